Context: an optimization exercise on an open-source flow, tuned for small area. The choices shown serve that exercise and are no tape-out recipe. RTL that was checked went through simulation tests only; none was proved equivalent to the original. Runs are listed by start time; runs that overlapped did not see each other's results, and the first one shown may already differ from the original design. The series may have gaps, and a smaller design here may also do less where the tests do not look. For runs 9 to 17, 24 to 26 and 33, only the layout was checked, not whether the RTL still works. No driver is modelled on the clock port, so clocking that relies on it looks cheaper here than on a real chip.

**flow/run.sh**
```bash
#!/bin/bash
# synth_recipe.tcl (not shown) runs the flow's synth.tcl, then flattens the netlist and writes it again
# the make line also repeats each setting of config.mk as NAME=value (left out here)
make -C /OpenROAD-flow-scripts/flow DESIGN_CONFIG=/design/flow/config.mk WORK_HOME=/design/flow/orfs CLKGATE_MAP_FILE= SYNTH_SCRIPT=/design/flow/synth_recipe.tcl finish
```
**flow/config.mk**
```make
export PLATFORM = sky130hd
export DESIGN_NAME = uart_caesar_decoder
export DESIGN_NICKNAME = uart_caesar_decoder
export VERILOG_FILES = /design/flow/design.v
export SDC_FILE = /design/flow/constraint.sdc
export NUM_CORES = 8
export LEC_CHECK = 0
export CAP_MARGIN = 30
export CORE_MARGIN = 2
export CORE_UTILIZATION = 30
export SLEW_MARGIN = 20
```
**flow/constraint.sdc**
```tcl
create_clock -name core_clock -period 20.0 [get_ports {clk}]
set_input_delay 4.0000 -clock core_clock [delete_from_list [all_inputs] [get_ports {clk}]]
set_output_delay 4.0000 -clock core_clock [all_outputs]
set_load 0.01 [all_outputs]
```
**flow/design.v**
```verilog
module uart_rx #(parameter CLK_FREQ = 50000000, parameter BAUD_RATE = 9600)(
    input wire clk, rst_n, rx,
    output reg [7:0] rx_data,
    output reg rx_ready,
    input wire rx_ack
);
    localparam integer CLKS_PER_BIT = CLK_FREQ / BAUD_RATE;
    localparam integer HALF_BIT = CLKS_PER_BIT / 2;
    reg [15:0] clk_count;
    reg [3:0] bit_index;
    reg [7:0] data_buffer;
    reg rx_reg, rx_sync;
    reg [1:0] state;
    localparam IDLE=0, START=1, DATA=2, STOP=3;
    always @(posedge clk or negedge rst_n) begin
        if (!rst_n) begin
            rx_ready <= 0;
            state <= IDLE;
            clk_count <= 0;
            bit_index <= 0;
        end else begin
            rx_sync <= rx;
            rx_reg <= rx_sync;
            if (rx_ack) rx_ready <= 0;
            case(state)
                IDLE: begin
                    if (!rx_reg) begin
                        state <= START;
                        clk_count <= 0;
                    end
                end
                START: begin
                    if (clk_count == HALF_BIT) begin
                        if (!rx_reg) begin
                            state <= DATA;
                            clk_count <= 0;
                            bit_index <= 0;
                        end else state <= IDLE;
                    end else clk_count <= clk_count + 1;
                end
                DATA: begin
                    if (clk_count == CLKS_PER_BIT-1) begin
                        clk_count <= 0;
                        data_buffer[bit_index] <= rx_reg;
                        if (bit_index == 7) state <= STOP;
                        bit_index <= bit_index + 1;
                    end else clk_count <= clk_count + 1;
                end
                STOP: begin
                    if (clk_count == CLKS_PER_BIT-1) begin
                        rx_data <= data_buffer;
                        rx_ready <= 1;
                        state <= IDLE;
                    end else clk_count <= clk_count + 1;
                end
            endcase
        end
    end
endmodule
module uart_tx #(parameter CLK_FREQ = 50000000, parameter BAUD_RATE = 9600)(
    input wire clk, rst_n,
    output reg tx,
    input wire [7:0] tx_data,
    input wire tx_start,
    output reg tx_busy
);
    localparam integer CLKS_PER_BIT = CLK_FREQ / BAUD_RATE;
    reg [15:0] clk_count;
    reg [3:0] bit_index;
    reg [9:0] tx_shift;
    always @(posedge clk or negedge rst_n) begin
        if (!rst_n) begin
            tx <= 1;
            tx_busy <= 0;
        end else begin
            if (tx_start && !tx_busy) begin
                tx_shift <= {1'b1, tx_data, 1'b0};
                tx_busy <= 1;
                bit_index <= 0;
                clk_count <= 0;
            end else if (tx_busy) begin
                if (clk_count == CLKS_PER_BIT-1) begin
                    clk_count <= 0;
                    tx <= tx_shift[bit_index];
                    bit_index <= bit_index + 1;
                    if (bit_index == 9) tx_busy <= 0;
                end else clk_count <= clk_count + 1;
            end
        end
    end
endmodule
module uart_caesar_decoder (
    input  wire       clk,         
    input  wire       rst_n,       
    input  wire       uart_rx,     
    output wire       uart_tx,     
    output reg [3:0]  leds         
);
    parameter CLK_FREQ  = 50000000;  
    parameter BAUD_RATE = 1000000;
    wire        rx_ready;
    wire [7:0]  rx_data;
    reg         rx_ack;
    reg         tx_start;
    reg  [7:0]  tx_data;
    wire        tx_busy;
    uart_rx #(
        .CLK_FREQ(CLK_FREQ),
        .BAUD_RATE(BAUD_RATE)
    ) uart_receiver (
        .clk(clk),
        .rst_n(rst_n),
        .rx(uart_rx),
        .rx_data(rx_data),
        .rx_ready(rx_ready),
        .rx_ack(rx_ack)
    );
    uart_tx #(
        .CLK_FREQ(CLK_FREQ),
        .BAUD_RATE(BAUD_RATE)
    ) uart_transmitter (
        .clk(clk),
        .rst_n(rst_n),
        .tx(uart_tx),
        .tx_data(tx_data),
        .tx_start(tx_start),
        .tx_busy(tx_busy)
    );
    localparam S_WAIT_SHIFT = 0;
    localparam S_WAIT_MSG   = 1;
    localparam S_DECODE     = 2;
    localparam S_SEND       = 3;
    reg [1:0] state;
    reg [7:0] shift;
    reg [7:0] message[0:63];  
    reg [6:0] msg_index;
    reg       overflow_flag;
    reg [6:0] decode_index;   
    reg [6:0] send_index;     
    reg signed [8:0] tmp;     
    reg [25:0] blink_counter;
    always @(posedge clk or negedge rst_n) begin
        if (!rst_n) begin
            state <= S_WAIT_SHIFT;
            shift <= 0;
            msg_index <= 0;
            rx_ack <= 0;
            tx_start <= 0;
            overflow_flag <= 0;
            decode_index <= 0;
            send_index <= 0;
            leds <= 4'b0000;
            blink_counter <= 0;
        end else begin
            rx_ack   <= 0;
            tx_start <= 0;
            blink_counter <= blink_counter + 1;
            case (state)
                S_WAIT_SHIFT: begin
                    leds <= 4'b0000;  
                    if (rx_ready && !rx_ack) begin
                        if (rx_data >= "0" && rx_data <= "9")
                            shift <= rx_data - "0";
                        else
                            shift <= rx_data;
                        rx_ack <= 1;
                        msg_index <= 0;
                        overflow_flag <= 0;
                        state <= S_WAIT_MSG;
                    end
                end
                S_WAIT_MSG: begin
                    leds <= (4'b0001 << blink_counter[21:20]);
                    if (rx_ready && !rx_ack) begin
                        rx_ack <= 1;
                        if (rx_data == 8'h0A) begin  
                            decode_index <= 0;
                            state <= S_DECODE;
                        end else begin
                            if (msg_index < 64) begin
                                message[msg_index] <= rx_data;
                                msg_index <= msg_index + 1;
                            end else begin
                                overflow_flag <= 1;  
                            end
                        end
                    end
                end
                S_DECODE: begin
                    leds <= (4'b0001 << blink_counter[21:20]);
                    if (!overflow_flag && decode_index < msg_index && decode_index < 64) begin
                        if (message[decode_index] >= "A" && message[decode_index] <= "Z") begin
                            tmp = message[decode_index] - "A" - shift;
                            if (tmp < 0)
                                tmp = tmp + 26;
                            message[decode_index] <= tmp + "A";
                        end else if (message[decode_index] >= "a" && message[decode_index] <= "z") begin
                            tmp = message[decode_index] - "a" - shift;
                            if (tmp < 0)
                                tmp = tmp + 26;
                            message[decode_index] <= tmp + "a";
                        end
                        decode_index <= decode_index + 1;
                    end else begin
                        send_index <= 0;
                        state <= S_SEND;
                    end
                end
                S_SEND: begin
                    leds <= (4'b0001 << blink_counter[21:20]);
                    if (!tx_busy && !tx_start) begin
                        if (overflow_flag) begin
                            if (send_index == 0) begin
                                tx_data <= "!";
                                tx_start <= 1;
                                send_index <= 1;
                            end else begin
                                tx_data <= 8'h0A;  
                                tx_start <= 1;
                                state <= S_WAIT_SHIFT;
                            end
                        end else begin
                            if (send_index < msg_index) begin
                                tx_data <= message[send_index];
                                tx_start <= 1;
                                send_index <= send_index + 1;
                            end else begin
                                tx_data <= 8'h0A;  
                                tx_start <= 1;
                                state <= S_WAIT_SHIFT;
                            end
                        end
                    end
                end
            endcase
        end
    end
endmodule
```
==> out/results.ini, run 1 <==
[outcome]
run_status = complete, no violations

[final_layout]
top_register = message
final_cells = 4582
syn_to_final_growth_pct = 17.67
drive_gt1_frac = 0.1607
layout.core_utilization = 0.3571
largest_register_ffs = 512
layout.nets = 3087
reg_top3 = message x512, blink_counter x22
fillers = 10870

[setup_path]
cp-endpoint = message[36][4]
r2r_start = decode_index[3]
r2r_setup_slack_ns = 11.57
crit_type = reg2reg
critPathArrivalTime_ns = 8.78
startpoint_type = register
crit_path_max_fanout = 64
crit_start = decode_index[3]
r2r-end = message[36][4]
cp-end-kind = register
crit_required_ns = 20.36
reg2regPathDepth = 23

[clocking]
htreeDepth = 3
clockBufferDepth = 3
clk_latency_ns = 0.69
cts_sinks = 651
cts_buffers = 74
cts_resized = 0
cts_tree = done
root_buffer = clkbuf_16
post_cts_buffers = 0
ctsHoldBuffers = 0
clk_pin_slew_ns = 0.06

[synthesis]
syn-cell-area_sq_mm = 0.03368
syn_avg_cell_area_sq_um = 11.46
synth-async-reset-ratio = 0.1306
yosysSeqAreaShare = 0.5679
synth_ff_type = edfxtp_1
ys_warn_count = 4
synth_cell_types = 83
synth_mux_area_frac = 0.01739
synth_edf_count = 566
synth-compound-area-share = 0.1649
yosysTopAreaCellShare = 0.5047
synth_cells = 2940
ys_ff_latch = 651
synthSimpleGateAreaFrac = 0.1725
ys_top_cells_by_area = edfxtp_1 (50%), dfrtp_1 (6.2%), nand3_1 (5.4%)
synthXorXnorAreaFrac = 0.01965
syn_nets = 3010
synthAdderAreaFrac = 0.02511
synth_top_family_by_area = simple AND/OR/NAND/NOR gates
yosysTopAreaCell = edfxtp_1

[placed_design]
gp_congestion = 1.109
dpl_worst_slack_ns = 11.86
placedCellCount = 4417
io_buffers = 7
dp_hpwl_um = 123200

[timing]
timing.fmax_mhz = 118.6
setup_slack_ns = 11.57
rsz0062_at_grt = false
hold_viol = 0
slew_headroom = 0.1702
finalMaxSlewViolations = 0
period_share = 0.4214
tns_ns = 0
worst_pin_slew_ns = 1.235
setup_viol = 0
period_minus_slack_ns = 8.429
fin_worst_skew_ns = 0.04782

[floorplan]
die_w_um = 339.1
die-area_sq_mm = 0.1150
die_y_um = 339.1
core_sq_mm = 0.1110
rows = 122
initial_utilization = 0.3035
io_pins = 8

[drt]
vias = 31030
vias_per_cell = 6.773
routed_wl_um = 182900
ant_nets = 0
initialDrtViolationCount = 6481
first_pass_iters = 10
wire_per_inst_um = 39.91
drc = 0

[run]
cap_violations = 0

[global_route]
grt_pass1_wl_um = 244900
grt_max_degree = 70
grt_pass1_vias = 28500
antenna_found_initial = 13
track_usage = 0.3099
grt_overflow = 0

[min_path]
min_path_type = reg2reg

metal layers:
| metal | track usage | vias to the layer above | wire length [um] |
|---|---|---|---|
| met1 | 0.3717 | 15300 | 63780 |
| met3 | 0.1578 | 933 | 29460 |
| met5 | 0.01000 | - | 344 |
| met2 | 0.4256 | 3026 | 72450 |
| met4 | 0.2168 | 13 | 16820 |
| li1 | - | 11760 | - |
layout by cell type (no fill, tap or decap), types with 18 or more instances in the layout:
cell type / instances
edfxtp_1: 566
nand3_1: 362
nand2_1: 190
buf_4: 151
a22oi_1: 133
nand4_1: 126
nor2_1: 109
a21oi_1: 108
a22o_1: 88
o21ai_0: 84
dfrtp_1: 80
clkbuf_16: 75
inv_1: 67
a221oi_1: 66
ha_1: 64
xnor2_1: 50
nor2_2: 50
a211oi_4: 50
and3_1: 48
nor3_1: 38
nor4_1: 31
mux2i_1: 27
mux2_2: 24
xor2_1: 23
a31oi_1: 22
and2_1: 21
diode_2: 19
nor2b_1: 19
a21o_1: 19
buf_8: 18
worst min-delay path by stage:
| stage | startpoint | to | depth (start not counted) |
|---|---|---|---|
| after detailed placement | tx_data[2] | uart_transmitter.tx_shift[3] | 0 |
| after CTS | tx_data[2] | uart_transmitter.tx_shift[3] | 0 |
| final | tx_data[2] | uart_transmitter.tx_shift[3] | 0 |
| after floorplan | uart_receiver.rx_sync | uart_receiver.rx_reg | 0 |
| after global routing | tx_data[2] | uart_transmitter.tx_shift[3] | 0 |
| after global placement | tx_data[5] | uart_transmitter.tx_shift[6] | 0 |
layout make-up:
class,instances,area [sq um],area share
Tap cell,1488,1862,0.04698
Antenna cell,19,47.55,0.001200
Inverter,71,266.5,0.006725
Clock buffer,85,1914,0.04831
Timing Repair Buffer,192,1668,0.04209
Sequential cell,651,19130,0.4827
Clock inverter,49,471.7,0.01190
Multi-Input combinational cell,2027,14270,0.3601
synthesized netlist by cell type, types with 38 or more instances:
master    instances
nand3_1         363
and3_1           49
nand4_1         126
o21ai_0          84
clkbuf_1        119
ha_1             66
a22oi_1         133
inv_1            67
nor2_1          162
buf_2            38
a22o_1           90
a221oi_1         69
edfxtp_1        566
nor3_1           44
xnor2_1          50
dfrtp_1          84
a21oi_1         113
a211oi_2         54
nand2_1         190
through the flow:
stage	hold slack, ns	cell area (sq um)
2_1_floorplan	0.4003	33680
3_3_place_gp	0.4037	36660
3_5_place_dp	0.4054	37020
4_1_cts	0.4153	39410
5_1_grt	0.4186	39580
6_report	0.4155	39630
cell families (layout without fill, tap and decap cells):
| group | count (synthesis) | after routing |
|---|---|---|
| adder cells (fa/ha/maj) | 67 | 67 |
| XOR/XNOR | 74 | 74 |
| other | 0 | 19 |
| multiplexers | 53 | 53 |
| flip-flops | 651 | 651 |
| buffers and inverters | 262 | 397 |
| AND/OR/NAND/NOR | 1120 | 1120 |
| AO/OA/AOI/OAI | 713 | 713 |
worst max-delay path: stages (launching register included):
cell	delay, ns
dfrtp_2	0.87
buf_4	0.59
and2_2	0.43
buf_4	0.70
a21oi_1	0.08
o2111ai_1	0.42
or3_1	0.54
mux2i_1	0.55
inv_1	0.14
ha_1	0.32
ha_1	0.20
or3_1	0.39
a2111o_1	0.31
nand3_1	0.13
and2_1	0.37
xnor2_1	0.17
ha_1	0.25
and2_1	0.18
nor3_1	0.06
a41oi_1	0.22
xnor2_1	0.14
mux2i_1	0.13
a21oi_4	0.17
buf_4	0.53
Power of run 1 is not shown: the default activity estimate is doubtful for this run.
==> run 2, diff against run 1 <==
==> flow/design.v (replaced) <==
module uart_rx #(parameter CLK_FREQ = 50000000, parameter BAUD_RATE = 9600)(
    input  wire       clk, rst_n, rx,
    output reg  [7:0] data,
    output wire       done
);
    localparam integer CLKS_PER_BIT = CLK_FREQ / BAUD_RATE;
    localparam integer HALF_BIT = CLKS_PER_BIT / 2;
    localparam IDLE=0, START=1, DATA=2, STOP=3;
    reg       rx_sync, rx_reg;
    reg [1:0] state;
    reg [5:0] cnt;
    reg [2:0] bit_index;
    wire last = (cnt == CLKS_PER_BIT-1);
    assign done = (state == STOP) && last;
    always @(posedge clk) begin
        rx_sync <= rx;
        rx_reg  <= rx_sync;
    end
    always @(posedge clk) begin
        if (state == DATA && last) data <= {rx_reg, data[7:1]};
    end
    always @(posedge clk or negedge rst_n) begin
        if (!rst_n) begin
            state <= IDLE;
            bit_index <= 0;
        end else begin
            case (state)
                IDLE:  if (!rx_reg) state <= START;
                START: if (cnt == HALF_BIT) state <= rx_reg ? IDLE : DATA;
                DATA:  if (last) begin
                           bit_index <= bit_index + 1;
                           if (bit_index == 7) state <= STOP;
                       end
                STOP:  if (last) state <= IDLE;
            endcase
        end
    end
    always @(posedge clk) begin
        if (state == IDLE || (state == START && cnt == HALF_BIT) || last) cnt <= 0;
        else cnt <= cnt + 1;
    end
endmodule
module uart_tx #(parameter CLK_FREQ = 50000000, parameter BAUD_RATE = 9600)(
    input  wire       clk, rst_n,
    output wire       tx,
    input  wire [7:0] data,
    input  wire       start,
    output wire       idle
);
    localparam integer CLKS_PER_BIT = CLK_FREQ / BAUD_RATE;
    reg [5:0] cnt;
    reg [3:0] bit_index;    
    wire last = (cnt == CLKS_PER_BIT-1);
    assign idle = (bit_index == 10);
    assign tx = !(bit_index == 1 || (bit_index >= 2 && bit_index <= 9 && !data[bit_index-2]));
    always @(posedge clk or negedge rst_n) begin
        if (!rst_n) bit_index <= 10;
        else if (start) bit_index <= 15;
        else if (bit_index == 15) bit_index <= 0;
        else if (bit_index != 10 && last) bit_index <= bit_index + 1;
    end
    always @(posedge clk) begin
        if (bit_index == 15 || last) cnt <= 0;
        else cnt <= cnt + 1;
    end
endmodule
module uart_caesar_decoder (
    input  wire       clk,         
    input  wire       rst_n,       
    input  wire       uart_rx,     
    output wire       uart_tx,     
    output wire [3:0] leds         
);
    parameter CLK_FREQ  = 50000000;  
    parameter BAUD_RATE = 1000000;
    wire [7:0] rx_data;
    wire       rx_done;
    wire       tx_idle;
    reg  [7:0] tx_data;
    wire       issue;
    uart_rx #(.CLK_FREQ(CLK_FREQ), .BAUD_RATE(BAUD_RATE)) uart_receiver (
        .clk(clk), .rst_n(rst_n), .rx(uart_rx), .data(rx_data), .done(rx_done));
    uart_tx #(.CLK_FREQ(CLK_FREQ), .BAUD_RATE(BAUD_RATE)) uart_transmitter (
        .clk(clk), .rst_n(rst_n), .tx(uart_tx), .data(tx_data), .start(issue), .idle(tx_idle));
    localparam S_WAIT_SHIFT = 0;
    localparam S_WAIT_MSG   = 1;
    localparam S_DECODE     = 2;
    localparam S_SEND       = 3;
    reg  [1:0] state;
    reg        avail;         
    reg  [7:0] shift;
    reg  [6:0] msg_len;
    reg  [6:0] index;
    reg        overflow_flag;
    reg        active;        
    reg [21:0] blink;
    always @(posedge clk or negedge rst_n)
        if (!rst_n) blink <= 22'h3fffff;
        else        blink <= blink + 1;
    assign leds = active ? (4'b0001 << blink[21:20]) : 4'b0000;
    reg  [511:0] ring;
    wire         slot = (blink[5:0] == index[5:0]);
    wire [4:0] low   = rx_data[4:0];
    wire       alpha = (rx_data[7:6] == 2'b01) && (low != 0) && (low <= 26);
    wire [7:0] dec   = alpha ? (rx_data - shift + ((low <= shift) ? 8'd26 : 8'd0)) : rx_data;
    wire is_digit = (rx_data >= "0" && rx_data <= "9");
    wire newline  = (rx_data == 8'h0A);
    wire write = (state == S_WAIT_MSG) && avail && !newline && !msg_len[6] && slot;
    wire take  = ((state == S_WAIT_SHIFT) && avail) ||
                 ((state == S_WAIT_MSG) && avail && (newline || msg_len[6] || slot));
    assign issue = (state == S_SEND) && tx_idle;
    always @(posedge clk)
        ring <= {ring[503:0], write ? dec : ring[511:504]};
    always @(posedge clk or negedge rst_n) begin
        if (!rst_n) begin
            state  <= S_WAIT_SHIFT;
            avail  <= 0;
            active <= 0;
        end else begin
            active <= (state != S_WAIT_SHIFT);
            if (take) avail <= 0;
            else if (rx_done) avail <= 1;
            case (state)
                S_WAIT_SHIFT: if (avail) state <= S_WAIT_MSG;
                S_WAIT_MSG:   if (avail && newline) state <= S_DECODE;
                S_DECODE:     if (overflow_flag || index == msg_len) state <= S_SEND;
                S_SEND:       if (tx_idle && (overflow_flag ? index != 0 : index == msg_len))
                                  state <= S_WAIT_SHIFT;
            endcase
        end
    end
    always @(posedge clk) begin
        if (rx_done && (state == S_DECODE || state == S_SEND || (state == S_WAIT_SHIFT && !avail)))
            shift <= is_digit ? {4'd0, rx_data[3:0]} : rx_data;
        case (state)
            S_WAIT_SHIFT: begin
                msg_len <= 0;
                index <= 0;
                overflow_flag <= 0;
            end
            S_WAIT_MSG: begin
                if (avail) begin
                    if (newline) index <= 0;
                    else if (msg_len[6]) overflow_flag <= 1;
                    else if (slot) begin
                        msg_len <= msg_len + 1;
                        index <= index + 1;
                    end
                end
            end
            S_DECODE: begin
                if (overflow_flag || index == msg_len) index <= 0;
                else index <= index + 1;
            end
            S_SEND: begin
                if (tx_idle) begin
                    if (overflow_flag) index <= 1;
                    else if (index != msg_len) index <= index + 1;
                end
            end
        endcase
        if (issue) begin
            if (overflow_flag) tx_data <= (index == 0) ? "!" : 8'h0A;
            else if (index == msg_len) tx_data <= 8'h0A;
        end else if (state == S_SEND && !overflow_flag && index != 0 && slot)
            tx_data <= ring[7:0];
    end
endmodule
==> out/results.ini, run 2 <==
[final_layout]
layout.core_utilization = 0.3585
fin_area_sq_mm = 0.01795
drive_gt1_frac = 0.1193
final_cell_mix = dfxtp_1 (526), clkbuf_16 (55), nor2_1 (53)
reg_top3 = ring x512, blink x22
layout.nets = 1075
diodes = 0
syn_to_final_growth_pct = 18.37
final_common_cell = dfxtp_1
largest_register_ffs = 512
top_register = ring
fillers = 4780

[setup_path]
critPathArrivalTime_ns = 2.88
crit_required_ns = 16.00
startpoint_type = register
crit_buf_inv = 2
crit_top_cell = o21ai_0
crit_path_max_fanout = 7
cp-end-kind = primary output
slowest_stage = dfstp_2
cp_top_family = buffers and inverters
cpPeakStageDelay_ns = 0.59
path_cells = inv_1 -> ha_1 -> mux4_2 -> o21ai_0 -> o21ai_0 -> a21oi_1 -> a31oi_1 -> clkdlybuf4s50_1
crit_type = reg2out

[clocking]
ctsHoldBuffers = 0
cts_resized = 0
clk_latency_ns = 0.57
cts_buffers = 53
post_cts_buffers = 0
htreeDepth = 2
root_buffer = clkbuf_16
cts_sinks = 600
cts_tree = done
clockBufferDepth = 3
clk_pin_slew_ns = 0.06

[drt]
vias = 6501
first_pass_iters = 4
vias_per_cell = 3.726
drc = 0
routed_wl_um = 18520
initialDrtViolationCount = 330
wire_per_inst_um = 10.61
ant_nets = 0

[synthesis]
yosysTopAreaCellShare = 0.6944
synth_cell_types = 54
yosysSeqAreaShare = 0.8314
syn_nets = 1021
synth_ff_type = dfxtp_1
yosysTopAreaCell = dfxtp_1
syn-cell-area_sq_mm = 0.01516
synth_most_common_cell = dfxtp_1
synth-async-reset-ratio = 0.05833
synth_cells = 980
syn_avg_cell_area_sq_um = 15.47
ys_top_cells_by_area = dfxtp_1 (69%), edfxtp_1 (7.7%), dfstp_2 (4.2%)
ys_warn_count = 3
synth_commonest_cells = dfxtp_1 (526), nor2_1 (53), edfxtp_1 (39), xnor2_1 (38), nand2_1 (36)
synth_edf_count = 39
ys_ff_latch = 600

[timing]
slew_headroom = 0.4020
rsz0062_at_grt = false
period_minus_slack_ns = 6.882
hold_viol = 0
tns_ns = 0
fin_worst_skew_ns = 0.01620
worst_pin_slew_ns = 0.8937
timing.fmax_mhz = 145.3
finalMaxSlewViolations = 0
setup_viol = 0
period_share = 0.3441

[min_path]
min_path_type = reg2reg

[placed_design]
placed_area_sq_mm = 0.01603
gp_congestion = 0.7922
dp_hpwl_um = 10270
io_buffers = 7

[run]
cap_violations = 0

[floorplan]
core_sq_mm = 0.05007
rows = 82
die-area_sq_mm = 0.05236
initial_utilization = 0.3029
die_w_um = 228.8
die_y_um = 228.8
io_pins = 8

[global_route]
grt_pass1_wl_um = 32230
grt_pass1_vias = 6576
antenna_found_initial = 0
track_usage = 0.07395
grt_max_degree = 36
grt_overflow = 0

[outcome]
run_status = complete, no violations

## run 2: final timing paths
path,start,end,slack (ns),cells past startpoint
worst max-delay path,uart_transmitter.bit_index[1],uart_tx,13.12,8
worst min-delay path,ring[167],ring[175],0.32,0
worst max register to register,uart_receiver.data[2],ring[7],15.89,13
worst min register to register,ring[167],ring[175],0.32,0
max in group asynchronous,rst_n,uart_transmitter.bit_index[3],15.80,2
min in group asynchronous,rst_n,uart_receiver.bit_index[1],3.85,2
## run 2: area by class of cell
class | count | area, sq um | area share
inverters | 33 | 123.9 | 0.006901
clock buffers | 71 | 1546 | 0.08616
well taps | 672 | 840.8 | 0.04684
repair buffers | 9 | 85.08 | 0.004740
flip-flops and latches | 600 | 12610 | 0.7024
multi-input cells | 337 | 2379 | 0.1325
clock inverters | 23 | 367.9 | 0.02049
## run 2: per-layer routing
layer	track usage	vias to the layer above	wire (um)
li1	-	3315	-
met1	0.1034	3056	9727
met2	0.1056	84	7390
met3	0.02146	46	861
met4	0.03287	0	540
met5	0	-	0
## run 2: logic make-up after synthesis
kind of cell	synth area share
xor gates and xnor gates	0.03465
adders and majority gates	0.03333
DFF	0.8314
muxes	0.008828
AOI/OAI and AO/OA	0.02648
buffers and inverters	0.01180
and+or+nand+nor	0.05355
## run 2: stage by stage
stage                     setup WS (ns)  cells  hold slack (ns)
after floorplan                   14.36    980           0.3096
after global placement            13.75   1650           0.3119
after detailed placement          13.73   1650           0.3121
after CTS                         13.11   1744           0.3180
after global routing              12.95   1745           0.3169
final                             13.12   1745           0.3179
Power of run 2 is not shown: the default activity estimate is doubtful for this run.
==> run 3, diff against run 2 <==
--- a/flow/config.mk
+++ b/flow/config.mk
@@ -8,4 +8,6 @@
 export CAP_MARGIN = 30
 export CORE_MARGIN = 2
 export CORE_UTILIZATION = 30
+export CTS_CLUSTER_DIAMETER = 100
+export CTS_CLUSTER_SIZE = 30
 export SLEW_MARGIN = 20
==> out/results.ini, run 3 <==
[clocking]
cts_tree = done
post_cts_buffers = 0
clockBufferDepth = 3
ctsHoldBuffers = 0
cts_sinks = 600
cts_resized = 0
cts_buffers = 23
root_buffer = clkbuf_16
htreeDepth = 1
clk_pin_slew_ns = 0.11
clk_latency_ns = 0.55

[drt]
vias = 6238
ant_nets = 0
drc = 0
routed_wl_um = 17770
wire_per_inst_um = 10.58
first_pass_iters = 6
vias_per_cell = 3.713
initialDrtViolationCount = 435

[global_route]
met3_usage = 0.01659
grt_pass1_wl_um = 30890
track_usage = 0.07002
antenna_found_initial = 0
met2_usage = 0.1014
grt_pass1_vias = 6190
grt_max_degree = 36
grt_overflow = 0
grt_busiest_layer = met1
met1_usage = 0.1032

[final_layout]
reg_top3 = ring x512, blink x22
drive_gt1_frac = 0.06250
diodes = 0
final_cell_mix = dfxtp_1 (526), nor2_1 (53), edfxtp_1 (39)
final_common_cell = dfxtp_1
syn_to_final_growth_pct = 9.720
fillers = 4893
largest_register_ffs = 512
top_register = ring
layout.nets = 1045
final_cells = 1680

[setup_path]
cp-end-kind = primary output
crit_type = reg2out
crit_required_ns = 16.00
critPathArrivalTime_ns = 2.90
crit_path_max_fanout = 7
reg2regPathDepth = 13
startpoint_type = register

[synthesis]
syn-cell-area_sq_mm = 0.01516
yosysSeqAreaShare = 0.8314
synth-async-reset-ratio = 0.05833
syn_avg_cell_area_sq_um = 15.47
synth_commonest_cells = dfxtp_1 (526), nor2_1 (53), edfxtp_1 (39), xnor2_1 (38), nand2_1 (36)
synth_cells = 980
synth_cell_types = 54
synth_most_common_cell = dfxtp_1
synth_edf_count = 39
synth_ff_type = dfxtp_1
ys_warn_count = 3
yosysTopAreaCell = dfxtp_1
syn_nets = 1021
ys_top_cells_by_area = dfxtp_1 (69%), edfxtp_1 (7.7%), dfstp_2 (4.2%)
ys_ff_latch = 600
yosysTopAreaCellShare = 0.6944

[timing]
timing.fmax_mhz = 145.0
fin_worst_skew_ns = 0.01282
setup_viol = 0
period_minus_slack_ns = 6.896
finalMaxSlewViolations = 0
period_share = 0.3448
slew_headroom = 0.4033
tns_ns = 0
rsz0062_at_grt = false
hold_viol = 0
worst_pin_slew_ns = 0.8918

[floorplan]
initial_utilization = 0.3029
die_w_um = 228.8
die-area_sq_mm = 0.05236
die_y_um = 228.8
io_pins = 8
core_sq_mm = 0.05007
rows = 82

[outcome]
run_status = complete, no violations

[min_path]
whs_path_depth = 0
min_path_type = reg2reg

[placed_design]
dp_hpwl_um = 10270
gp_congestion = 0.7922
io_buffers = 7
placedCellCount = 1650

[run]
cap_violations = 0

## run 3: final cells by class
| cell class | instances | area [sq um] | area share |
|---|---|---|---|
| Timing Repair Buffer | 9 | 85.08 | 0.005114 |
| Tap cell | 672 | 840.8 | 0.05053 |
| Sequential cell | 600 | 12610 | 0.7577 |
| Inverter | 33 | 123.9 | 0.007445 |
| Clock inverter | 1 | 8.758 | 0.0005264 |
| Multi-Input combinational cell | 337 | 2379 | 0.1430 |
| Clock buffer | 28 | 594.3 | 0.03572 |
## run 3: cell families after synthesis
kind of cell / synth area share
buf+inv: 0.01180
mux: 0.008828
fa+ha+maj: 0.03333
flops: 0.8314
compound gates: 0.02648
xor+xnor: 0.03465
simple gates: 0.05355
## run 3: critical path, stage by stage (launching register included)
cell and delay (ns):
dfstp_2 0.61, inv_1 0.09, ha_1 0.33, mux4_2 0.21
o21ai_0 0.07, o21ai_0 0.19, a21oi_1 0.11, a31oi_1 0.17
clkdlybuf4s50_1 0.56
## run 3: metal layers
| metal | wire length (um) | vias up |
|---|---|---|
| met2 | 7082 | 44 |
| met1 | 9711 | 2961 |
| li1 | - | 3207 |
| met5 | 0 | - |
| met3 | 580 | 26 |
| met4 | 396 | 0 |
## run 3: final timing paths
| kind | end | slack (ns) | startpoint |
|---|---|---|---|
| min | ring[511] | 0.32 | ring[503] |
| max | uart_tx | 13.10 | uart_transmitter.bit_index[1] |
| max reg2reg | ring[7] | 15.86 | uart_receiver.data[2] |
| min in group asynchronous | uart_receiver.bit_index[1] | 3.85 | rst_n |
| min reg2reg | ring[511] | 0.32 | ring[503] |
| max in group asynchronous | blink[0] | 15.81 | rst_n |
## run 3: per-stage QoR
step	area, sq um	util	setup slack [ns]	hold WS [ns]
after floorplan	15160	-	14.36	0.3096
after global placement	16030	0.3201	13.75	0.3119
after detailed placement	16030	0.3201	13.73	0.3121
after CTS	16630	0.3322	13.09	0.3255
after global routing	16640	0.3323	12.92	0.3314
final	16640	0.3323	13.10	0.3224
Power of run 3 is not shown: the default activity estimate is doubtful for this run.
==> run 4, diff against run 3 <==
--- a/flow/config.mk
+++ b/flow/config.mk
@@ -8,6 +8,5 @@
 export CAP_MARGIN = 30
 export CORE_MARGIN = 2
 export CORE_UTILIZATION = 30
-export CTS_CLUSTER_DIAMETER = 100
-export CTS_CLUSTER_SIZE = 30
+export CTS_BUF_LIST = sky130_fd_sc_hd__clkbuf_8
 export SLEW_MARGIN = 20
==> out/results.ini, run 4 <==
[clocking]
cts_resized = 0
clockBufferDepth = 3
clk_pin_slew_ns = 0.06
cts_buffers = 85
post_cts_buffers = 0
htreeDepth = 3
ctsHoldBuffers = 0
cts_sinks = 600
cts_tree = done
clk_latency_ns = 0.61
root_buffer = clkbuf_8

[global_route]
track_usage = 0.07654
grt_overflow = 0
grt_pass1_vias = 6877
antenna_found_initial = 0
grt_max_degree = 36
grt_pass1_wl_um = 32950

[drt]
initialDrtViolationCount = 333
ant_nets = 0
vias = 6682
routed_wl_um = 18990
wire_per_inst_um = 10.54
vias_per_cell = 3.710
drc = 0
first_pass_iters = 4

[setup_path]
critPathArrivalTime_ns = 2.92
crit_path_max_fanout = 7
reg2regPathDepth = 13
r2r_start = uart_receiver.data[2]
cp-end-kind = primary output
r2r-end = ring[7]
crit_type = reg2out
startpoint_type = register
crit_required_ns = 16.00
r2r_setup_slack_ns = 15.82

[floorplan]
rows = 82
initial_utilization = 0.3029
io_pins = 8
die_w_um = 228.8
die_y_um = 228.8
core_sq_mm = 0.05007
die-area_sq_mm = 0.05236

[final_layout]
fillers = 4828
reg_top3 = ring x512, blink x22
final_cells = 1801
drive_gt1_frac = 0.1453
diodes = 0
largest_register_ffs = 512
final_common_cell = dfxtp_1
final_cell_mix = dfxtp_1 (526), clkbuf_8 (106), inv_1 (58)
syn_to_final_growth_pct = 17.18
layout.nets = 1107
top_register = ring

[timing]
fin_worst_skew_ns = 0.01713
finalMaxSlewViolations = 0
worst_pin_slew_ns = 0.9053
slew_headroom = 0.3942
period_minus_slack_ns = 6.925
timing.fmax_mhz = 144.4
tns_ns = 0
rsz0062_at_grt = false
period_share = 0.3462
setup_viol = 0
hold_viol = 0

[synthesis]
synth-compound-area-share = 0.02649
ys_ff_latch = 600
synthXorXnorAreaFrac = 0.03465
synth_commonest_cells = dfxtp_1 (526), nor2_1 (53), edfxtp_1 (39), xnor2_1 (38), nand2_1 (36)
synth_cell_types = 54
syn-cell-area_sq_mm = 0.01516
synth_edf_count = 39
synth_ff_type = dfxtp_1
yosysSeqAreaShare = 0.8314
ys_warn_count = 3
synthAdderAreaFrac = 0.03333
synth_top_family_by_area = simple AND/OR/NAND/NOR gates
synth_most_common_cell = dfxtp_1
syn_avg_cell_area_sq_um = 15.47
synthSimpleGateAreaFrac = 0.05355
syn_nets = 1021
yosysTopAreaCell = dfxtp_1
yosysTopAreaCellShare = 0.6944
ys_top_cells_by_area = dfxtp_1 (69%), edfxtp_1 (7.7%), dfstp_2 (4.2%)
synth-async-reset-ratio = 0.05833
synth_mux_area_frac = 0.008828
synth_cells = 980

[min_path]
min_from = ring[88]
whs_endpoint = ring[96]
whs_path_depth = 0
min_path_type = reg2reg

[placed_design]
dp_hpwl_um = 10270
io_buffers = 7
placedCellCount = 1650
gp_congestion = 0.7922

[outcome]
run_status = complete, no violations

[run]
cap_violations = 0

run 4: how the worst max path moves through the flow:
stage	startpoint	end	slack (ns)	cells after the start
after global placement	uart_transmitter.bit_index[1]	uart_tx	13.75	8
final	uart_transmitter.bit_index[1]	uart_tx	13.08	8
after detailed placement	uart_transmitter.bit_index[1]	uart_tx	13.73	8
after floorplan	uart_transmitter.bit_index[1]	uart_tx	14.36	7
after CTS	uart_transmitter.bit_index[1]	uart_tx	13.04	8
after global routing	uart_transmitter.bit_index[1]	uart_tx	12.88	8
run 4: area by class of cell:
| type | count | area, sq um | share of cell area |
|---|---|---|---|
| Multi-Input combinational cell | 337 | 2379 | 0.1339 |
| Clock buffer | 106 | 1459 | 0.08210 |
| Tap cell | 672 | 840.8 | 0.04732 |
| Inverter | 33 | 123.9 | 0.006971 |
| Clock inverter | 44 | 275.3 | 0.01549 |
| Sequential cell | 600 | 12610 | 0.7095 |
| Timing Repair Buffer | 9 | 85.08 | 0.004788 |
run 4: through the flow:
| step | util | hold slack, ns | instance area, sq um | setup WS [ns] |
|---|---|---|---|---|
| 6_report | 0.3549 | 0.3134 | 17770 | 13.08 |
| 5_1_grt | 0.3549 | 0.3114 | 17770 | 12.88 |
| 4_1_cts | 0.3548 | 0.2927 | 17760 | 13.04 |
| 3_5_place_dp | 0.3201 | 0.3121 | 16030 | 13.73 |
| 3_3_place_gp | 0.3201 | 0.3119 | 16030 | 13.75 |
| 2_1_floorplan | - | 0.3096 | 15160 | 14.36 |
run 4: kinds of logic after synthesis:
family,Yosys count
flops,600
buf+inv,43
mux,10
xor+xnor,60
simple gates,161
fa+ha+maj,38
compound gates,68
run 4: worst max-delay path, stage by stage, from the launching register on:
cell             delay [ns]
dfstp_2                0.59
inv_1                  0.09
ha_1                   0.33
mux4_2                 0.21
o21ai_0                0.07
o21ai_0                0.19
a21oi_1                0.11
a31oi_1                0.17
clkdlybuf4s50_1        0.56
run 4: routing by layer:
metal	up-vias	wire length, um	GRT usage
met5	-	0	0
met2	87	7640	0.1049
li1	3386	-	-
met4	0	470	0.04241
met3	40	768	0.02695
met1	3169	10110	0.1045
Power of run 4 is not shown: the default activity estimate is doubtful for this run.
==> run 5, diff against run 4 <==
--- a/flow/config.mk
+++ b/flow/config.mk
@@ -8,5 +8,5 @@
 export CAP_MARGIN = 30
 export CORE_MARGIN = 2
 export CORE_UTILIZATION = 30
-export CTS_BUF_LIST = sky130_fd_sc_hd__clkbuf_8
+export CTS_BUF_LIST = sky130_fd_sc_hd__clkbuf_4
 export SLEW_MARGIN = 20
==> out/results.ini, run 5 <==
[setup_path]
cpPeakStageDelay_ns = 0.59
crit_top_cell = o21ai_0
r2r_start = uart_receiver.data[2]
r2r_setup_slack_ns = 15.88
crit_path_max_fanout = 7
crit_required_ns = 16.00
slowest_stage = dfstp_2
cp-end-kind = primary output
startpoint_type = register
r2r-end = ring[7]
reg2regPathDepth = 13
crit_type = reg2out
path_cells = inv_1 -> ha_1 -> mux4_2 -> o21ai_0 -> o21ai_0 -> a21oi_1 -> a31oi_1 -> clkdlybuf4s50_1
critPathArrivalTime_ns = 3.10

[placed_design]
dp_hpwl_um = 10270
io_buffers = 7
gp_congestion = 0.7922

[min_path]
min_path_type = reg2reg
min_from = ring[38]
whs_path_depth = 0
whs_endpoint = ring[46]

[synthesis]
synth_edf_count = 39
yosysSeqAreaShare = 0.8314
ys_warn_count = 3
synth_cells = 980
syn_avg_cell_area_sq_um = 15.47
synth-async-reset-ratio = 0.05833
synth_cell_types = 54
syn-cell-area_sq_mm = 0.01516
synth_most_common_cell = dfxtp_1
synth_ff_type = dfxtp_1
ys_ff_latch = 600
yosysTopAreaCellShare = 0.6944
ys_top_cells_by_area = dfxtp_1 (69%), edfxtp_1 (7.7%), dfstp_2 (4.2%)
syn_nets = 1021
synth_commonest_cells = dfxtp_1 (526), nor2_1 (53), edfxtp_1 (39), xnor2_1 (38), nand2_1 (36)
yosysTopAreaCell = dfxtp_1

[clocking]
ctsHoldBuffers = 0
clk_latency_ns = 0.80
htreeDepth = 4
root_buffer = clkbuf_4
post_cts_buffers = 0
cts_sinks = 600
clockBufferDepth = 3
clk_pin_slew_ns = 0.06
cts_resized = 0
cts_tree = done
cts_buffers = 140

[timing]
fin_worst_skew_ns = 0.04678
worst_pin_slew_ns = 0.8880
period_share = 0.3552
setup_viol = 0
tns_ns = 0
slew_headroom = 0.4058
timing.fmax_mhz = 140.8
finalMaxSlewViolations = 0
hold_viol = 0
rsz0062_at_grt = false
period_minus_slack_ns = 7.103

[global_route]
track_usage = 0.08061
antenna_found_initial = 1
grt_max_degree = 36
grt_pass1_wl_um = 34570
grt_overflow = 0
grt_pass1_vias = 7417

[floorplan]
initial_utilization = 0.3029
io_pins = 8
die_y_um = 228.8
rows = 82
die-area_sq_mm = 0.05236
core_sq_mm = 0.05007
die_w_um = 228.8

[final_layout]
reg_top3 = ring x512, blink x22
drive_gt1_frac = 0.2228
layout.nets = 1162
final_cell_mix = dfxtp_1 (526), clkbuf_4 (217), nor2_1 (53)
top_register = ring
final_common_cell = dfxtp_1
layout.core_utilization = 0.3575
largest_register_ffs = 512
syn_to_final_growth_pct = 18.04

[drt]
first_pass_iters = 4
ant_nets = 0
vias = 7032
vias_per_cell = 3.695
drc = 0
initialDrtViolationCount = 331
wire_per_inst_um = 10.28
routed_wl_um = 19570

[run]
cap_violations = 0

[outcome]
run_status = complete, no violations

-- run 5: critical path, delay by kind of cell, from the launching register on --
kind                     cells  cell delay, ns
adder cells (fa/ha/maj)      1            0.32
flip-flops                   1            0.59
multiplexers                 1            0.21
buffers and inverters        2            0.65
AO/OA/AOI/OAI                4            0.54
-- run 5: cells by family (layout without fill, tap and decap cells) --
family / after synthesis / count (layout) / synth area share
other cells: 0 / 1 / 0
xor+xnor: 60 / 60 / 0.03465
fa+ha+maj: 38 / 38 / 0.03333
flops: 600 / 600 / 0.8314
simple gates: 161 / 161 / 0.05355
mux: 10 / 10 / 0.008828
compound gates: 68 / 68 / 0.02648
buf+inv: 43 / 293 / 0.01180
-- run 5: per-stage QoR --
stage / cell area [sq um] / setup WS [ns] / hold WS (ns) / std cells
2_1_floorplan: 15160 / 14.36 / 0.3096 / 980
3_3_place_gp: 16030 / 13.75 / 0.3119 / 1650
3_5_place_dp: 16030 / 13.73 / 0.3121 / 1650
4_1_cts: 17890 / 12.83 / 0.2892 / 1901
5_1_grt: 17900 / 12.66 / 0.3000 / 1903
6_report: 17900 / 12.90 / 0.2962 / 1903
-- run 5: worst max path at each step --
stage | slack, ns | cells after the start | start | end
global route | 12.66 | 8 | uart_transmitter.bit_index[1] | uart_tx
CTS | 12.83 | 8 | uart_transmitter.bit_index[1] | uart_tx
detailed placement | 13.73 | 8 | uart_transmitter.bit_index[1] | uart_tx
finish | 12.90 | 8 | uart_transmitter.bit_index[1] | uart_tx
floorplan | 14.36 | 7 | uart_transmitter.bit_index[1] | uart_tx
global placement | 13.75 | 8 | uart_transmitter.bit_index[1] | uart_tx
-- run 5: layout make-up --
class,instances,area [sq um]
fill,4912,32170
sequential,600,12610
multi-input combinational,337,2379
clock buffer,217,1629
tap,672,840.8
clock inverter,34,232.7
inverter,33,123.9
timing repair buffer,9,85.08
antenna,1,2.502
-- run 5: layer usage --
layer	wire [um]	track usage
met1	10090	0.1039
met2	7865	0.1080
met3	1028	0.03767
met4	587	0.05032
met5	0	0
Power of run 5 is not shown: the default activity estimate is doubtful for this run.
==> run 6, diff against run 5 <==
--- a/flow/config.mk
+++ b/flow/config.mk
@@ -7,6 +7,6 @@
 export LEC_CHECK = 0
 export CAP_MARGIN = 30
 export CORE_MARGIN = 2
-export CORE_UTILIZATION = 30
-export CTS_BUF_LIST = sky130_fd_sc_hd__clkbuf_4
+export CORE_UTILIZATION = 60
+export PLACE_DENSITY = 0.8
 export SLEW_MARGIN = 20
==> out/results.ini, run 6 <==
[clocking]
cts_tree = done
root_buffer = clkbuf_16
ctsHoldBuffers = 0
post_cts_buffers = 0
cts_buffers = 52
cts_sinks = 600
cts_resized = 0
clk_pin_slew_ns = 0.07
clk_latency_ns = 0.56
htreeDepth = 2
clockBufferDepth = 3

[global_route]
antenna_found_initial = 0
grt_overflow = 0
grt_pass1_wl_um = 35620
grt_pass1_vias = 6975
track_usage = 0.1698
grt_max_degree = 36

[setup_path]
crit_required_ns = 16.00
critPathArrivalTime_ns = 2.84
slowest_stage = dfstp_2
path_cells = inv_1 -> ha_1 -> mux4_2 -> o21ai_0 -> o21ai_0 -> a21oi_1 -> a31oi_1 -> clkdlybuf4s50_1
reg2regPathDepth = 15
r2r_start = uart_receiver.data[1]
cp-end-kind = primary output
crit_top_cell = o21ai_0
crit_type = reg2out
cpPeakStageDelay_ns = 0.59
crit_path_max_fanout = 7
r2r-end = ring[7]
startpoint_type = register
r2r_setup_slack_ns = 15.42

[final_layout]
diodes = 0
top_register = ring
reg_top3 = ring x512, blink x22
final_common_cell = dfxtp_1
layout.nets = 1076
drive_gt1_frac = 0.1197
largest_register_ffs = 512
syn_to_final_growth_pct = 14.98
final_cell_mix = dfxtp_1 (526), nor2_1 (53), clkbuf_16 (53)

[min_path]
min_from = ring[480]
whs_path_depth = 0
whs_endpoint = ring[488]
min_path_type = reg2reg

[synthesis]
synth_most_common_cell = dfxtp_1
syn_nets = 1021
ys_ff_latch = 600
syn_avg_cell_area_sq_um = 15.47
ys_top_cells_by_area = dfxtp_1 (69%), edfxtp_1 (7.7%), dfstp_2 (4.2%)
synth_edf_count = 39
yosysTopAreaCell = dfxtp_1
yosysTopAreaCellShare = 0.6944
yosysSeqAreaShare = 0.8314
synth_ff_type = dfxtp_1
synth-async-reset-ratio = 0.05833
synth_cells = 980
synth_cell_types = 54
syn-cell-area_sq_mm = 0.01516
ys_warn_count = 3
synth_commonest_cells = dfxtp_1 (526), nor2_1 (53), edfxtp_1 (39), xnor2_1 (38), nand2_1 (36)

[drt]
initialDrtViolationCount = 323
routed_wl_um = 21510
vias_per_cell = 4.772
vias = 6719
wire_per_inst_um = 15.28
ant_nets = 0
drc = 0
first_pass_iters = 5

[outcome]
run_status = complete, no violations

[floorplan]
core_sq_mm = 0.02496
die_w_um = 163.0
io_pins = 8
die-area_sq_mm = 0.02656
rows = 58
initial_utilization = 0.6075
die_y_um = 163.0

[timing]
setup_viol = 0
hold_viol = 0
fin_worst_skew_ns = 0.01526
finalMaxSlewViolations = 0
tns_ns = 0
slew_headroom = 0.4095
timing.fmax_mhz = 146.1
worst_pin_slew_ns = 0.8858
period_minus_slack_ns = 6.845
rsz0062_at_grt = false
period_share = 0.3422

[placed_design]
dp_hpwl_um = 10640
gp_congestion = 0.8119
io_buffers = 7

[run]
cap_violations = 0

## run 6: cell type report
class | count | area [sq um]
sequential | 600 | 12610
fill | 1601 | 7528
multi-input combinational | 337 | 2379
clock buffer | 71 | 1484
tap | 330 | 412.9
clock inverter | 26 | 331.6
inverter | 33 | 123.9
timing repair buffer | 11 | 97.59
## run 6: per-layer routing
metal  share of wire  vias to the layer above  routed length (um)  GRT usage
li1                -                     3304                   -          -
met1            0.47                     3204               10160     0.2318
met2            0.46                      156                9832     0.2706
met3           0.044                       55                 952    0.03667
met4           0.026                        0                 567    0.06195
met5               0                        -                   0          0
## run 6: how the worst max path moves through the flow
stage,start,end
final,uart_transmitter.bit_index[1],uart_tx
after CTS,uart_transmitter.bit_index[1],uart_tx
after floorplan,uart_transmitter.bit_index[1],uart_tx
after detailed placement,uart_transmitter.bit_index[1],uart_tx
after global placement,uart_transmitter.bit_index[1],uart_tx
after global routing,uart_transmitter.bit_index[1],uart_tx
## run 6: metrics by stage
stage | setup WS [ns] | hold slack, ns | instances | cell area, sq um | util
2_1_floorplan | 14.36 | 0.3096 | 980 | 15160 | -
3_3_place_gp | 13.77 | 0.3103 | 1308 | 15600 | 0.6249
3_5_place_dp | 13.77 | 0.3121 | 1310 | 15610 | 0.6254
4_1_cts | 13.16 | 0.3203 | 1407 | 17430 | 0.6981
5_1_grt | 13.06 | 0.3193 | 1408 | 17440 | 0.6984
6_report | 13.16 | 0.3163 | 1408 | 17440 | 0.6984
## run 6: cells by family after synthesis
logic type               synth area share
flip-flops                         0.8314
AO/OA/AOI/OAI                     0.02648
multiplexers                     0.008828
XOR/XNOR                          0.03465
buffers and inverters             0.01180
adder cells (fa/ha/maj)           0.03333
AND/OR/NAND/NOR                   0.05355
## run 6: worst max-delay path: cells and delay by family, from the launching register on
family	cells	cell delay [ns]
buffers and inverters	2	0.65
flip-flops	1	0.59
AO/OA/AOI/OAI	4	0.47
adder cells (fa/ha/maj)	1	0.34
multiplexers	1	0.24
Power of run 6 is not shown: the default activity estimate is doubtful for this run.
==> run 7, diff against run 6 <==
--- a/flow/config.mk
+++ b/flow/config.mk
@@ -8,5 +8,7 @@
 export CAP_MARGIN = 30
 export CORE_MARGIN = 2
 export CORE_UTILIZATION = 60
+export CTS_CLUSTER_DIAMETER = 100
+export CTS_CLUSTER_SIZE = 30
 export PLACE_DENSITY = 0.8
 export SLEW_MARGIN = 20
==> out/results.ini, run 7 <==
[global_route]
grt_pass1_wl_um = 30660
track_usage = 0.1430
grt_pass1_vias = 6269
grt_max_degree = 36
antenna_found_initial = 0
grt_overflow = 0

[drt]
wire_per_inst_um = 13.60
ant_nets = 0
vias_per_cell = 4.701
first_pass_iters = 5
initialDrtViolationCount = 297
routed_wl_um = 18260
drc = 0
vias = 6314

[timing]
rsz0062_at_grt = false
timing.fmax_mhz = 146.2
hold_ws_ns = 0.3271
hold_viol = 0
setup_slack_ns = 13.16
slew_headroom = 0.4220
tns_ns = 0
worst_pin_slew_ns = 0.8670
finalMaxSlewViolations = 0
setup_viol = 0
period_share = 0.3421
period_minus_slack_ns = 6.841
fin_worst_skew_ns = 0.01156

[setup_path]
cp-end-kind = primary output
cpPeakStageDelay_ns = 0.61
crit_required_ns = 16.00
crit_top_cell = o21ai_0
startpoint_type = register
crit_path_max_fanout = 7
path_cells = inv_1 -> ha_1 -> mux4_2 -> o21ai_0 -> o21ai_0 -> a21oi_1 -> a31oi_1 -> clkdlybuf4s50_1
slowest_stage = dfstp_2
crit_type = reg2out
reg2regPathDepth = 15
critPathArrivalTime_ns = 2.84

[final_layout]
fillers = 1731
syn_to_final_growth_pct = 7.054
fin_area_sq_mm = 0.01623
top_register = ring
drive_gt1_frac = 0.06417
reg_top3 = ring x512, blink x22
largest_register_ffs = 512
layout.nets = 1047
final_cell_mix = dfxtp_1 (526), nor2_1 (53), edfxtp_1 (39)
diodes = 0
final_common_cell = dfxtp_1

[synthesis]
synth_cell_types = 54
synth_most_common_cell = dfxtp_1
ys_top_cells_by_area = dfxtp_1 (69%), edfxtp_1 (7.7%), dfstp_2 (4.2%)
syn-cell-area_sq_mm = 0.01516
synth_ff_type = dfxtp_1
syn_nets = 1021
yosysTopAreaCellShare = 0.6944
synth_commonest_cells = dfxtp_1 (526), nor2_1 (53), edfxtp_1 (39), xnor2_1 (38), nand2_1 (36)
yosysSeqAreaShare = 0.8314
synth_edf_count = 39
synth_cells = 980
synth-async-reset-ratio = 0.05833
ys_ff_latch = 600
syn_avg_cell_area_sq_um = 15.47
yosysTopAreaCell = dfxtp_1
ys_warn_count = 3

[placed_design]
placed_area_sq_mm = 0.01561
gp_congestion = 0.8119
io_buffers = 7
dp_hpwl_um = 10640
dpl_worst_slack_ns = 13.77

[clocking]
root_buffer = clkbuf_16
htreeDepth = 1
clk_pin_slew_ns = 0.11
clk_latency_ns = 0.55
cts_resized = 0
cts_sinks = 600
clockBufferDepth = 3
cts_tree = done
post_cts_buffers = 0
cts_buffers = 23
ctsHoldBuffers = 0

[floorplan]
core_sq_mm = 0.02496
die_w_um = 163.0
rows = 58
initial_utilization = 0.6075
io_pins = 8
die_y_um = 163.0
die-area_sq_mm = 0.02656

[run]
cap_violations = 0

[outcome]
run_status = complete, no violations

[min_path]
whs_path_depth = 0
min_path_type = reg2reg

==> run 7: cell counts after synthesis <==
No cell type changed its count.
==> run 7: worst paths after layout <==
check / slack (ns) / to / from
min: 0.33 / ring[90] / ring[82]
max reg2reg: 15.80 / ring[7] / uart_receiver.data[1]
min reg2reg: 0.33 / ring[90] / ring[82]
max: 13.16 / uart_tx / uart_transmitter.bit_index[1]
min in group asynchronous: 3.84 / state[0] / rst_n
max in group asynchronous: 15.80 / blink[6] / rst_n
==> run 7: cell type report <==
class / instances / area [sq um] / share of cell area
clock buffer: 31 / 605.6 / 0.03730
clock inverter: 1 / 8.758 / 0.0005395
inverter: 33 / 123.9 / 0.007630
multi-input combinational: 337 / 2379 / 0.1465
sequential: 600 / 12610 / 0.7766
tap: 330 / 412.9 / 0.02543
timing repair buffer: 11 / 97.59 / 0.006012
==> run 7: kinds of logic (layout without fill, tap and decap cells) <==
group / count (synthesis) / in the layout / share of synthesized area
adders and majority gates: 38 / 38 / 0.03333
buffers and inverters: 43 / 76 / 0.01180
and+or+nand+nor: 161 / 161 / 0.05355
DFF: 600 / 600 / 0.8314
xor gates and xnor gates: 60 / 60 / 0.03465
muxes: 10 / 10 / 0.008828
AOI/OAI and AO/OA: 68 / 68 / 0.02648
==> run 7: through the flow <==
step / utilization / std cells
finish: 0.6503 / 1343
global route: 0.6503 / 1343
CTS: 0.6500 / 1342
detailed placement: 0.6254 / 1310
global placement: 0.6249 / 1308
floorplan: - / 980
==> run 7: critical path: cells and delay by family (launching register included) <==
kind	cells	cell delay [ns]
mux	1	0.24
fa+ha+maj	1	0.34
buf+inv	2	0.65
flops	1	0.61
compound gates	4	0.45
==> run 7: metal layers <==
metal  part of all wire  routed length, um  vias up  global-route usage
li1                   -                  -     3202                   -
met1               0.52               9508     2997              0.2158
met2               0.42               7754       88              0.2173
met3              0.036                656       27             0.02266
met4              0.019                340        0             0.03942
met5                  0                  0        -                   0
Power of run 7 is not shown: the default activity estimate is doubtful for this run.
==> run 8, diff against run 7 <==
==> flow/flow/run.sh (new file) <==
#!/bin/bash
# Own layout flow: the standard synthesis, then the combinational logic is
# re-mapped with a stronger ABC script (every register instance is kept as
# it is), then the standard layout with custom clock-tree options.
set -euo pipefail
W=$(pwd)
F=$W/flow
R=$W/orfs/results/$FLOW_PLATFORM/uart_caesar_decoder/base
PLAT=$FLOW_HOME/platforms/$FLOW_PLATFORM
LIB=$PLAT/lib/sky130_fd_sc_hd__tt_025C_1v80.lib

# 1. standard synthesis
bash standard.sh synth > $W/log_1_synth.log 2>&1

# 2. re-map the combinational logic; flip-flops stay as they are
cp $R/1_2_yosys.v $W/std_1_2_yosys.v
DU=$(sed -n '/DONT_USE_CELLS/,/^$/p' $PLAT/config.mk | grep -o 'sky130_fd_sc_hd__[a-z0-9_]*' | sed 's/^/-dont_use /' | tr '\n' ' ')
yosys -l $W/log_2_resyn.log -p "
read_liberty -ignore_miss_func $LIB
blackbox sky130_fd_sc_hd__df* sky130_fd_sc_hd__edf* sky130_fd_sc_hd__sdf* sky130_fd_sc_hd__dl*
read_verilog $W/std_1_2_yosys.v
hierarchy -top $FLOW_TOP
flatten
opt -purge
abc -liberty $LIB $DU -script $F/resyn.abc
opt_clean -purge
hilomap -singleton -hicell sky130_fd_sc_hd__conb_1 HI -locell sky130_fd_sc_hd__conb_1 LO
opt_clean -purge
tee -o $W/resyn_stat.txt stat -liberty $LIB
write_verilog -noattr -nohex -nodec $W/resyn_1_2_yosys.v
" > /dev/null
cp $W/resyn_1_2_yosys.v $R/1_2_yosys.v
rm -f $R/1_synth.odb $R/1_synth.sdc

# 3. layout
export CTS_ARGS="${CTS_ARGS_OVERRIDE:--sink_clustering_enable -repair_clock_nets -sink_clustering_size 30 -sink_clustering_max_diameter 100 -dont_use_dummy_load}"
bash standard.sh finish > $W/log_3_layout.log 2>&1
==> flow/flow/resyn.abc (new file) <==
strash
dc2
dch -f
amap -m
topo
==> flow/standard.sh (new file) <==
#!/bin/bash
# synth_recipe.tcl (not shown) runs the flow's synth.tcl, then flattens the netlist and writes it again
# the make line also repeats each setting of config.mk as NAME=value (left out here)
make -C /OpenROAD-flow-scripts/flow DESIGN_CONFIG=/design/flow/config.mk WORK_HOME=/design/flow/orfs CLKGATE_MAP_FILE= SYNTH_SCRIPT=/design/flow/synth_recipe.tcl "${@:-finish}"
--- a/flow/config.mk
+++ b/flow/config.mk
@@ -7,8 +7,5 @@
 export LEC_CHECK = 0
 export CAP_MARGIN = 30
 export CORE_MARGIN = 2
-export CORE_UTILIZATION = 60
-export CTS_CLUSTER_DIAMETER = 100
-export CTS_CLUSTER_SIZE = 30
-export PLACE_DENSITY = 0.8
+export CORE_UTILIZATION = 30
 export SLEW_MARGIN = 20
removed: flow/run.sh
==> out/results.ini, run 8 <==
[floorplan]
io_pins = 8
initial_utilization = 0.3040
rows = 80
core_sq_mm = 0.04785
die-area_sq_mm = 0.05027
die_y_um = 224.2
die_w_um = 224.2

[drt]
wire_per_inst_um = 10.79
initialDrtViolationCount = 369
routed_wl_um = 17670
first_pass_iters = 4
drc = 0
vias_per_cell = 3.966
vias = 6496
ant_nets = 0

[final_layout]
layout.nets = 1028
layout.core_utilization = 0.3343
final_cell_mix = dfxtp_1 (526), nor2_1 (119), clkinv_1 (62)
largest_register_ffs = 512
final_common_cell = dfxtp_1
reg_top3 = ring x512, blink x22
diodes = 0
top_register = ring
syn_to_final_growth_pct = 9.960
drive_gt1_frac = 0.05083

[clocking]
post_cts_buffers = 0
cts_tree = done
clk_pin_slew_ns = 0.10
ctsHoldBuffers = 0
cts_sinks = 600
htreeDepth = 1
cts_resized = 0
cts_buffers = 23
root_buffer = clkbuf_16
clockBufferDepth = 3
clk_latency_ns = 0.55

[synthesis]
syn_avg_cell_area_sq_um = 14.72
syn-cell-area_sq_mm = 0.01455
ys_warn_count = 3
synth_cells = 988
syn_nets = 991

[timing]
worst_pin_slew_ns = 0.8908
rsz0062_at_grt = false
hold_viol = 0
setup_viol = 0
tns_ns = 0
hold_ws_ns = 0.3116
setup_slack_ns = 13.00
period_share = 0.3501
slew_headroom = 0.3999
timing.fmax_mhz = 142.8
finalMaxSlewViolations = 0
fin_worst_skew_ns = 0.03268
period_minus_slack_ns = 7.002

[setup_path]
r2r-end = blink[21]
r2r_start = blink[0]
critPathArrivalTime_ns = 3.00
crit_start = uart_transmitter.bit_index[1]
reg2regPathDepth = 19
crit_required_ns = 16.00
r2r_setup_slack_ns = 16.45
cp.depth = 6
slowest_stage = dfstp_2
cp-end-kind = primary output
crit_top_cell = clkinv_1
path_cells = clkinv_1 -> o21ai_0 -> clkinv_1 -> a222oi_1 -> o311ai_0 -> clkdlybuf4s50_1
startpoint_type = register
cpPeakStageDelay_ns = 0.60
cp-endpoint = uart_tx
crit_path_max_fanout = 6
crit_type = reg2out
cp_top_family = compound AO/OA/AOI/OAI gates
crit_buf_inv = 3

[outcome]
run_status = complete, no violations

[global_route]
grt_max_degree = 36
grt_overflow = 0
antenna_found_initial = 0
track_usage = 0.07339
grt_pass1_vias = 6388
grt_pass1_wl_um = 30900

[placed_design]
dp_hpwl_um = 10720
dpl_worst_slack_ns = 13.55
gp_congestion = 0.7635
io_buffers = 7

[run]
cap_violations = 0

[min_path]
min_path_type = reg2reg

run 8: per-stage QoR:
step	cell area, sq um	cells
detailed placement	15410	1614
CTS	15990	1637
global placement	15410	1613
global route	16000	1638
finish	16000	1638
floorplan	14550	988
run 8: worst register-to-register path, stage by stage (launching register included):
cell and delay, ns:
dfstp_2 0.56, clkinv_1 0.09, nor2_1 0.15, clkinv_1 0.10, nor2_1 0.15, clkinv_1 0.10
nor2_1 0.15, clkinv_1 0.10, nor2_1 0.17, and3_1 0.22, and3_1 0.20, and3_1 0.20
and3_1 0.20, and3_1 0.21, and3_1 0.22, and3_1 0.21, nand2_1 0.10, nor2_1 0.16
nor2_1 0.06, a21oi_1 0.12
run 8: cell type report:
cell class | count | area [sq um]
multi-input cells | 326 | 1708
fillers | 4615 | 31850
well taps | 615 | 769.5
repair buffers | 12 | 102.6
clock buffers | 23 | 575.6
inverters | 62 | 232.7
flip-flops and latches | 600 | 12610
run 8: per-layer routing:
metal,global-route usage,routed length (um),up-vias
met2,0.1085,7059,95
met3,0.01692,719,26
li1,-,-,3314
met5,0,0,-
met4,0.02008,368,0
met1,0.1074,9525,3061
run 8: worst min-delay path by stage:
stage	from	endpoint	slack, ns	cells past startpoint
final	ring[484]	ring[492]	0.31	0
after global placement	ring[411]	ring[419]	0.31	0
after detailed placement	ring[95]	ring[103]	0.31	0
after floorplan	ring[92]	ring[100]	0.31	0
after CTS	ring[484]	ring[492]	0.32	0
after global routing	ring[484]	ring[492]	0.33	0
Power of run 8 is not shown: the default activity estimate is doubtful for this run.
==> run 9, diff against run 8 <==
--- a/flow/design.v
+++ b/flow/design.v
@@ -105,9 +105,9 @@
     wire [7:0] dec   = alpha ? (rx_data - shift + ((low <= shift) ? 8'd26 : 8'd0)) : rx_data;
     wire is_digit = (rx_data >= "0" && rx_data <= "9");
     wire newline  = (rx_data == 8'h0A);
-    wire write = (state == S_WAIT_MSG) && avail && !newline && !msg_len[6] && slot;
+    wire write = (state == S_WAIT_MSG) && avail && !newline && !index[6] && slot;
     wire take  = ((state == S_WAIT_SHIFT) && avail) ||
-                 ((state == S_WAIT_MSG) && avail && (newline || msg_len[6] || slot));
+                 ((state == S_WAIT_MSG) && avail && (newline || index[6] || slot));
     assign issue = (state == S_SEND) && tx_idle;
     always @(posedge clk)
         ring <= {ring[503:0], write ? dec : ring[511:504]};
@@ -134,18 +134,17 @@
             shift <= is_digit ? {4'd0, rx_data[3:0]} : rx_data;
         case (state)
             S_WAIT_SHIFT: begin
-                msg_len <= 0;
                 index <= 0;
                 overflow_flag <= 0;
             end
             S_WAIT_MSG: begin
                 if (avail) begin
-                    if (newline) index <= 0;
-                    else if (msg_len[6]) overflow_flag <= 1;
-                    else if (slot) begin
-                        msg_len <= msg_len + 1;
-                        index <= index + 1;
+                    if (newline) begin
+                        msg_len <= index;
+                        index <= 0;
                     end
+                    else if (index[6]) overflow_flag <= 1;
+                    else if (slot) index <= index + 1;
                 end
             end
             S_DECODE: begin
--- a/flow/flow/run.sh
+++ b/flow/flow/run.sh
@@ -33,5 +33,7 @@
 rm -f $R/1_synth.odb $R/1_synth.sdc
 
 # 3. layout
-export CTS_ARGS="${CTS_ARGS_OVERRIDE:--sink_clustering_enable -repair_clock_nets -sink_clustering_size 30 -sink_clustering_max_diameter 100 -dont_use_dummy_load}"
+export CTS_ARGS="-sink_clustering_enable -repair_clock_nets -sink_clustering_size 30 -sink_clustering_max_diameter 100 -dont_use_dummy_load"
+if [[ -f $F/cts_args ]]; then export CTS_ARGS="$(cat $F/cts_args)"; fi
+if [[ -f $F/extra_env ]]; then set -a; source $F/extra_env; set +a; fi
 bash standard.sh finish > $W/log_3_layout.log 2>&1
==> flow/flow/cts_args (new file) <==
-sink_clustering_enable -repair_clock_nets -sink_clustering_size 35 -sink_clustering_max_diameter 80 -dont_use_dummy_load
==> out/results.ini, run 9 <==
[drt]
vias = 6342
drc = 0
routed_wl_um = 17230
ant_nets = 0
wire_per_inst_um = 10.56
first_pass_iters = 4
initialDrtViolationCount = 382
vias_per_cell = 3.888

[synthesis]
syn_nets = 986
synth_cells = 983
syn_avg_cell_area_sq_um = 14.73
ys_warn_count = 3
syn-cell-area_sq_mm = 0.01448

[timing]
timing.fmax_mhz = 157.4
rsz0062_at_grt = false
period_minus_slack_ns = 6.354
worst_pin_slew_ns = 0.8087
finalMaxSlewViolations = 0
hold_viol = 0
period_share = 0.3177
slew_headroom = 0.4589
tns_ns = 0
setup_viol = 0
fin_worst_skew_ns = 0.04260

[floorplan]
rows = 80
die_y_um = 223.7
io_pins = 8
die_w_um = 223.7
initial_utilization = 0.3040
die-area_sq_mm = 0.05005
core_sq_mm = 0.04765

[clocking]
clk_pin_slew_ns = 0.12
cts_resized = 0
clk_latency_ns = 0.56
clockBufferDepth = 3
post_cts_buffers = 0
ctsHoldBuffers = 0
cts_sinks = 600
htreeDepth = 1
cts_buffers = 21
root_buffer = clkbuf_16
cts_tree = done

[placed_design]
gp_congestion = 0.8033
io_buffers = 7
dp_hpwl_um = 10680

[final_layout]
drive_gt1_frac = 0.04828
final_common_cell = dfxtp_1
reg_top3 = ring x512, blink x22
layout.nets = 1020
final_cell_mix = dfxtp_1 (526), nor2_1 (125), clkinv_1 (56)
fillers = 4623
top_register = ring
largest_register_ffs = 512
syn_to_final_growth_pct = 9.633

[global_route]
track_usage = 0.06934
antenna_found_initial = 1
grt_overflow = 0
grt_pass1_vias = 6017
grt_pass1_wl_um = 28850
grt_max_degree = 36

[outcome]
run_status = complete, no violations

[setup_path]
critPathArrivalTime_ns = 2.35
cp-end-kind = primary output
slowest_stage = dfstp_2
cpPeakStageDelay_ns = 0.61
path_cells = clkinv_1 -> nor2_1 -> o21ai_0 -> o221ai_1 -> o2111ai_1 -> clkdlybuf4s50_1
crit_required_ns = 16.00
crit_type = reg2out
startpoint_type = register
crit_path_max_fanout = 7

[min_path]
min_path_type = reg2reg

[run]
cap_violations = 0

==> run 9: final timing paths <==
| kind | startpoint | to | slack [ns] | cells after the start |
|---|---|---|---|---|
| setup / recovery | uart_transmitter.bit_index[1] | uart_tx | 13.65 | 6 |
| hold / removal | ring[283] | ring[291] | 0.29 | 0 |
| setup reg to reg | uart_receiver.data[1] | ring[6] | 16.15 | 19 |
| hold reg to reg | ring[283] | ring[291] | 0.29 | 0 |
| max in group asynchronous | rst_n | uart_transmitter.bit_index[3] | 15.77 | 2 |
| min in group asynchronous | rst_n | avail | 3.86 | 2 |
==> run 9: area by class of cell <==
class	instances	area, sq um	share of cell area
clock buffers	21	525.5	0.03310
multi-input cells	327	1665	0.1049
well taps	615	769.5	0.04846
repair buffers	11	97.59	0.006147
flip-flops and latches	600	12610	0.7940
diodes	1	2.502	0.0001576
inverters	56	210.2	0.01324
==> run 9: worst max-delay path, delay by kind of cell, from the launching register on <==
kind,cells,cell delay [ns]
AOI/OAI and AO/OA,3,0.44
buffers and inverters,2,0.64
DFF,1,0.61
and+or+nand+nor,1,0.11
==> run 9: through the flow <==
| step | cells | util | area, sq um | setup WS (ns) | hold slack, ns |
|---|---|---|---|---|---|
| 3_3_place_gp | 1608 | 0.3221 | 15340 | 14.27 | 0.3100 |
| 2_1_floorplan | 983 | - | 14480 | 14.86 | 0.3096 |
| 5_1_grt | 1630 | 0.3332 | 15880 | 13.44 | 0.3030 |
| 3_5_place_dp | 1609 | 0.3222 | 15350 | 14.24 | 0.3121 |
| 4_1_cts | 1630 | 0.3332 | 15880 | 13.61 | 0.2950 |
| 6_report | 1631 | 0.3332 | 15880 | 13.65 | 0.2922 |
==> run 9: routing by layer <==
layer  GRT usage  up-vias  part of all wire
met2      0.1015       82              0.40
li1            -     3275                 -
met3     0.01692       28             0.041
met1      0.1017     2957              0.54
met4     0.01914        0             0.018
met5           0        -                 0
Power of run 9 is not shown: the default activity estimate is doubtful for this run.
==> run 10, diff against run 9 <==
==> flow/flow/cts_args (replaced) <==
-sink_clustering_enable -repair_clock_nets -dont_use_dummy_load
==> out/results.ini, run 10 <==
[timing]
finalMaxSlewViolations = 0
worst_pin_slew_ns = 0.8098
period_minus_slack_ns = 6.348
setup_viol = 0
slew_headroom = 0.4581
tns_ns = 0
period_share = 0.3174
timing.fmax_mhz = 157.5
setup_slack_ns = 13.65
hold_ws_ns = 0.2680
hold_viol = 0
fin_worst_skew_ns = 0.06964
rsz0062_at_grt = false

[synthesis]
syn_nets = 986
syn_avg_cell_area_sq_um = 14.73
syn-cell-area_sq_mm = 0.01448
ys_warn_count = 3
synth_cells = 983

[global_route]
grt_pass1_vias = 6430
grt_max_degree = 36
grt_overflow = 0
grt_pass1_wl_um = 30590
antenna_found_initial = 1
track_usage = 0.07464

[drt]
first_pass_iters = 4
routed_wl_um = 17890
ant_nets = 0
drc = 0
initialDrtViolationCount = 335
vias = 6539
vias_per_cell = 3.939
wire_per_inst_um = 10.78

[run]
cap_violations = 0

[setup_path]
crit_path_max_fanout = 7
crit_start = uart_transmitter.bit_index[1]
crit_required_ns = 16.00
r2r_start = uart_receiver.data[1]
critPathArrivalTime_ns = 2.35
startpoint_type = register
crit_type = reg2out
cp-end-kind = primary output

[floorplan]
die-area_sq_mm = 0.05005
initial_utilization = 0.3040
rows = 80
die_w_um = 223.7
core_sq_mm = 0.04765
die_y_um = 223.7
io_pins = 8

[clocking]
cts_tree = done
ctsHoldBuffers = 0
cts_sinks = 600
clk_pin_slew_ns = 0.06
cts_resized = 0
clk_latency_ns = 0.58
cts_buffers = 50
clockBufferDepth = 3
post_cts_buffers = 0
htreeDepth = 2
root_buffer = clkbuf_16

[final_layout]
syn_to_final_growth_pct = 14.64
final_cell_mix = dfxtp_1 (526), nor2_1 (125), clkinv_1 (56)
largest_register_ffs = 512
reg_top3 = ring x512, blink x22
layout.nets = 1049
top_register = ring
final_cells = 1660
drive_gt1_frac = 0.07471
final_common_cell = dfxtp_1

[placed_design]
dp_hpwl_um = 10680
io_buffers = 7
dpl_worst_slack_ns = 14.24
gp_congestion = 0.8033
placedCellCount = 1609

[min_path]
min_path_type = reg2reg
min_from = ring[230]

[outcome]
run_status = complete, no violations

-- run 10: cell types whose count changed in the layout (fill, tap and decap cells not counted) --
cell / before / now
clkbuf_16: 21 / 50
-- run 10: layer usage --
metal  up-vias  GRT usage  wire length, um
met5         -          0                0
met4         0    0.03462              549
met3        51    0.02269             1032
met2       121     0.1057             7091
met1      3026     0.1041             9222
li1       3341          -                -
-- run 10: critical path, cell delays in order (launching register included) --
cell	delay [ns]
dfstp_2	0.58
clkinv_1	0.11
nor2_1	0.11
o21ai_0	0.08
o221ai_1	0.20
o2111ai_1	0.17
clkdlybuf4s50_1	0.53
-- run 10: worst paths after layout --
kind                            cells after the start  slack [ns]                          to
worst max-delay path                                6       13.65                     uart_tx
worst min-delay path                                0        0.27                   ring[238]
worst max register to register                     19       16.13                     ring[6]
worst min register to register                      0        0.27                   ring[238]
max in group asynchronous                           2       15.75  uart_receiver.bit_index[0]
min in group asynchronous                           2        3.86                      active
-- run 10: final cells by class --
cell class | instances | area, sq um
fill | 4548 | 31040
sequential | 600 | 12610
multi-input combinational | 327 | 1665
clock buffer | 50 | 1251
tap | 615 | 769.5
inverter | 56 | 210.2
timing repair buffer | 11 | 97.59
antenna | 1 | 2.502
-- run 10: metrics by stage --
stage / instance area [sq um] / utilization
after floorplan: 14480 / -
after global placement: 15340 / 0.3221
after detailed placement: 15350 / 0.3222
after CTS: 16600 / 0.3484
after global routing: 16600 / 0.3484
final: 16600 / 0.3485
Power of run 10 is not shown: the default activity estimate is doubtful for this run.
==> run 11, diff against run 10 <==
==> flow/flow/extra_env (new file) <==
BUFFER_PORTS_ARGS="-buffer_cell sky130_fd_sc_hd__buf_1"
removed: flow/flow/cts_args
==> out/results.ini, run 11 <==
[outcome]
run_status = complete, no violations

[setup_path]
cp_top_family = flip-flops
critPathArrivalTime_ns = 1.98
cpPeakStageDelay_ns = 0.60
slowest_stage = dfstp_2
r2r_setup_slack_ns = 16.40
cp-end-kind = primary output
cp-endpoint = uart_tx
crit_type = reg2out
path_cells = clkinv_1 -> nor2_1 -> o21ai_0 -> o221ai_1 -> o2111ai_1 -> buf_1
crit_start = uart_transmitter.bit_index[1]
r2r-end = ring[6]
crit_required_ns = 16.00
crit_buf_inv = 2
r2r_start = uart_receiver.data[1]
startpoint_type = register
reg2regPathDepth = 18
cp.depth = 6
crit_path_max_fanout = 7

[clocking]
cts_sinks = 600
cts_resized = 0
root_buffer = clkbuf_16
htreeDepth = 1
cts_buffers = 23
post_cts_buffers = 0
clk_latency_ns = 0.59
clockBufferDepth = 3
ctsHoldBuffers = 0
clk_pin_slew_ns = 0.11
cts_tree = done

[run]
cap_violations = 0

[final_layout]
layout.nets = 1022
final_common_cell = dfxtp_1
layout.core_utilization = 0.3338
syn_to_final_growth_pct = 9.806
multiInputGateArea_sq_mm = 0.001665
final_cell_mix = dfxtp_1 (526), nor2_1 (125), clkinv_1 (56)
regArea_sq_mm = 0.01261
top_register = ring
reg_top3 = ring x512, blink x22
largest_register_ffs = 512
fillers = 4648
drive_gt1_frac = 0.05113
diodes = 0

[floorplan]
die_w_um = 223.7
initial_utilization = 0.3040
core_sq_mm = 0.04765
die_y_um = 223.7
rows = 80
io_pins = 8
die-area_sq_mm = 0.05005

[placed_design]
gp_congestion = 0.7805
io_buffers = 7
dp_hpwl_um = 10550
dpl_worst_slack_ns = 14.64

[timing]
period_share = 0.2992
setup_viol = 0
timing.fmax_mhz = 167.1
setup_slack_ns = 14.02
period_minus_slack_ns = 5.984
rsz0062_at_grt = false
hold_viol = 0
slew_headroom = 0.4384
finalMaxSlewViolations = 0
worst_pin_slew_ns = 0.8393
tns_ns = 0
fin_worst_skew_ns = 0.07955

[min_path]
min_path_type = reg2reg
whs_path_depth = 0

[global_route]
grt_pass1_vias = 6033
grt_max_degree = 36
antenna_found_initial = 0
track_usage = 0.07074
grt_pass1_wl_um = 29450
grt_overflow = 0

[drt]
wire_per_inst_um = 10.64
initialDrtViolationCount = 430
vias_per_cell = 3.914
routed_wl_um = 17360
first_pass_iters = 4
vias = 6387
drc = 0
ant_nets = 0

[synthesis]
synth_cells = 983
syn_nets = 986
syn-cell-area_sq_mm = 0.01448
ys_warn_count = 3
syn_avg_cell_area_sq_um = 14.73

==> run 11: worst min-delay path by stage <==
stage / from / end / slack (ns)
after floorplan: ring[92] / ring[100] / 0.31
after global placement: ring[263] / ring[271] / 0.31
after detailed placement: ring[124] / ring[132] / 0.31
after CTS: ring[216] / ring[224] / 0.27
after global routing: ring[216] / ring[224] / 0.28
final: ring[216] / ring[224] / 0.28
==> run 11: layer usage <==
metal  track usage  vias to the layer above  part of all wire
met5             0                        -                 0
met1        0.1055                     3024              0.54
met4       0.02194                        0             0.024
met2        0.1010                       62              0.39
li1              -                     3268                 -
met3       0.01653                       33             0.041
==> run 11: cell type report <==
cell class / count / area share
tap: 615 / 0.04839
sequential: 600 / 0.7928
clock buffer: 23 / 0.03619
multi-input combinational: 327 / 0.1047
inverter: 56 / 0.01322
timing repair buffer: 11 / 0.004721
==> run 11: metrics by stage <==
step	cell area, sq um	hold WS (ns)	cells
2_1_floorplan	14480	0.3096	983
3_3_place_gp	15290	0.3102	1607
3_5_place_dp	15300	0.3121	1608
6_report	15900	0.2752	1632
5_1_grt	15900	0.2767	1632
4_1_cts	15880	0.2730	1631
Power of run 11 is not shown: the default activity estimate is doubtful for this run.
==> run 12, diff against run 11 <==
==> flow/flow/cts_args (new file) <==
-sink_clustering_enable -repair_clock_nets -sink_clustering_size 20 -sink_clustering_max_diameter 50 -dont_use_dummy_load -buf_list sky130_fd_sc_hd__clkbuf_8
removed: flow/flow/extra_env
==> out/results.ini, run 12 <==
[timing]
rsz0062_at_grt = false
finalMaxSlewViolations = 0
period_minus_slack_ns = 6.371
worst_pin_slew_ns = 0.7967
timing.fmax_mhz = 157.0
tns_ns = 0
period_share = 0.3185
setup_viol = 0
fin_worst_skew_ns = 0.08713
hold_viol = 0
slew_headroom = 0.4669

[drt]
ant_nets = 0
first_pass_iters = 4
vias_per_cell = 3.877
vias = 6390
routed_wl_um = 17510
initialDrtViolationCount = 364
drc = 0
wire_per_inst_um = 10.63

[floorplan]
die_w_um = 223.7
die-area_sq_mm = 0.05005
io_pins = 8
initial_utilization = 0.3040
rows = 80
core_sq_mm = 0.04765
die_y_um = 223.7

[placed_design]
dp_hpwl_um = 10680
gp_congestion = 0.8033
io_buffers = 7

[final_layout]
drive_gt1_frac = 0.06395
final_common_cell = dfxtp_1
layout.nets = 1037
final_cell_mix = dfxtp_1 (526), nor2_1 (125), clkinv_1 (56)
reg_top3 = ring x512, blink x22
largest_register_ffs = 512
top_register = ring
fillers = 4652
syn_to_final_growth_pct = 9.615

[setup_path]
cp-end-kind = primary output
startpoint_type = register
r2r_start = uart_receiver.data[1]
critPathArrivalTime_ns = 2.37
crit_start = uart_transmitter.bit_index[1]
crit_required_ns = 16.00
r2r_setup_slack_ns = 16.13
cp-endpoint = uart_tx
crit_type = reg2out
r2r-end = ring[6]
reg2regPathDepth = 19
crit_path_max_fanout = 7

[clocking]
htreeDepth = 2
cts_resized = 0
clk_latency_ns = 0.58
clockBufferDepth = 3
cts_buffers = 38
post_cts_buffers = 0
cts_tree = done
ctsHoldBuffers = 0
root_buffer = clkbuf_8
cts_sinks = 600
clk_pin_slew_ns = 0.11

[synthesis]
ys_warn_count = 3
syn_avg_cell_area_sq_um = 14.73
syn-cell-area_sq_mm = 0.01448
syn_nets = 986
synth_cells = 983

[min_path]
min_path_type = reg2reg
min_from = ring[234]

[run]
cap_violations = 0

[global_route]
track_usage = 0.07179
grt_overflow = 0
antenna_found_initial = 1
grt_max_degree = 36
grt_pass1_vias = 6217
grt_pass1_wl_um = 29440

[outcome]
run_status = complete, no violations

## run 12: metal layers
layer | wire (um) | GRT usage | vias up
met5 | 0 | 0 | -
met4 | 405 | 0.03075 | 0
met1 | 9314 | 0.1023 | 2943
met3 | 954 | 0.02059 | 32
met2 | 6837 | 0.1012 | 109
li1 | - | - | 3306
## run 12: worst min path at each step
stage	to	cells past startpoint
2_1_floorplan	ring[100]	0
3_3_place_gp	ring[67]	0
3_5_place_dp	ring[164]	0
4_1_cts	ring[242]	0
5_1_grt	ring[178]	0
6_report	ring[242]	0
## run 12: worst max-delay path, cell delays in order (launching register included)
cell and delay [ns]:
dfstp_2 0.60, clkinv_1 0.11, nor2_1 0.11, o21ai_0 0.08
o221ai_1 0.20, o2111ai_1 0.18, clkdlybuf4s50_1 0.53
## run 12: layout make-up
class	count	area [sq um]	area share
flip-flops and latches	600	12610	0.7941
multi-input cells	327	1665	0.1049
well taps	615	769.5	0.04847
clock buffers	38	523.0	0.03294
inverters	56	210.2	0.01324
repair buffers	11	97.59	0.006148
diodes	1	2.502	0.0001576
## run 12: per-stage QoR
| stage | utilization | instances | area (sq um) | hold slack (ns) | setup slack [ns] |
|---|---|---|---|---|---|
| final | 0.3332 | 1648 | 15880 | 0.2615 | 13.63 |
| after global routing | 0.3331 | 1647 | 15870 | 0.2544 | 13.41 |
| after CTS | 0.3331 | 1647 | 15870 | 0.2675 | 13.57 |
| after detailed placement | 0.3222 | 1609 | 15350 | 0.3121 | 14.24 |
| after global placement | 0.3221 | 1608 | 15340 | 0.3100 | 14.27 |
| after floorplan | - | 983 | 14480 | 0.3096 | 14.86 |
Power of run 12 is not shown: the default activity estimate is doubtful for this run.
==> run 13, diff against run 12 <==
==> flow/flow/cts_args (replaced) <==
-sink_clustering_enable -repair_clock_nets -sink_clustering_size 18 -sink_clustering_max_diameter 60 -dont_use_dummy_load -buf_list sky130_fd_sc_hd__clkbuf_8
==> out/results.ini, run 13 <==
[outcome]
run_status = complete, no violations

[drt]
first_pass_iters = 4
ant_nets = 0
vias_per_cell = 3.885
routed_wl_um = 17550
drc = 0
vias = 6407
wire_per_inst_um = 10.64
initialDrtViolationCount = 323

[clocking]
cts_resized = 0
cts_sinks = 600
cts_tree = done
htreeDepth = 2
root_buffer = clkbuf_8
clk_pin_slew_ns = 0.10
cts_buffers = 39
clk_latency_ns = 0.59
clockBufferDepth = 3
post_cts_buffers = 0
ctsHoldBuffers = 0

[floorplan]
rows = 80
core_sq_mm = 0.04765
io_pins = 8
die-area_sq_mm = 0.05005
die_y_um = 223.7
die_w_um = 223.7
initial_utilization = 0.3040

[run]
cap_violations = 0

[timing]
finalMaxSlewViolations = 0
period_minus_slack_ns = 6.372
tns_ns = 0
setup_viol = 0
timing.fmax_mhz = 156.9
worst_pin_slew_ns = 0.7945
fin_worst_skew_ns = 0.06213
hold_viol = 0
slew_headroom = 0.4684
period_share = 0.3186
rsz0062_at_grt = false

[final_layout]
top_register = ring
largest_register_ffs = 512
drive_gt1_frac = 0.06486
multiInputGateArea_sq_mm = 0.001665
fillers = 4612
final_common_cell = dfxtp_1
layout.core_utilization = 0.3335
reg_top3 = ring x512, blink x22
fin_area_sq_mm = 0.01589
layout.nets = 1038
syn_to_final_growth_pct = 9.711
regArea_sq_mm = 0.01261
final_cell_mix = dfxtp_1 (526), nor2_1 (125), clkinv_1 (56)

[global_route]
antenna_found_initial = 1
grt_overflow = 0
grt_max_degree = 36
grt_pass1_wl_um = 29470
grt_pass1_vias = 6221
track_usage = 0.07190

[synthesis]
synth_cells = 983
syn_nets = 986
ys_warn_count = 3
syn-cell-area_sq_mm = 0.01448
syn_avg_cell_area_sq_um = 14.73

[placed_design]
gp_congestion = 0.8033
io_buffers = 7
placed_area_sq_mm = 0.01535
dp_hpwl_um = 10680

[setup_path]
crit_required_ns = 16.00
crit_path_max_fanout = 7
cp-end-kind = primary output
crit_type = reg2out
startpoint_type = register
critPathArrivalTime_ns = 2.37

[min_path]
min_path_type = reg2reg

## run 13: path summary, 6_finish.rpt
kind,from,end,slack [ns],cells after the start
worst min register to register,ring[271],ring[279],0.30,0
worst max-delay path,uart_transmitter.bit_index[1],uart_tx,13.63,6
worst min-delay path,ring[271],ring[279],0.30,0
min in group asynchronous,rst_n,active,3.83,2
max in group asynchronous,rst_n,state[1],15.78,2
worst max register to register,uart_receiver.data[1],ring[6],16.11,19
## run 13: layer usage
metal / global-route usage / routed length, um
met1: 0.1017 / 9299
met2: 0.1020 / 6828
met5: 0 / 0
met4: 0.03290 / 473
met3: 0.01981 / 947
## run 13: area by class of cell
| cell class | count | area share |
|---|---|---|
| flip-flops and latches | 600 | 0.7934 |
| well taps | 615 | 0.04843 |
| repair buffers | 11 | 0.006142 |
| inverters | 56 | 0.01323 |
| multi-input cells | 327 | 0.1048 |
| clock buffers | 39 | 0.03378 |
| diodes | 1 | 0.0001575 |
## run 13: worst max-delay path, stage by stage (launching register included)
cell and delay, ns:
dfstp_2 0.60, clkinv_1 0.11, nor2_1 0.11, o21ai_0 0.08, o221ai_1 0.20, o2111ai_1 0.18
clkdlybuf4s50_1 0.53
## run 13: per-stage QoR
stage | hold slack (ns) | cells | setup slack, ns
final | 0.2990 | 1649 | 13.63
after global routing | 0.2959 | 1648 | 13.41
after CTS | 0.3062 | 1648 | 13.56
after detailed placement | 0.3121 | 1609 | 14.24
after global placement | 0.3100 | 1608 | 14.27
after floorplan | 0.3096 | 983 | 14.86
Power of run 13 is not shown: the default activity estimate is doubtful for this run.
==> run 14, diff against run 13 <==
==> flow/flow/cts_args (replaced) <==
-sink_clustering_enable -repair_clock_nets -sink_clustering_size 22 -sink_clustering_max_diameter 60 -dont_use_dummy_load -buf_list sky130_fd_sc_hd__clkbuf_8
==> out/results.ini, run 14 <==
[outcome]
run_status = complete, no violations

[setup_path]
cpPeakStageDelay_ns = 0.60
crit_required_ns = 16.00
reg2regPathDepth = 19
cp.depth = 6
slowest_stage = dfstp_2
r2r_setup_slack_ns = 16.16
crit_path_max_fanout = 7
crit_type = reg2out
cp_top_family = buffers and inverters
r2r_start = uart_receiver.data[1]
crit_buf_inv = 2
critPathArrivalTime_ns = 2.36
path_cells = clkinv_1 -> nor2_1 -> o21ai_0 -> o221ai_1 -> o2111ai_1 -> clkdlybuf4s50_1
r2r-end = ring[6]
cp-end-kind = primary output
startpoint_type = register

[clocking]
post_cts_buffers = 0
cts_tree = done
ctsHoldBuffers = 0
clockBufferDepth = 3
htreeDepth = 2
cts_buffers = 34
root_buffer = clkbuf_8
clk_latency_ns = 0.59
cts_sinks = 600
clk_pin_slew_ns = 0.11
cts_resized = 0

[final_layout]
largest_register_ffs = 512
final_cell_mix = dfxtp_1 (526), nor2_1 (125), clkinv_1 (56)
top_register = ring
layout.nets = 1033
drive_gt1_frac = 0.06031
layout.core_utilization = 0.3320
syn_to_final_growth_pct = 9.236
reg_top3 = ring x512, blink x22
final_cells = 1644
final_common_cell = dfxtp_1

[synthesis]
ys_warn_count = 3
syn_avg_cell_area_sq_um = 14.73
synth_cells = 983
syn_nets = 986
syn-cell-area_sq_mm = 0.01448

[min_path]
whs_path_depth = 0
min_from = ring[502]
min_path_type = reg2reg
whs_endpoint = ring[510]

[global_route]
grt_overflow = 0
grt_pass1_vias = 6191
track_usage = 0.07139
grt_max_degree = 36
grt_pass1_wl_um = 29280
antenna_found_initial = 1

[drt]
vias_per_cell = 3.894
drc = 0
ant_nets = 0
initialDrtViolationCount = 379
wire_per_inst_um = 10.58
vias = 6402
routed_wl_um = 17400
first_pass_iters = 6

[timing]
slew_headroom = 0.4579
fin_worst_skew_ns = 0.09751
period_minus_slack_ns = 6.363
setup_slack_ns = 13.64
worst_pin_slew_ns = 0.8101
finalMaxSlewViolations = 0
setup_viol = 0
hold_viol = 0
timing.fmax_mhz = 157.2
rsz0062_at_grt = false
period_share = 0.3181
tns_ns = 0

[placed_design]
dpl_worst_slack_ns = 14.24
dp_hpwl_um = 10680
io_buffers = 7
gp_congestion = 0.8033
placedCellCount = 1609

[floorplan]
die_w_um = 223.7
core_sq_mm = 0.04765
die_y_um = 223.7
rows = 80
io_pins = 8
initial_utilization = 0.3040
die-area_sq_mm = 0.05005

[run]
cap_violations = 0

run 14: cell type report:
class / instances / area, sq um
Clock buffer: 34 / 467.9
Timing Repair Buffer: 11 / 97.59
Sequential cell: 600 / 12610
Fill cell: 4645 / 31830
Tap cell: 615 / 769.5
Inverter: 56 / 210.2
Multi-Input combinational cell: 327 / 1665
Antenna cell: 1 / 2.502
run 14: how the worst max path moves through the flow:
stage | from | to | slack (ns)
finish | uart_transmitter.bit_index[1] | uart_tx | 13.64
global route | uart_transmitter.bit_index[1] | uart_tx | 13.42
CTS | uart_transmitter.bit_index[1] | uart_tx | 13.58
detailed placement | uart_transmitter.bit_index[1] | uart_tx | 14.24
global placement | uart_transmitter.bit_index[1] | uart_tx | 14.27
floorplan | uart_transmitter.bit_index[1] | uart_tx | 14.86
run 14: worst register-to-register path, stage by stage, from the launching register on:
cell	delay, ns
edfxtp_1	0.52
nor2b_1	0.23
nor3_1	0.07
o311ai_0	0.43
nand3_1	0.12
nand2_1	0.10
a21oi_1	0.10
nor2_1	0.13
a21oi_1	0.06
nor2_1	0.23
nor2_1	0.08
nor2_1	0.16
nor2_1	0.07
nor2_1	0.18
o22ai_1	0.16
nor2_1	0.14
nor2_1	0.09
nor2_1	0.09
a211oi_1	0.06
o32ai_1	0.64
run 14: layer usage:
metal | track usage | routed length [um]
met1 | 0.1007 | 9306
met2 | 0.1025 | 6838
met3 | 0.01967 | 791
met4 | 0.03054 | 464
met5 | 0 | 0
run 14: through the flow:
| stage | area (sq um) | hold WS, ns |
|---|---|---|
| after floorplan | 14480 | 0.3096 |
| after global placement | 15340 | 0.3100 |
| after detailed placement | 15350 | 0.3121 |
| after CTS | 15820 | 0.2895 |
| after global routing | 15820 | 0.2942 |
| final | 15820 | 0.2848 |
Power of run 14 is not shown: the default activity estimate is doubtful for this run.
==> run 15, diff against run 14 <==
--- a/flow/config.mk
+++ b/flow/config.mk
@@ -7,5 +7,6 @@
 export LEC_CHECK = 0
 export CAP_MARGIN = 30
 export CORE_MARGIN = 2
-export CORE_UTILIZATION = 30
+export CORE_UTILIZATION = 50
+export PLACE_DENSITY = 0.75
 export SLEW_MARGIN = 20
==> out/results.ini, run 15 <==
[setup_path]
cp-end-kind = primary output
crit_required_ns = 16.00
crit_type = reg2out
crit_path_max_fanout = 7
critPathArrivalTime_ns = 2.31
startpoint_type = register

[timing]
worst_pin_slew_ns = 0.8021
fin_worst_skew_ns = 0.05229
tns_ns = 0
hold_viol = 0
setup_viol = 0
finalMaxSlewViolations = 0
rsz0062_at_grt = false
period_share = 0.3156
timing.fmax_mhz = 158.4
slew_headroom = 0.4616
period_minus_slack_ns = 6.312

[clocking]
cts_sinks = 600
clk_pin_slew_ns = 0.12
cts_resized = 0
clk_latency_ns = 0.55
clockBufferDepth = 3
cts_buffers = 34
ctsHoldBuffers = 0
root_buffer = clkbuf_8
cts_tree = done
post_cts_buffers = 0
htreeDepth = 2

[global_route]
grt_pass1_vias = 6202
grt_pass1_wl_um = 29260
antenna_found_initial = 1
track_usage = 0.1180
grt_max_degree = 36
grt_overflow = 0

[synthesis]
syn_nets = 986
syn_avg_cell_area_sq_um = 14.73
synth_cells = 983
ys_warn_count = 3
syn-cell-area_sq_mm = 0.01448

[floorplan]
die_y_um = 174.2
die-area_sq_mm = 0.03034
die_w_um = 174.2
io_pins = 8
rows = 62
initial_utilization = 0.5059
core_sq_mm = 0.02863

[drt]
routed_wl_um = 17500
vias_per_cell = 4.565
wire_per_inst_um = 12.40
vias = 6441
initialDrtViolationCount = 551
ant_nets = 0
drc = 0
first_pass_iters = 5

[final_layout]
syn_to_final_growth_pct = 7.170
fillers = 2249
fin_area_sq_mm = 0.01552
layout.nets = 1032
reg_top3 = ring x512, blink x22
regArea_sq_mm = 0.01261
final_cells = 1411
diodes = 0
final_cell_mix = dfxtp_1 (526), nor2_1 (125), clkinv_1 (56)
final_common_cell = dfxtp_1
largest_register_ffs = 512
multiInputGateArea_sq_mm = 0.001665
drive_gt1_frac = 0.05940
top_register = ring

[placed_design]
io_buffers = 7
gp_congestion = 0.8498
placedCellCount = 1377
dp_hpwl_um = 10640
placed_area_sq_mm = 0.01505

[run]
cap_violations = 0

[min_path]
min_path_type = reg2reg

[outcome]
run_status = complete, no violations

[run 15: cell types whose count changed in the layout (fill, tap and decap cells not counted), sizes merged]
cell	before	now
diode	1	0
buf	4	3
[run 15: area by class of cell]
cell class                 instances  share of cell area
inverter                          56             0.01354
timing repair buffer              10            0.005804
sequential                       600              0.8123
tap                              384             0.03096
multi-input combinational        327              0.1073
clock buffer                      34             0.03015
[run 15: layer usage]
metal	vias to the layer above	track usage	routed length [um]
met3	46	0.02450	831
met2	111	0.1682	7048
met1	2997	0.1770	9123
met4	0	0.04622	499
li1	3287	-	-
met5	-	0	0
[run 15: final timing paths]
check,start,to,slack [ns],cells after the start
setup reg to reg,uart_receiver.data[2],ring[6],16.26,18
max in group asynchronous,rst_n,uart_transmitter.bit_index[3],15.72,2
hold / removal,ring[467],ring[475],0.30,0
setup / recovery,uart_transmitter.bit_index[1],uart_tx,13.69,6
min in group asynchronous,rst_n,active,3.87,2
hold reg to reg,ring[467],ring[475],0.30,0
[run 15: critical path, stage by stage, from the launching register on]
cell and delay [ns]:
dfstp_2 0.60, clkinv_1 0.12, nor2_1 0.11, o21ai_0 0.11, o221ai_1 0.20, o2111ai_1 0.14, clkdlybuf4s50_1 0.51
[run 15: through the flow]
stage | hold WS [ns] | utilization | setup WS (ns)
2_1_floorplan | 0.3096 | - | 14.86
3_3_place_gp | 0.3097 | 0.5257 | 14.29
3_5_place_dp | 0.3121 | 0.5259 | 14.28
4_1_cts | 0.2982 | 0.5422 | 13.68
5_1_grt | 0.3026 | 0.5422 | 13.50
6_report | 0.3043 | 0.5422 | 13.69
Power of run 15 is not shown: the default activity estimate is doubtful for this run.
==> run 16, diff against run 15 <==
--- a/flow/design.v
+++ b/flow/design.v
@@ -5,38 +5,30 @@
 );
     localparam integer CLKS_PER_BIT = CLK_FREQ / BAUD_RATE;
     localparam integer HALF_BIT = CLKS_PER_BIT / 2;
-    localparam IDLE=0, START=1, DATA=2, STOP=3;
     reg       rx_sync, rx_reg;
-    reg [1:0] state;
+    reg [3:0] state;
     reg [5:0] cnt;
-    reg [2:0] bit_index;
     wire last = (cnt == CLKS_PER_BIT-1);
-    assign done = (state == STOP) && last;
+    assign done = (state == 15) && last;
     always @(posedge clk) begin
         rx_sync <= rx;
         rx_reg  <= rx_sync;
     end
     always @(posedge clk) begin
-        if (state == DATA && last) data <= {rx_reg, data[7:1]};
+        if (state >= 7 && state <= 14 && last) data <= {rx_reg, data[7:1]};
     end
     always @(posedge clk or negedge rst_n) begin
-        if (!rst_n) begin
-            state <= IDLE;
-            bit_index <= 0;
-        end else begin
-            case (state)
-                IDLE:  if (!rx_reg) state <= START;
-                START: if (cnt == HALF_BIT) state <= rx_reg ? IDLE : DATA;
-                DATA:  if (last) begin
-                           bit_index <= bit_index + 1;
-                           if (bit_index == 7) state <= STOP;
-                       end
-                STOP:  if (last) state <= IDLE;
-            endcase
+        if (!rst_n) state <= 0;
+        else if (state == 0) begin
+            if (!rx_reg) state <= 6;
+        end else if (last) begin
+            if (state == 6 && rx_reg) state <= 0;
+            else state <= state + 1;
         end
     end
     always @(posedge clk) begin
-        if (state == IDLE || (state == START && cnt == HALF_BIT) || last) cnt <= 0;
+        if (state == 0) cnt <= CLKS_PER_BIT-1 - HALF_BIT;
+        else if (last) cnt <= 0;
         else cnt <= cnt + 1;
     end
 endmodule
@@ -48,19 +40,19 @@
     output wire       idle
 );
     localparam integer CLKS_PER_BIT = CLK_FREQ / BAUD_RATE;
+    reg [3:0] state;
     reg [5:0] cnt;
-    reg [3:0] bit_index;    
     wire last = (cnt == CLKS_PER_BIT-1);
-    assign idle = (bit_index == 10);
-    assign tx = !(bit_index == 1 || (bit_index >= 2 && bit_index <= 9 && !data[bit_index-2]));
+    assign idle = (state == 0);
+    assign tx = state[3] ? data[state[2:0]] : (state != 7);
     always @(posedge clk or negedge rst_n) begin
-        if (!rst_n) bit_index <= 10;
-        else if (start) bit_index <= 15;
-        else if (bit_index == 15) bit_index <= 0;
-        else if (bit_index != 10 && last) bit_index <= bit_index + 1;
+        if (!rst_n) state <= 0;
+        else if (start) state <= 6;
+        else if (state != 0 && last) state <= state + 1;
     end
     always @(posedge clk) begin
-        if (bit_index == 15 || last) cnt <= 0;
+        if (start) cnt <= 6'h3f;
+        else if (last) cnt <= 0;
         else cnt <= cnt + 1;
     end
 endmodule
--- a/flow/config.mk
+++ b/flow/config.mk
@@ -7,6 +7,5 @@
 export LEC_CHECK = 0
 export CAP_MARGIN = 30
 export CORE_MARGIN = 2
-export CORE_UTILIZATION = 50
-export PLACE_DENSITY = 0.75
+export CORE_UTILIZATION = 30
 export SLEW_MARGIN = 20
==> out/results.ini, run 16 <==
[final_layout]
final_cell_mix = dfxtp_1 (526), nor2_1 (115), clkinv_1 (69)
reg_top3 = ring x512, blink x22
diodes = 0
layout.nets = 1054
top_register = ring
drive_gt1_frac = 0.06101
largest_register_ffs = 512
final_common_cell = dfxtp_1
syn_to_final_growth_pct = 9.467

[synthesis]
syn-cell-area_sq_mm = 0.01454
synth_cells = 1001
syn_nets = 1004
syn_avg_cell_area_sq_um = 14.52
ys_warn_count = 3

[floorplan]
io_pins = 8
initial_utilization = 0.3045
core_sq_mm = 0.04775
die_y_um = 224.1
rows = 80
die-area_sq_mm = 0.05024
die_w_um = 224.1

[drt]
routed_wl_um = 17320
ant_nets = 0
vias = 6562
wire_per_inst_um = 10.41
initialDrtViolationCount = 347
vias_per_cell = 3.944
drc = 0
first_pass_iters = 5

[global_route]
track_usage = 0.07141
grt_pass1_wl_um = 29950
grt_overflow = 0
grt_pass1_vias = 6231
antenna_found_initial = 0
grt_max_degree = 35

[outcome]
run_status = complete, no violations

[placed_design]
gp_congestion = 0.7742
io_buffers = 7
dp_hpwl_um = 10360

[clocking]
cts_sinks = 599
cts_resized = 0
htreeDepth = 2
root_buffer = clkbuf_8
clk_latency_ns = 0.55
clockBufferDepth = 3
cts_buffers = 36
cts_tree = done
ctsHoldBuffers = 0
clk_pin_slew_ns = 0.11
post_cts_buffers = 0

[setup_path]
startpoint_type = register
cp-end-kind = primary output
crit_required_ns = 16.00
r2r-end = ring[7]
critPathArrivalTime_ns = 2.62
crit_type = reg2out
crit_path_max_fanout = 6
r2r_setup_slack_ns = 15.80
r2r_start = uart_receiver.data[1]
reg2regPathDepth = 22

[timing]
period_minus_slack_ns = 6.625
worst_pin_slew_ns = 0.8273
hold_viol = 0
period_share = 0.3312
timing.fmax_mhz = 150.9
rsz0062_at_grt = false
tns_ns = 0
finalMaxSlewViolations = 0
setup_viol = 0
slew_headroom = 0.4439
fin_worst_skew_ns = 0.05868

[min_path]
min_path_type = reg2reg
min_from = ring[447]
whs_path_depth = 0
whs_endpoint = ring[455]

[run]
cap_violations = 0

-- run 16: layer usage --
metal / wire length, um / track usage / share of wire / vias to the layer above
li1: - / - / - / 3344
met1: 9265 / 0.1045 / 0.53 / 3096
met4: 465 / 0.02817 / 0.027 / 0
met5: 0 / 0 / 0 / -
met2: 6774 / 0.09888 / 0.39 / 88
met3: 813 / 0.01967 / 0.047 / 34
-- run 16: worst max-delay path by stage --
stage / cells after the start / slack, ns / end / from
after floorplan: 7 / 14.75 / uart_tx / uart_transmitter.state[1]
after global placement: 8 / 13.98 / uart_tx / uart_transmitter.state[1]
after detailed placement: 8 / 14.02 / uart_tx / uart_transmitter.state[1]
after CTS: 8 / 13.36 / uart_tx / uart_transmitter.state[1]
after global routing: 8 / 13.27 / uart_tx / uart_transmitter.state[1]
final: 8 / 13.38 / uart_tx / uart_transmitter.state[1]
-- run 16: cell type report --
| class | count | area, sq um |
|---|---|---|
| well taps | 615 | 769.5 |
| inverters | 69 | 259.0 |
| repair buffers | 12 | 105.1 |
| fillers | 4585 | 31830 |
| multi-input cells | 333 | 1707 |
| flip-flops and latches | 599 | 12580 |
| clock buffers | 36 | 495.5 |
-- run 16: stage by stage --
stage	hold slack [ns]	util	std cells	setup slack, ns	cell area, sq um
after floorplan	0.3096	-	1001	14.75	14540
after global placement	0.3104	0.3229	1627	13.98	15410
after detailed placement	0.3121	0.3230	1628	14.02	15420
after CTS	0.2706	0.3333	1664	13.36	15920
after global routing	0.2679	0.3333	1664	13.27	15920
final	0.2768	0.3333	1664	13.38	15920
-- run 16: critical path, cell delays in order (launching register included) --
cell,delay (ns)
dfrtp_1,0.47
clkinv_1,0.14
nor2_1,0.15
a22o_1,0.15
a221oi_1,0.04
a22oi_1,0.19
nor2_1,0.06
a31oi_1,0.26
clkdlybuf4s50_1,0.60
Power of run 16 is not shown: the default activity estimate is doubtful for this run.
==> run 17, diff against run 16 <==
==> flow/flow/extra_env (new file) <==
BUFFER_PORTS_ARGS="-buffer_cell sky130_fd_sc_hd__buf_1"
==> out/results.ini, run 17 <==
[outcome]
run_status = complete, no violations

[floorplan]
io_pins = 8
core_sq_mm = 0.04775
rows = 80
die_w_um = 224.1
die_y_um = 224.1
die-area_sq_mm = 0.05024
initial_utilization = 0.3045

[drt]
wire_per_inst_um = 10.61
first_pass_iters = 4
drc = 0
ant_nets = 0
routed_wl_um = 17640
initialDrtViolationCount = 357
vias = 6553
vias_per_cell = 3.940

[placed_design]
dp_hpwl_um = 10560
placed_area_sq_mm = 0.01537
dpl_worst_slack_ns = 14.48
io_buffers = 7
gp_congestion = 0.7976

[timing]
fin_worst_skew_ns = 0.08764
setup_viol = 0
setup_slack_ns = 13.88
worst_pin_slew_ns = 0.9223
slew_headroom = 0.3800
period_share = 0.3061
hold_viol = 0
rsz0062_at_grt = false
timing.fmax_mhz = 163.4
finalMaxSlewViolations = 0
period_minus_slack_ns = 6.121
tns_ns = 0

[clocking]
cts_resized = 0
htreeDepth = 2
ctsHoldBuffers = 0
cts_buffers = 35
post_cts_buffers = 0
cts_tree = done
cts_sinks = 599
clockBufferDepth = 3
clk_pin_slew_ns = 0.12
root_buffer = clkbuf_8
clk_latency_ns = 0.56

[final_layout]
reg_top3 = ring x512, blink x22
drive_gt1_frac = 0.06107
layout.nets = 1053
diodes = 0
fillers = 4554
final_common_cell = dfxtp_1
syn_to_final_growth_pct = 9.217
multiInputGateArea_sq_mm = 0.001707
largest_register_ffs = 512
regArea_sq_mm = 0.01258
final_cell_mix = dfxtp_1 (526), nor2_1 (115), clkinv_1 (69)
top_register = ring
fin_area_sq_mm = 0.01588

[global_route]
antenna_found_initial = 0
grt_pass1_vias = 6259
grt_max_degree = 35
grt_pass1_wl_um = 29880
track_usage = 0.07178
grt_overflow = 0

[setup_path]
cpPeakStageDelay_ns = 0.45
path_cells = clkinv_1 -> nor2_1 -> a22o_1 -> a221oi_1 -> a22oi_1 -> nor2_1 -> a31oi_1 -> buf_1
r2r_setup_slack_ns = 15.98
cp-end-kind = primary output
startpoint_type = register
crit_top_cell = nor2_1
slowest_stage = dfrtp_1
critPathArrivalTime_ns = 2.12
crit_buf_inv = 2
crit_required_ns = 16.00
cp_top_family = compound AO/OA/AOI/OAI gates
crit_type = reg2out
crit_path_max_fanout = 6

[synthesis]
syn-cell-area_sq_mm = 0.01454
syn_nets = 1004
synth_cells = 1001
syn_avg_cell_area_sq_um = 14.52
ys_warn_count = 3

[run]
cap_violations = 0

[min_path]
min_path_type = reg2reg

==> run 17: per-stage QoR <==
stage	hold WS (ns)	instances	util
final	0.2487	1663	0.3326
after global routing	0.2373	1663	0.3326
after CTS	0.2426	1662	0.3320
after detailed placement	0.3121	1627	0.3219
after global placement	0.3100	1626	0.3218
after floorplan	0.3096	1001	-
==> run 17: layer usage <==
metal  part of all wire  track usage
met4              0.024      0.02796
met3              0.048      0.01771
met5                  0            0
met2               0.40       0.1018
met1               0.52       0.1045
==> run 17: final cells by class <==
type / instances / share of cell area
clock buffers: 35 / 0.03034
inverters: 69 / 0.01631
multi-input cells: 333 / 0.1075
flip-flops and latches: 599 / 0.7922
well taps: 615 / 0.04846
repair buffers: 12 / 0.005201
==> run 17: path summary, 6_finish.rpt <==
kind,cells after the start,end,start
min reg2reg,0,ring[399],ring[391]
max reg2reg,22,ring[7],uart_receiver.data[1]
max,8,uart_tx,uart_transmitter.state[1]
min,0,ring[399],ring[391]
max in group asynchronous,2,blink[12],rst_n
min in group asynchronous,1,uart_transmitter.state[3],rst_n
Power of run 17 is not shown: the default activity estimate is doubtful for this run.
==> run 18, diff against run 17 <==
--- a/flow/design.v
+++ b/flow/design.v
@@ -8,7 +8,16 @@
     reg       rx_sync, rx_reg;
     reg [3:0] state;
     reg [5:0] cnt;
-    wire last = (cnt == CLKS_PER_BIT-1);
+    function [5:0] lfsr_at(input integer k);
+        integer i;
+        begin
+            lfsr_at = 6'd1;
+            for (i = 0; i < k; i = i + 1) lfsr_at = {lfsr_at[4:0], lfsr_at[5] ^ lfsr_at[4]};
+        end
+    endfunction
+    localparam [5:0] LAST  = lfsr_at(CLKS_PER_BIT-1);
+    localparam [5:0] START = lfsr_at(CLKS_PER_BIT-1 - HALF_BIT);
+    wire last = (cnt == LAST);
     assign done = (state == 15) && last;
     always @(posedge clk) begin
         rx_sync <= rx;
@@ -27,9 +36,9 @@
         end
     end
     always @(posedge clk) begin
-        if (state == 0) cnt <= CLKS_PER_BIT-1 - HALF_BIT;
-        else if (last) cnt <= 0;
-        else cnt <= cnt + 1;
+        if (state == 0) cnt <= START;
+        else if (last) cnt <= 6'd1;
+        else cnt <= {cnt[4:0], cnt[5] ^ cnt[4]};
     end
 endmodule
 module uart_tx #(parameter CLK_FREQ = 50000000, parameter BAUD_RATE = 9600)(
@@ -42,7 +51,16 @@
     localparam integer CLKS_PER_BIT = CLK_FREQ / BAUD_RATE;
     reg [3:0] state;
     reg [5:0] cnt;
-    wire last = (cnt == CLKS_PER_BIT-1);
+    function [5:0] lfsr_at(input integer k);
+        integer i;
+        begin
+            lfsr_at = 6'd1;
+            for (i = 0; i < k; i = i + 1) lfsr_at = {lfsr_at[4:0], lfsr_at[5] ^ lfsr_at[4]};
+        end
+    endfunction
+    localparam [5:0] LAST = lfsr_at(CLKS_PER_BIT-1);
+    localparam [5:0] WAIT = lfsr_at(62);    
+    wire last = (cnt == LAST);
     assign idle = (state == 0);
     assign tx = state[3] ? data[state[2:0]] : (state != 7);
     always @(posedge clk or negedge rst_n) begin
@@ -51,9 +69,9 @@
         else if (state != 0 && last) state <= state + 1;
     end
     always @(posedge clk) begin
-        if (start) cnt <= 6'h3f;
-        else if (last) cnt <= 0;
-        else cnt <= cnt + 1;
+        if (start) cnt <= WAIT;
+        else if (last) cnt <= 6'd1;
+        else cnt <= {cnt[4:0], cnt[5] ^ cnt[4]};
     end
 endmodule
 module uart_caesar_decoder (
removed: flow/flow/extra_env
==> out/results.ini, run 18 <==
[clocking]
ctsHoldBuffers = 0
cts_resized = 0
clk_latency_ns = 0.57
clk_pin_slew_ns = 0.11
post_cts_buffers = 0
cts_sinks = 599
cts_buffers = 35
root_buffer = clkbuf_8
htreeDepth = 2
cts_tree = done
clockBufferDepth = 3

[placed_design]
io_buffers = 7
dp_hpwl_um = 10290
gp_congestion = 0.7869

[drt]
vias_per_cell = 3.892
initialDrtViolationCount = 348
routed_wl_um = 17380
vias = 6324
ant_nets = 0
drc = 0
wire_per_inst_um = 10.70
first_pass_iters = 5

[setup_path]
cpPeakStageDelay_ns = 0.62
startpoint_type = register
r2r_setup_slack_ns = 16.53
crit_path_max_fanout = 9
cp-end-kind = primary output
crit_start = uart_transmitter.state[0]
reg2regPathDepth = 11
path_cells = clkinv_1 -> nor2_1 -> a32o_1 -> a2111oi_0 -> o31ai_1 -> clkdlybuf4s50_1
critPathArrivalTime_ns = 2.60
slowest_stage = clkdlybuf4s50_1
r2r_start = index[0]
r2r-end = ring[1]
crit_required_ns = 16.00
crit_type = reg2out

[timing]
fin_worst_skew_ns = 0.05797
worst_pin_slew_ns = 0.8460
hold_viol = 0
period_minus_slack_ns = 6.601
period_share = 0.3301
tns_ns = 0
setup_viol = 0
slew_headroom = 0.4360
rsz0062_at_grt = false
finalMaxSlewViolations = 0
timing.fmax_mhz = 151.5

[synthesis]
syn_avg_cell_area_sq_um = 14.89
syn_nets = 967
synth_cells = 964
ys_warn_count = 3
syn-cell-area_sq_mm = 0.01436

[min_path]
min_path_type = reg2reg
whs_endpoint = ring[302]
whs_path_depth = 0
min_from = ring[294]

[final_layout]
regArea_sq_mm = 0.01258
final_common_cell = dfxtp_1
drive_gt1_frac = 0.06040
largest_register_ffs = 512
layout.nets = 1015
multiInputGateArea_sq_mm = 0.001593
fillers = 4640
syn_to_final_growth_pct = 9.352
reg_top3 = ring x512, blink x22
top_register = ring
final_cell_mix = dfxtp_1 (526), nor2_1 (114), clkinv_1 (49)
diodes = 0

[floorplan]
die-area_sq_mm = 0.04962
core_sq_mm = 0.04745
die_y_um = 222.8
die_w_um = 222.8
io_pins = 8
initial_utilization = 0.3026
rows = 80

[global_route]
grt_pass1_vias = 6165
track_usage = 0.07131
grt_overflow = 0
antenna_found_initial = 0
grt_pass1_wl_um = 29380
grt_max_degree = 35

[outcome]
run_status = complete, no violations

[run]
cap_violations = 0

-- run 18: cell types whose count changed in the layout (fill, tap and decap cells not counted), moves of 3 or more --
cell             change
clkdlybuf4s50_1      +6
buf_1                -5
or3_1                -5
a21oi_1              +8
nand3_1              +3
clkinv_1            -20
o21ai_0              -6
nand2_1              -5
and2_0               +6
o22ai_1              -3
o21a_1               -6
nor3_1               -4
-- run 18: layout make-up --
type                    instances  share of cell area
inverters                      49             0.01172
well taps                     615             0.04902
flip-flops and latches        599              0.8013
clock buffers                  35             0.03068
multi-input cells             316              0.1015
repair buffers                 11            0.005818
-- run 18: worst max path at each step --
stage / end / slack [ns]
floorplan: uart_tx / 14.75
global placement: uart_tx / 13.91
detailed placement: uart_tx / 13.89
CTS: uart_tx / 13.26
global route: uart_tx / 13.10
finish: uart_tx / 13.40
-- run 18: critical path, delay by kind of cell (launching register included) --
| family | cells | cell delay [ns] |
|---|---|---|
| compound gates | 3 | 0.63 |
| flops | 1 | 0.52 |
| simple gates | 1 | 0.14 |
| buf+inv | 2 | 0.77 |
-- run 18: metal layers --
metal  GRT usage  part of all wire  up-vias
met4     0.03161             0.033        0
met3     0.01746             0.040       46
met2      0.1012              0.40       72
met5           0                 0        -
met1      0.1025              0.53     2992
li1            -                 -     3214
-- run 18: stage by stage --
step / hold slack (ns) / area [sq um] / utilization / cells / setup WS [ns]
after floorplan: 0.3096 / 14360 / - / 964 / 14.75
after global placement: 0.3098 / 15210 / 0.3206 / 1589 / 13.91
after detailed placement: 0.3121 / 15220 / 0.3207 / 1590 / 13.89
after CTS: 0.2619 / 15700 / 0.3309 / 1625 / 13.26
after global routing: 0.2521 / 15700 / 0.3309 / 1625 / 13.10
final: 0.2594 / 15700 / 0.3309 / 1625 / 13.40
Power of run 18 is not shown: the default activity estimate is doubtful for this run.
==> run 19, diff against run 18 <==
==> flow/flow/extra_env (new file) <==
BUFFER_PORTS_ARGS="-buffer_cell sky130_fd_sc_hd__buf_1"
==> out/results.ini, run 19 <==
[drt]
drc = 0
first_pass_iters = 5
ant_nets = 0
routed_wl_um = 17240
vias_per_cell = 3.915
wire_per_inst_um = 10.62
initialDrtViolationCount = 388
vias = 6358

[floorplan]
die_w_um = 222.8
initial_utilization = 0.3026
io_pins = 8
rows = 80
die-area_sq_mm = 0.04962
die_y_um = 222.8
core_sq_mm = 0.04745

[clocking]
cts_tree = done
cts_resized = 0
clk_latency_ns = 0.57
htreeDepth = 2
clk_pin_slew_ns = 0.11
cts_buffers = 35
clockBufferDepth = 3
post_cts_buffers = 0
ctsHoldBuffers = 0
cts_sinks = 599
root_buffer = clkbuf_8

[final_layout]
drive_gt1_frac = 0.06145
fin_area_sq_mm = 0.01567
syn_to_final_growth_pct = 9.168
fillers = 4635
largest_register_ffs = 512
layout.nets = 1014
final_common_cell = dfxtp_1
diodes = 0
final_cell_mix = dfxtp_1 (526), nor2_1 (114), clkinv_1 (49)
layout.core_utilization = 0.3303
reg_top3 = ring x512, blink x22
top_register = ring
final_cells = 1624

[setup_path]
cp_top_family = compound AO/OA/AOI/OAI gates
path_cells = clkinv_1 -> and3_1 -> a2111oi_0 -> o31ai_1 -> buf_1
cpPeakStageDelay_ns = 0.50
cp-end-kind = primary output
crit_start = uart_transmitter.state[0]
crit_path_max_fanout = 9
r2r-end = ring[1]
crit_type = reg2out
slowest_stage = dfrtp_1
startpoint_type = register
r2r_start = blink[0]
critPathArrivalTime_ns = 2.23
r2r_setup_slack_ns = 16.63
crit_buf_inv = 2
crit_required_ns = 16.00
reg2regPathDepth = 11

[timing]
rsz0062_at_grt = false
period_minus_slack_ns = 6.231
finalMaxSlewViolations = 0
period_share = 0.3115
timing.fmax_mhz = 160.5
slew_headroom = 0.4122
tns_ns = 0
setup_viol = 0
worst_pin_slew_ns = 0.8749
hold_viol = 0
fin_worst_skew_ns = 0.05313

[global_route]
grt_pass1_wl_um = 28860
grt_pass1_vias = 6078
track_usage = 0.06987
antenna_found_initial = 0
grt_overflow = 0
grt_max_degree = 35

[synthesis]
syn_avg_cell_area_sq_um = 14.89
synth_cells = 964
syn-cell-area_sq_mm = 0.01436
ys_warn_count = 3
syn_nets = 967

[min_path]
min_path_type = reg2reg
whs_path_depth = 0
min_from = ring[260]
whs_endpoint = ring[268]

[placed_design]
placed_area_sq_mm = 0.01517
dp_hpwl_um = 10200
io_buffers = 7
gp_congestion = 0.7572
placedCellCount = 1588

[outcome]
run_status = complete, no violations

[run]
cap_violations = 0

run 19: cell count changes in the layout (fill, tap and decap cells not counted), sizes merged:
cell,before,now
clkdlybuf4s50,6,0
buf,5,9
clkbuf,35,36
run 19: metrics by stage:
| stage | hold slack [ns] | worst slack [ns] |
|---|---|---|
| final | 0.3009 | 13.77 |
| after CTS | 0.2851 | 13.73 |
| after global placement | 0.3099 | 14.34 |
| after global routing | 0.2948 | 13.51 |
| after floorplan | 0.3096 | 14.75 |
| after detailed placement | 0.3121 | 14.33 |
run 19: cell type report:
| cell class | instances | area, sq um | share of cell area |
|---|---|---|---|
| Multi-Input combinational cell | 316 | 1598 | 0.1019 |
| Tap cell | 615 | 769.5 | 0.04910 |
| Timing Repair Buffer | 10 | 60.06 | 0.003832 |
| Sequential cell | 599 | 12580 | 0.8027 |
| Clock buffer | 35 | 481.7 | 0.03074 |
| Inverter | 49 | 183.9 | 0.01174 |
run 19: how the worst max path moves through the flow:
stage / endpoint / depth (start not counted)
6_report: uart_tx / 5
5_1_grt: uart_tx / 5
4_1_cts: uart_tx / 6
3_5_place_dp: uart_tx / 6
3_3_place_gp: uart_tx / 6
2_1_floorplan: uart_tx / 5
run 19: layer usage:
metal,wire length (um),track usage
met3,925,0.01970
met4,525,0.03226
met2,6946,0.09950
met1,8843,0.09795
met5,0,0
Power of run 19 is not shown: the default activity estimate is doubtful for this run.
==> run 20, diff against run 19 <==
--- a/flow/config.mk
+++ b/flow/config.mk
@@ -5,7 +5,7 @@
 export SDC_FILE = /design/flow/constraint.sdc
 export NUM_CORES = 8
 export LEC_CHECK = 0
-export CAP_MARGIN = 30
+export CAP_MARGIN = 0
 export CORE_MARGIN = 2
 export CORE_UTILIZATION = 30
-export SLEW_MARGIN = 20
+export SLEW_MARGIN = 0
==> out/results.ini, run 20 <==
[outcome]
run_status = complete, no violations

[global_route]
antenna_found_initial = 1
track_usage = 0.07010
grt_pass1_vias = 6087
grt_overflow = 0
grt_pass1_wl_um = 29000
grt_max_degree = 35

[floorplan]
rows = 80
io_pins = 8
initial_utilization = 0.3026
die_y_um = 222.8
die_w_um = 222.8
core_sq_mm = 0.04745
die-area_sq_mm = 0.04962

[synthesis]
syn_nets = 967
syn_avg_cell_area_sq_um = 14.89
syn-cell-area_sq_mm = 0.01436
synth_cells = 964
ys_warn_count = 3

[final_layout]
final_cell_mix = dfxtp_1 (526), nor2_1 (114), clkinv_1 (49)
fin_area_sq_mm = 0.01565
top_register = ring
diodes = 0
reg_top3 = ring x512, blink x22
drive_gt1_frac = 0.05952
fillers = 4608
regArea_sq_mm = 0.01258
syn_to_final_growth_pct = 8.994
multiInputGateArea_sq_mm = 0.001593
largest_register_ffs = 512
final_common_cell = dfxtp_1
layout.nets = 1013

[drt]
drc = 0
first_pass_iters = 5
ant_nets = 0
vias = 6385
wire_per_inst_um = 10.50
vias_per_cell = 3.934
initialDrtViolationCount = 369
routed_wl_um = 17040

[setup_path]
critPathArrivalTime_ns = 2.24
cp-end-kind = primary output
crit_required_ns = 16.00
startpoint_type = register
crit_path_max_fanout = 9
crit_type = reg2out

[timing]
finalMaxSlewViolations = 0
tns_ns = 0
worst_pin_slew_ns = 1.059
slew_headroom = 0.2867
period_share = 0.3119
period_minus_slack_ns = 6.238
hold_viol = 0
rsz0062_at_grt = false
timing.fmax_mhz = 160.3
setup_viol = 0
fin_worst_skew_ns = 0.05359

[clocking]
post_cts_buffers = 0
cts_buffers = 35
clk_latency_ns = 0.57
clk_pin_slew_ns = 0.11
clockBufferDepth = 3
root_buffer = clkbuf_8
cts_sinks = 599
cts_resized = 0
cts_tree = done
htreeDepth = 2
ctsHoldBuffers = 0

[placed_design]
gp_congestion = 0.7572
placed_area_sq_mm = 0.01516
io_buffers = 7
dp_hpwl_um = 10130

[run]
cap_violations = 0

[min_path]
min_path_type = reg2reg

-- run 20: path summary, 6_finish.rpt --
check                                           from                endpoint  slack [ns]  cells past startpoint
max in group asynchronous                      rst_n                   avail       15.84                      1
hold / removal                              ring[37]                ring[45]        0.27                      0
setup / recovery           uart_transmitter.state[0]                 uart_tx       13.76                      6
hold reg to reg                             ring[37]                ring[45]        0.27                      0
setup reg to reg                            index[0]                 ring[1]       16.58                     11
min in group asynchronous                      rst_n  uart_receiver.state[2]        3.56                      1
-- run 20: layout make-up --
cell class	count	area share
repair buffers	9	0.002559
flip-flops and latches	599	0.8039
clock buffers	35	0.03079
well taps	615	0.04918
multi-input cells	316	0.1018
inverters	49	0.01175
-- run 20: through the flow --
step	util	instances	setup slack, ns	hold slack [ns]
2_1_floorplan	-	964	14.75	0.3096
3_3_place_gp	0.3195	1587	14.34	0.3099
3_5_place_dp	0.3195	1587	14.32	0.3121
4_1_cts	0.3297	1622	13.72	0.2794
5_1_grt	0.3298	1623	13.52	0.2882
6_report	0.3298	1623	13.76	0.2746
-- run 20: worst max-delay path: stages, from the launching register on --
cell	delay [ns]
dfrtp_1	0.47
clkinv_1	0.11
nor2_1	0.06
a32o_1	0.22
a2111oi_0	0.47
o31ai_1	0.23
buf_1	0.17
-- run 20: layer usage --
metal,share of wire,track usage
met1,0.51,0.09804
met2,0.40,0.09940
met3,0.050,0.01970
met4,0.035,0.03399
met5,0.00076,0
Power of run 20 is not shown: the default activity estimate is doubtful for this run.
==> run 21, diff against run 20 <==
--- a/flow/config.mk
+++ b/flow/config.mk
@@ -5,7 +5,8 @@
 export SDC_FILE = /design/flow/constraint.sdc
 export NUM_CORES = 8
 export LEC_CHECK = 0
-export CAP_MARGIN = 0
+export CAP_MARGIN = 30
 export CORE_MARGIN = 2
-export CORE_UTILIZATION = 30
-export SLEW_MARGIN = 0
+export CORE_UTILIZATION = 50
+export PLACE_DENSITY = 0.75
+export SLEW_MARGIN = 20
==> out/results.ini, run 21 <==
[floorplan]
core_sq_mm = 0.02847
die_w_um = 173.4
io_pins = 8
die-area_sq_mm = 0.03008
die_y_um = 173.4
rows = 62
initial_utilization = 0.5043

[synthesis]
syn-cell-area_sq_mm = 0.01436
ys_warn_count = 3
syn_nets = 967
syn_avg_cell_area_sq_um = 14.89
synth_cells = 964

[final_layout]
reg_top3 = ring x512, blink x22
top_register = ring
drive_gt1_frac = 0.05952
layout.nets = 1013
syn_to_final_growth_pct = 6.911
diodes = 0
final_cell_mix = dfxtp_1 (526), nor2_1 (114), clkinv_1 (49)
largest_register_ffs = 512
final_common_cell = dfxtp_1

[placed_design]
dp_hpwl_um = 10120
io_buffers = 7
gp_congestion = 0.8164

[clocking]
cts_sinks = 599
cts_tree = done
htreeDepth = 2
clk_latency_ns = 0.56
ctsHoldBuffers = 0
clk_pin_slew_ns = 0.11
root_buffer = clkbuf_8
clockBufferDepth = 3
post_cts_buffers = 0
cts_resized = 0
cts_buffers = 34

[timing]
slew_headroom = 0.3930
hold_viol = 0
period_share = 0.3077
fin_worst_skew_ns = 0.05203
finalMaxSlewViolations = 0
setup_viol = 0
timing.fmax_mhz = 162.5
tns_ns = 0
rsz0062_at_grt = false
period_minus_slack_ns = 6.155
worst_pin_slew_ns = 0.9072

[setup_path]
cp_top_family = compound AO/OA/AOI/OAI gates
slowest_stage = dfrtp_1
critPathArrivalTime_ns = 2.15
path_cells = clkinv_1 -> nor2_1 -> a32o_1 -> a2111oi_0 -> o31ai_1 -> buf_1
cp-end-kind = primary output
crit_required_ns = 16.00
crit_buf_inv = 2
startpoint_type = register
cpPeakStageDelay_ns = 0.49
crit_type = reg2out
crit_path_max_fanout = 9

[global_route]
grt_max_degree = 35
grt_overflow = 0
grt_pass1_wl_um = 28710
track_usage = 0.1162
grt_pass1_vias = 6073
antenna_found_initial = 0

[run]
cap_violations = 0

[drt]
wire_per_inst_um = 12.19
first_pass_iters = 5
initialDrtViolationCount = 384
routed_wl_um = 16970
drc = 0
vias = 6256
vias_per_cell = 4.494
ant_nets = 0

[min_path]
min_path_type = reg2reg

[outcome]
run_status = complete, no violations

-- run 21: path summary, 6_finish.rpt --
kind	depth (start not counted)	slack [ns]	to	startpoint
worst max-delay path	6	13.85	uart_tx	uart_transmitter.state[0]
worst min-delay path	0	0.29	ring[460]	ring[452]
worst max register to register	10	16.23	ring[1]	index[0]
worst min register to register	0	0.29	ring[460]	ring[452]
max in group asynchronous	1	15.94	avail	rst_n
min in group asynchronous	1	3.53	uart_receiver.state[0]	rst_n
-- run 21: cell type report --
| cell class | instances | area (sq um) |
|---|---|---|
| Tap cell | 384 | 480.5 |
| Multi-Input combinational cell | 316 | 1594 |
| Fill cell | 2331 | 13120 |
| Inverter | 49 | 183.9 |
| Clock buffer | 34 | 467.9 |
| Timing Repair Buffer | 10 | 42.54 |
| Sequential cell | 599 | 12580 |
-- run 21: worst register-to-register path: stages, from the launching register on --
cell,delay [ns]
edfxtp_1,0.48
clkinv_1,0.16
a222oi_1,0.34
o221ai_1,0.17
a2111oi_1,0.78
clkinv_1,0.24
nor2_1,0.17
nand2_1,0.11
nor2_1,0.45
clkinv_1,0.37
o32a_1,0.42
-- run 21: per-stage QoR --
step	hold WS [ns]	utilization	area [sq um]	setup slack, ns	std cells
floorplan	0.3096	-	14360	14.75	964
global placement	0.3095	0.5221	14860	14.53	1355
detailed placement	0.3121	0.5226	14880	14.47	1358
CTS	0.2868	0.5391	15350	13.81	1392
finish	0.2865	0.5391	15350	13.85	1392
global route	0.2824	0.5391	15350	13.66	1392
-- run 21: metal layers --
metal  track usage  wire [um]  part of all wire
met1        0.1751       9131              0.54
met5             0          0                 0
met2        0.1610       6529              0.38
met4       0.04979        464             0.027
met3       0.02654        840             0.050
Power of run 21 is not shown: the default activity estimate is doubtful for this run.
==> run 22, diff against run 21 <==
==> flow/config.mk (replaced) <==
export PLATFORM = sky130hd
export DESIGN_NAME = uart_caesar_decoder
export DESIGN_NICKNAME = uart_caesar_decoder
export VERILOG_FILES = /design/flow/design.v
export SDC_FILE = /design/flow/constraint.sdc
export NUM_CORES = 8
export LEC_CHECK = 0
export CAP_MARGIN = 0
export CORE_MARGIN = 2
export CORE_UTILIZATION = 70
export PLACE_DENSITY = 0.85
export SLEW_MARGIN = 0
==> out/results.ini, run 22 <==
[outcome]
run_status = complete, no violations

[synthesis]
ys_warn_count = 3
syn_nets = 967
syn-cell-area_sq_mm = 0.01436
syn_avg_cell_area_sq_um = 14.89
synth_cells = 964

[global_route]
track_usage = 0.1765
antenna_found_initial = 0
grt_pass1_wl_um = 30520
grt_max_degree = 35
grt_overflow = 0
grt_pass1_vias = 6328

[setup_path]
slowest_stage = dfrtp_1
crit_type = reg2out
crit_path_max_fanout = 9
path_cells = clkinv_1 -> and3_1 -> a2111oi_0 -> o31ai_1 -> buf_1
reg2regPathDepth = 10
r2r-end = ring[1]
startpoint_type = register
cpPeakStageDelay_ns = 0.51
r2r_start = index[0]
critPathArrivalTime_ns = 2.29
crit_required_ns = 16.00
r2r_setup_slack_ns = 16.10
cp-end-kind = primary output

[clocking]
cts_resized = 0
ctsHoldBuffers = 0
cts_buffers = 34
clk_latency_ns = 0.55
cts_sinks = 599
clockBufferDepth = 3
cts_tree = done
htreeDepth = 2
post_cts_buffers = 0
clk_pin_slew_ns = 0.12
root_buffer = clkbuf_8

[timing]
finalMaxSlewViolations = 0
hold_viol = 0
period_share = 0.3147
tns_ns = 0
fin_worst_skew_ns = 0.07699
period_minus_slack_ns = 6.295
timing.fmax_mhz = 158.9
worst_pin_slew_ns = 1.108
setup_viol = 0
rsz0062_at_grt = false
slew_headroom = 0.2571

[drt]
drc = 0
routed_wl_um = 18570
wire_per_inst_um = 14.55
vias = 6366
first_pass_iters = 7
ant_nets = 0
vias_per_cell = 4.989
initialDrtViolationCount = 411

[run]
cap_violations = 0

[final_layout]
final_common_cell = dfxtp_1
syn_to_final_growth_pct = 5.857
layout.nets = 1011
final_cell_mix = dfxtp_1 (526), nor2_1 (114), clkinv_1 (49)
reg_top3 = ring x512, blink x22
diodes = 0
largest_register_ffs = 512
drive_gt1_frac = 0.05765
final_cells = 1276
top_register = ring

[placed_design]
placedCellCount = 1242
io_buffers = 7
gp_congestion = 0.9002
dp_hpwl_um = 11710

[floorplan]
die_w_um = 147.2
die_y_um = 147.2
io_pins = 8
initial_utilization = 0.7118
core_sq_mm = 0.02017
rows = 52
die-area_sq_mm = 0.02167

[min_path]
min_path_type = reg2reg
whs_endpoint = ring[190]
whs_path_depth = 0
min_from = ring[182]

## run 22: critical path: cells and delay by family (launching register included)
family,cells,cell delay [ns]
AND/OR/NAND/NOR,1,0.19
flip-flops,1,0.51
AO/OA/AOI/OAI,2,0.72
buffers and inverters,2,0.33
## run 22: layout make-up
cell class              instances  area (sq um)
flip-flops and latches        599         12580
fillers                      1196          4972
multi-input cells             316          1593
clock buffers                  34         467.9
well taps                     270         337.8
inverters                      49         183.9
repair buffers                  8         35.03
## run 22: worst max-delay path by stage
stage / startpoint / endpoint / slack, ns / depth (start not counted)
2_1_floorplan: uart_transmitter.state[0] / uart_tx / 14.75 / 5
3_3_place_gp: uart_transmitter.state[0] / uart_tx / 14.54 / 6
3_5_place_dp: uart_transmitter.state[0] / uart_tx / 14.30 / 5
4_1_cts: uart_transmitter.state[0] / uart_tx / 13.69 / 5
5_1_grt: uart_transmitter.state[0] / uart_tx / 13.58 / 5
6_report: uart_transmitter.state[0] / uart_tx / 13.71 / 5
## run 22: per-layer routing
layer  GRT usage  vias to the layer above  routed length [um]
met4     0.06010                        0                 486
met2      0.2741                      134                8303
met3     0.03416                       42                 991
li1            -                     3209                   -
met5           0                        -                   0
met1      0.2545                     2981                8785
## run 22: per-stage QoR
step / setup slack [ns] / utilization / hold WS [ns] / instance area, sq um
after floorplan: 14.75 / - / 0.3096 / 14360
after global placement: 14.54 / 0.7303 / 0.3098 / 14730
after detailed placement: 14.30 / 0.7303 / 0.3121 / 14730
after CTS: 13.69 / 0.7535 / 0.2546 / 15200
after global routing: 13.58 / 0.7535 / 0.2585 / 15200
final: 13.71 / 0.7535 / 0.2532 / 15200
Power of run 22 is not shown: the default activity estimate is doubtful for this run.
==> run 23, diff against run 22 <==
--- a/flow/config.mk
+++ b/flow/config.mk
@@ -7,6 +7,6 @@
 export LEC_CHECK = 0
 export CAP_MARGIN = 0
 export CORE_MARGIN = 2
-export CORE_UTILIZATION = 70
-export PLACE_DENSITY = 0.85
+export CORE_UTILIZATION = 50
+export PLACE_DENSITY = 0.75
 export SLEW_MARGIN = 0
==> out/results.ini, run 23 <==
[clocking]
cts_resized = 0
ctsHoldBuffers = 0
post_cts_buffers = 0
root_buffer = clkbuf_8
htreeDepth = 2
clk_latency_ns = 0.57
cts_sinks = 599
clk_pin_slew_ns = 0.11
cts_buffers = 34
cts_tree = done
clockBufferDepth = 3

[global_route]
grt_pass1_vias = 5962
grt_max_degree = 35
grt_pass1_wl_um = 28560
grt_overflow = 0
antenna_found_initial = 1
track_usage = 0.1155

[timing]
setup_slack_ns = 13.90
hold_viol = 0
worst_pin_slew_ns = 1.163
fin_worst_skew_ns = 0.08213
slew_headroom = 0.2049
rsz0062_at_grt = false
period_minus_slack_ns = 6.103
finalMaxSlewViolations = 0
period_share = 0.3052
setup_viol = 0
timing.fmax_mhz = 163.9
tns_ns = 0
hold_ws_ns = 0.2934

[final_layout]
syn_to_final_growth_pct = 6.798
layout.core_utilization = 0.5385
diodes = 0
regArea_sq_mm = 0.01258
fillers = 2293
final_cell_mix = dfxtp_1 (526), nor2_1 (114), clkinv_1 (49)
multiInputGateArea_sq_mm = 0.001593
top_register = ring
drive_gt1_frac = 0.05672
layout.nets = 1010
final_common_cell = dfxtp_1
largest_register_ffs = 512
reg_top3 = ring x512, blink x22

[setup_path]
startpoint_type = register
cp-end-kind = primary output
crit_path_max_fanout = 9
critPathArrivalTime_ns = 2.10
crit_type = reg2out
crit_required_ns = 16.00

[floorplan]
initial_utilization = 0.5043
die-area_sq_mm = 0.03008
die_y_um = 173.4
core_sq_mm = 0.02847
die_w_um = 173.4
rows = 62
io_pins = 8

[drt]
drc = 0
first_pass_iters = 6
ant_nets = 0
wire_per_inst_um = 12.15
vias_per_cell = 4.498
initialDrtViolationCount = 473
vias = 6248
routed_wl_um = 16880

[synthesis]
syn-cell-area_sq_mm = 0.01436
synth_cells = 964
syn_avg_cell_area_sq_um = 14.89
syn_nets = 967
ys_warn_count = 3

[placed_design]
gp_congestion = 0.8164
dpl_worst_slack_ns = 14.51
io_buffers = 7
dp_hpwl_um = 10010

[min_path]
min_path_type = reg2reg

[run]
cap_violations = 0

[outcome]
run_status = complete, no violations

## run 23: worst paths after layout
kind	slack, ns	depth (start not counted)	from	endpoint
worst max-delay path	13.90	6	uart_transmitter.state[0]	uart_tx
worst min-delay path	0.29	0	ring[452]	ring[460]
worst max register to register	15.84	10	index[0]	ring[1]
worst min register to register	0.29	0	ring[452]	ring[460]
max in group asynchronous	15.92	1	rst_n	active
min in group asynchronous	3.52	1	rst_n	uart_receiver.state[0]
## run 23: layout make-up
cell class                      count  area share
Clock buffer                       34     0.03052
Inverter                           49     0.01200
Multi-Input combinational cell    316      0.1039
Sequential cell                   599      0.8205
Tap cell                          384     0.03134
Timing Repair Buffer                7    0.001795
## run 23: stage by stage
| step | area [sq um] | std cells |
|---|---|---|
| 6_report | 15330 | 1389 |
| 2_1_floorplan | 14360 | 964 |
| 4_1_cts | 15330 | 1389 |
| 3_3_place_gp | 14860 | 1355 |
| 5_1_grt | 15330 | 1389 |
| 3_5_place_dp | 14860 | 1355 |
## run 23: worst max-delay path: stages, from the launching register on
cell and delay (ns):
dfrtp_1 0.49, clkinv_1 0.15, nor2_1 0.16, a32o_1 0.15, a2111oi_0 0.06, o31ai_1 0.33
buf_1 0.20
## run 23: per-layer routing
metal | wire length [um] | vias to the layer above | track usage
met4 | 393 | 0 | 0.04379
met1 | 9053 | 2876 | 0.1765
met5 | 0 | - | 0
met2 | 6615 | 122 | 0.1610
li1 | - | 3213 | -
met3 | 814 | 37 | 0.02522
Power of run 23 is not shown: the default activity estimate is doubtful for this run.
==> run 24, diff against run 23 <==
--- a/flow/design.v
+++ b/flow/design.v
@@ -104,12 +104,16 @@
     reg        overflow_flag;
     reg        active;        
     reg [21:0] blink;
+    wire [5:0] phase = blink[5:0];
+    wire [5:0] phase_next = {phase[4:0], phase[5] ^ phase[4] ^ (phase[4:0] == 5'd0)};
     always @(posedge clk or negedge rst_n)
-        if (!rst_n) blink <= 22'h3fffff;
-        else        blink <= blink + 1;
+        if (!rst_n) blink <= {16'hffff, 6'b100000};
+        else        blink <= {blink[21:6] + (phase == 6'b100000), phase_next};
     assign leds = active ? (4'b0001 << blink[21:20]) : 4'b0000;
     reg  [511:0] ring;
-    wire         slot = (blink[5:0] == index[5:0]);
+    wire         slot = (phase == index[5:0]);
+    wire [6:0]   index_next = {index[6] | (index[5:0] == 6'b100000),
+                               index[4:0], index[5] ^ index[4] ^ (index[4:0] == 5'd0)};
     wire [4:0] low   = rx_data[4:0];
     wire       alpha = (rx_data[7:6] == 2'b01) && (low != 0) && (low <= 26);
     wire [7:0] dec   = alpha ? (rx_data - shift + ((low <= shift) ? 8'd26 : 8'd0)) : rx_data;
@@ -154,17 +158,17 @@
                         index <= 0;
                     end
                     else if (index[6]) overflow_flag <= 1;
-                    else if (slot) index <= index + 1;
+                    else if (slot) index <= index_next;
                 end
             end
             S_DECODE: begin
                 if (overflow_flag || index == msg_len) index <= 0;
-                else index <= index + 1;
+                else index <= index_next;
             end
             S_SEND: begin
                 if (tx_idle) begin
                     if (overflow_flag) index <= 1;
-                    else if (index != msg_len) index <= index + 1;
+                    else if (index != msg_len) index <= index_next;
                 end
             end
         endcase
==> flow/flow/cts_args (replaced) <==
-sink_clustering_enable -repair_clock_nets -dont_use_dummy_load -sink_clustering_size 12 -sink_clustering_max_diameter 40 -buf_list sky130_fd_sc_hd__clkbuf_4
==> out/results.ini, run 24 <==
[placed_design]
dp_hpwl_um = 10120
placedCellCount = 1337
gp_congestion = 0.8663
io_buffers = 7

[final_layout]
layout.nets = 1020
syn_to_final_growth_pct = 6.459
reg_top3 = ring x512, blink x22
final_common_cell = dfxtp_1
final_cell_mix = dfxtp_1 (526), nor2_1 (115), clkbuf_4 (56)
drive_gt1_frac = 0.07291
largest_register_ffs = 512
final_cells = 1394
top_register = ring

[setup_path]
cpPeakStageDelay_ns = 0.46
slowest_stage = dfrtp_1
crit_path_max_fanout = 7
r2r-end = ring[7]
crit_type = reg2out
r2r_setup_slack_ns = 16.48
reg2regPathDepth = 18
startpoint_type = register
cp-end-kind = primary output
path_cells = clkinv_1 -> a32o_1 -> a211oi_1 -> a22oi_1 -> mux2_1 -> buf_1
crit_required_ns = 16.00
r2r_start = uart_receiver.data[1]
critPathArrivalTime_ns = 2.35

[global_route]
grt_pass1_wl_um = 29370
antenna_found_initial = 2
track_usage = 0.1190
grt_pass1_vias = 6243
grt_max_degree = 35
grt_overflow = 0

[synthesis]
ys_warn_count = 3
synth_cells = 952
syn-cell-area_sq_mm = 0.01430
syn_nets = 955
syn_avg_cell_area_sq_um = 15.02

[run]
cap_violations = 0

[min_path]
whs_path_depth = 0
min_path_type = reg2reg
whs_endpoint = ring[308]
min_from = ring[300]

[floorplan]
core_sq_mm = 0.02793
die-area_sq_mm = 0.02996
die_w_um = 173.1
io_pins = 8
die_y_um = 173.1
rows = 61
initial_utilization = 0.5118

[clocking]
root_buffer = clkbuf_4
clockBufferDepth = 3
cts_sinks = 599
post_cts_buffers = 0
cts_buffers = 56
ctsHoldBuffers = 0
cts_resized = 0
clk_pin_slew_ns = 0.11
cts_tree = done
clk_latency_ns = 0.71
htreeDepth = 2

[drt]
vias_per_cell = 4.548
first_pass_iters = 5
routed_wl_um = 16980
wire_per_inst_um = 12.18
vias = 6340
ant_nets = 0
initialDrtViolationCount = 385
drc = 0

[timing]
hold_viol = 0
fin_worst_skew_ns = 0.08409
period_share = 0.3173
rsz0062_at_grt = false
tns_ns = 0
finalMaxSlewViolations = 0
slew_headroom = 0.1911
setup_viol = 0
timing.fmax_mhz = 157.6
worst_pin_slew_ns = 1.210
period_minus_slack_ns = 6.347

[outcome]
run_status = complete, no violations

==> run 24: cell types whose count changed in the layout (fill, tap and decap cells not counted), sizes merged, moves of 3 or more <==
cell,before,now
o21ai,30,24
and2,8,4
dfrtp,12,17
nor3,17,14
nand3,8,4
nand2,26,30
dfstp,22,17
nand4,4,1
clkbuf,35,57
a21oi,31,24
==> run 24: cell type report <==
| cell class | instances | area, sq um |
|---|---|---|
| Antenna cell | 1 | 2.502 |
| Multi-Input combinational cell | 304 | 1539 |
| Tap cell | 378 | 473.0 |
| Inverter | 49 | 183.9 |
| Clock buffer | 56 | 420.4 |
| Fill cell | 2234 | 12710 |
| Sequential cell | 599 | 12570 |
| Timing Repair Buffer | 7 | 27.53 |
==> run 24: worst max-delay path by stage <==
stage,startpoint,to,slack (ns),cells past startpoint
floorplan,uart_transmitter.state[1],uart_tx,14.65,6
global placement,uart_transmitter.state[1],uart_tx,14.45,7
detailed placement,uart_transmitter.state[1],uart_tx,14.42,6
CTS,uart_transmitter.state[1],uart_tx,13.61,6
global route,uart_transmitter.state[1],uart_tx,13.52,6
finish,uart_transmitter.state[1],uart_tx,13.65,6
==> run 24: critical path: cells and delay by family (launching register included) <==
family | cells | cell delay, ns
mux | 1 | 0.33
compound gates | 3 | 0.55
flops | 1 | 0.46
buf+inv | 2 | 0.32
==> run 24: layer usage <==
layer,wire length [um],GRT usage
met5,13,0
met4,485,0.05155
met3,902,0.03298
met2,6802,0.1645
met1,8777,0.1753
==> run 24: stage by stage <==
| stage | hold WS [ns] | worst slack (ns) | util | area, sq um |
|---|---|---|---|---|
| 3_5_place_dp | 0.3121 | 14.42 | 0.5297 | 14800 |
| 3_3_place_gp | 0.3103 | 14.45 | 0.5297 | 14800 |
| 4_1_cts | 0.2442 | 13.61 | 0.5447 | 15220 |
| 2_1_floorplan | 0.3096 | 14.65 | - | 14300 |
| 6_report | 0.2857 | 13.65 | 0.5448 | 15220 |
| 5_1_grt | 0.2321 | 13.52 | 0.5448 | 15220 |
Power of run 24 is not shown: the default activity estimate is doubtful for this run.
==> run 25, diff against run 24 <==
==> flow/flow/cts_args (replaced) <==
-sink_clustering_enable -repair_clock_nets -dont_use_dummy_load -sink_clustering_size 14 -sink_clustering_max_diameter 50 -buf_list sky130_fd_sc_hd__buf_4
==> out/results.ini, run 25 <==
[outcome]
run_status = complete, no violations

[floorplan]
core_sq_mm = 0.02793
io_pins = 8
die_y_um = 173.1
rows = 61
die-area_sq_mm = 0.02996
initial_utilization = 0.5118
die_w_um = 173.1

[drt]
vias = 6278
ant_nets = 0
drc = 0
wire_per_inst_um = 12.16
vias_per_cell = 4.526
routed_wl_um = 16870
initialDrtViolationCount = 380
first_pass_iters = 5

[clocking]
clk_pin_slew_ns = 0.11
cts_tree = done
cts_buffers = 49
post_cts_buffers = 0
ctsHoldBuffers = 0
htreeDepth = 2
clk_latency_ns = 0.55
cts_sinks = 599
clockBufferDepth = 3
root_buffer = buf_4
cts_resized = 0

[synthesis]
syn_avg_cell_area_sq_um = 15.02
ys_warn_count = 3
syn-cell-area_sq_mm = 0.01430
syn_nets = 955
synth_cells = 952

[timing]
finalMaxSlewViolations = 0
tns_ns = 0
worst_pin_slew_ns = 1.209
rsz0062_at_grt = false
slew_headroom = 0.1914
period_minus_slack_ns = 6.226
fin_worst_skew_ns = 0.05530
setup_viol = 0
period_share = 0.3113
hold_viol = 0
timing.fmax_mhz = 160.6

[final_layout]
reg_top3 = ring x512, blink x22
largest_register_ffs = 512
layout.nets = 1013
final_cell_mix = dfxtp_1 (526), nor2_1 (115), clkinv_1 (49), buf_4 (49), edfxtp_1 (39)
top_register = ring
final_common_cell = dfxtp_1
drive_gt1_frac = 0.06647
syn_to_final_growth_pct = 6.091

[setup_path]
crit_type = reg2out
crit_required_ns = 16.00
crit_path_max_fanout = 7
critPathArrivalTime_ns = 2.23
cp-end-kind = primary output
startpoint_type = register

[global_route]
grt_max_degree = 35
track_usage = 0.1176
antenna_found_initial = 1
grt_pass1_wl_um = 29110
grt_overflow = 0
grt_pass1_vias = 6141

[min_path]
min_path_type = reg2reg

[placed_design]
dp_hpwl_um = 10120
gp_congestion = 0.8663
io_buffers = 7

[run]
cap_violations = 0

run 25: per-stage QoR:
step / cells / util / setup WS [ns] / hold slack [ns] / cell area, sq um
after global placement: 1337 / 0.5297 / 14.45 / 0.3103 / 14800
after CTS: 1386 / 0.5429 / 13.75 / 0.2682 / 15160
after floorplan: 952 / - / 14.65 / 0.3096 / 14300
after detailed placement: 1337 / 0.5297 / 14.42 / 0.3121 / 14800
after global routing: 1387 / 0.5430 / 13.65 / 0.2626 / 15170
final: 1387 / 0.5430 / 13.77 / 0.2716 / 15170
run 25: worst paths after layout:
| check | start | end | slack, ns | cells past startpoint |
|---|---|---|---|---|
| worst max-delay path | uart_transmitter.state[1] | uart_tx | 13.77 | 6 |
| worst min-delay path | ring[82] | ring[90] | 0.27 | 0 |
| worst max register to register | uart_receiver.data[1] | ring[7] | 16.44 | 18 |
| worst min register to register | ring[82] | ring[90] | 0.27 | 0 |
| max in group asynchronous | rst_n | uart_transmitter.state[0] | 15.98 | 1 |
| min in group asynchronous | rst_n | blink[3] | 3.51 | 1 |
run 25: worst max-delay path: stages, from the launching register on:
cell      delay (ns)
dfrtp_1         0.46
clkinv_1        0.17
a32o_1          0.25
a211oi_1        0.19
a22oi_1         0.13
mux2_1          0.33
buf_1           0.14
run 25: routing by layer:
| metal | vias up | part of all wire | track usage |
|---|---|---|---|
| met5 | - | 0 | 0 |
| met3 | 41 | 0.050 | 0.02924 |
| met4 | 0 | 0.023 | 0.04484 |
| li1 | 3189 | - | - |
| met2 | 121 | 0.40 | 0.1648 |
| met1 | 2927 | 0.52 | 0.1762 |
run 25: layout make-up:
type | instances | area, sq um
Timing Repair Buffer | 7 | 27.53
Clock buffer | 49 | 367.9
Fill cell | 2222 | 12770
Sequential cell | 599 | 12570
Tap cell | 378 | 473.0
Inverter | 49 | 183.9
Antenna cell | 1 | 2.502
Multi-Input combinational cell | 304 | 1539
Power of run 25 is not shown: the default activity estimate is doubtful for this run.
==> run 26, diff against run 25 <==
==> flow/flow/cts_args (replaced) <==
-sink_clustering_enable -repair_clock_nets -dont_use_dummy_load -sink_clustering_size 22 -sink_clustering_max_diameter 60 -buf_list sky130_fd_sc_hd__clkbuf_8
==> out/results.ini, run 26 <==
[final_layout]
fin_area_sq_mm = 0.01522
layout.nets = 995
syn_to_final_growth_pct = 6.486
drive_gt1_frac = 0.04949
final_cell_mix = dfxtp_1 (526), nor2_1 (115), clkinv_1 (49)
reg_top3 = ring x512, blink x22
final_common_cell = dfxtp_1
diodes = 0
top_register = ring
largest_register_ffs = 512

[timing]
finalMaxSlewViolations = 0
period_minus_slack_ns = 6.247
hold_viol = 0
setup_viol = 0
slew_headroom = 0.1811
rsz0062_at_grt = false
fin_worst_skew_ns = 0.07357
worst_pin_slew_ns = 1.225
period_share = 0.3124
tns_ns = 0
timing.fmax_mhz = 160.1

[floorplan]
core_sq_mm = 0.02793
die-area_sq_mm = 0.02996
io_pins = 8
die_y_um = 173.1
die_w_um = 173.1
rows = 61
initial_utilization = 0.5118

[outcome]
run_status = complete, no violations

[drt]
routed_wl_um = 16660
initialDrtViolationCount = 398
drc = 0
vias_per_cell = 4.499
wire_per_inst_um = 12.18
first_pass_iters = 5
ant_nets = 0
vias = 6154

[clocking]
clockBufferDepth = 3
ctsHoldBuffers = 0
clk_pin_slew_ns = 0.11
cts_tree = done
cts_resized = 0
clk_latency_ns = 0.62
htreeDepth = 1
cts_buffers = 31
cts_sinks = 599
root_buffer = clkbuf_8
post_cts_buffers = 0

[setup_path]
cp-endpoint = uart_tx
cp-end-kind = primary output
r2r-end = ring[7]
startpoint_type = register
crit_required_ns = 16.00
crit_type = reg2out
critPathArrivalTime_ns = 2.25
crit_path_max_fanout = 7
r2r_setup_slack_ns = 16.43
crit_start = uart_transmitter.state[1]
reg2regPathDepth = 18
r2r_start = uart_receiver.data[1]

[min_path]
min_path_type = reg2reg

[synthesis]
syn_avg_cell_area_sq_um = 15.02
syn-cell-area_sq_mm = 0.01430
synth_cells = 952
ys_warn_count = 3
syn_nets = 955

[global_route]
antenna_found_initial = 0
grt_max_degree = 35
grt_pass1_wl_um = 28330
grt_overflow = 0
grt_pass1_vias = 5957
track_usage = 0.1137

[placed_design]
placed_area_sq_mm = 0.01480
io_buffers = 7
gp_congestion = 0.8663
dp_hpwl_um = 10120

[run]
cap_violations = 0

[run 26: worst min path at each step]
stage               from   endpoint  slack (ns)  cells after the start
5_1_grt         ring[13]   ring[21]        0.23                      0
3_3_place_gp   ring[234]  ring[242]        0.31                      0
3_5_place_dp   ring[306]  ring[314]        0.31                      0
4_1_cts         ring[13]   ring[21]        0.25                      0
2_1_floorplan   ring[92]  ring[100]        0.31                      0
6_report        ring[13]   ring[21]        0.26                      0
[run 26: cell type report]
type                       instances  area [sq um]
fill                            2205         12710
sequential                       599         12570
multi-input combinational        304          1539
tap                              378         473.0
clock buffer                      31         426.7
inverter                          49         183.9
timing repair buffer               7         27.53
[run 26: layer usage]
layer | share of wire | track usage | vias up | wire length, um
met2 | 0.39 | 0.1602 | 111 | 6578
li1 | - | - | 3155 | -
met5 | 0 | 0 | - | 0
met3 | 0.049 | 0.02375 | 31 | 820
met4 | 0.023 | 0.03531 | 0 | 377
met1 | 0.53 | 0.1760 | 2857 | 8886
[run 26: worst max-delay path, cell delays in order, from the launching register on]
cell and delay (ns):
dfrtp_1 0.47, clkinv_1 0.18, a32o_1 0.25, a211oi_1 0.19, a22oi_1 0.12, mux2_1 0.32, buf_1 0.14
[run 26: stage by stage]
stage,cells,worst slack (ns),hold slack (ns),utilization
after floorplan,952,14.65,0.3096,-
after global placement,1337,14.45,0.3103,0.5297
after detailed placement,1337,14.42,0.3121,0.5297
after CTS,1368,13.75,0.2484,0.5450
after global routing,1368,13.65,0.2323,0.5450
final,1368,13.75,0.2588,0.5450
Power of run 26 is not shown: the default activity estimate is doubtful for this run.
==> run 27, diff against run 26 <==
--- a/flow/design.v
+++ b/flow/design.v
@@ -107,9 +107,9 @@
     wire [5:0] phase = blink[5:0];
     wire [5:0] phase_next = {phase[4:0], phase[5] ^ phase[4] ^ (phase[4:0] == 5'd0)};
     always @(posedge clk or negedge rst_n)
-        if (!rst_n) blink <= {16'hffff, 6'b100000};
-        else        blink <= {blink[21:6] + (phase == 6'b100000), phase_next};
-    assign leds = active ? (4'b0001 << blink[21:20]) : 4'b0000;
+        if (!rst_n) blink <= 22'd0;
+        else        blink <= {blink[21:6] - (phase == 6'd0), phase_next};
+    assign leds = active ? (4'b0001 << ~blink[21:20]) : 4'b0000;
     reg  [511:0] ring;
     wire         slot = (phase == index[5:0]);
     wire [6:0]   index_next = {index[6] | (index[5:0] == 6'b100000),
==> flow/flow/cts_args (replaced) <==
-sink_clustering_enable -repair_clock_nets -dont_use_dummy_load -sink_clustering_size 12 -sink_clustering_max_diameter 40 -buf_list sky130_fd_sc_hd__clkbuf_4
==> out/results.ini, run 27 <==
[clocking]
cts_tree = done
cts_resized = 0
htreeDepth = 2
ctsHoldBuffers = 0
cts_sinks = 599
post_cts_buffers = 0
clk_latency_ns = 0.70
cts_buffers = 58
clockBufferDepth = 3
clk_pin_slew_ns = 0.11
root_buffer = clkbuf_4

[drt]
vias = 6309
first_pass_iters = 5
initialDrtViolationCount = 383
wire_per_inst_um = 12.46
drc = 0
routed_wl_um = 17420
ant_nets = 0
vias_per_cell = 4.513

[placed_design]
gp_congestion = 0.8224
dp_hpwl_um = 10530
io_buffers = 7

[final_layout]
drive_gt1_frac = 0.05992
syn_to_final_growth_pct = 6.697
final_cell_mix = dfxtp_1 (526), nor2_1 (88), clkbuf_4 (58)
final_common_cell = dfxtp_1
top_register = ring
reg_top3 = ring x512, blink x22
largest_register_ffs = 512
layout.nets = 1023

[floorplan]
io_pins = 8
die_y_um = 173.0
initial_utilization = 0.5110
rows = 61
core_sq_mm = 0.02793
die-area_sq_mm = 0.02992
die_w_um = 173.0

[timing]
period_minus_slack_ns = 6.256
tns_ns = 0
rsz0062_at_grt = false
setup_viol = 0
fin_worst_skew_ns = 0.1238
finalMaxSlewViolations = 0
hold_viol = 0
slew_headroom = 0.1447
timing.fmax_mhz = 159.8
period_share = 0.3128
worst_pin_slew_ns = 1.270

[setup_path]
slowest_stage = dfrtp_1
crit_required_ns = 16.00
critPathArrivalTime_ns = 2.26
cpPeakStageDelay_ns = 0.42
cp-end-kind = primary output
path_cells = clkinv_1 -> nor2_1 -> a221oi_1 -> a32oi_1 -> mux2_1 -> buf_1
cp_top_family = compound AO/OA/AOI/OAI gates
crit_buf_inv = 2
crit_path_max_fanout = 7
startpoint_type = register
crit_type = reg2out

[synthesis]
syn_avg_cell_area_sq_um = 15.01
syn-cell-area_sq_mm = 0.01427
ys_warn_count = 3
synth_cells = 951
syn_nets = 954

[min_path]
min_path_type = reg2reg

[global_route]
grt_overflow = 0
grt_max_degree = 35
track_usage = 0.1211
antenna_found_initial = 1
grt_pass1_vias = 6350
grt_pass1_wl_um = 29850

[outcome]
run_status = complete, no violations

[run]
cap_violations = 0

==> run 27: layer usage <==
| layer | up-vias | part of all wire | GRT usage |
|---|---|---|---|
| met5 | - | 0 | 0 |
| met4 | 0 | 0.024 | 0.04626 |
| met3 | 41 | 0.053 | 0.03188 |
| met2 | 126 | 0.41 | 0.1775 |
| met1 | 2902 | 0.51 | 0.1733 |
| li1 | 3240 | - | - |
==> run 27: worst register-to-register path, delay by kind of cell (launching register included) <==
kind,cells,cell delay (ns)
and+or+nand+nor,16,3.98
DFF,1,0.43
AOI/OAI and AO/OA,1,0.25
==> run 27: worst paths after layout <==
check | start | endpoint | slack [ns] | cells past startpoint
setup / recovery | uart_transmitter.state[1] | uart_tx | 13.74 | 6
hold / removal | ring[376] | ring[384] | 0.20 | 0
setup reg to reg | blink[1] | blink[21] | 15.23 | 17
hold reg to reg | ring[376] | ring[384] | 0.20 | 0
max in group asynchronous | rst_n | state[1] | 16.01 | 1
min in group asynchronous | rst_n | blink[15] | 3.39 | 1
==> run 27: layout make-up <==
| type | count | area (sq um) |
|---|---|---|
| antenna | 2 | 5.005 |
| timing repair buffer | 9 | 42.54 |
| inverter | 46 | 172.7 |
| sequential | 599 | 12550 |
| clock buffer | 58 | 435.4 |
| tap | 378 | 473.0 |
| multi-input combinational | 306 | 1549 |
| fill | 2244 | 12700 |
==> run 27: per-stage QoR <==
step           setup WS [ns]    util  instance area, sq um  hold WS, ns  cells
2_1_floorplan          14.74       -                 14270       0.3096    951
3_3_place_gp           14.57  0.5294                 14790       0.3099   1338
3_5_place_dp           14.50  0.5294                 14790       0.3121   1338
4_1_cts                13.69  0.5450                 15220       0.1968   1396
5_1_grt                13.60  0.5452                 15230       0.1670   1398
6_report               13.74  0.5452                 15230       0.1986   1398
Power of run 27 is not shown: the default activity estimate is doubtful for this run.
==> run 28, diff against run 27 <==
==> flow/flow/cts_args (replaced) <==
-sink_clustering_enable -repair_clock_nets -dont_use_dummy_load -sink_clustering_size 12 -sink_clustering_max_diameter 40 -buf_list sky130_fd_sc_hd__buf_4
==> out/results.ini, run 28 <==
[timing]
tns_ns = 0
fin_worst_skew_ns = 0.1170
finalMaxSlewViolations = 0
period_share = 0.3077
setup_viol = 0
slew_headroom = 0.1287
timing.fmax_mhz = 162.5
worst_pin_slew_ns = 1.293
rsz0062_at_grt = false
period_minus_slack_ns = 6.154
hold_viol = 0

[final_layout]
syn_to_final_growth_pct = 6.662
fillers = 2245
top_register = ring
drive_gt1_frac = 0.05992
layout.nets = 1023
final_cell_mix = dfxtp_1 (526), nor2_1 (88), buf_4 (60)
reg_top3 = ring x512, blink x22
largest_register_ffs = 512
diodes = 0
regArea_sq_mm = 0.01255
multiInputGateArea_sq_mm = 0.001549
final_common_cell = dfxtp_1

[setup_path]
path_cells = clkinv_1 -> nor2_1 -> a221oi_1 -> a32oi_1 -> mux2_1 -> buf_1
cp_top_family = compound AO/OA/AOI/OAI gates
cp-end-kind = primary output
cpPeakStageDelay_ns = 0.41
startpoint_type = register
critPathArrivalTime_ns = 2.15
reg2regPathDepth = 17
crit_required_ns = 16.00
slowest_stage = dfrtp_1
r2r-end = blink[21]
crit_type = reg2out
r2r_start = blink[1]
crit_buf_inv = 2
r2r_setup_slack_ns = 15.25
crit_start = uart_transmitter.state[1]
crit_path_max_fanout = 7

[min_path]
min_path_type = reg2reg
min_from = ring[376]
whs_path_depth = 0
whs_endpoint = ring[384]

[drt]
routed_wl_um = 17470
vias_per_cell = 4.469
wire_per_inst_um = 12.51
vias = 6239
first_pass_iters = 4
drc = 0
initialDrtViolationCount = 348
ant_nets = 0

[global_route]
met3_usage = 0.03232
antenna_found_initial = 0
grt_pass1_wl_um = 29900
grt_busiest_layer = met2
track_usage = 0.1214
met2_usage = 0.1778
grt_overflow = 0
met1_usage = 0.1734
grt_pass1_vias = 6348
grt_max_degree = 35

[clocking]
root_buffer = buf_4
cts_buffers = 58
clockBufferDepth = 3
htreeDepth = 2
clk_latency_ns = 0.61
ctsHoldBuffers = 0
clk_pin_slew_ns = 0.10
post_cts_buffers = 0
cts_tree = done
cts_sinks = 599
cts_resized = 0

[floorplan]
die-area_sq_mm = 0.02992
rows = 61
die_w_um = 173.0
initial_utilization = 0.5110
io_pins = 8
core_sq_mm = 0.02793
die_y_um = 173.0

[outcome]
run_status = complete, no violations

[placed_design]
gp_congestion = 0.8224
dp_hpwl_um = 10530
io_buffers = 7

[synthesis]
ys_warn_count = 3
synth_cells = 951
syn_nets = 954
syn-cell-area_sq_mm = 0.01427
syn_avg_cell_area_sq_um = 15.01

[run]
cap_violations = 0

-- run 28: metrics by stage --
stage	std cells	area [sq um]	util	hold WS, ns	setup slack [ns]
CTS	1396	15220	0.5450	0.2115	13.79
global route	1396	15220	0.5450	0.1795	13.71
floorplan	951	14270	-	0.3096	14.74
global placement	1338	14790	0.5294	0.3099	14.57
finish	1396	15220	0.5450	0.2045	13.85
detailed placement	1338	14790	0.5294	0.3121	14.50
-- run 28: layout make-up --
cell class / count / area share
sequential: 599 / 0.8245
multi-input combinational: 306 / 0.1017
tap: 378 / 0.03107
clock buffer: 58 / 0.02860
inverter: 46 / 0.01134
timing repair buffer: 9 / 0.002794
-- run 28: per-layer routing --
metal | wire length [um] | up-vias
met4 | 438 | 0
met2 | 7206 | 102
met5 | 0 | -
met1 | 8931 | 2884
met3 | 889 | 40
li1 | - | 3213
-- run 28: worst max-delay path by stage --
stage | to | slack (ns) | cells after the start
floorplan | uart_tx | 14.74 | 5
global placement | uart_tx | 14.57 | 7
detailed placement | uart_tx | 14.50 | 7
CTS | uart_tx | 13.79 | 7
global route | uart_tx | 13.71 | 7
finish | uart_tx | 13.85 | 6
-- run 28: worst register-to-register path, stage by stage (launching register included) --
cell and delay [ns]:
dfrtp_1 0.43, nor4_1 0.39, nand2_1 0.14, or2_0 0.25
or2_0 0.24, or2_0 0.24, or2_0 0.25, or2_0 0.25
or2_0 0.26, or2_0 0.24, or2_0 0.26, or2_0 0.26
or2_0 0.25, or2_0 0.26, or3_1 0.40, nor2_1 0.18
nand2_1 0.11, o21ai_0 0.24
Power of run 28 is not shown: the default activity estimate is doubtful for this run.
==> run 29, diff against run 28 <==
==> flow/flow/cts_args (replaced) <==
-sink_clustering_enable -repair_clock_nets -dont_use_dummy_load -sink_clustering_size 13 -sink_clustering_max_diameter 45 -buf_list sky130_fd_sc_hd__buf_4
==> out/results.ini, run 29 <==
[outcome]
run_status = complete, no violations

[setup_path]
critPathArrivalTime_ns = 2.16
crit_path_max_fanout = 7
crit_type = reg2out
cp-end-kind = primary output
crit_required_ns = 16.00
startpoint_type = register

[drt]
drc = 0
vias = 6238
vias_per_cell = 4.485
routed_wl_um = 17480
ant_nets = 0
initialDrtViolationCount = 387
wire_per_inst_um = 12.56
first_pass_iters = 5

[timing]
hold_viol = 0
finalMaxSlewViolations = 0
period_share = 0.3079
period_minus_slack_ns = 6.158
setup_viol = 0
tns_ns = 0
rsz0062_at_grt = false
slew_headroom = 0.1448
worst_pin_slew_ns = 1.269
fin_worst_skew_ns = 0.1119
timing.fmax_mhz = 162.4

[clocking]
clk_pin_slew_ns = 0.12
cts_tree = done
htreeDepth = 2
post_cts_buffers = 0
cts_buffers = 53
root_buffer = buf_4
ctsHoldBuffers = 0
cts_sinks = 599
clk_latency_ns = 0.61
clockBufferDepth = 3
cts_resized = 0

[final_layout]
reg_top3 = ring x512, blink x22
syn_to_final_growth_pct = 6.399
final_cell_mix = dfxtp_1 (526), nor2_1 (88), nand2_1 (56)
diodes = 0
multiInputGateArea_sq_mm = 0.001549
layout.nets = 1018
final_cells = 1391
regArea_sq_mm = 0.01255
largest_register_ffs = 512
drive_gt1_frac = 0.05528
top_register = ring
fillers = 2232
final_common_cell = dfxtp_1

[synthesis]
ys_warn_count = 3
synth_cells = 951
syn-cell-area_sq_mm = 0.01427
syn_avg_cell_area_sq_um = 15.01
syn_nets = 954

[floorplan]
io_pins = 8
die_y_um = 173.0
die_w_um = 173.0
die-area_sq_mm = 0.02992
initial_utilization = 0.5110
rows = 61
core_sq_mm = 0.02793

[global_route]
met1_usage = 0.1726
grt_pass1_wl_um = 29860
antenna_found_initial = 0
met3_usage = 0.03386
grt_max_degree = 35
grt_busiest_layer = met2
met2_usage = 0.1782
grt_overflow = 0
track_usage = 0.1213
grt_pass1_vias = 6281

[run]
cap_violations = 0

[placed_design]
dp_hpwl_um = 10530
placedCellCount = 1338
gp_congestion = 0.8224
io_buffers = 7

[min_path]
min_path_type = reg2reg

[run 29: cell count changes in the layout (fill, tap and decap cells not counted), sizes merged]
cell  before  now
buf       66   61
[run 29: critical path: stages, from the launching register on]
cell and delay, ns:
dfrtp_1 0.42, clkinv_1 0.12, nor2_1 0.08, a221oi_1 0.35, a32oi_1 0.15, mux2_1 0.31, buf_1 0.14
[run 29: worst paths after layout]
path                       slack [ns]  depth (start not counted)                      start         to
max                             13.84                          6  uart_transmitter.state[1]    uart_tx
min                              0.24                          0                   ring[14]   ring[22]
max reg2reg                     15.23                         17                   blink[1]  blink[21]
min reg2reg                      0.24                          0                   ring[14]   ring[22]
max in group asynchronous       15.92                          1                      rst_n   state[1]
min in group asynchronous        3.50                          1                      rst_n  blink[16]
[run 29: area by class of cell]
class,instances,area share
Clock buffer,53,0.02620
Inverter,46,0.01137
Multi-Input combinational cell,306,0.1020
Sequential cell,599,0.8265
Tap cell,378,0.03114
Timing Repair Buffer,9,0.002801
[run 29: layer usage]
layer,vias up,wire length (um)
met5,-,0
met2,116,7199
met4,0,389
met3,37,970
li1,3201,-
met1,2884,8915
[run 29: through the flow]
step | setup slack [ns] | hold slack (ns) | area, sq um | utilization
floorplan | 14.74 | 0.3096 | 14270 | -
global placement | 14.57 | 0.3099 | 14790 | 0.5294
detailed placement | 14.50 | 0.3121 | 14790 | 0.5294
CTS | 13.80 | 0.2330 | 15190 | 0.5437
global route | 13.69 | 0.2176 | 15190 | 0.5437
finish | 13.84 | 0.2405 | 15190 | 0.5437
Power of run 29 is not shown: the default activity estimate is doubtful for this run.
==> run 30, diff against run 29 <==
--- a/flow/config.mk
+++ b/flow/config.mk
@@ -7,6 +7,6 @@
 export LEC_CHECK = 0
 export CAP_MARGIN = 0
 export CORE_MARGIN = 2
-export CORE_UTILIZATION = 50
-export PLACE_DENSITY = 0.75
+export CORE_UTILIZATION = 65
+export PLACE_DENSITY = 0.85
 export SLEW_MARGIN = 0
==> out/results.ini, run 30 <==
[final_layout]
final_cell_mix = dfxtp_1 (526), nor2_1 (88), nand2_1 (56), buf_4 (56), clkinv_1 (46)
drive_gt1_frac = 0.05621
final_cells = 1294
top_register = ring
layout.nets = 1019
reg_top3 = ring x512, blink x22
layout.core_utilization = 0.6949
diodes = 0
syn_to_final_growth_pct = 5.593
final_common_cell = dfxtp_1
largest_register_ffs = 512

[global_route]
grt_overflow = 0
grt_max_degree = 35
grt_pass1_wl_um = 31660
grt_pass1_vias = 6516
antenna_found_initial = 0
track_usage = 0.1684

[clocking]
htreeDepth = 2
ctsHoldBuffers = 0
cts_buffers = 54
clk_latency_ns = 0.62
post_cts_buffers = 0
clk_pin_slew_ns = 0.11
cts_resized = 0
cts_tree = done
root_buffer = buf_4
clockBufferDepth = 3
cts_sinks = 599

[setup_path]
crit_required_ns = 16.00
crit_path_max_fanout = 6
startpoint_type = register
critPathArrivalTime_ns = 2.14
cp-end-kind = primary output
crit_type = reg2out

[outcome]
run_status = complete, no violations

[placed_design]
gp_congestion = 0.8586
io_buffers = 7
placedCellCount = 1240
dp_hpwl_um = 11720

[drt]
vias_per_cell = 4.917
vias = 6362
drc = 0
ant_nets = 0
wire_per_inst_um = 14.58
initialDrtViolationCount = 415
routed_wl_um = 18870
first_pass_iters = 5

[synthesis]
ys_warn_count = 3
synth_cells = 951
syn_nets = 954
syn-cell-area_sq_mm = 0.01427
syn_avg_cell_area_sq_um = 15.01

[timing]
tns_ns = 0
rsz0062_at_grt = false
finalMaxSlewViolations = 0
period_minus_slack_ns = 6.138
period_share = 0.3069
fin_worst_skew_ns = 0.09972
hold_viol = 0
timing.fmax_mhz = 162.9
setup_viol = 0
slew_headroom = 0.2197
worst_pin_slew_ns = 1.158
hold_ws_ns = 0.2345

[floorplan]
die_y_um = 152.2
core_sq_mm = 0.02169
die-area_sq_mm = 0.02316
die_w_um = 152.2
io_pins = 8
rows = 54
initial_utilization = 0.6581

[min_path]
min_path_type = reg2reg

[run]
cap_violations = 0

run 30: changes by cell type in the layout (fill, tap and decap cells not counted):
cell / previous run / this run
buf_4: 55 / 56
run 30: worst paths after layout:
check	slack (ns)	endpoint	startpoint	cells past startpoint
worst max-delay path	13.86	uart_tx	uart_transmitter.state[0]	7
worst min-delay path	0.23	ring[33]	ring[25]	0
worst max register to register	15.27	blink[21]	blink[1]	18
worst min register to register	0.23	ring[33]	ring[25]	0
max in group asynchronous	15.93	uart_transmitter.state[1]	rst_n	1
min in group asynchronous	3.50	blink[5]	rst_n	1
run 30: per-layer routing:
metal,share of wire,global-route usage
met1,0.46,0.2317
met2,0.46,0.2726
met5,0,0
met4,0.024,0.05118
met3,0.053,0.03754
run 30: area by class of cell:
class                           count  area [sq um]
Sequential cell                   599         12550
Inverter                           46         172.7
Timing Repair Buffer                9         42.54
Multi-Input combinational cell    306          1549
Fill cell                        1345          6616
Clock buffer                       54         405.4
Tap cell                          280         350.3
run 30: metrics by stage:
step	instance area, sq um	worst slack (ns)
after floorplan	14270	14.74
after global placement	14670	14.57
after detailed placement	14670	14.50
after CTS	15070	13.82
after global routing	15070	13.70
final	15070	13.86
run 30: worst max-delay path: stages, from the launching register on:
cell and delay [ns]:
dfrtp_1 0.45, clkinv_1 0.15, nand2_1 0.13, o21ai_0 0.08
a221oi_1 0.21, a32oi_1 0.09, mux2_1 0.32, buf_1 0.14
Power of run 30 is not shown: the default activity estimate is doubtful for this run.
==> run 31, diff against run 30 <==
==> flow/flow/cts_args (replaced) <==
-sink_clustering_enable -repair_clock_nets -dont_use_dummy_load -sink_clustering_size 14 -sink_clustering_max_diameter 40 -buf_list sky130_fd_sc_hd__buf_4
--- a/flow/config.mk
+++ b/flow/config.mk
@@ -7,6 +7,6 @@
 export LEC_CHECK = 0
 export CAP_MARGIN = 0
 export CORE_MARGIN = 2
-export CORE_UTILIZATION = 65
-export PLACE_DENSITY = 0.85
+export CORE_UTILIZATION = 50
+export PLACE_DENSITY = 0.75
 export SLEW_MARGIN = 0
==> out/results.ini, run 31 <==
[synthesis]
synth_cells = 951
syn_nets = 954
syn_avg_cell_area_sq_um = 15.01
ys_warn_count = 3
syn-cell-area_sq_mm = 0.01427

[final_layout]
drive_gt1_frac = 0.05435
syn_to_final_growth_pct = 6.364
top_register = ring
reg_top3 = ring x512, blink x22
largest_register_ffs = 512
final_cell_mix = dfxtp_1 (526), nor2_1 (88), nand2_1 (56)
final_common_cell = dfxtp_1
layout.nets = 1017

[clocking]
cts_sinks = 599
htreeDepth = 2
clk_pin_slew_ns = 0.11
cts_resized = 0
cts_tree = done
clk_latency_ns = 0.60
cts_buffers = 52
root_buffer = buf_4
ctsHoldBuffers = 0
post_cts_buffers = 0
clockBufferDepth = 3

[global_route]
antenna_found_initial = 1
grt_overflow = 0
grt_busiest_layer = met2
track_usage = 0.1217
grt_pass1_vias = 6295
met3_usage = 0.03188
met1_usage = 0.1749
met2_usage = 0.1788
grt_max_degree = 35
grt_pass1_wl_um = 30020

[timing]
timing.fmax_mhz = 162.3
rsz0062_at_grt = false
setup_viol = 0
fin_worst_skew_ns = 0.1246
hold_viol = 0
finalMaxSlewViolations = 0
worst_pin_slew_ns = 1.257
period_minus_slack_ns = 6.161
tns_ns = 0
slew_headroom = 0.1531
period_share = 0.3080

[drt]
first_pass_iters = 5
initialDrtViolationCount = 349
vias = 6233
ant_nets = 0
drc = 0
vias_per_cell = 4.481
wire_per_inst_um = 12.62
routed_wl_um = 17560

[outcome]
run_status = complete, no violations

[min_path]
min_from = ring[4]
whs_path_depth = 0
min_path_type = reg2reg
whs_endpoint = ring[12]

[floorplan]
die_y_um = 173.0
die_w_um = 173.0
io_pins = 8
core_sq_mm = 0.02793
rows = 61
initial_utilization = 0.5110
die-area_sq_mm = 0.02992

[setup_path]
critPathArrivalTime_ns = 2.16
startpoint_type = register
r2r_start = blink[1]
reg2regPathDepth = 17
crit_type = reg2out
crit_required_ns = 16.00
cp-end-kind = primary output
crit_path_max_fanout = 7
r2r_setup_slack_ns = 15.28
crit_start = uart_transmitter.state[1]
r2r-end = blink[21]

[placed_design]
gp_congestion = 0.8224
io_buffers = 7
dp_hpwl_um = 10530

[run]
cap_violations = 0

-- run 31: metrics by stage --
stage | setup slack (ns) | instances | instance area, sq um | hold WS, ns | util
floorplan | 14.74 | 951 | 14270 | 0.3096 | -
global placement | 14.57 | 1338 | 14790 | 0.3099 | 0.5294
detailed placement | 14.50 | 1338 | 14790 | 0.3121 | 0.5294
CTS | 13.79 | 1390 | 15180 | 0.2290 | 0.5434
global route | 13.70 | 1391 | 15180 | 0.2307 | 0.5435
finish | 13.84 | 1391 | 15180 | 0.2305 | 0.5435
-- run 31: worst max-delay path by stage --
stage	end	cells after the start
3_3_place_gp	uart_tx	7
3_5_place_dp	uart_tx	7
5_1_grt	uart_tx	7
6_report	uart_tx	6
2_1_floorplan	uart_tx	5
4_1_cts	uart_tx	7
-- run 31: per-layer routing --
layer  share of wire  routed length (um)
met3           0.052                 910
met5               0                   0
met2            0.41                7256
met4           0.022                 380
met1            0.51                9009
-- run 31: worst max-delay path: stages (launching register included) --
cell and delay [ns]:
dfrtp_1 0.42, clkinv_1 0.13, nor2_1 0.08, a221oi_1 0.35, a32oi_1 0.15, mux2_1 0.31
buf_1 0.14
-- run 31: area by class of cell --
class	instances	area, sq um
fill	2254	12750
sequential	599	12550
multi-input combinational	306	1549
tap	378	473.0
clock buffer	52	390.4
inverter	46	172.7
timing repair buffer	9	42.54
antenna	1	2.502
Power of run 31 is not shown: the default activity estimate is doubtful for this run.
==> run 32, diff against run 31 <==
==> flow/flow/cts_args (replaced) <==
-sink_clustering_enable -repair_clock_nets -dont_use_dummy_load -sink_clustering_size 13 -sink_clustering_max_diameter 45 -buf_list sky130_fd_sc_hd__buf_4 sky130_fd_sc_hd__buf_8
==> out/results.ini, run 32 <==
[outcome]
run_status = aborted with a tool error
haltStage = clock tree synthesis (4_1_cts)
toolErrorMsg = [ERROR STA-0564] clock_tree_synthesis positional arguments not supported.

[floorplan]
io_pins = 8
rows = 61
die_w_um = 173.0
initial_utilization = 0.5110
die_y_um = 173.0

[synthesis]
syn_nets = 954
syn_avg_cell_area_sq_um = 15.01
synth_cells = 951
syn-cell-area_sq_mm = 0.01427
ys_warn_count = 3

[placed_design]
dp_hpwl_um = 10530
dpl_worst_slack_ns = 14.50
gp_congestion = 0.8224
io_buffers = 7

==> run 32: how the worst min path moves through the flow <==
stage               depth (start not counted)        end       from
floorplan                                   0  ring[100]   ring[92]
global placement                            0   ring[45]   ring[37]
detailed placement                          0  ring[322]  ring[314]
==> run 32: through the flow <==
stage	std cells	hold WS, ns	area [sq um]
after detailed placement	1338	0.3121	14790
after global placement	1338	0.3099	14790
after floorplan	951	0.3096	14270
==> run 33, diff against run 32 <==
--- a/flow/design.v
+++ b/flow/design.v
@@ -7,18 +7,10 @@
     localparam integer HALF_BIT = CLKS_PER_BIT / 2;
     reg       rx_sync, rx_reg;
     reg [3:0] state;
-    reg [5:0] cnt;
-    function [5:0] lfsr_at(input integer k);
-        integer i;
-        begin
-            lfsr_at = 6'd1;
-            for (i = 0; i < k; i = i + 1) lfsr_at = {lfsr_at[4:0], lfsr_at[5] ^ lfsr_at[4]};
-        end
-    endfunction
-    localparam [5:0] LAST  = lfsr_at(CLKS_PER_BIT-1);
-    localparam [5:0] START = lfsr_at(CLKS_PER_BIT-1 - HALF_BIT);
-    wire last = (cnt == LAST);
+    wire      last;
     assign done = (state == 15) && last;
+    bit_timer #(.PERIOD(CLKS_PER_BIT), .DELAY(HALF_BIT + 1)) timer (
+        .clk(clk), .load(state == 0), .last(last));
     always @(posedge clk) begin
         rx_sync <= rx;
         rx_reg  <= rx_sync;
@@ -35,11 +27,43 @@
             else state <= state + 1;
         end
     end
-    always @(posedge clk) begin
-        if (state == 0) cnt <= START;
-        else if (last) cnt <= 6'd1;
-        else cnt <= {cnt[4:0], cnt[5] ^ cnt[4]};
-    end
+endmodule
+module bit_timer #(parameter integer PERIOD = 50, parameter integer DELAY = 50)(
+    input  wire clk,
+    input  wire load,
+    output wire last
+);
+    function [5:0] lfsr_at(input integer k);    
+        integer i;
+        begin
+            lfsr_at = 6'd1;
+            for (i = 0; i < k; i = i + 1) lfsr_at = {lfsr_at[4:0], lfsr_at[5] ^ lfsr_at[4]};
+        end
+    endfunction
+    generate
+        if (PERIOD <= 63 && DELAY <= PERIOD + 1) begin : lfsr
+            localparam [5:0] LAST = lfsr_at(PERIOD - 1);
+            localparam [5:0] INIT = lfsr_at((PERIOD - DELAY + 63) % 63);
+            reg [5:0] cnt;
+            assign last = (cnt == LAST);
+            always @(posedge clk) begin
+                if (load) cnt <= INIT;
+                else if (last) cnt <= 6'd1;
+                else cnt <= {cnt[4:0], cnt[5] ^ cnt[4]};
+            end
+        end else begin : binary
+            localparam integer W = $clog2(PERIOD + DELAY + 1);
+            localparam [W-1:0] LAST = PERIOD - 1;
+            localparam [W-1:0] INIT = PERIOD - DELAY;    
+            reg [W-1:0] cnt;
+            assign last = (cnt == LAST);
+            always @(posedge clk) begin
+                if (load) cnt <= INIT;
+                else if (last) cnt <= 0;
+                else cnt <= cnt + 1'b1;
+            end
+        end
+    endgenerate
 endmodule
 module uart_tx #(parameter CLK_FREQ = 50000000, parameter BAUD_RATE = 9600)(
     input  wire       clk, rst_n,
@@ -50,28 +74,15 @@
 );
     localparam integer CLKS_PER_BIT = CLK_FREQ / BAUD_RATE;
     reg [3:0] state;
-    reg [5:0] cnt;
-    function [5:0] lfsr_at(input integer k);
-        integer i;
-        begin
-            lfsr_at = 6'd1;
-            for (i = 0; i < k; i = i + 1) lfsr_at = {lfsr_at[4:0], lfsr_at[5] ^ lfsr_at[4]};
-        end
-    endfunction
-    localparam [5:0] LAST = lfsr_at(CLKS_PER_BIT-1);
-    localparam [5:0] WAIT = lfsr_at(62);    
-    wire last = (cnt == LAST);
+    wire      last;
+    bit_timer #(.PERIOD(CLKS_PER_BIT), .DELAY(CLKS_PER_BIT + 1)) timer (
+        .clk(clk), .load(start), .last(last));
     assign idle = (state == 0);
     assign tx = state[3] ? data[state[2:0]] : (state != 7);
     always @(posedge clk or negedge rst_n) begin
         if (!rst_n) state <= 0;
         else if (start) state <= 6;
         else if (state != 0 && last) state <= state + 1;
-    end
-    always @(posedge clk) begin
-        if (start) cnt <= WAIT;
-        else if (last) cnt <= 6'd1;
-        else cnt <= {cnt[4:0], cnt[5] ^ cnt[4]};
     end
 endmodule
 module uart_caesar_decoder (
==> flow/flow/run.sh (replaced) <==
#!/bin/bash
# Own layout flow:
#  1. the standard synthesis (unchanged);
#  2. the combinational logic between the registers is mapped again with
#     stronger ABC scripts (several runs in parallel, the smallest netlist
#     that Yosys proves equivalent to the standard one is kept; every
#     register instance stays as the standard synthesis made it);
#  3. the standard layout, with the clock-tree options in flow/cts_args
#     and the settings in flow/extra_env.
# Each tool's output goes to a log_*.log file in the work folder.
set -euo pipefail
W=$(pwd)
F=$W/flow
R=$W/orfs/results/$FLOW_PLATFORM/uart_caesar_decoder/base
PLAT=$FLOW_HOME/platforms/$FLOW_PLATFORM
LIB=$PLAT/lib/sky130_fd_sc_hd__tt_025C_1v80.lib
export CTS_ARGS="-sink_clustering_enable -repair_clock_nets -dont_use_dummy_load"
if [[ -f $F/cts_args ]]; then export CTS_ARGS="$(cat $F/cts_args)"; fi
if [[ -f $F/extra_env ]]; then set -a; source $F/extra_env; set +a; fi

# 1. standard synthesis
bash standard.sh synth > $W/log_1_synth.log 2>&1
cp $R/1_2_yosys.v $W/std_1_2_yosys.v

# 2. re-map the combinational logic
DU=$(sed -n '/DONT_USE_CELLS/,/^$/p' $PLAT/config.mk | grep -o 'sky130_fd_sc_hd__[a-z0-9_]*' | sed 's/^/-dont_use /' | tr '\n' ' ')
mkdir -p $W/resyn
remap() {  # remap NAME ABC_SCRIPT
    yosys -l $W/log_2_resyn_$1.log -p "
read_liberty -ignore_miss_func $LIB
blackbox sky130_fd_sc_hd__df* sky130_fd_sc_hd__edf* sky130_fd_sc_hd__sdf* sky130_fd_sc_hd__dl*
read_verilog $W/std_1_2_yosys.v
hierarchy -top $FLOW_TOP
flatten
opt -purge
abc -liberty $LIB $DU -script $2
opt_clean -purge
hilomap -singleton -hicell sky130_fd_sc_hd__conb_1 HI -locell sky130_fd_sc_hd__conb_1 LO
opt_clean -purge
tee -o $W/resyn/$1.stat stat -liberty $LIB
write_verilog -noattr -nohex -nodec $W/resyn/$1.v
" > /dev/null 2>&1 || true
}
cp $F/resyn.abc $W/resyn/base.abc
remap base $W/resyn/base.abc &
for s in 1 2 3 4 5 6; do
    printf 'strash\n&get -n\n&deepsyn -T %s -o -S %s\n&put\ndch -f\namap -m\ntopo\n' "${DEEPSYN_T:-90}" $s > $W/resyn/ds$s.abc
    remap ds$s $W/resyn/ds$s.abc &
done
wait

# equivalence of a re-mapped netlist with the standard one (registers paired by name)
proven() {
    sed -E 's/\b_([0-9]+)_\b/G_\1_/g' $W/resyn/$1.v > $W/resyn/$1_gate.v
    yosys -l $W/log_2_equiv_$1.log -p "
read_liberty -ignore_miss_func $LIB
read_verilog $W/std_1_2_yosys.v
rename $FLOW_TOP gold
read_verilog $W/resyn/$1_gate.v
rename $FLOW_TOP gate
flatten
async2sync
opt_clean
equiv_make gold gate eq
hierarchy -top eq
equiv_simple -undef
equiv_induct -undef
equiv_status -assert
" > /dev/null 2>&1
}
BEST=""
for n in $(for f in $W/resyn/*.stat; do b=$(basename $f .stat); a=$(grep 'Chip area' $f | awk '{print $NF}'); [[ -n "$a" ]] && echo "$a $b"; done | sort -n | awk '{print $2}'); do
    if proven $n; then BEST=$n; break; fi
done
echo "chosen: ${BEST:-standard}" > $W/resyn/chosen.txt
if [[ -n "$BEST" ]]; then
    cp $W/resyn/$BEST.v $W/resyn_1_2_yosys.v
    cp $W/resyn_1_2_yosys.v $R/1_2_yosys.v
    rm -f $R/1_synth.odb $R/1_synth.sdc
fi

# 3. layout
bash standard.sh finish > $W/log_3_layout.log 2>&1
==> flow/flow/cts_args (replaced) <==
-sink_clustering_enable -repair_clock_nets -dont_use_dummy_load -sink_clustering_size 13 -sink_clustering_max_diameter 45 -buf_list sky130_fd_sc_hd__buf_4
==> out/results.ini, run 33 <==
[clocking]
post_cts_buffers = 0
ctsHoldBuffers = 0
root_buffer = buf_4
cts_buffers = 53
htreeDepth = 2
clk_pin_slew_ns = 0.12
cts_resized = 0
clk_latency_ns = 0.63
clockBufferDepth = 3
cts_sinks = 599
cts_tree = done

[drt]
first_pass_iters = 4
drc = 0
initialDrtViolationCount = 357
ant_nets = 0
vias_per_cell = 4.481
routed_wl_um = 16940
vias = 6107
wire_per_inst_um = 12.43

[final_layout]
layout.nets = 990
syn_to_final_growth_pct = 6.464
final_cell_mix = dfxtp_1 (526), nor2_1 (76), nand2_1 (55), buf_4 (55), clkinv_1 (52)
drive_gt1_frac = 0.05685
largest_register_ffs = 512
top_register = ring
reg_top3 = ring x512, blink x22
final_common_cell = dfxtp_1
diodes = 0

[timing]
period_share = 0.2989
setup_slack_ns = 14.02
period_minus_slack_ns = 5.979
setup_viol = 0
fin_worst_skew_ns = 0.08105
slew_headroom = 0.2650
tns_ns = 0
hold_viol = 0
rsz0062_at_grt = false
timing.fmax_mhz = 167.3
finalMaxSlewViolations = 0
worst_pin_slew_ns = 1.094

[setup_path]
crit_path_max_fanout = 5
crit_required_ns = 16.00
cp-end-kind = primary output
startpoint_type = register
critPathArrivalTime_ns = 1.98
crit_type = reg2out

[global_route]
grt_max_degree = 35
grt_overflow = 0
grt_pass1_wl_um = 27630
grt_pass1_vias = 5805
antenna_found_initial = 0
track_usage = 0.1173

[placed_design]
dp_hpwl_um = 10050
dpl_worst_slack_ns = 14.66
io_buffers = 7
gp_congestion = 0.8661

[synthesis]
syn_avg_cell_area_sq_um = 15.31
synth_cells = 923
ys_warn_count = 5
syn_nets = 926
syn-cell-area_sq_mm = 0.01413

[floorplan]
die-area_sq_mm = 0.02962
die_y_um = 172.1
io_pins = 8
initial_utilization = 0.5086
core_sq_mm = 0.02778
die_w_um = 172.1
rows = 61

[run]
cap_violations = 0

[min_path]
min_path_type = reg2reg

[outcome]
run_status = complete, no violations

## run 33: critical path, stage by stage, from the launching register on
cell and delay, ns:
dfrtp_1 0.42, clkinv_1 0.16, nand2_1 0.15, o32a_1 0.14
o311a_1 0.15, nor2_1 0.04, o22ai_1 0.15, buf_1 0.18
## run 33: routing by layer
layer / up-vias / GRT usage / part of all wire
met5: - / 0 / 0
met4: 0 / 0.04750 / 0.021
met3: 35 / 0.03159 / 0.052
met2: 115 / 0.1629 / 0.41
met1: 2852 / 0.1743 / 0.52
li1: 3105 / - / -
## run 33: cell type report
| type | count | area [sq um] |
|---|---|---|
| clock buffers | 53 | 397.9 |
| fillers | 2228 | 12740 |
| inverters | 52 | 195.2 |
| multi-input cells | 272 | 1383 |
| flip-flops and latches | 599 | 12550 |
| well taps | 378 | 473.0 |
| repair buffers | 9 | 42.54 |
## run 33: path summary, 6_finish.rpt
kind,start,end,slack [ns],cells after the start
setup / recovery,uart_transmitter.state[0],uart_tx,14.02,7
hold / removal,ring[229],ring[237],0.27,0
setup reg to reg,uart_receiver.data[2],ring[6],15.25,23
hold reg to reg,ring[229],ring[237],0.27,0
max in group asynchronous,rst_n,blink[7],15.95,1
min in group asynchronous,rst_n,uart_receiver.state[3],3.47,1
## run 33: metrics by stage
stage | hold slack [ns] | std cells | utilization | cell area [sq um]
after detailed placement | 0.3121 | 1310 | 0.5272 | 14650
final | 0.2742 | 1363 | 0.5415 | 15040
after global routing | 0.2715 | 1363 | 0.5415 | 15040
after global placement | 0.3102 | 1310 | 0.5272 | 14650
after floorplan | 0.3096 | 923 | - | 14130
after CTS | 0.2827 | 1363 | 0.5415 | 15040
Power of run 33 is not shown: the default activity estimate is doubtful for this run.
==> run 34, diff against run 33 <==
--- a/flow/design.v
+++ b/flow/design.v
@@ -33,6 +33,12 @@
     input  wire load,
     output wire last
 );
+    function integer bits_for(input integer n);    
+        begin
+            bits_for = 1;
+            while ((1 << bits_for) <= n) bits_for = bits_for + 1;
+        end
+    endfunction
     function [5:0] lfsr_at(input integer k);    
         integer i;
         begin
@@ -52,7 +58,7 @@
                 else cnt <= {cnt[4:0], cnt[5] ^ cnt[4]};
             end
         end else begin : binary
-            localparam integer W = $clog2(PERIOD + DELAY + 1);
+            localparam integer W = bits_for(PERIOD + DELAY);
             localparam [W-1:0] LAST = PERIOD - 1;
             localparam [W-1:0] INIT = PERIOD - DELAY;    
             reg [W-1:0] cnt;
==> out/results.ini, run 34 <==
[outcome]
run_status = complete, no violations

[clocking]
clk_pin_slew_ns = 0.12
cts_resized = 0
cts_tree = done
cts_sinks = 599
htreeDepth = 2
ctsHoldBuffers = 0
clockBufferDepth = 3
post_cts_buffers = 0
root_buffer = buf_4
cts_buffers = 53
clk_latency_ns = 0.63

[timing]
period_share = 0.2989
setup_viol = 0
worst_pin_slew_ns = 1.094
slew_headroom = 0.2650
hold_viol = 0
setup_slack_ns = 14.02
finalMaxSlewViolations = 0
fin_worst_skew_ns = 0.08105
period_minus_slack_ns = 5.979
rsz0062_at_grt = false
timing.fmax_mhz = 167.3
tns_ns = 0

[global_route]
grt_busiest_layer = met1
grt_max_degree = 35
antenna_found_initial = 0
met1_usage = 0.1743
grt_overflow = 0
met2_usage = 0.1629
grt_pass1_wl_um = 27630
grt_pass1_vias = 5805
track_usage = 0.1173
met3_usage = 0.03159

[setup_path]
r2r_setup_slack_ns = 15.25
startpoint_type = register
reg2regPathDepth = 23
crit_path_max_fanout = 5
r2r_start = uart_receiver.data[2]
crit_required_ns = 16.00
crit_type = reg2out
r2r-end = ring[6]
critPathArrivalTime_ns = 1.98
cp-end-kind = primary output

[placed_design]
io_buffers = 7
dp_hpwl_um = 10050
dpl_worst_slack_ns = 14.66
placedCellCount = 1310
gp_congestion = 0.8661

[final_layout]
final_cell_mix = dfxtp_1 (526), nor2_1 (76), nand2_1 (55), buf_4 (55), clkinv_1 (52)
final_cells = 1363
fillers = 2228
reg_top3 = ring x512, blink x22
diodes = 0
top_register = ring
final_common_cell = dfxtp_1
layout.nets = 990
drive_gt1_frac = 0.05685
largest_register_ffs = 512
syn_to_final_growth_pct = 6.464

[floorplan]
die_w_um = 172.1
rows = 61
io_pins = 8
die_y_um = 172.1
core_sq_mm = 0.02778
die-area_sq_mm = 0.02962
initial_utilization = 0.5086

[drt]
vias = 6107
drc = 0
first_pass_iters = 4
routed_wl_um = 16940
initialDrtViolationCount = 357
wire_per_inst_um = 12.43
ant_nets = 0
vias_per_cell = 4.481

[min_path]
min_from = ring[229]
whs_path_depth = 0
min_path_type = reg2reg
whs_endpoint = ring[237]

[synthesis]
syn-cell-area_sq_mm = 0.01413
syn_nets = 926
synth_cells = 923
ys_warn_count = 5
syn_avg_cell_area_sq_um = 15.31

[run]
cap_violations = 0

[run 34: worst max-delay path, cell delays in order, from the launching register on]
cell      delay (ns)
dfrtp_1         0.42
clkinv_1        0.16
nand2_1         0.15
o32a_1          0.14
o311a_1         0.15
nor2_1          0.04
o22ai_1         0.15
buf_1           0.18
[run 34: area by class of cell]
class                   instances  area [sq um]  area share
clock buffers                  53         397.9     0.02645
multi-input cells             272          1383     0.09191
inverters                      52         195.2     0.01298
repair buffers                  9         42.54    0.002828
well taps                     378         473.0     0.03144
flip-flops and latches        599         12550      0.8344
[run 34: routing by layer]
layer  routed length, um  up-vias
met4                 363        0
met1                8770     2852
met5                   0        -
met2                6930      115
li1                    -     3105
met3                 877       35
[run 34: worst max path at each step]
stage	from	endpoint	slack, ns	cells after the start
floorplan	uart_transmitter.state[0]	uart_tx	14.87	6
global route	uart_transmitter.state[0]	uart_tx	13.86	7
detailed placement	uart_transmitter.state[0]	uart_tx	14.66	7
global placement	uart_transmitter.state[0]	uart_tx	14.71	7
finish	uart_transmitter.state[0]	uart_tx	14.02	7
CTS	uart_transmitter.state[0]	uart_tx	13.96	7
[run 34: stage by stage]
| stage | cell area (sq um) | hold WS [ns] | utilization |
|---|---|---|---|
| final | 15040 | 0.2742 | 0.5415 |
| after global routing | 15040 | 0.2715 | 0.5415 |
| after detailed placement | 14650 | 0.3121 | 0.5272 |
| after CTS | 15040 | 0.2827 | 0.5415 |
| after floorplan | 14130 | 0.3096 | - |
| after global placement | 14650 | 0.3102 | 0.5272 |
Power of run 34 is not shown: the default activity estimate is doubtful for this run.
==> run 35, diff against run 34 <==
--- a/flow/design.v
+++ b/flow/design.v
@@ -117,8 +117,7 @@
     reg        avail;         
     reg  [7:0] shift;
     reg  [6:0] msg_len;
-    reg  [6:0] index;
-    reg        overflow_flag;
+    reg  [6:0] index;          
     reg        active;        
     reg [21:0] blink;
     wire [5:0] phase = blink[5:0];
@@ -136,6 +135,7 @@
     wire [7:0] dec   = alpha ? (rx_data - shift + ((low <= shift) ? 8'd26 : 8'd0)) : rx_data;
     wire is_digit = (rx_data >= "0" && rx_data <= "9");
     wire newline  = (rx_data == 8'h0A);
+    wire overflow_flag = msg_len[6] && msg_len[0];
     wire write = (state == S_WAIT_MSG) && avail && !newline && !index[6] && slot;
     wire take  = ((state == S_WAIT_SHIFT) && avail) ||
                  ((state == S_WAIT_MSG) && avail && (newline || index[6] || slot));
@@ -164,17 +164,14 @@
         if (rx_done && (state == S_DECODE || state == S_SEND || (state == S_WAIT_SHIFT && !avail)))
             shift <= is_digit ? {4'd0, rx_data[3:0]} : rx_data;
         case (state)
-            S_WAIT_SHIFT: begin
-                index <= 0;
-                overflow_flag <= 0;
-            end
+            S_WAIT_SHIFT: index <= 0;
             S_WAIT_MSG: begin
                 if (avail) begin
                     if (newline) begin
                         msg_len <= index;
                         index <= 0;
                     end
-                    else if (index[6]) overflow_flag <= 1;
+                    else if (index[6]) index <= 7'b1000001;
                     else if (slot) index <= index_next;
                 end
             end
==> out/results.ini, run 35 <==
[clocking]
cts_buffers = 52
cts_sinks = 598
post_cts_buffers = 0
clockBufferDepth = 3
clk_pin_slew_ns = 0.11
root_buffer = buf_4
htreeDepth = 2
cts_resized = 0
clk_latency_ns = 0.58
ctsHoldBuffers = 0
cts_tree = done

[placed_design]
gp_congestion = 0.8555
io_buffers = 7
dp_hpwl_um = 9499
placedCellCount = 1298

[global_route]
antenna_found_initial = 0
grt_pass1_wl_um = 27570
grt_pass1_vias = 5887
track_usage = 0.1155
grt_overflow = 0
grt_max_degree = 35

[setup_path]
path_cells = clkinv_1 -> or3_1 -> a31oi_1 -> o21a_1 -> a31oi_1 -> buf_1
startpoint_type = register
critPathArrivalTime_ns = 2.19
cpPeakStageDelay_ns = 0.50
cp-end-kind = primary output
crit_top_cell = a31oi_1
crit_buf_inv = 2
crit_required_ns = 16.00
cp_top_family = flip-flops
crit_type = reg2out
crit_path_max_fanout = 8
slowest_stage = dfrtp_1

[floorplan]
die-area_sq_mm = 0.02958
core_sq_mm = 0.02778
initial_utilization = 0.5080
die_w_um = 172
die_y_um = 172
io_pins = 8
rows = 61

[final_layout]
reg_top3 = ring x512, blink x22
layout.nets = 977
final_cells = 1350
syn_to_final_growth_pct = 6.365
diodes = 0
largest_register_ffs = 512
drive_gt1_frac = 0.05556
layout.core_utilization = 0.5403
final_common_cell = dfxtp_1
final_cell_mix = dfxtp_1 (526), nor2_1 (58), buf_4 (53)
fillers = 2242
top_register = ring

[min_path]
min_path_type = reg2reg

[timing]
slew_headroom = 0.1962
rsz0062_at_grt = false
hold_ws_ns = 0.3129
setup_viol = 0
finalMaxSlewViolations = 0
fin_worst_skew_ns = 0.03313
period_minus_slack_ns = 6.193
timing.fmax_mhz = 161.5
tns_ns = 0
period_share = 0.3097
worst_pin_slew_ns = 1.197
hold_viol = 0

[drt]
highest_layer = met4
vias_per_cell = 4.470
vias = 6035
wire_per_inst_um = 12.12
routed_wl_um = 16370
dr_wl_met2_um = 6630
wl_met1_um = 8537
ant_nets = 0
wl_met3_um = 779
first_pass_iters = 5
drc = 0
initialDrtViolationCount = 465

[synthesis]
ys_warn_count = 5
synth_cells = 912
syn-cell-area_sq_mm = 0.01411
syn_avg_cell_area_sq_um = 15.47
syn_nets = 915

[outcome]
run_status = complete, no violations

[run]
cap_violations = 0

run 35: layer usage:
metal  track usage  vias up
li1              -     3081
met1        0.1691     2799
met2        0.1634      113
met3       0.03136       42
met4       0.04604        0
met5             0        -
run 35: final timing paths:
kind	startpoint	endpoint	slack (ns)	depth (start not counted)
max	uart_transmitter.state[0]	uart_tx	13.81	6
min	ring[214]	ring[222]	0.31	0
max reg2reg	blink[3]	blink[21]	15.60	18
min reg2reg	ring[214]	ring[222]	0.31	0
max in group asynchronous	rst_n	avail	15.96	1
min in group asynchronous	rst_n	blink[12]	3.49	1
run 35: area by class of cell:
class | instances | area, sq um | area share
flip-flops and latches | 598 | 12520 | 0.8342
multi-input cells | 265 | 1406 | 0.09369
inverters | 49 | 183.9 | 0.01225
clock buffers | 52 | 390.4 | 0.02601
well taps | 378 | 473.0 | 0.03151
repair buffers | 8 | 35.03 | 0.002334
run 35: stage by stage:
step                      setup WS, ns  area, sq um
final                            13.81        15010
after global routing             13.65        15010
after CTS                        13.77        15010
after detailed placement         14.44        14620
after global placement           14.56        14620
after floorplan                  14.79        14110
Power of run 35 is not shown: the default activity estimate is doubtful for this run.

## what the ideal ports hide
No port has a modelled driver above. Below, the same layouts with a new extraction and two added sets of constraints.
Step 1 (the two cells are an assumption about what drives the block):
set clk [get_ports {clk}]
set_driving_cell -lib_cell sky130_fd_sc_hd__clkbuf_16 $clk
set_driving_cell -lib_cell sky130_fd_sc_hd__buf_2 [delete_from_list [all_inputs] $clk]
Step 2 adds t to the input delays and takes it off the output delays; t is the mean of the earliest and latest rising clock arrival at the registers after step 1. Input paths then give back, and output paths get back, about the clock's delay inside the block.
Slacks: no drivers / after step 1 / after step 2; pairs: no drivers / after step 1.
run | t, ns | setup WS [ns] | latest minus earliest clock arrival (ns)
run 1 | 0.738 | 11.571 / 11.571 / 11.571 | 0.049 / 0.049
run 2 | 0.611 | 13.118 / 13.065 / 13.676 | 0.021 / 0.021
run 3 | 0.601 | 13.104 / 13.052 / 13.653 | 0.018 / 0.018
run 4 | 0.652 | 13.075 / 13.028 / 13.680 | 0.022 / 0.022
run 5 | 0.823 | 12.897 / 12.847 / 13.670 | 0.047 / 0.047
run 6 | 0.595 | 13.155 / 13.109 / 13.704 | 0.022 / 0.022
run 7 | 0.586 | 13.159 / 13.113 / 13.699 | 0.016 / 0.016
run 8 | 0.580 | 12.998 / 12.947 / 13.526 | 0.038 / 0.039
run 9 | 0.575 | 13.646 / 13.595 / 14.170 | 0.062 / 0.062
run 10 | 0.588 | 13.652 / 13.603 / 14.191 | 0.075 / 0.074
run 11 | 0.600 | 14.016 / 13.966 / 14.566 | 0.086 / 0.086
run 12 | 0.586 | 13.629 / 13.584 / 14.170 | 0.100 / 0.100
run 13 | 0.601 | 13.628 / 13.581 / 14.183 | 0.063 / 0.063
run 14 | 0.589 | 13.637 / 13.588 / 14.177 | 0.100 / 0.100
run 15 | 0.568 | 13.688 / 13.644 / 14.212 | 0.066 / 0.066
run 16 | 0.570 | 13.375 / 13.328 / 13.898 | 0.078 / 0.078
run 17 | 0.566 | 13.879 / 13.833 / 14.398 | 0.097 / 0.097
run 18 | 0.590 | 13.399 / 13.353 / 13.943 | 0.064 / 0.064
run 19 | 0.588 | 13.769 / 13.721 / 14.309 | 0.053 / 0.053
run 20 | 0.589 | 13.762 / 13.716 / 14.305 | 0.062 / 0.062
run 21 | 0.578 | 13.845 / 13.798 / 14.376 | 0.053 / 0.053
run 22 | 0.552 | 13.705 / 13.665 / 14.217 | 0.078 / 0.078
run 23 | 0.572 | 13.897 / 13.855 / 14.426 | 0.083 / 0.083
run 24 | 0.708 | 13.653 / 13.611 / 14.319 | 0.085 / 0.084
run 25 | 0.582 | 13.774 / 13.732 / 14.314 | 0.095 / 0.094
run 26 | 0.625 | 13.753 / 13.709 / 14.333 | 0.077 / 0.077
run 27 | 0.689 | 13.744 / 13.699 / 14.388 | 0.133 / 0.132
run 28 | 0.594 | 13.846 / 13.807 / 14.401 | 0.123 / 0.124
run 29 | 0.598 | 13.842 / 13.800 / 14.398 | 0.116 / 0.116
run 30 | 0.591 | 13.862 / 13.824 / 14.415 | 0.136 / 0.136
run 31 | 0.590 | 13.839 / 13.796 / 14.386 | 0.143 / 0.143
run 33 | 0.629 | 14.021 / 13.983 / 14.612 | 0.084 / 0.083
run 34 | 0.629 | 14.021 / 13.983 / 14.612 | 0.084 / 0.083
run 35 | 0.605 | 13.807 / 13.770 / 14.376 | 0.038 / 0.037
After both steps every run listed still meets setup and hold.
